What follows belongs to an exercise in optimizing a design on an open flow for small area and a short achievable clock period; a production flow would make more cautious choices. At most, simulation tests tie the RTL to the original design; equivalence was not proved. The runs stand in the order in which they began. Some may have run side by side, so a run need not build on the results above it, and the first need not be the original design. Not every run is shown, and edits may drop behaviour that the tests do not exercise. No functional check of the RTL was part of runs 3 to 7 and 15. The clock cells of runs 12 to 22 come from the design's own scripts or RTL, not from TritonCTS. No driver is modelled on the clock port, so clock power and skew are understated where the tree is cut down; a real chip needs a root buffer or a tree. Power figures rest on the tool's default switching activity, not on a simulated workload.

[flow/config.mk]
export PLATFORM = sky130hd
export DESIGN_NAME = voting_machine
export DESIGN_NICKNAME = voting_machine
export VERILOG_FILES = /design/flow/design.v
export SDC_FILE = /design/flow/constraint.sdc
export NUM_CORES = 4
export LEC_CHECK = 0
export CAP_MARGIN = 20
export CORE_MARGIN = 2
export CORE_UTILIZATION = 40
export SLEW_MARGIN = 20
[flow/constraint.sdc]
create_clock -name core_clock -period 100.0 [get_ports {clk}]
set_input_delay 20.0000 -clock core_clock [delete_from_list [all_inputs] [get_ports {clk}]]
set_output_delay 20.0000 -clock core_clock [all_outputs]
set_load 0.01 [all_outputs]
[flow/design.v]
module sevseg(in, mode, ones, tens, hundreds, thousands);
	input [2:0] mode;
	input[15:0] in;
	output [6:0] ones;
	output[6:0] tens;
	output[6:0] hundreds;
	output [6:0] thousands;
	wire [2:0] mode;  
	reg [6:0] ones;
	reg [6:0] tens;
	reg[6:0] hundreds;
	reg [6:0] thousands;
always @(*)
begin		
	if (mode == 3'b111) begin
		case({in[3], in[2], in[1], in[0]})
			4'h0: ones = 7'b1000000;
			4'h1: ones = 7'b1111001;
			4'h2: ones = 7'b0100100;
			4'h3: ones = 7'b0110000;
			4'h4: ones = 7'b0011001;
			4'h5: ones = 7'b0010010;
			4'h6: ones = 7'b0000010;
			4'h7: ones = 7'b1111000;
			4'h8: ones = 7'b0000000;
			4'h9: ones = 7'b0010000;
			4'ha: ones = 7'b0001000;
			4'hb: ones = 7'b0000011;
			4'hc: ones = 7'b1000110;
			4'hd: ones = 7'b0100001;
			4'he: ones = 7'b0000110;
			4'hf: ones = 7'b0001110;
			default: ones = 7'b1111111;
		endcase
		case({in[7], in[6], in[5], in[4]})
			4'h0: tens = 7'b1000000;
			4'h1: tens = 7'b1111001;
			4'h2: tens = 7'b0100100;
			4'h3: tens = 7'b0110000;
			4'h4: tens = 7'b0011001;
			4'h5: tens = 7'b0010010;
			4'h6: tens = 7'b0000010;
			4'h7: tens = 7'b1111000;
			4'h8: tens = 7'b0000000;
			4'h9: tens = 7'b0010000;
			4'ha: tens = 7'b0001000;
			4'hb: tens = 7'b0000011;
			4'hc: tens = 7'b1000110;
			4'hd: tens = 7'b0100001;
			4'he: tens = 7'b0000110;
			4'hf: tens = 7'b0001110;
			default: tens = 7'b1111111;
	endcase
		case({in[11], in[10], in[9], in[8]})
			4'h0: hundreds = 7'b1000000;
			4'h1: hundreds = 7'b1111001;
			4'h2: hundreds = 7'b0100100;
			4'h3: hundreds = 7'b0110000;
			4'h4: hundreds = 7'b0011001;
			4'h5: hundreds = 7'b0010010;
			4'h6: hundreds = 7'b0000010;
			4'h7: hundreds = 7'b1111000;
			4'h8: hundreds = 7'b0000000;
			4'h9: hundreds = 7'b0010000;
			4'ha: hundreds = 7'b0001000;
			4'hb: hundreds = 7'b0000011;
			4'hc: hundreds = 7'b1000110;
			4'hd: hundreds = 7'b0100001;
			4'he: hundreds = 7'b0000110;
			4'hf: hundreds = 7'b0001110;
			default: hundreds = 7'b1111111;
		endcase
		case({in[15], in[14], in[13], in[12]})
			4'h0: thousands = 7'b1000000;
			4'h1: thousands = 7'b1111001;
			4'h2: thousands = 7'b0100100;
			4'h3: thousands = 7'b0110000;
			4'h4: thousands = 7'b0011001;
			4'h5: thousands = 7'b0010010;
			4'h6: thousands = 7'b0000010;
			4'h7: thousands = 7'b1111000;
			4'h8: thousands = 7'b0000000;
			4'h9: thousands = 7'b0010000;
			4'ha: thousands = 7'b0001000;
			4'hb: thousands = 7'b0000011;
			4'hc: thousands = 7'b1000110;
			4'hd: thousands = 7'b0100001;
			4'he: thousands = 7'b0000110;
			4'hf: thousands= 7'b0001110;
			default: thousands = 7'b1111111;
		endcase
		end
		else if (mode == 3'b101) begin
			thousands = 7'b1000110;
			hundreds = 7'b1000000;
			tens = 7'b0101011;
			ones = 7'b0001110;
		end	
		else begin
			ones = 7'b1111111;
			tens = 7'b1111111;
			hundreds = 7'b1111111;
			thousands = 7'b1111111;
		end
end
endmodule
module vga_out(clk, rst, run, VGA_R, VGA_G, VGA_B,VGA_HS, VGA_VS,VGA_SYNC, VGA_BLANK,in1,in2);
input clk,rst,run;
input [15:0] in1;
input [15:0] in2;
reg [15:0] height1;
reg [15:0] height2;
output [7:0] VGA_R, VGA_G, VGA_B;
output VGA_BLANK, VGA_SYNC, VGA_HS, VGA_VS;
reg [31:0] pc, lc;
reg [7:0] VGA_R, VGA_G, VGA_B;
reg  VGA_HS, VGA_VS, h_blank, v_blank;
wire VGA_BLANK, VGA_SYNC;
assign VGA_SYNC = 0;
assign VGA_BLANK = h_blank || v_blank;
reg [7:0]r,g,b;
always @(posedge clk or negedge rst)
if (rst==1'b0)begin
	height1<=40;
	height2<=40;
	end
else if (!run) begin
	height1<=40;
	height2<=40;
	end
else begin
	if (in1>in2)begin
		height1<=40;
		height2<=600-560*in2/in1;
		end
	if (in2>in1) begin	
		height2<=40;
		height1<=600-560*in1/in2;
		end
	if(in1==in2) begin 
		height2<=40;
		height1<=40;
		end 
	if (in1==0 &&in2==0)begin
		height1<=600;
		height2<=600;
	end
	end
parameter
		sqpclx=250,sqpcrx=1040,sqlctx=600, sqlcbx=610;
parameter
		sqpcly=250,sqpcry=260,sqlcty=40, sqlcby=610;
parameter
		sqpcl1=400,sqpcr1=500, sqlcb1=600;
parameter
		sqpcl2=800,sqpcr2=900, sqlcb2=600;
parameter
		sqpclg1=250,sqpcrg1=1040,sqlctg1=544, sqlcbg1=545;
parameter
		sqpclg2=250,sqpcrg2=1040,sqlctg2=488, sqlcbg2=489;
parameter
		sqpclg3=250,sqpcrg3=1040,sqlctg3=432, sqlcbg3=433;
parameter
		sqpclg4=250,sqpcrg4=1040,sqlctg4=376, sqlcbg4=377;
parameter
		sqpclg5=250,sqpcrg5=1040,sqlctg5=320, sqlcbg5=321;
parameter
		sqpclg6=250,sqpcrg6=1040,sqlctg6=264, sqlcbg6=265;
parameter
		sqpclg7=250,sqpcrg7=1040,sqlctg7=208, sqlcbg7=209;
parameter
		sqpclg8=250,sqpcrg8=1040,sqlctg8=152, sqlcbg8=153;
parameter
		sqpclg9=250,sqpcrg9=1040,sqlctg9=96, sqlcbg9=97;
always@(posedge clk or negedge rst)
begin
	if (rst==1'b0)
		begin
		r<=8'hff;
		g<=8'hff;
		b<=8'hff;
		end
		else if (!run)
		begin
		r<=8'hff;
		g<=8'hff;
		b<=8'hff;
		end
		else
		begin 
			if((pc>=sqpclx && pc<=sqpcrx)&&(lc>=sqlctx && lc <=sqlcbx)) 
			begin
				r<=8'h0;
				g<=8'hff;
				b<=8'h0;
			end
			else if ((pc>=sqpcly && pc<=sqpcry)&&(lc>=sqlcty && lc <=sqlcby)) 
			begin
				r<=8'h0;
				g<=8'hff;
				b<=8'h0;
			end
			else if ((pc>=sqpcl1 && pc<=sqpcr1)&&(lc>=height1 && lc <=sqlcb1)) 
			begin
				r<=8'hff;
				g<=8'h0;
				b<=8'h0;
			end
			else if ((pc>=sqpcl2 && pc<=sqpcr2)&&(lc>=height2 && lc <=sqlcb2)) 
			begin
				r<=8'h0;
				g<=8'h0;
				b<=8'hff;
			end
			else if ((pc>=sqpclg1 && pc<=sqpcrg1)&&(lc>=sqlctg1 && lc <=sqlcbg1))
			begin
				r<=8'h0;
				g<=8'h0;
				b<=8'h0;
			end
			else if ((pc>=sqpclg2 && pc<=sqpcrg2)&&(lc>=sqlctg2 && lc <=sqlcbg2))
			begin
				r<=8'h0;
				g<=8'h0;
				b<=8'h0;
			end
			else if ((pc>=sqpclg3 && pc<=sqpcrg3)&&(lc>=sqlctg3 && lc <=sqlcbg3))
			begin
				r<=8'h0;
				g<=8'h0;
				b<=8'h0;
			end
			else if ((pc>=sqpclg4 && pc<=sqpcrg4)&&(lc>=sqlctg4 && lc <=sqlcbg4))
			begin
				r<=8'h0;
				g<=8'h0;
				b<=8'h0;
			end
			else if ((pc>=sqpclg5 && pc<=sqpcrg5)&&(lc>=sqlctg5 && lc <=sqlcbg5))
			begin
				r<=8'h0;
				g<=8'h0;
				b<=8'h0;
			end
			else if ((pc>=sqpclg6 && pc<=sqpcrg6)&&(lc>=sqlctg6 && lc <=sqlcbg6))
			begin
				r<=8'h0;
				g<=8'h0;
				b<=8'h0;
			end
			else if ((pc>=sqpclg7 && pc<=sqpcrg7)&&(lc>=sqlctg7 && lc <=sqlcbg7))
			begin
				r<=8'h0;
				g<=8'h0;
				b<=8'h0;
			end
			else if ((pc>=sqpclg8 && pc<=sqpcrg8)&&(lc>=sqlctg8 && lc <=sqlcbg8))
			begin
				r<=8'h0;
				g<=8'h0;
				b<=8'h0;
			end
			else if ((pc>=sqpclg9 && pc<=sqpcrg9)&&(lc>=sqlctg9 && lc <=sqlcbg9))
			begin
				r<=8'h0;
				g<=8'h0;
				b<=8'h0;
			end
			else
			begin 
				r<=8'hff;
				g<=8'hff;
				b<=8'hff;
			end
		end
end
parameter hpixeltotal = 1056;
parameter hpixelwith =     800;
parameter hsynctime = 80;
parameter hfpte = 240;
parameter hbpts = 1040;
parameter vpixeltotal = 625;
parameter vpixelwith =  600;
parameter vsynctime = 3;
parameter vfpte = 24;
parameter vbpts =  624;
always@(posedge clk or negedge rst)
begin
	if (rst==1'b0)
		begin
		pc<=32'd0;
		lc<=32'd0;
		end
		else if (!run)
		begin
		pc<=32'd0;
		lc<=32'd0;
		end
		else
		if (pc>hpixeltotal)
			begin
				pc<=32'd0;
				if (lc>vpixeltotal)
					lc<=32'd0;
				else
					lc<= lc+1;
			end
		else
			pc<= pc+1;
end
always@(posedge clk or negedge rst)
begin
	if (rst == 1'b0)
		begin 
		VGA_HS<=1'b0;
		h_blank<=1'b1;
		VGA_R<=8'h00;
		VGA_G<=8'h00;
		VGA_B<=8'h00;
		end
	else if (!run)
		begin
		VGA_HS<=1'b0;
		h_blank<=1'b1;
		VGA_R<=8'h00;
		VGA_G<=8'h00;
		VGA_B<=8'h00;
		end
	else
	begin
	if (pc<hsynctime)
		VGA_HS<=1'b0;
	else
		VGA_HS<=1'b1;
	if ((pc>=hsynctime && pc<hfpte)|| (pc>=hbpts))
		h_blank<=1'b0;
	else
		h_blank<=1'b1;
	if (pc>=hfpte && pc<hbpts)
		begin
		VGA_R<=r;
		VGA_G<=g;
		VGA_B<=b;
		end
	else
		begin
		VGA_R<=8'h00;
		VGA_G<=8'h00;
		VGA_B<=8'h00;
		end
	end 
end 
always@(posedge clk or negedge rst)
begin 
	if (rst ==1'b0)
		begin
		VGA_VS<=1'b0;
		v_blank <= 1'b0;
		end
	else if (!run)
		begin
		VGA_VS<=1'b0;
		v_blank <= 1'b0;
		end
	else
	begin
	if (lc<vsynctime)
		VGA_VS<=1'b0;
	else
		VGA_VS <= 1'b1;
	if ((lc >=vsynctime && lc<vfpte)|| lc>=vbpts)
		v_blank<=1'b1;
	else
		v_blank <= 1'b0;
	end 
end
endmodule
module voting_machine(clk, reset, vote_r, vote_b, confirmY, confirmN, hex_count0, hex_count1, hex_count2, hex_count3,enable_vga,VGA_R,VGA_G,VGA_B,VGA_HS,VGA_VS,VGA_SYNC,VGA_BLANK);
input clk,  
      reset,  
       vote_r, vote_b,  
       confirmY, confirmN,  
		 enable_vga;  
output [6:0] hex_count0,  hex_count1,  hex_count2, hex_count3;
output [7:0] VGA_R, VGA_G, VGA_B;
output VGA_BLANK, VGA_SYNC, VGA_HS, VGA_VS;
reg [15:0] count_r, count_b, count_t;  
reg [3:0] state;
reg [2:0] mode;  
reg [15:0] r_buffer, b_buffer;
reg [15:0] count;
wire [6:0] hex_count0,  hex_count1,  hex_count2, hex_count3;  
wire vga_run = (state == DISPLAY_MODE) && enable_vga;
vga_out u_vga(clk, reset, vga_run, VGA_R, VGA_G, VGA_B,VGA_HS, VGA_VS,VGA_SYNC, VGA_BLANK, count_r,count_b); 
sevseg u_sevseg(count_t, mode, hex_count0, hex_count1, hex_count2,hex_count3);  
parameter WAITING = 4'b0000, RED_VOTE_BUTTON_PRESSED = 4'b0001, RED_VOTE_RECORDED = 4'b0010, confirm_WAITING = 4'b0011, confirmYES_PRESSED = 4'b0100, confirmYES_RECORDED = 4'b0101, display_count = 4'b0111, BLUE_VOTE_BUTTON_PRESSED = 4'b1000, BLUE_VOTE_RECORDED = 4'b1001, confirmNO_PRESSED = 4'b1010, confirmNO_RECORDED = 4'b1011, DISPLAY_MODE = 4'b1111;
always @ (posedge clk or negedge reset)
begin
	if (!reset)
		begin
		state <= WAITING;
		count_r <= 16'd0;
		count_b <= 16'd0;
		count_t <= 16'd0;
		r_buffer <= 0;
		b_buffer <= 0;
		end
	else begin
		case (state)
			WAITING: begin
				count_r <= count_r;
				count_b <= count_b;
				count_t <= count_t; 
				r_buffer <= 0;
				b_buffer <= 0;			
				if (vote_b == 1'b0) state <=BLUE_VOTE_BUTTON_PRESSED;
				else if (vote_r == 1'b0) state <=RED_VOTE_BUTTON_PRESSED;
				else if (enable_vga == 1'b1) state <= DISPLAY_MODE;
				else state <= WAITING;	
				end
			BLUE_VOTE_BUTTON_PRESSED: begin
				count_r <= count_r;
				count_b <= count_b;
				count_t <= count_t;
				r_buffer <= 0;
				b_buffer <= 0;			
				if (vote_b  == 1'b0)	state <=BLUE_VOTE_BUTTON_PRESSED;
				else state <= BLUE_VOTE_RECORDED;
				end
			BLUE_VOTE_RECORDED: begin
				count_r <= count_r;
				count_b <= count_b;
				count_t <= count_t; 
				r_buffer <= 0;
				b_buffer <= 1;			
				state <= confirm_WAITING;
				end
			RED_VOTE_BUTTON_PRESSED: begin
				count_r <= count_r;
				count_b <= count_b;
				count_t <= count_t; 
				r_buffer <= 0;
				b_buffer <= 0;			
				if (vote_r == 1'b0) state <= RED_VOTE_BUTTON_PRESSED;
				else state <= RED_VOTE_RECORDED;
			   end
			RED_VOTE_RECORDED: begin
				count_r <= count_r;
				count_b <= count_b;
				count_t <= count_t;
				r_buffer <= 1;
				b_buffer <= 0;			
				state <= confirm_WAITING;
				end
			confirm_WAITING: begin
				count_r <= count_r;
				count_b <= count_b;
				count_t <= count_t; 
				r_buffer <= r_buffer;
				b_buffer <= b_buffer;
				if (confirmY == 1'b0) state <=confirmYES_PRESSED;
				else if (confirmN == 1'b0) state <=confirmNO_PRESSED;
				else state <=confirm_WAITING;
				end
			confirmYES_PRESSED: begin
				count_r <= count_r;
				count_b <= count_b;
				count_t <= count_t; 
				r_buffer <= r_buffer;
				b_buffer <= b_buffer;
				if (confirmY == 1'b0) state <= confirmYES_PRESSED;
				else state<= confirmYES_RECORDED;	
				end
			confirmYES_RECORDED: begin
				count_r <= count_r + r_buffer;
				count_b <= count_b + b_buffer;
				count_t <= count_t + 1; 			
				r_buffer <= r_buffer;
				b_buffer <= b_buffer;
				state <= WAITING;
				end
			confirmNO_PRESSED: begin
				count_r <= count_r;
				count_b <= count_b;
				count_t <= count_t; 
				r_buffer <= r_buffer;
				b_buffer <= b_buffer;
				if (confirmN == 1'b0) state <= confirmNO_PRESSED;
				else state<= confirmNO_RECORDED;
				end
			confirmNO_RECORDED: begin
				count_r <= count_r;
				count_b <= count_b;
				count_t <= count_t; 
				r_buffer <= r_buffer;
				b_buffer <= b_buffer;
				state <= WAITING;
				end
			DISPLAY_MODE: begin
				count_r <= count_r;
				count_b <= count_b;
				count_t <= count_t; 
				r_buffer <= 0;
				b_buffer <= 0;			
				if (enable_vga == 0) state <= WAITING;
				else state <= DISPLAY_MODE;
			end
		endcase
	end
end
always @ (*)
begin
	case(state)
		WAITING: mode = 3'b000;
		RED_VOTE_BUTTON_PRESSED: mode = 3'b000;
		RED_VOTE_RECORDED: mode = 3'b000;
		BLUE_VOTE_BUTTON_PRESSED: mode = 3'b000;
		BLUE_VOTE_RECORDED: mode = 3'b000;
		confirm_WAITING: mode = 3'b101;
		confirmYES_PRESSED: mode = 3'b101;
		confirmYES_RECORDED: mode = 3'b101;
		DISPLAY_MODE: mode = 3'b111;
		confirmNO_PRESSED: mode = 3'b101;
		confirmNO_RECORDED: mode = 3'b101;
		default: mode = 3'b000;
	endcase	
end
endmodule
[flow/run.sh]
#!/bin/bash
# synth_recipe.tcl (not shown) runs the flow's synth.tcl, then flattens the netlist and writes it again
# the make line also repeats each setting of config.mk as NAME=value (left out here)
make -C /OpenROAD-flow-scripts/flow DESIGN_CONFIG=/design/flow/config.mk WORK_HOME=/design/flow/orfs CLKGATE_MAP_FILE= SYNTH_SCRIPT=/design/flow/synth_recipe.tcl finish
==> impl_results.md, run 1 <==
- Startpoint of the most critical setup path: count_r[8]
- Clock tree skew after final layout: 0.0123 ns
- Worst skew pair latency: 0.47 ns
- Class of the most critical hold timing path: register to register
- Async set-or-reset flop fraction in the synthesized netlist: 100%
- Total number of nets in the final design: 9,895
- Worst Min Path Start: u_vga.lc[24]
- Outcome: no timing/DRC/antenna violations
- Worst endpoint data arrival time: 93.73 ns
- Via count of the first global-routing pass: 61,181
- Average detailed-routed wire length per instance: 19.8 um
- Startpoint of the worst-slack reg-to-reg timing path: count_r[8]
- Vias per inst: 6.02
- Post-Place Worst Slack: 1.11 ns
- Slowest CP cell: or4b_2
- Number of rows in the core area: 141
- Data required time at the worst endpoint: 100.34 ns
- Terminus of the critical flop-to-flop path: u_vga.height1[14]
- Max Root-Sink Buffers: 2
- # DRC: 0
- I/O pin count: 63
- Slack of the worst reg-to-reg path: 6.61 ns
- Number of routed nets with antenna violations: 0
- Tightest hold margin: 0.489 ns
- Commonest non-fill, non-tap cell in the layout: ha_1
- Final standard cell count with taps included and fillers excluded: 10,818
- Vertical extent of the die: 389 um
- Final Slew Violations: 0
- Final design area excluding fillers: 68,500 um^2
- Final Hold Fails: 0
- Worst slew margin: 24.3%
- Number of max-cap violations: 0
- Ant. Diodes: 0
- First drt pass iteration count: 6
- Clk slew on worst S/H paths: 0.08 ns
- Floorplan core area: 147,000 um^2
- GP Congestion: 0.997
- Average cell area after synthesis: 7.19 um^2
- Cell taking the most area after synthesis: ha_1
- Yosys reg bits: 160
- Critical path endpoint category: register
- Total length of routed met3 wires: 13.4 mm
- Uppermost metal layer occupied by signal nets: met4
- Synth Instances: 8,233
- Filler instances: 14,746
- Metal1 wirelength: 98.4 mm
- Proportion of layout cells with a drive suffix above 1: 14.8%
- Cell with the most instances on the worst path: o21a_1
- Dpl hpwl: 173 mm
- Fmax: 10.7 MHz
- Total number of yosys warnings: 3
- Number of DRC markers in iteration 0: 5,162
- Effective utilization at floorplan: 40.2%
- Library cell used as clock root buffer: clkbuf_16
- GRT Util Overall: 27.3%
- Count of cell types in the netlist: 133
- Path type of the worst setup path: register to register
- Placement Cell Area: 67,100 um^2
- Total gr overflow: 0
- Total via count after detailed routing: 65,130
- Setup violations, final: 0
- Worst setup slack after layout: 6.61 ns
- Most frequent cells in the layout: ha_1 (987), buf_4 (787), nor2_1 (779), nand2_1 (700), a21oi_1 (575)
- Final critical-path required period: 93.39 ns
- CTS tree: built
- Initial antenna violation count: 1
- Mapped cell area: 59,200 um^2
- Worst-margin pin slew: 1.13 ns
- Largest stage delay on the critical path: 0.77 ns
- Sequential-to-total area share from yosys stat: 6.78%
- Top_reg_cell synth: dfrtp_1
- Total CTS buffers: 17
- First-pass GRT wire length: 336 mm
- TritonCTS Sinks: 160
- Number of synthesized flops with an enable pin: 0
- Most area-consuming cells after synthesis: ha_1 (21%), dfrtp_1 (6.4%), nor2_1 (5.0%)
- Reg2Reg Depth: 448
- Synth top area share: 20.9%
- Worst Path Max Fanout: 26
- CP Launch Type: register
- Placed Instances: 10,764
- Largest net degree at the start of global routing: 101
- CTS H-tree depth: 4
- Area overhead of the layout relative to synthesis: 15.6%
- Met2 WL post-DR: 95.8 mm
- Width of the die: 389 um
- Fraction of the cycle the final worst path needs: 93.4%
- Total length of routed wires: 214 mm
- Count of buffers from port buffering: 61
- Die Footprint: 151,000 um^2
- Crit path capture: u_vga.height1[14]
==> area by class of cell <==
cell class                 count  area (um^2)  share of cell area (%)
clock buffer                  17          425                   0.621
clock inverter                15          215                   0.314
inverter                     385         1450                    2.12
multi-input combinational   7455        53300                    77.9
sequential                   160         4020                    5.87
tap                         1930         2410                    3.53
timing repair buffer         856         6630                    9.68
==> through the flow <==
step	setup TNS [ns]	util, %
finish	0	46.5
global route	-0.121	46.5
detailed placement	0	45.5
floorplan	0	-
global placement	0	45.5
CTS	0	46.0
==> synthesized netlist by cell type (19+ instances only) <==
cell type / n
a21boi_0: 34
or3_1: 76
nand2_1: 706
mux2_2: 157
mux2i_1: 62
a21o_1: 222
nor2_1: 792
dfrtp_1: 152
a31o_2: 19
o21ai_1: 38
or4_1: 27
o21ai_0: 424
xor2_1: 162
a31oi_1: 82
inv_1: 381
nand4_1: 112
nand3b_1: 23
buf_2: 27
or2_2: 83
and2_1: 120
a21oi_1: 589
o31a_1: 24
buf_1: 22
a211oi_1: 83
buf_4: 31
nor2b_1: 96
o211ai_1: 72
o31ai_1: 217
o21a_1: 375
fa_1: 26
nor4_1: 70
clkbuf_1: 182
a211o_1: 21
xnor2_1: 315
o22ai_1: 31
nand2b_1: 128
o2111ai_1: 21
and3_1: 82
nor3_1: 445
and4_1: 28
ha_1: 987
o21bai_1: 40
nand3_1: 209
==> logic make-up (layout without fill, tap and decap cells) <==
group	after synthesis	count (layout)	synth area share (%)
AOI/OAI and AO/OA	2612	2613	29.9
xor gates and xnor gates	480	480	7.14
adders and majority gates	1016	1016	21.8
buffers and inverters	650	1273	4.41
DFF	160	160	6.78
muxes	224	224	4.19
other	1	32	0.00633
and+or+nand+nor	3090	3090	25.8
==> worst min-delay path by stage <==
stage	endpoint	slack (ns)	depth (start not counted)
detailed placement	u_vga.lc[28]	0.47	1
floorplan	u_vga.lc[27]	0.45	1
global route	u_vga.lc[26]	0.52	1
finish	u_vga.lc[24]	0.49	1
CTS	u_vga.lc[26]	0.50	1
global placement	u_vga.lc[24]	0.47	1
==> per-layer routing <==
metal	GRT usage (%)	vias to the layer above
li1	-	32054
met1	37.4	30779
met2	45.1	1987
met3	2.97	310
met4	7.53	0
met5	0	-
==> sequential cells by signal, indices dropped and copies added (netlist names) <==
register	count
count_r	16
u_vga.height1	16
u_vga.lc	32
u_vga.v_blank	1
u_vga.height2	16
u_vga.g	1
u_vga.pc	32
u_vga.r	1
u_vga.VGA_R	1
state	4
u_vga.VGA_B	1
u_vga.h_blank	1
count_b	16
b_buffer	1
r_buffer	1
u_vga.VGA_VS	1
u_vga.b	1
u_vga.VGA_G	1
u_vga.VGA_HS	1
count_t	16
==> what timing repair did <==
action / 4_1_cts / 5_1_grt
setup buffers: 0 / 20
hold buffers: 0 / 0
setup endpoints to repair: 0 / 32
gates resized for setup: 0 / 147
endpoints found under the hold margin: 0 / 0
==> critical path, delay by kind of cell, from the launching register on <==
kind	cells	cell delay, ns
xor gates and xnor gates	2	0.47
muxes	11	3.62
buffers and inverters	35	5.82
AOI/OAI and AO/OA	264	53.15
and+or+nand+nor	101	18.91
DFF	1	0.48
adders and majority gates	35	10.68
Power of run 1 is not shown: default switching activity piles up to over one toggle a cycle in this logic, so the estimate is an artifact.
==> run 2, diff against run 1 <==
==> flow/design.v (replaced) <==
module sevseg(in, disp, msg, ones, tens, hundreds, thousands);
	input [15:0] in;
	input disp, msg;
	output [6:0] ones, tens, hundreds, thousands;
	function [6:0] seg;
		input [3:0] d;
		case (d)
			4'h0: seg = 7'b1000000;
			4'h1: seg = 7'b1111001;
			4'h2: seg = 7'b0100100;
			4'h3: seg = 7'b0110000;
			4'h4: seg = 7'b0011001;
			4'h5: seg = 7'b0010010;
			4'h6: seg = 7'b0000010;
			4'h7: seg = 7'b1111000;
			4'h8: seg = 7'b0000000;
			4'h9: seg = 7'b0010000;
			4'ha: seg = 7'b0001000;
			4'hb: seg = 7'b0000011;
			4'hc: seg = 7'b1000110;
			4'hd: seg = 7'b0100001;
			4'he: seg = 7'b0000110;
			default: seg = 7'b0001110;
		endcase
	endfunction
	assign ones      = disp ? seg(in[3:0])   : msg ? 7'b0001110 : 7'b1111111;
	assign tens      = disp ? seg(in[7:4])   : msg ? 7'b0101011 : 7'b1111111;
	assign hundreds  = disp ? seg(in[11:8])  : msg ? 7'b1000000 : 7'b1111111;
	assign thousands = disp ? seg(in[15:12]) : msg ? 7'b1000110 : 7'b1111111;
endmodule
module vga_out(clk, rst, run, VGA_R, VGA_G, VGA_B, VGA_HS, VGA_VS, VGA_SYNC, VGA_BLANK, cnt_t, cnt_b);
input clk, rst, run;
input [15:0] cnt_t, cnt_b;
output [7:0] VGA_R, VGA_G, VGA_B;
output VGA_BLANK, VGA_SYNC, VGA_HS, VGA_VS;
reg vr, vg, vb, hs, vs, blank;
assign VGA_R = {8{vr}};
assign VGA_G = {8{vg}};
assign VGA_B = {8{vb}};
assign VGA_HS = hs;
assign VGA_VS = vs;
assign VGA_BLANK = blank;
assign VGA_SYNC = 1'b0;
reg [10:0] pc;
reg [9:0] lc;
wire pc_wrap = (pc == 11'd1057);
wire lc_wrap = (lc == 10'd626);
always @(posedge clk)
	if (!run) begin
		pc <= 11'd0;
		lc <= 10'd0;
	end else if (pc_wrap) begin
		pc <= 11'd0;
		lc <= lc_wrap ? 10'd0 : lc + 10'd1;
	end else
		pc <= pc + 11'd1;
wire [4:0] cyc = pc[4:0];
wire [3:0] j = pc[8:5];
wire redp = pc[9];
wire c0 = (cyc == 5'd0);
reg [31:0] e;
reg prev, c1, c2, brw, nz, f_red, f_blue;
wire t_c = cnt_t[cyc[3:0]];
wire b_c = cnt_b[cyc[3:0]];
wire brw_in = c0 ? 1'b0 : brw;
wire r_c = t_c ^ b_c ^ brw_in;
wire hi = cyc[4];
wire xv = !hi & (redp ? r_c : b_c);
wire yv = !hi & (redp ? b_c : r_c);
reg aj, cj;
always @(*) begin
	aj = (j == 4'd0) || (j == 4'd4) || (j == 4'd5);
	if (redp)
		cj = (j == 4'd0) || (j == 4'd3) || (j == 4'd5) || (j == 4'd7) || (j == 4'd8) || (j == 4'd9);
	else
		cj = (j == 4'd0) || (j == 4'd3) || (j == 4'd5) || (j == 4'd6);
end
reg lk;
always @(*)
	case (j)
		4'd0: lk = lc[9];
		4'd1: lk = lc[8];
		4'd2: lk = lc[7];
		4'd3: lk = lc[6];
		4'd4: lk = lc[5];
		4'd5: lk = lc[4];
		4'd6: lk = lc[3];
		4'd7: lk = lc[2];
		4'd8: lk = lc[1];
		4'd9: lk = lc[0];
		default: lk = 1'b0;
	endcase
wire ypos = lk & !cj;
wire yneg = !lk & cj;
wire fb = (c0 || j == 4'd0) ? 1'b0 : prev;
wire opa = aj & xv;
wire opb = ypos ? yv : yneg ? !yv : 1'b0;
wire c1_in = c0 ? 1'b0 : c1;
wire c2_in = c0 ? yneg : c2;
wire s1 = fb ^ opa ^ c1_in;
wire e_new = s1 ^ opb ^ c2_in;
always @(posedge clk) begin
	e <= {e_new, e[31:1]};
	prev <= e[0];
	c1 <= (fb & opa) | (fb & c1_in) | (opa & c1_in);
	c2 <= (s1 & opb) | (s1 & c2_in) | (opb & c2_in);
	brw <= (!t_c & b_c) | (!(t_c ^ b_c) & brw_in);
	nz <= (c0 ? 1'b0 : nz) | (!hi & (t_c | b_c));
	if (cyc == 5'd31 && j == 4'd9 && !pc[10]) begin
		if (redp) f_red <= !e_new & nz;
		else f_blue <= !e_new & nz;
	end
end
wire px  = (pc >= 11'd251) && (pc <= 11'd1041);
wire py  = (pc >= 11'd251) && (pc <= 11'd261);
wire pb1 = (pc >= 11'd401) && (pc <= 11'd501);
wire pb2 = (pc >= 11'd801) && (pc <= 11'd901);
wire lx  = (lc >= 10'd600) && (lc <= 10'd610);
wire ly  = (lc >= 10'd40) && (lc <= 10'd610);
wire lg  = (lc == 10'd96) || (lc == 10'd97) || (lc == 10'd152) || (lc == 10'd153) ||
           (lc == 10'd208) || (lc == 10'd209) || (lc == 10'd264) || (lc == 10'd265) ||
           (lc == 10'd320) || (lc == 10'd321) || (lc == 10'd376) || (lc == 10'd377) ||
           (lc == 10'd432) || (lc == 10'd433) || (lc == 10'd488) || (lc == 10'd489) ||
           (lc == 10'd544) || (lc == 10'd545);
wire axis = (px && lx) || (py && ly);
wire bar1 = pb1 && ly && f_red;
wire bar2 = pb2 && ly && f_blue;
wire grid = px && lg;
wire col_r = !axis && (bar1 || !(bar2 || grid));
wire col_g = axis || !(bar1 || bar2 || grid);
wire col_b = !axis && !bar1 && (bar2 || !grid);
wire vis = (pc >= 11'd240) && (pc < 11'd1040);
always @(posedge clk or negedge rst)
	if (!rst) begin
		vr <= 1'b0; vg <= 1'b0; vb <= 1'b0;
		hs <= 1'b0; vs <= 1'b0; blank <= 1'b1;
	end else begin
		vr <= run && vis && col_r;
		vg <= run && vis && col_g;
		vb <= run && vis && col_b;
		hs <= run && (pc >= 11'd80);
		vs <= run && (lc >= 10'd3);
		blank <= !run || !(((pc >= 11'd80) && (pc < 11'd240)) || (pc >= 11'd1040)) ||
		         ((lc >= 10'd3) && (lc < 10'd24)) || (lc >= 10'd624);
	end
endmodule
module voting_machine(clk, reset, vote_r, vote_b, confirmY, confirmN, hex_count0, hex_count1, hex_count2, hex_count3,enable_vga,VGA_R,VGA_G,VGA_B,VGA_HS,VGA_VS,VGA_SYNC,VGA_BLANK);
input clk, reset, vote_r, vote_b, confirmY, confirmN, enable_vga;
output [6:0] hex_count0, hex_count1, hex_count2, hex_count3;
output [7:0] VGA_R, VGA_G, VGA_B;
output VGA_BLANK, VGA_SYNC, VGA_HS, VGA_VS;
localparam [3:0]
	S_WAIT   = 4'b0000,
	S_RP     = 4'b0001,
	S_RR     = 4'b0010,
	S_BP     = 4'b0100,
	S_BR     = 4'b0101,
	S_DISP   = 4'b0111,
	S_CW_R   = 4'b1000,
	S_CW_B   = 4'b1001,
	S_YP_R   = 4'b1010,
	S_YP_B   = 4'b1011,
	S_YR_R   = 4'b1100,
	S_YR_B   = 4'b1101,
	S_NP     = 4'b1110,
	S_NR     = 4'b1111;
reg [3:0] state;
reg [15:0] count_t, count_b;
always @(posedge clk or negedge reset)
	if (!reset) begin
		state <= S_WAIT;
		count_t <= 16'd0;
		count_b <= 16'd0;
	end else begin
		case (state)
			S_WAIT:  state <= !vote_b ? S_BP : !vote_r ? S_RP : enable_vga ? S_DISP : S_WAIT;
			S_BP:    state <= !vote_b ? S_BP : S_BR;
			S_BR:    state <= S_CW_B;
			S_RP:    state <= !vote_r ? S_RP : S_RR;
			S_RR:    state <= S_CW_R;
			S_CW_R:  state <= !confirmY ? S_YP_R : !confirmN ? S_NP : S_CW_R;
			S_CW_B:  state <= !confirmY ? S_YP_B : !confirmN ? S_NP : S_CW_B;
			S_YP_R:  state <= !confirmY ? S_YP_R : S_YR_R;
			S_YP_B:  state <= !confirmY ? S_YP_B : S_YR_B;
			S_YR_R:  state <= S_WAIT;
			S_YR_B:  state <= S_WAIT;
			S_NP:    state <= !confirmN ? S_NP : S_NR;
			S_NR:    state <= S_WAIT;
			S_DISP:  state <= enable_vga ? S_DISP : S_WAIT;
			default: state <= state;
		endcase
		if (state == S_YR_R || state == S_YR_B)
			count_t <= count_t + 16'd1;
		if (state == S_YR_B)
			count_b <= count_b + 16'd1;
	end
wire disp = (state == S_DISP);
wire msg = state[3];
sevseg u_sevseg(count_t, disp, msg, hex_count0, hex_count1, hex_count2, hex_count3);
wire vga_run = disp && enable_vga;
vga_out u_vga(clk, reset, vga_run, VGA_R, VGA_G, VGA_B, VGA_HS, VGA_VS, VGA_SYNC, VGA_BLANK, count_t, count_b);
endmodule
==> run 2 against run 1 <==
First-iteration DRC count fell by 93%; non-clock buffer count shrank 793; via count decreased by 92%; final cell count fell by 92%; maximum frequency rose to 4.1 times the previous value; sequential cell count is 58 lower; highest routed layer unchanged.
==> impl_results.md, run 2 <==
- Outcome: no timing/DRC/antenna violations
- Buffer and inverter count on the worst path: 2 (-94%)
- TritonCTS Sinks: 102 (-36%)
- Final standard cell count with taps included and fillers excluded: 894 (-92%)
- Clock tree skew after final layout: 0.00748 ns (-0.00477 ns)
- GRT Util Overall: 17.1% (-10 points)
- Delay-heaviest family, CP: simple AND/OR/NAND/NOR gates
- Ant. Diodes: 0 (unchanged)
- Reg with most FFs: u_vga.e
- GP Congestion: 0.859 (-14%)
- Worst slew margin: 46.2% (+22 points)
- Slowest CP cell: dfrtp_1
- Worst Path Max Fanout: 28 (+7.7%)
- Initial antenna violation count: 0 (-1)
- CP Cell Sequence: nor2b_1 -> nand2_1 -> nor2_1 -> buf_4 -> nor2_1 -> a21o_1 -> clkdlybuf4s50_1
- Leading cell type by number of instances after synthesis: dfxtp_1
- Proportion of layout cells with a drive suffix above 1: 5.67% (-9.1 points)
- Synth top area share: 18.8% (-2.1 points)
- Worst skew pair latency: 0.34 ns (-0.13 ns)
- Mapped cell area: 6180 um^2 (-90%)
- Critical path endpoint category: output pin
- Power density over the cells: 17.3 nW/um^2
- Number of routed nets with antenna violations: 0 (unchanged)
- Power consumption: 0.121 mW
- Post-Place Worst Slack: 77.64 ns (+76.53 ns)
- Largest stage delay on the critical path: 0.59 ns (-0.18 ns)
- Final critical-path required period: 22.75 ns (-70.64 ns)
- Die Footprint: 16,500 um^2 (-89%)
- Leakage power figure: 2.72 nW
- Fmax: 44.0 MHz (+310%)
- Count of buffers from port buffering: 61 (unchanged)
- Average cell area after synthesis: 8.88 um^2 (+23%)
- First drt pass iteration count: 4 (-2)
- Number of post-CTS setup repair buffers: 0 (unchanged)
- Total number of yosys warnings: 3 (unchanged)
- Dpl hpwl: 9.38 mm (-95%)
- Unrepaired setup endpoints after global routing: false
- Sequential-to-total area share from yosys stat: 36.8% (+30 points)
- Final Slew Violations: 0 (unchanged)
- Largest registers: u_vga.e (32), count_b (16), count_t (16)
- Total gr overflow: 0 (unchanged)
- Total number of nets in the final design: 745 (-92%)
- Clk slew on worst S/H paths: 0.07 ns (about the same)
- First-pass GRT wire length: 23.1 mm (-93%)
- Commonest non-fill, non-tap cell in the layout: clkdlybuf4s50_1
- CTS tree: built
- Class of the most critical hold timing path: register to register
- Cell with the most instances on the worst path: nor2_1
- CTS H-tree depth: 3 (-1)
- Setup violations, final: 0 (unchanged)
- Total length of routed wires: 13.3 mm (-94%)
- Post-cts repair resize count: 0 (unchanged)
- Width of the die: 128 um (-67%)
- Tightest hold margin: 0.329 ns (-0.161 ns)
- Worst-margin pin slew: 0.806 ns (-0.319 ns)
- Largest net degree at the start of global routing: 43 (-57%)
- Average detailed-routed wire length per instance: 14.9 um (-25%)
- Data required time at the worst endpoint: 80.00 ns (-20.34 ns)
- Max Root-Sink Buffers: 2 (unchanged)
- Most frequent cells in the layout: clkdlybuf4s50_1 (60), dfxtp_1 (58), nand2_1 (57)
- Worst endpoint data arrival time: 2.75 ns (-90.98 ns)
- Area overhead of the layout relative to synthesis: 13.2%
- Placed Instances: 878 (-92%)
- Yosys reg bits: 102 (-36%)
- Cell taking the most area after synthesis: dfxtp_1
- Final Hold Fails: 0 (unchanged)
- Floorplan core area: 15,100 um^2 (-90%)
- Number of rows in the core area: 45 (-68%)
- Total via count after detailed routing: 4,888 (-92%)
- Fraction of the cycle the final worst path needs: 22.7% (-71 points)
- Library cell used as clock root buffer: clkbuf_16
- Synth Instances: 696 (-92%)
- CP Launch Type: register
- Number of max-cap violations: 0 (unchanged)
- Count of cell types in the netlist: 70 (-47%)
- Vertical extent of the die: 128 um (-67%)
- Via count of the first global-routing pass: 4,750 (-92%)
- Largest register FFs: 32
- # DRC: 0 (unchanged)
- Number of DRC markers in iteration 0: 352 (-93%)
- Vias per inst: 5.47 (-9.2%)
- Number of hold buffers added after CTS: 0 (unchanged)
- Path type of the worst setup path: register to output pin
- Number of synthesized flops with an enable pin: 2 (+2)
- Most common library cells after synthesis: dfxtp_1 (58), nand2_1 (57), a21oi_1 (44), nor2_1 (44), o21ai_0 (44)
- Top_reg_cell synth: dfxtp_1
- Most area-consuming cells after synthesis: dfxtp_1 (19%), dfrtp_1 (17%), ha_1 (6.9%)
- Sum of negative setup slack: 0 ns (unchanged)
- Worst setup slack after layout: 77.25 ns (+70.64 ns)
- Maximum vdd ir drop: 0.00853 mV
- Total CTS buffers: 9 (-8)
- I/O pin count: 63 (unchanged)
- Effective utilization at floorplan: 40.8% (+0.61 points)
- Async set-or-reset flop fraction in the synthesized netlist: 41.2% (-59 points)
[run 2: kinds of logic after synthesis]
group           count (synthesis)  share of synthesized area (%)
simple gates                  222                           18.7
compound gates                152                           15.5
buf+inv                       111                           8.36
flops                         102                           36.8
xor+xnor                       43                           6.09
fa+ha+maj                      37                           7.86
mux                            28                           6.60
other cells                     1                         0.0607
[run 2: worst paths after layout]
path | start | endpoint | slack [ns] | depth (start not counted)
setup reg to reg | u_vga.pc[2] | u_vga.f_blue | 95.86 | 8
min in group asynchronous | reset | u_vga.vr | 19.65 | 1
hold / removal | u_vga.e[1] | u_vga.e[0] | 0.33 | 0
setup / recovery | state[2] | hex_count2[3] | 77.25 | 7
hold reg to reg | u_vga.e[1] | u_vga.e[0] | 0.33 | 0
max in group asynchronous | reset | count_b[0] | 79.96 | 1
[run 2: layer usage]
metal / global-route usage, % / up-vias / part of all wire (%)
li1: - / 2412 / -
met1: 23.0 / 2355 / 49
met2: 28.2 / 111 / 47
met3: 2.71 / 10 / 2.9
met4: 5.17 / 0 / 0.97
met5: 0 / - / 0
[run 2: worst reg2reg max path: stages (launching register included)]
cell and delay (ns):
dfxtp_1 0.85, mux4_2 0.62, mux4_2 0.52, fa_1 0.55
mux2i_1 0.07, nor2_1 0.16, fa_1 0.47, fa_1 0.59
nor2b_1 0.07
[run 2: report_power, final]
part,internal [mW],total [mW],switching (mW)
Combinational,0.0142,0.0290,0.0148
Sequential,0.0504,0.0562,0.00577
Clock,0.0181,0.0358,0.0177
Total,0.0827,0.121,0.0383
[run 2: through the flow]
| step | utilization (%) | area, um^2 |
|---|---|---|
| 2_1_floorplan | - | 6180 |
| 3_3_place_gp | 44.1 | 6680 |
| 3_5_place_dp | 44.1 | 6680 |
| 4_1_cts | 46.2 | 6990 |
| 5_1_grt | 46.2 | 7000 |
| 6_report | 46.2 | 7000 |
[run 2: layout make-up]
cell class | count | area, um^2
fill | 1441 | 8150
multi-input combinational | 483 | 3390
sequential | 102 | 2270
timing repair buffer | 63 | 623
tap | 188 | 235
clock buffer | 9 | 225
inverter | 42 | 158
clock inverter | 7 | 91.3
==> run 3, diff against run 2 <==
--- a/flow/design.v
+++ b/flow/design.v
@@ -41,24 +41,36 @@
 assign VGA_VS = vs;
 assign VGA_BLANK = blank;
 assign VGA_SYNC = 1'b0;
-reg [10:0] pc;
+reg [4:0] pl;
+reg [5:0] ph;
 reg [9:0] lc;
-wire pc_wrap = (pc == 11'd1057);
+wire pl_wrap = (pl == 5'd26);
+wire pc_wrap = (ph == 6'd39) && (pl == 5'd4);
 wire lc_wrap = (lc == 10'd626);
 always @(posedge clk)
 	if (!run) begin
-		pc <= 11'd0;
+		pl <= 5'd0;
+		ph <= 6'd0;
 		lc <= 10'd0;
 	end else if (pc_wrap) begin
-		pc <= 11'd0;
+		pl <= 5'd0;
+		ph <= 6'd0;
 		lc <= lc_wrap ? 10'd0 : lc + 10'd1;
+	end else if (pl_wrap) begin
+		pl <= 5'd0;
+		ph <= ph + 6'd1;
 	end else
-		pc <= pc + 11'd1;
-wire [4:0] cyc = pc[4:0];
-wire [3:0] j = pc[8:5];
-wire redp = pc[9];
+		pl <= pl + 5'd1;
+function ge;
+	input [5:0] h;
+	input [4:0] l;
+	ge = (ph > h) || (ph == h && pl >= l);
+endfunction
+wire [4:0] cyc = pl;
+wire [3:0] j = ph[3:0];
+wire redp = ph[4];
 wire c0 = (cyc == 5'd0);
-reg [31:0] e;
+reg [26:0] e;
 reg prev, c1, c2, brw, nz, f_red, f_blue;
 wire t_c = cnt_t[cyc[3:0]];
 wire b_c = cnt_b[cyc[3:0]];
@@ -100,21 +112,21 @@
 wire s1 = fb ^ opa ^ c1_in;
 wire e_new = s1 ^ opb ^ c2_in;
 always @(posedge clk) begin
-	e <= {e_new, e[31:1]};
+	e <= {e_new, e[26:1]};
 	prev <= e[0];
 	c1 <= (fb & opa) | (fb & c1_in) | (opa & c1_in);
 	c2 <= (s1 & opb) | (s1 & c2_in) | (opb & c2_in);
 	brw <= (!t_c & b_c) | (!(t_c ^ b_c) & brw_in);
 	nz <= (c0 ? 1'b0 : nz) | (!hi & (t_c | b_c));
-	if (cyc == 5'd31 && j == 4'd9 && !pc[10]) begin
+	if (pl_wrap && j == 4'd9 && !ph[5]) begin
 		if (redp) f_red <= !e_new & nz;
 		else f_blue <= !e_new & nz;
 	end
 end
-wire px  = (pc >= 11'd251) && (pc <= 11'd1041);
-wire py  = (pc >= 11'd251) && (pc <= 11'd261);
-wire pb1 = (pc >= 11'd401) && (pc <= 11'd501);
-wire pb2 = (pc >= 11'd801) && (pc <= 11'd901);
+wire px  = ge(6'd9, 5'd8) && !ge(6'd38, 5'd16);
+wire py  = ge(6'd9, 5'd8) && !ge(6'd9, 5'd19);
+wire pb1 = ge(6'd14, 5'd23) && !ge(6'd18, 5'd16);
+wire pb2 = ge(6'd29, 5'd18) && !ge(6'd33, 5'd11);
 wire lx  = (lc >= 10'd600) && (lc <= 10'd610);
 wire ly  = (lc >= 10'd40) && (lc <= 10'd610);
 wire lg  = (lc == 10'd96) || (lc == 10'd97) || (lc == 10'd152) || (lc == 10'd153) ||
@@ -129,7 +141,7 @@
 wire col_r = !axis && (bar1 || !(bar2 || grid));
 wire col_g = axis || !(bar1 || bar2 || grid);
 wire col_b = !axis && !bar1 && (bar2 || !grid);
-wire vis = (pc >= 11'd240) && (pc < 11'd1040);
+wire vis = ge(6'd8, 5'd24) && !ge(6'd38, 5'd14);
 always @(posedge clk or negedge rst)
 	if (!rst) begin
 		vr <= 1'b0; vg <= 1'b0; vb <= 1'b0;
@@ -138,9 +150,9 @@
 		vr <= run && vis && col_r;
 		vg <= run && vis && col_g;
 		vb <= run && vis && col_b;
-		hs <= run && (pc >= 11'd80);
+		hs <= run && ge(6'd2, 5'd26);
 		vs <= run && (lc >= 10'd3);
-		blank <= !run || !(((pc >= 11'd80) && (pc < 11'd240)) || (pc >= 11'd1040)) ||
+		blank <= !run || !((ge(6'd2, 5'd26) && !ge(6'd8, 5'd24)) || ge(6'd38, 5'd14)) ||
 		         ((lc >= 10'd3) && (lc < 10'd24)) || (lc >= 10'd624);
 	end
 endmodule
==> flow/flow/run.sh (new file) <==
#!/bin/bash
# Standard ORFS layout (standard.sh, standard synthesis unchanged) with
# two changes: ports are buffered with the smallest buffer instead of the
# delay buffer buffer_ports picks by default, and clock tree synthesis uses
# smaller clock buffers and no dummy loads.
set -euo pipefail
KNOBS=(
  "BUFFER_PORTS_ARGS=-buffer_cell sky130_fd_sc_hd__buf_1"
  "CTS_ARGS=-sink_clustering_enable -repair_clock_nets -dont_use_dummy_load -buf_list {sky130_fd_sc_hd__clkbuf_4 sky130_fd_sc_hd__clkbuf_8}"
)
bash standard.sh "${KNOBS[@]}" synth > synth.log 2>&1
bash standard.sh "${KNOBS[@]}" finish > layout.log 2>&1
==> flow/standard.sh (new file) <==
#!/bin/bash
# synth_recipe.tcl (not shown) runs the flow's synth.tcl, then flattens the netlist and writes it again
# the make line also repeats each setting of config.mk as NAME=value (left out here)
make -C /OpenROAD-flow-scripts/flow DESIGN_CONFIG=/design/flow/config.mk WORK_HOME=/design/flow/orfs CLKGATE_MAP_FILE= SYNTH_SCRIPT=/design/flow/synth_recipe.tcl "${@:-finish}"
removed: flow/run.sh
==> run 3 against run 2 <==
Sequential share of layout area up 1.6 points; core utilization down 4.0 points; critical path type unchanged; final area down 9.0%; synthesized area down 0.69%; sequential power about the same.
==> impl_results.md, run 3 <==
- Outcome: no timing/DRC/antenna violations
- Vertical extent of the die: 128 um (-0.34%)
- Fraction of the cycle the final worst path needs: 22.1% (-0.61 points)
- GRT Util Overall: 16.6% (-0.44 points)
- Library cell used as clock root buffer: clkbuf_8
- Class of the most critical hold timing path: register to register
- Max Root-Sink Buffers: 2 (unchanged)
- Largest registers: u_vga.e (27), count_b (16), count_t (16)
- Area used by sequential logic in the layout: 2170 um^2 (-4.4%)
- Clk slew on worst S/H paths: 0.10 ns (+0.03 ns)
- Worst Path Max Fanout: 31 (+11%)
- Via count of the first global-routing pass: 4,638 (-2.4%)
- Data required time at the worst endpoint: 80.00 ns (about the same)
- Sequential-to-total area share from yosys stat: 35.4% (-1.4 points)
- Post-cts repair resize count: 0 (unchanged)
- Reg with most FFs: u_vga.e
- Unrepaired setup endpoints after global routing: false
- Critical path endpoint category: output pin
- Proportion of layout cells with a drive suffix above 1: 6.17% (+0.50 points)
- Total CTS buffers: 9 (unchanged)
- Setup violations, final: 0 (unchanged)
- Top_reg_cell synth: dfxtp_1
- Most common library cells after synthesis: nand2_1 (63), dfxtp_1 (53), nor2_1 (43)
- Largest register FFs: 27 (-16%)
- Final Hold Fails: 0 (unchanged)
- Number of DRC markers in iteration 0: 360 (+2.3%)
- Most area-consuming cells after synthesis: dfxtp_1 (17%), dfrtp_1 (17%), ha_1 (7.7%)
- CTS H-tree depth: 3 (unchanged)
- Total number of nets in the final design: 731 (-1.9%)
- # DRC: 0 (unchanged)
- Clock tree skew after final layout: 0.0268 ns (+0.0194 ns)
- Sum of negative setup slack: 0 ns (unchanged)
- Leading cell type by number of instances after synthesis: nand2_1
- Count of buffers from port buffering: 61 (unchanged)
- Worst setup slack after layout: 77.86 ns (+0.610 ns)
- Reg2Reg Depth: 9 (+1)
- Final critical-path required period: 22.14 ns (-0.610 ns)
- Total via count after detailed routing: 4,858 (-0.61%)
- CTS tree: built
- Count of cell types in the netlist: 80 (+14%)
- Final Slew Violations: 0 (unchanged)
- Initial antenna violation count: 0 (unchanged)
- Total length of routed met3 wires: 665 um (+71%)
- Worst-margin pin slew: 0.846 ns (+0.0406 ns)
- Post-Place Worst Slack: 78.27 ns (+0.631 ns)
- Synth top area share: 17.3% (-1.5 points)
- Synth Instances: 679 (-2.4%)
- Maximum vdd ir drop: 0.0129 mV (+52%)
- Worst endpoint data arrival time: 2.14 ns (-0.61 ns)
- Worst skew pair latency: 0.38 ns (+0.04 ns)
- Met2 WL post-DR: 6.10 mm (-2.9%)
- First drt pass iteration count: 5 (+1)
- Yosys reg bits: 97 (-4.9%)
- Total length of routed wires: 13.1 mm (-2.1%)
- Number of synthesized flops with an enable pin: 2 (unchanged)
- CP Launch Type: register
- Total gr overflow: 0 (unchanged)
- GP Congestion: 0.890 (+3.6%)
- Filler instances: 1,487 (+3.2%)
- Total number of yosys warnings: 3 (unchanged)
- Leakage power figure: 2.47 nW (-9.2%)
- TritonCTS Sinks: 97 (-4.9%)
- Number of cells on the worst hold path: 0 (unchanged)
- Fmax: 45.2 MHz (+2.8%)
- Number of rows in the core area: 45 (unchanged)
- Async set-or-reset flop fraction in the synthesized netlist: 43.3% (+2.1 points)
- Number of post-CTS setup repair buffers: 0 (unchanged)
- Metal1 wirelength: 6.09 mm (-6.8%)
- Floorplan core area: 15,100 um^2 (-0.37%)
- Area used by multi-input combinational logic: 3460 um^2 (+2.0%)
- Dpl hpwl: 9.37 mm (-0.11%)
- Area overhead of the layout relative to synthesis: 3.77%
- First-pass GRT wire length: 22.2 mm (-3.8%)
- Effective utilization at floorplan: 40.7% (-0.13 points)
- Die Footprint: 16,300 um^2 (-0.67%)
- Largest net degree at the start of global routing: 43 (unchanged)
- I/O pin count: 63 (unchanged)
- Average cell area after synthesis: 9.04 um^2 (+1.8%)
- Uppermost metal layer occupied by signal nets: met4
- Vias per inst: 5.59 (+2.2%)
- Most frequent cells in the layout: nand2_1 (63), buf_1 (60), dfxtp_1 (53), nor2_1 (43), dfrtp_1 (41)
- Ant. Diodes: 0 (unchanged)
- Commonest non-fill, non-tap cell in the layout: nand2_1
- Number of max-cap violations: 0 (unchanged)
- Cell taking the most area after synthesis: dfxtp_1
- Power density over the cells: 17.8 nW/um^2 (+3.0%)
- Path type of the worst setup path: register to output pin
- Worst slew margin: 43.1% (-3.1 points)
- Number of hold buffers added after CTS: 0 (unchanged)
- Average detailed-routed wire length per instance: 15.0 um (+0.70%)
- Width of the die: 128 um (-0.34%)
- Mapped cell area: 6140 um^2 (-0.69%)
- Number of routed nets with antenna violations: 0 (unchanged)
==> run 3: cell count changes after synthesis, moves of 9 or more <==
cell      before  now
a21oi_1       44   33
o21ai_0       44   31
inv_1         42   29
xor2_1         8   17
buf_2          5   17
clkbuf_1      35   22
==> run 3: final cells by class <==
| class | count | area share, % |
|---|---|---|
| repair buffers | 65 | 4.09 |
| inverters | 32 | 1.89 |
| flip-flops and latches | 97 | 34.1 |
| clock buffers | 9 | 1.94 |
| well taps | 188 | 3.69 |
| multi-input cells | 478 | 54.3 |
==> run 3: layer usage <==
layer	vias up	global-route usage (%)
met5	-	0
met1	2344	22.2
li1	2351	-
met2	145	26.8
met4	0	5.24
met3	18	3.88
==> run 3: worst max-delay path, cell delays in order, from the launching register on <==
cell,delay [ns]
dfrtp_1,0.62
inv_2,0.14
nor3_2,0.17
buf_4,0.31
nor2_1,0.18
a21o_1,0.20
buf_1,0.13
==> run 3: path summary, 6_finish.rpt <==
kind,start,endpoint,slack [ns]
hold / removal,u_vga.e[24],u_vga.e[23],0.31
hold reg to reg,u_vga.e[24],u_vga.e[23],0.31
setup reg to reg,u_vga.pl[0],u_vga.f_blue,95.60
setup / recovery,state[1],hex_count3[0],77.86
min in group asynchronous,reset,count_t[15],19.69
max in group asynchronous,reset,state[3],79.88
==> run 3: through the flow <==
stage	area, um^2	cells	util (%)	power, mW	hold slack, ns
after floorplan	6140	679	-	0.0834	0.310
after global placement	6240	860	41.4	0.0930	0.313
after detailed placement	6240	860	41.4	0.0945	0.312
after CTS	6370	869	42.2	0.115	0.304
after global routing	6370	869	42.2	0.123	0.305
final	6370	869	42.2	0.113	0.306
==> run 3: cell families (layout without fill, tap and decap cells) <==
kind of cell / Yosys count / in the layout / share of synthesized area [%]
simple gates: 225 / 225 / 19.6
compound gates: 135 / 135 / 14.1
buf+inv: 104 / 106 / 8.36
flops: 97 / 97 / 35.4
xor+xnor: 47 / 47 / 6.83
fa+ha+maj: 42 / 42 / 8.89
mux: 28 / 28 / 6.71
other cells: 1 / 1 / 0.0611
==> run 3: power breakdown <==
part           leakage (nW)  internal [mW]  switching, mW  total, mW
combinational          1.39         0.0157         0.0215     0.0372
clock                0.0647        0.00808         0.0118     0.0199
sequential             1.02         0.0485        0.00786     0.0564
==> run 4, diff against run 3 <==
--- a/flow/design.v
+++ b/flow/design.v
@@ -3,30 +3,22 @@
 	input disp, msg;
 	output [6:0] ones, tens, hundreds, thousands;
 	function [6:0] seg;
-		input [3:0] d;
-		case (d)
-			4'h0: seg = 7'b1000000;
-			4'h1: seg = 7'b1111001;
-			4'h2: seg = 7'b0100100;
-			4'h3: seg = 7'b0110000;
-			4'h4: seg = 7'b0011001;
-			4'h5: seg = 7'b0010010;
-			4'h6: seg = 7'b0000010;
-			4'h7: seg = 7'b1111000;
-			4'h8: seg = 7'b0000000;
-			4'h9: seg = 7'b0010000;
-			4'ha: seg = 7'b0001000;
-			4'hb: seg = 7'b0000011;
-			4'hc: seg = 7'b1000110;
-			4'hd: seg = 7'b0100001;
-			4'he: seg = 7'b0000110;
-			default: seg = 7'b0001110;
-		endcase
+		input [3:0] n;
+		begin
+		seg[0] = !n[3]&!n[2]&!n[1]&n[0] | !n[3]&n[2]&!n[1]&!n[0] | n[3]&!n[2]&n[1]&n[0] | n[3]&n[2]&!n[1]&n[0];
+		seg[1] = n[2]&n[1]&!n[0] | n[3]&n[2]&!n[0] | n[3]&n[1]&n[0] | !n[3]&n[2]&!n[1]&n[0];
+		seg[2] = !n[3]&!n[2]&n[1]&!n[0] | n[3]&n[2]&!n[0] | n[3]&n[2]&n[1];
+		seg[3] = !n[3]&!n[2]&!n[1]&n[0] | !n[3]&n[2]&!n[1]&!n[0] | n[2]&n[1]&n[0] | n[3]&!n[2]&n[1]&!n[0];
+		seg[4] = !n[3]&n[0] | !n[3]&n[2]&!n[1] | !n[2]&!n[1]&n[0];
+		seg[5] = !n[3]&!n[2]&n[0] | !n[3]&!n[2]&n[1] | !n[3]&n[1]&n[0] | n[3]&n[2]&!n[1]&n[0];
+		seg[6] = !n[3]&!n[2]&!n[1] | !n[3]&n[2]&n[1]&n[0] | n[3]&n[2]&!n[1]&!n[0];
+		end
 	endfunction
-	assign ones      = disp ? seg(in[3:0])   : msg ? 7'b0001110 : 7'b1111111;
-	assign tens      = disp ? seg(in[7:4])   : msg ? 7'b0101011 : 7'b1111111;
-	assign hundreds  = disp ? seg(in[11:8])  : msg ? 7'b1000000 : 7'b1111111;
-	assign thousands = disp ? seg(in[15:12]) : msg ? 7'b1000110 : 7'b1111111;
+	wire off = !disp & !msg;
+	assign ones      = {7{disp}} & seg(in[3:0])   | {7{off}} | {7{msg}} & 7'b0001110;
+	assign tens      = {7{disp}} & seg(in[7:4])   | {7{off}} | {7{msg}} & 7'b0101011;
+	assign hundreds  = {7{disp}} & seg(in[11:8])  | {7{off}} | {7{msg}} & 7'b1000000;
+	assign thousands = {7{disp}} & seg(in[15:12]) | {7{off}} | {7{msg}} & 7'b1000110;
 endmodule
 module vga_out(clk, rst, run, VGA_R, VGA_G, VGA_B, VGA_HS, VGA_VS, VGA_SYNC, VGA_BLANK, cnt_t, cnt_b);
 input clk, rst, run;
@@ -47,20 +39,32 @@
 wire pl_wrap = (pl == 5'd26);
 wire pc_wrap = (ph == 6'd39) && (pl == 5'd4);
 wire lc_wrap = (lc == 10'd626);
-always @(posedge clk)
-	if (!run) begin
-		pl <= 5'd0;
-		ph <= 6'd0;
-		lc <= 10'd0;
-	end else if (pc_wrap) begin
-		pl <= 5'd0;
-		ph <= 6'd0;
-		lc <= lc_wrap ? 10'd0 : lc + 10'd1;
-	end else if (pl_wrap) begin
-		pl <= 5'd0;
-		ph <= ph + 6'd1;
-	end else
-		pl <= pl + 5'd1;
+wire [5:0] cpl;
+wire [6:0] cph;
+wire [10:0] clc;
+assign cpl[0] = 1'b1;
+assign cph[0] = pl_wrap;
+assign clc[0] = pc_wrap;
+genvar gi;
+generate
+	for (gi = 0; gi < 5; gi = gi + 1) begin : g_pl
+		assign cpl[gi+1] = cpl[gi] & pl[gi];
+	end
+	for (gi = 0; gi < 6; gi = gi + 1) begin : g_ph
+		assign cph[gi+1] = cph[gi] & ph[gi];
+	end
+	for (gi = 0; gi < 10; gi = gi + 1) begin : g_lc
+		assign clc[gi+1] = clc[gi] & lc[gi];
+	end
+endgenerate
+wire clr_pl = !run || pl_wrap || pc_wrap;
+wire clr_ph = !run || pc_wrap;
+wire clr_lc = !run || (pc_wrap && lc_wrap);
+always @(posedge clk) begin
+	pl <= (pl ^ cpl[4:0]) & {5{!clr_pl}};
+	ph <= (ph ^ cph[5:0]) & {6{!clr_ph}};
+	lc <= (lc ^ clc[9:0]) & {10{!clr_lc}};
+end
 function ge;
 	input [5:0] h;
 	input [4:0] l;
@@ -178,6 +182,16 @@
 	S_NR     = 4'b1111;
 reg [3:0] state;
 reg [15:0] count_t, count_b;
+wire [16:0] ct, cb;
+assign ct[0] = (state == S_YR_R) || (state == S_YR_B);
+assign cb[0] = (state == S_YR_B);
+genvar gi;
+generate for (gi = 0; gi < 16; gi = gi + 1) begin : g_inc
+	assign ct[gi+1] = ct[gi] & count_t[gi];
+	assign cb[gi+1] = cb[gi] & count_b[gi];
+end endgenerate
+wire [15:0] inc_t = ct[15:0];
+wire [15:0] inc_b = cb[15:0];
 always @(posedge clk or negedge reset)
 	if (!reset) begin
 		state <= S_WAIT;
@@ -201,10 +215,8 @@
 			S_DISP:  state <= enable_vga ? S_DISP : S_WAIT;
 			default: state <= state;
 		endcase
-		if (state == S_YR_R || state == S_YR_B)
-			count_t <= count_t + 16'd1;
-		if (state == S_YR_B)
-			count_b <= count_b + 16'd1;
+		count_t <= count_t ^ inc_t;
+		count_b <= count_b ^ inc_b;
 	end
 wire disp = (state == S_DISP);
 wire msg = state[3];
==> run 4 against run 3 <==
Maximum frequency down 2.7%; non-clock buffer count down 4; worst setup slack worse by 0.60 ns; clock power down 3%; sequential cell count unchanged; clock-buffer cell count unchanged; clock skew down 0.0046 ns; combinational power down about 40%; critical endpoint is now hex_count1[0]; highest routed layer unchanged.
==> impl_results.md, run 4 <==
- Outcome: no timing/DRC/antenna violations
- Total length of routed wires: 11.5 mm (-12%)
- Most frequent cells in the layout: buf_1 (60), nor2_1 (53), dfxtp_1 (53), nand2_1 (52), ha_1 (49)
- Library cell used as clock root buffer: clkbuf_8
- Worst slew margin: 37.7% (-5.5 points)
- First drt pass iteration count: 4 (-1)
- Clk slew on worst S/H paths: 0.09 ns (about the same)
- Total CTS buffers: 9 (unchanged)
- Synth top area share: 18.2% (+0.93 points)
- Reg2Reg Depth: 8 (-1)
- Post-cts repair resize count: 0 (unchanged)
- First-pass GRT wire length: 20.1 mm (-9.2%)
- Post-layout utilization of the core: 41.7% (-0.47 points)
- Commonest non-fill, non-tap cell in the layout: buf_1
- TritonCTS Sinks: 97 (unchanged)
- Number of hold buffers added after CTS: 0 (unchanged)
- Placement Cell Area: 5870 um^2 (-6.0%)
- Worst-margin pin slew: 0.931 ns (+0.0850 ns)
- Setup violations, final: 0 (unchanged)
- Proportion of layout cells with a drive suffix above 1: 5.54% (-0.63 points)
- CTS H-tree depth: 3 (unchanged)
- Area overhead of the layout relative to synthesis: 2.96%
- Maximum vdd ir drop: 0.00648 mV (-50%)
- Data required time at the worst endpoint: 80.00 ns (about the same)
- Sequential-to-total area share from yosys stat: 37.3% (+1.9 points)
- Worst skew pair latency: 0.35 ns (-0.03 ns)
- Average cell area after synthesis: 9.23 um^2 (+2.1%)
- GRT Util Overall: 15.3% (-1.3 points)
- Final standard cell count with taps included and fillers excluded: 816 (-6.1%)
- CP Cell Sequence: nor2b_1 -> nand2_1 -> nor2_1 -> o311ai_0 -> buf_1
- GP Congestion: 0.876 (-1.6%)
- CTS tree: built
- Max Root-Sink Buffers: 2 (unchanged)
- Worst endpoint data arrival time: 2.74 ns (+0.60 ns)
- Reg with most FFs: u_vga.e
- Class of the most critical hold timing path: register to register
- Slowest CP cell: nor2_1
- Total number of nets in the final design: 693 (-5.2%)
- Number of cells on the worst hold path: 0 (unchanged)
- Number of post-CTS setup repair buffers: 0 (unchanged)
- Clock tree skew after final layout: 0.0223 ns (-0.00457 ns)
- Via count of the first global-routing pass: 4,300 (-7.3%)
- Largest registers: u_vga.e (27), count_b (16), count_t (16)
- Fmax: 44.0 MHz (-2.7%)
- Fraction of the cycle the final worst path needs: 22.7% (+0.60 points)
- Sum of negative setup slack: 0 ns (unchanged)
- Vias per inst: 5.49 (-1.7%)
- Placed Instances: 807 (-6.2%)
- Power density over the cells: 16.0 nW/um^2 (-10%)
- Delay-heaviest family, CP: simple AND/OR/NAND/NOR gates
- Count of cell types in the netlist: 85 (+6.3%)
- Yosys reg bits: 97 (unchanged)
- CP Launch Type: register
- Critical path endpoint category: output pin
- Tightest hold margin: 0.325 ns (+0.0188 ns)
- Number of synthesized flops with an enable pin: 2 (unchanged)
- Number of max-cap violations: 0 (unchanged)
- Initial antenna violation count: 0 (unchanged)
- Average detailed-routed wire length per instance: 14.1 um (-5.9%)
- I/O pin count: 63 (unchanged)
- CP Depth: 5 (-1)
- Most common library cells after synthesis: dfxtp_1 (53), nor2_1 (53), nand2_1 (52)
- Number of rows in the core area: 44 (-2.2%)
- Dpl hpwl: 8.35 mm (-11%)
- Final critical-path required period: 22.74 ns (+0.603 ns)
- Filler instances: 1,395 (-6.2%)
- Leakage power figure: 2.56 nW (+3.6%)
- Effective utilization at floorplan: 40.5% (-0.14 points)
- Mapped cell area: 5820 um^2 (-5.1%)
- Total number of yosys warnings: 3 (unchanged)
- Most area-consuming cells after synthesis: dfxtp_1 (18%), dfrtp_1 (18%), ha_1 (11%)
- # DRC: 0 (unchanged)
- Worst Path Max Fanout: 32 (+3.2%)
- Final Hold Fails: 0 (unchanged)
- Largest net degree at the start of global routing: 43 (unchanged)
- Largest stage delay on the critical path: 0.73 ns (+0.11 ns)
- Final design area excluding fillers: 6000 um^2 (-5.8%)
- Vertical extent of the die: 125 um (-2.5%)
- Largest register FFs: 27 (unchanged)
- Unrepaired setup endpoints after global routing: false
- Floorplan core area: 14,400 um^2 (-4.8%)
- Final Slew Violations: 0 (unchanged)
- Synth Instances: 631 (-7.1%)
- Top_reg_cell synth: dfxtp_1
- Cell taking the most area after synthesis: dfxtp_1
- Width of the die: 125 um (-2.5%)
- Total via count after detailed routing: 4,482 (-7.7%)
- Buffer and inverter count on the worst path: 1 (-2)
- Async set-or-reset flop fraction in the synthesized netlist: 43.3% (unchanged)
- Number of DRC markers in iteration 0: 316 (-12%)
- Count of buffers from port buffering: 61 (unchanged)
- Path type of the worst setup path: register to output pin
- Ant. Diodes: 0 (unchanged)
- Total gr overflow: 0 (unchanged)
- Die Footprint: 15,500 um^2 (-4.9%)
- Number of routed nets with antenna violations: 0 (unchanged)
==> run 4: path summary, 6_finish.rpt <==
path                                 endpoint  slack (ns)        start
min in group asynchronous         count_t[15]       19.78        reset
worst max-delay path            hex_count1[0]       77.26     state[3]
worst max register to register    u_vga.f_red       95.69  u_vga.pl[0]
max in group asynchronous            u_vga.vs       79.62        reset
worst min register to register     u_vga.e[1]        0.32   u_vga.e[2]
worst min-delay path               u_vga.e[1]        0.32   u_vga.e[2]
==> run 4: cells by family after synthesis <==
family	Yosys count	synth area share, %
xor+xnor	12	1.80
compound gates	139	16.6
flops	97	37.3
buf+inv	84	8.03
simple gates	229	20.6
other cells	1	0.0644
mux	17	4.06
fa+ha+maj	52	11.6
==> run 4: power breakdown <==
| group | leakage, nW | total (mW) | internal (mW) | switching [mW] |
|---|---|---|---|---|
| Clock | 0.0647 | 0.0194 | 0.00809 | 0.0114 |
| Sequential | 1.02 | 0.0542 | 0.0466 | 0.00755 |
| Combinational | 1.48 | 0.0223 | 0.0103 | 0.0120 |
==> run 4: per-stage QoR <==
step           total power [mW]  setup slack, ns
6_report                 0.0960            77.26
5_1_grt                   0.103            77.02
4_1_cts                  0.0975            77.25
3_5_place_dp             0.0776            77.66
3_3_place_gp             0.0765            77.83
2_1_floorplan            0.0710            78.57
==> run 4: layout make-up <==
type	instances	area (um^2)	share of cell area [%]
timing repair buffer	61	230	3.84
clock buffer	9	124	2.07
tap	184	230	3.84
sequential	97	2170	36.2
inverter	15	56.3	0.939
multi-input combinational	450	3180	53.1
==> run 4: per-layer routing <==
layer	GRT usage, %	wire length, um	part of all wire [%]
met4	6.15	242	2.1
met5	0	0	0
met2	24.3	5320	46
met1	20.3	5510	48
met3	3.26	468	4.1
==> run 5, diff against run 4 <==
--- a/flow/config.mk
+++ b/flow/config.mk
@@ -8,4 +8,4 @@
 export CAP_MARGIN = 20
 export CORE_MARGIN = 2
 export CORE_UTILIZATION = 40
-export SLEW_MARGIN = 20
+export SLEW_MARGIN = 75
==> run 5 against run 4 <==
Still clean on timing, DRC and antenna; die area unchanged; combinational power rose by 3%; final area increased by 2.9%; largest power group unchanged.
==> impl_results.md, run 5 <==
- Outcome: no timing/DRC/antenna violations
- Sum of negative setup slack: 0 ns (unchanged)
- Fraction of the cycle the final worst path needs: 22.0% (-0.70 points)
- Path type of the worst setup path: register to output pin
- Max Root-Sink Buffers: 2 (unchanged)
- Number of rows in the core area: 44 (unchanged)
- Die Footprint: 15,500 um^2 (unchanged)
- Sequential-to-total area share from yosys stat: 37.3% (unchanged)
- Leakage power figure: 2.59 nW (+0.91%)
- XOR/XNOR Fraction of Synth Area: 1.80% (unchanged)
- Largest net degree at the start of global routing: 43 (unchanged)
- Total length of routed wires: 11.6 mm (+0.95%)
- Total number of yosys warnings: 3 (unchanged)
- Vertical extent of the die: 125 um (unchanged)
- Library cell used as clock root buffer: clkbuf_8
- Most frequent cells in the layout: buf_1 (60), nand2_1 (52), nor2_1 (51), ha_1 (49), dfxtp_1 (36)
- Number of DRC markers in iteration 0: 385 (+22%)
- Number of max-cap violations: 0 (unchanged)
- Most area-consuming cells after synthesis: dfxtp_1 (18%), dfrtp_1 (18%), ha_1 (11%)
- Largest family of logic cells by synthesized area: simple AND/OR/NAND/NOR gates
- Count of cell types in the netlist: 85 (unchanged)
- Number of hold buffers added after CTS: 0 (unchanged)
- Vias per inst: 5.49 (-0.12%)
- Commonest non-fill, non-tap cell in the layout: buf_1
- Reg with most FFs: u_vga.e
- Effective utilization at floorplan: 40.5% (unchanged)
- # DRC: 0 (unchanged)
- GRT Util Overall: 15.0% (-0.29 points)
- Maximum vdd ir drop: 0.00689 mV (+6.3%)
- TritonCTS Sinks: 97 (unchanged)
- Number of post-CTS setup repair buffers: 0 (unchanged)
- Width of the die: 125 um (unchanged)
- Worst endpoint data arrival time: 2.04 ns (-0.70 ns)
- Share of cell area taken by muxes after synthesis: 4.06% (unchanged)
- Async set-or-reset flop fraction in the synthesized netlist: 43.3% (unchanged)
- Total CTS buffers: 9 (unchanged)
- Final Hold Fails: 0 (unchanged)
- Synth Instances: 631 (unchanged)
- Critical path endpoint category: output pin
- Clk slew on worst S/H paths: 0.10 ns (about the same)
- Final critical-path required period: 22.04 ns (-0.698 ns)
- Synthesized-area fraction occupied by ao, oa, aoi and oai cells: 16.6% (unchanged)
- Most common library cells after synthesis: dfxtp_1 (53), nor2_1 (53), nand2_1 (52)
- Post-cts repair resize count: 0 (unchanged)
- Cell taking the most area after synthesis: dfxtp_1
- CTS tree: built
- Total number of nets in the final design: 698 (+0.72%)
- Worst Path Max Fanout: 32 (unchanged)
- Average detailed-routed wire length per instance: 14.2 um (+0.34%)
- Initial antenna violation count: 0 (unchanged)
- Post-Place Worst Slack: 78.31 ns (+0.652 ns)
- Power density over the cells: 15.7 nW/um^2 (-1.8%)
- Number of routed nets with antenna violations: 0 (unchanged)
- Fmax: 45.4 MHz (+3.2%)
- Via count of the first global-routing pass: 4,111 (-4.4%)
- Largest registers: u_vga.e (27), count_b (16), count_t (16)
- Number of synthesized flops with an enable pin: 2 (unchanged)
- Adder-cell share of the synthesized area: 11.6% (unchanged)
- Unrepaired setup endpoints after global routing: false
- Count of buffers from port buffering: 61 (unchanged)
- Total via count after detailed routing: 4,504 (+0.49%)
- First drt pass iteration count: 4 (unchanged)
- Synth top area share: 18.2% (unchanged)
- Mapped cell area: 5820 um^2 (unchanged)
- Worst setup slack after layout: 77.96 ns (+0.698 ns)
- Largest register FFs: 27 (unchanged)
- CP Cell Sequence: nor2b_1 -> nand2_1 -> nor2_4 -> o221ai_1 -> buf_1
- Floorplan core area: 14,400 um^2 (unchanged)
- CP Launch Type: register
- Clock tree skew after final layout: 0.0262 ns (+0.00389 ns)
- Total gr overflow: 0 (unchanged)
- Setup violations, final: 0 (unchanged)
- Worst skew pair latency: 0.36 ns (about the same)
- Area fraction in and, or, nand and nor cells after synthesis: 20.6% (unchanged)
- Largest stage delay on the critical path: 0.62 ns (-0.11 ns)
- Filler instances: 1,389 (-0.43%)
- I/O pin count: 63 (unchanged)
- Data required time at the worst endpoint: 80.00 ns (about the same)
- First-pass GRT wire length: 19.8 mm (-1.9%)
- Dpl hpwl: 8.35 mm (about the same)
- CTS H-tree depth: 3 (unchanged)
- Ant. Diodes: 0 (unchanged)
- Proportion of layout cells with a drive suffix above 1: 13.2% (+7.6 points)
- Post-layout utilization of the core: 42.9% (+1.2 points)
- Average cell area after synthesis: 9.23 um^2 (unchanged)
- Class of the most critical hold timing path: register to register
- GP Congestion: 0.876 (unchanged)
- Area overhead of the layout relative to synthesis: 5.91%
- Yosys reg bits: 97 (unchanged)
- Final Slew Violations: 0 (unchanged)
- Top_reg_cell synth: dfxtp_1
- Slowest CP cell: dfrtp_4
==> run 5: metrics by stage <==
step	instances	area [um^2]	total power [mW]	hold slack [ns]
floorplan	631	5820	0.0710	0.310
global placement	807	5870	0.0765	0.313
detailed placement	811	6000	0.0781	0.312
CTS	820	6120	0.0980	0.319
global route	821	6170	0.104	0.320
finish	821	6170	0.0969	0.315
==> run 5: worst paths after layout <==
kind	startpoint	endpoint	slack (ns)	depth (start not counted)
setup reg to reg	state[3]	count_b[15]	96.17	18
max in group asynchronous	reset	u_vga.blank	80.12	2
hold / removal	u_vga.e[4]	u_vga.e[3]	0.31	0
min in group asynchronous	reset	count_t[15]	19.43	1
setup / recovery	state[3]	hex_count1[5]	77.96	5
hold reg to reg	u_vga.e[4]	u_vga.e[3]	0.31	0
==> run 5: layout make-up <==
cell class | count | area, um^2 | share of cell area (%)
Multi-Input combinational cell | 450 | 3250 | 52.6
Sequential cell | 97 | 2230 | 36.1
Timing Repair Buffer | 66 | 285 | 4.62
Tap cell | 184 | 230 | 3.73
Clock buffer | 9 | 124 | 2.01
Inverter | 15 | 56.3 | 0.913
==> run 5: worst max-delay path: cells and delay by family (launching register included) <==
| kind | cells | cell delay (ns) |
|---|---|---|
| simple gates | 3 | 0.71 |
| flops | 1 | 0.62 |
| compound gates | 1 | 0.19 |
| buf+inv | 1 | 0.16 |
==> run 5: where the power goes <==
group	internal, mW	total [mW]	leakage [nW]	switching (mW)
sequential	0.0470	0.0546	1.01	0.00766
clock	0.00808	0.0194	0.0647	0.0113
combinational	0.0106	0.0229	1.51	0.0123
total	0.0656	0.0969	2.59	0.0313
==> run 5: metal layers <==
| metal | GRT usage [%] | share of wire [%] |
|---|---|---|
| met5 | 0 | 0 |
| met1 | 21.1 | 48 |
| met4 | 4.23 | 1.0 |
| met3 | 2.96 | 4.3 |
| met2 | 23.5 | 46 |
==> run 5: cell families (layout without fill, tap and decap cells) <==
kind of cell,count (synthesis),in the layout
simple gates,229,229
xor+xnor,12,12
buf+inv,84,90
fa+ha+maj,52,52
other cells,1,1
compound gates,139,139
mux,17,17
flops,97,97
==> run 6, diff against run 5 <==
--- a/flow/config.mk
+++ b/flow/config.mk
@@ -5,7 +5,7 @@
 export SDC_FILE = /design/flow/constraint.sdc
 export NUM_CORES = 4
 export LEC_CHECK = 0
-export CAP_MARGIN = 20
+export CAP_MARGIN = 60
 export CORE_MARGIN = 2
 export CORE_UTILIZATION = 40
-export SLEW_MARGIN = 75
+export SLEW_MARGIN = 60
==> run 6 against run 5 <==
Maximum frequency shrank 1.0%; non-clock buffer count shrank 4; global-route usage grew 0.20 points; critical path type unchanged; critical endpoint is now hex_count2[1]; largest cell class unchanged.
==> impl_results.md, run 6 <==
- Vias per inst: 5.51 (+0.38%)
- Async set-or-reset flop fraction in the synthesized netlist: 43.3% (unchanged)
- Filler instances: 1,421 (+2.3%)
- Number of cells on the worst hold path: 0 (unchanged)
- Worst Min Path Start: u_vga.e[4]
- Reg with most FFs: u_vga.e
- Most common library cells after synthesis: dfxtp_1 (53), nor2_1 (53), nand2_1 (52)
- Unrepaired setup endpoints after global routing: false
- Vertical extent of the die: 125 um (unchanged)
- Leakage power figure: 2.57 nW (-0.65%)
- Top_reg_cell synth: dfxtp_1
- Worst endpoint data arrival time: 2.27 ns (+0.23 ns)
- Data required time at the worst endpoint: 80.00 ns (about the same)
- Mapped cell area: 5820 um^2 (unchanged)
- Max Root-Sink Buffers: 2 (unchanged)
- Worst-margin pin slew: 0.559 ns
- Placement Cell Area: 5900 um^2 (-1.7%)
- CP Cell Sequence: nor2b_1 -> nand3_1 -> a221oi_1 -> nor2_1 -> buf_1
- Fraction of the cycle the final worst path needs: 22.3% (+0.23 points)
- Total number of nets in the final design: 694 (-0.57%)
- Floorplan core area: 14,400 um^2 (unchanged)
- Number of synthesized flops with an enable pin: 2 (unchanged)
- Largest register FFs: 27 (unchanged)
- Hold worst-path end: u_vga.e[3]
- # DRC: 0 (unchanged)
- Commonest non-fill, non-tap cell in the layout: buf_1
- Sequential-to-total area share from yosys stat: 37.3% (unchanged)
- Number of DRC markers in iteration 0: 290 (-25%)
- First drt pass iteration count: 6 (+2)
- Largest registers: u_vga.e (27), count_b (16), count_t (16)
- Startpoint of the most critical setup path: state[2]
- Die Footprint: 15,500 um^2 (unchanged)
- Adder-cell share of the synthesized area: 11.6% (unchanged)
- Critical path endpoint category: output pin
- First-pass GRT wire length: 20.0 mm (+1.4%)
- GP Congestion: 0.876 (unchanged)
- Slowest CP cell: dfrtp_1
- CP Launch Type: register
- Class of the most critical hold timing path: register to register
- Final Slew Violations: 0 (unchanged)
- Number of routed nets with antenna violations: 0 (unchanged)
- Power consumption: 0.0964 mW (-0.56%)
- Maximum vdd ir drop: 0.00648 mV (-5.9%)
- Total length of routed wires: 11.6 mm (-0.13%)
- Largest stage delay on the critical path: 0.63 ns (about the same)
- Synthesized-area fraction occupied by ao, oa, aoi and oai cells: 16.6% (unchanged)
- Most frequent cells in the layout: buf_1 (60), nand2_1 (52), nor2_1 (52), ha_1 (49), dfxtp_1 (46)
- Proportion of layout cells with a drive suffix above 1: 7.58% (-5.6 points)
- Ant. Diodes: 0 (unchanged)
- Path type of the worst setup path: register to output pin
- Outcome: no timing/DRC/antenna violations
- Worst Path Max Fanout: 16 (-50%)
- Count of cell types in the netlist: 85 (unchanged)
- Startpoint of the worst-slack reg-to-reg timing path: u_vga.pl[0]
- Setup violations, final: 0 (unchanged)
- Synth top area share: 18.2% (unchanged)
- Total number of yosys warnings: 3 (unchanged)
- GRT Util Overall: 15.2% (+0.20 points)
- Slack of the worst reg-to-reg path: 95.89 ns (-0.28 ns)
- Initial antenna violation count: 0 (unchanged)
- Total gr overflow: 0 (unchanged)
- XOR/XNOR Fraction of Synth Area: 1.80% (unchanged)
- Dpl hpwl: 8.33 mm (-0.16%)
- Total via count after detailed routing: 4,499 (-0.11%)
- Fmax: 44.9 MHz (-1.0%)
- Number of hold buffers added after CTS: 0 (unchanged)
- Width of the die: 125 um (unchanged)
- Area fraction in and, or, nand and nor cells after synthesis: 20.6% (unchanged)
- CTS H-tree depth: 3 (unchanged)
- Effective utilization at floorplan: 40.5% (unchanged)
- Library cell used as clock root buffer: clkbuf_8
- Reg2Reg Depth: 8 (-10)
- Via count of the first global-routing pass: 4,212 (+2.5%)
- Power density over the cells: 15.9 nW/um^2 (+1.5%)
- Final critical-path required period: 22.27 ns (+0.227 ns)
- Sum of negative setup slack: 0 ns (unchanged)
- Area used by multi-input combinational logic: 3210 um^2 (-1.3%)
- Largest net degree at the start of global routing: 43 (unchanged)
- Number of post-CTS setup repair buffers: 0 (unchanged)
- Count of buffers from port buffering: 61 (unchanged)
- Average cell area after synthesis: 9.23 um^2 (unchanged)
- I/O pin count: 63 (unchanged)
- Number of max-cap violations: 0 (unchanged)
- Post-cts repair resize count: 0 (unchanged)
- Worst skew pair latency: 0.36 ns (about the same)
- Largest family of logic cells by synthesized area: simple AND/OR/NAND/NOR gates
- Area used by sequential logic in the layout: 2180 um^2 (-1.9%)
- Share of cell area taken by muxes after synthesis: 4.06% (unchanged)
- Number of rows in the core area: 44 (unchanged)
- Synth Instances: 631 (unchanged)
- Terminus of the critical flop-to-flop path: u_vga.f_red
- Average detailed-routed wire length per instance: 14.2 um (+0.36%)
- Most area-consuming cells after synthesis: dfxtp_1 (18%), dfrtp_1 (18%), ha_1 (11%)
- Cell taking the most area after synthesis: dfxtp_1
- Clock tree skew after final layout: 0.0282 ns (+0.00204 ns)
- Area overhead of the layout relative to synthesis: 3.78%
- Worst slew margin: 62.7%
- Final design area excluding fillers: 6040 um^2 (-2.0%)
- CTS tree: built
- Total CTS buffers: 9 (unchanged)
- Clk slew on worst S/H paths: 0.10 ns (about the same)
- TritonCTS Sinks: 97 (unchanged)
- Final Hold Fails: 0 (unchanged)
- Yosys reg bits: 97 (unchanged)
## run 6: cell types whose count changed in the layout (fill, tap and decap cells not counted), moves of 2 or more
| cell | change |
|---|---|
| o311ai_1 | -2 |
| dfxtp_1 | +10 |
| dfxtp_2 | -7 |
| o311ai_0 | +2 |
| dfrtp_2 | -14 |
| buf_2 | -2 |
| a2111oi_0 | +2 |
| dfxtp_4 | -3 |
| a2111oi_2 | -2 |
| dfrtp_1 | +15 |
## run 6: metrics by stage
step | std cells | hold WS [ns] | util (%) | setup slack, ns
global route | 817 | 0.324 | 42.1 | 77.48
CTS | 816 | 0.322 | 41.9 | 77.68
detailed placement | 807 | 0.312 | 41.0 | 78.09
floorplan | 631 | 0.310 | - | 78.57
finish | 817 | 0.314 | 42.1 | 77.73
global placement | 807 | 0.313 | 40.9 | 77.83
## run 6: power breakdown
| group | internal, mW | switching (mW) | total (mW) | leakage, nW |
|---|---|---|---|---|
| registers | 0.0467 | 0.00761 | 0.0543 | 1.02 |
| clock network | 0.00809 | 0.0114 | 0.0195 | 0.0647 |
| logic | 0.0103 | 0.0123 | 0.0226 | 1.48 |
| total | 0.0651 | 0.0313 | 0.0964 | 2.57 |
## run 6: critical path: cells and delay by family (launching register included)
kind                   cells  cell delay, ns
AND/OR/NAND/NOR            3            0.73
flip-flops                 1            0.63
buffers and inverters      1            0.14
AO/OA/AOI/OAI              1            0.41
## run 6: how the worst max path moves through the flow
stage | cells after the start | slack [ns] | to
after detailed placement | 5 | 78.09 | hex_count1[0]
final | 5 | 77.73 | hex_count2[1]
after floorplan | 5 | 78.57 | hex_count1[5]
after global routing | 5 | 77.48 | hex_count0[5]
after CTS | 5 | 77.68 | hex_count1[0]
after global placement | 5 | 77.83 | hex_count1[3]
## run 6: cell type report
cell class / count / area share [%]
multi-input combinational: 450 / 53.0
sequential: 97 / 36.1
timing repair buffer: 62 / 4.04
tap: 184 / 3.81
clock buffer: 9 / 2.05
inverter: 15 / 0.931
## run 6: per-layer routing
metal | part of all wire, % | routed length [um] | GRT usage [%]
met1 | 47 | 5480 | 20.4
met2 | 47 | 5510 | 25.0
met3 | 4.3 | 504 | 2.41
met4 | 1.1 | 130 | 5.35
met5 | 0 | 0 | 0
## run 6: cell families after synthesis
family / count (synthesis)
buffers and inverters: 84
flip-flops: 97
XOR/XNOR: 12
AND/OR/NAND/NOR: 229
multiplexers: 17
AO/OA/AOI/OAI: 139
other: 1
adder cells (fa/ha/maj): 52
==> run 7, diff against run 6 <==
==> flow/flow/run.sh (replaced) <==
#!/bin/bash
# The standard layout (standard.sh) with three changes:
#  - after the standard synthesis, the combinational logic between the
#    registers is mapped again with an area-oriented ABC script; every
#    register keeps its instance name and cell type (flow/resynth.sh);
#  - ports are buffered with the smallest buffer instead of the delay buffer
#    buffer_ports picks by default;
#  - clock tree synthesis uses smaller clock buffers and no dummy loads.
# Each tool's output goes to a log file of its own in this folder.
set -euo pipefail
KNOBS=(
  "BUFFER_PORTS_ARGS=-buffer_cell sky130_fd_sc_hd__buf_1"
  "CTS_ARGS=-sink_clustering_enable -repair_clock_nets -dont_use_dummy_load -buf_list {sky130_fd_sc_hd__clkbuf_4 sky130_fd_sc_hd__clkbuf_8}"
)
RES=orfs/results/${FLOW_PLATFORM}/voting_machine/base
bash standard.sh "${KNOBS[@]}" "$PWD/$RES/1_2_yosys.v" > synth.log 2>&1
bash flow/resynth.sh "$RES/1_2_yosys.v" > resynth.log 2>&1
bash standard.sh "${KNOBS[@]}" finish > layout.log 2>&1
==> flow/flow/resynth.sh (new file) <==
#!/bin/bash
# Re-map the combinational cells of a synthesized netlist (in place).
# Sequential cells are kept as they are (same instances, names and types);
# everything else is flattened to gates and mapped again by ABC.
set -euo pipefail
NET=$1
YOSYS=${YOSYS_EXE:-$FLOW_HOME/../tools/install/yosys/bin/yosys}
LIB=$FLOW_HOME/platforms/$FLOW_PLATFORM/lib/sky130_fd_sc_hd__tt_025C_1v80.lib
# cells ABC may not use: clock, delay, low-power, probe, tie and large cells
DU=$(grep -o 'cell ("sky130_fd_sc_hd__[a-z0-9_]*")' "$LIB" | sed 's/cell ("//;s/")//' \
  | grep -E 'lpflow|probe|clk|dly|_12$|_16$|_8$|_6$|einv|ebuf|conb|tap|fill|decap|diode' \
  | sed 's/^/-dont_use /' | tr '\n' ' ')
cp "$NET" resynth_in.v
cat > resynth.abc <<'EOS'
strash; &get -n; &fraig -x; &put; scorr; dc2; strash; &get -n; &dch -f; &nf -R 1000; &put; topo; dnsize
EOS
"$YOSYS" -p "
read_liberty -ignore_miss_func $LIB
blackbox sky130_fd_sc_hd__df* sky130_fd_sc_hd__edf* sky130_fd_sc_hd__sdf* sky130_fd_sc_hd__sedf* sky130_fd_sc_hd__dl*
read_verilog resynth_in.v
hierarchy -top $FLOW_TOP
flatten
opt_clean -purge
abc -liberty $LIB $DU -script resynth.abc
opt_clean -purge
hilomap -singleton -hicell sky130_fd_sc_hd__conb_1 HI -locell sky130_fd_sc_hd__conb_1 LO
insbuf -buf sky130_fd_sc_hd__buf_1 A X
tee -o resynth_stat.txt stat -liberty $LIB
write_verilog -noattr -nohex -nodec resynth_out.v
"
cp resynth_out.v "$NET"
--- a/flow/config.mk
+++ b/flow/config.mk
@@ -5,7 +5,7 @@
 export SDC_FILE = /design/flow/constraint.sdc
 export NUM_CORES = 4
 export LEC_CHECK = 0
-export CAP_MARGIN = 60
+export CAP_MARGIN = 20
 export CORE_MARGIN = 2
 export CORE_UTILIZATION = 40
-export SLEW_MARGIN = 60
+export SLEW_MARGIN = 20
==> run 7 against run 6 <==
First-iteration DRC count grew 20%; maximum frequency fell by 0.51%; sequential power is 3% higher; highest routed layer unchanged; synthesized cell count fell by 2.9%; clock-buffer cell count unchanged; wire length rose by 1.5%; total power increased by 8.3%.
==> impl_results.md, run 7 <==
- Outcome: no timing/DRC/antenna violations
- Final critical-path required period: 22.38 ns (+0.113 ns)
- Worst skew pair latency: 0.36 ns (about the same)
- Max Root-Sink Buffers: 2 (unchanged)
- Ant. Diodes: 0 (unchanged)
- Critical path endpoint category: output pin
- First-pass GRT wire length: 19.8 mm (-1.1%)
- Worst Path Max Fanout: 27 (+11)
- Count of buffers from port buffering: 61 (unchanged)
- TritonCTS Sinks: 97 (unchanged)
- Power density over the cells: 19.1 nW/um^2 (+20%)
- Effective utilization at floorplan: 41.3% (+0.77 points)
- Width of the die: 116 um (-7.3%)
- Clk slew on worst S/H paths: 0.09 ns (about the same)
- Final Slew Violations: 0 (unchanged)
- Worst endpoint data arrival time: 2.38 ns (+0.11 ns)
- Total number of yosys warnings: 3 (unchanged)
- Final Hold Fails: 0 (unchanged)
- Mapped cell area: 4980 um^2 (-14%)
- Sum of negative setup slack: 0 ns (unchanged)
- Maximum vdd ir drop: 0.0123 mV (+90%)
- Clock tree skew after final layout: 0.0238 ns (-0.00444 ns)
- Total via count after detailed routing: 4,658 (+3.5%)
- Number of max-cap violations: 0 (unchanged)
- Area overhead of the layout relative to synthesis: 9.54%
- Fmax: 44.7 MHz (-0.51%)
- First drt pass iteration count: 5 (-1)
- Number of routed nets with antenna violations: 0 (unchanged)
- Proportion of layout cells with a drive suffix above 1: 1.82% (-5.8 points)
- CTS tree: built
- Number of hold buffers added after CTS: 0 (unchanged)
- Average cell area after synthesis: 8.13 um^2 (-12%)
- Commonest non-fill, non-tap cell in the layout: nor2_1
- Filler instances: 1,226 (-14%)
- Largest net degree at the start of global routing: 43 (unchanged)
- Setup violations, final: 0 (unchanged)
- Path type of the worst setup path: register to output pin
- Total length of routed wires: 11.8 mm (+1.5%)
- Dpl hpwl: 8.26 mm (-0.83%)
- Reg with most FFs: u_vga.e
- GRT Util Overall: 18.3% (+3.1 points)
- Die Footprint: 13,400 um^2 (-14%)
- GP Congestion: 0.886 (+1.2%)
- # DRC: 0 (unchanged)
- CP Launch Type: register
- Class of the most critical hold timing path: register to register
- Worst slew margin: 38.8% (-24 points)
- Total number of nets in the final design: 667 (-3.9%)
- Via count of the first global-routing pass: 4,136 (-1.8%)
- Average detailed-routed wire length per instance: 14.3 um (+0.40%)
- Synth Instances: 613 (-2.9%)
- CTS H-tree depth: 3 (unchanged)
- Vertical extent of the die: 116 um (-7.3%)
- Number of post-CTS setup repair buffers: 0 (unchanged)
- Fraction of the cycle the final worst path needs: 22.4% (+0.11 points)
- Floorplan core area: 12,100 um^2 (-16%)
- Total CTS buffers: 9 (unchanged)
- Number of DRC markers in iteration 0: 348 (+20%)
- Initial antenna violation count: 0 (unchanged)
- I/O pin count: 63 (unchanged)
- Worst-margin pin slew: 0.917 ns (+0.358 ns)
- Most frequent cells in the layout: nor2_1 (79), nand2_1 (67), a21oi_1 (60), buf_1 (60), dfxtp_1 (53)
- Post-cts repair resize count: 0 (unchanged)
- Leakage power figure: 2.03 nW (-21%)
- Vias per inst: 5.64 (+2.4%)
- Final design area excluding fillers: 5460 um^2 (-9.7%)
- Library cell used as clock root buffer: clkbuf_8
- Placement Cell Area: 5330 um^2 (-9.7%)
- Total gr overflow: 0 (unchanged)
- Data required time at the worst endpoint: 80.00 ns (about the same)
- Largest register FFs: 27 (unchanged)
- Largest registers: u_vga.e (27), count_b (16), count_t (16)
- Unrepaired setup endpoints after global routing: false
- Number of rows in the core area: 40 (-9.1%)
run 7: stage by stage:
| stage | instances | utilization, % | setup slack, ns | total power [mW] | hold WS, ns |
|---|---|---|---|---|---|
| 2_1_floorplan | 613 | - | 78.32 | 0.0754 | 0.310 |
| 3_3_place_gp | 817 | 44.2 | 77.78 | 0.0839 | 0.313 |
| 3_5_place_dp | 817 | 44.2 | 77.61 | 0.0851 | 0.312 |
| 4_1_cts | 826 | 45.2 | 77.19 | 0.105 | 0.311 |
| 5_1_grt | 826 | 45.2 | 77.33 | 0.112 | 0.320 |
| 6_report | 826 | 45.2 | 77.62 | 0.104 | 0.306 |
run 7: critical path, cell delays in order (launching register included):
cell and delay [ns]:
dfrtp_1 0.69, nor3_2 0.76, o21ai_0 0.18, a31oi_1 0.18
nor2_1 0.05, buf_1 0.16
run 7: power breakdown:
part | switching (mW) | internal [mW]
sequential | 0.00778 | 0.0481
combinational | 0.0170 | 0.0116
clock | 0.0118 | 0.00809
run 7: worst paths after layout:
check,start,to,slack [ns],cells past startpoint
max,state[3],hex_count3[5],77.62,5
max in group asynchronous,reset,count_b[14],79.66,1
min reg2reg,u_vga.e[1],u_vga.e[0],0.31,0
max reg2reg,u_vga.pl[0],u_vga.f_blue,96.30,12
min,u_vga.e[1],u_vga.e[0],0.31,0
min in group asynchronous,reset,count_t[13],19.77,1
run 7: cell type report:
| cell class | count | area (um^2) | share of cell area (%) |
|---|---|---|---|
| Multi-Input combinational cell | 471 | 2650 | 48.5 |
| Sequential cell | 97 | 2170 | 39.8 |
| Timing Repair Buffer | 61 | 230 | 4.22 |
| Tap cell | 168 | 210 | 3.85 |
| Clock buffer | 9 | 124 | 2.27 |
| Inverter | 20 | 75.1 | 1.38 |
run 7: routing by layer:
layer / global-route usage, % / part of all wire [%] / vias to the layer above
met2: 28.6 / 46 / 120
met5: 0 / 0 / -
met4: 5.06 / 1.1 / 0
met3: 3.50 / 4.3 / 16
li1: - / - / 2284
met1: 25.9 / 49 / 2238
==> run 8, diff against run 7 <==
--- a/flow/design.v
+++ b/flow/design.v
@@ -1,6 +1,6 @@
-module sevseg(in, disp, msg, ones, tens, hundreds, thousands);
+module sevseg(in, disp, off, ones, tens, hundreds, thousands);
 	input [15:0] in;
-	input disp, msg;
+	input disp, off;   
 	output [6:0] ones, tens, hundreds, thousands;
 	function [6:0] seg;
 		input [3:0] n;
@@ -14,11 +14,10 @@
 		seg[6] = !n[3]&!n[2]&!n[1] | !n[3]&n[2]&n[1]&n[0] | n[3]&n[2]&!n[1]&!n[0];
 		end
 	endfunction
-	wire off = !disp & !msg;
-	assign ones      = {7{disp}} & seg(in[3:0])   | {7{off}} | {7{msg}} & 7'b0001110;
-	assign tens      = {7{disp}} & seg(in[7:4])   | {7{off}} | {7{msg}} & 7'b0101011;
-	assign hundreds  = {7{disp}} & seg(in[11:8])  | {7{off}} | {7{msg}} & 7'b1000000;
-	assign thousands = {7{disp}} & seg(in[15:12]) | {7{off}} | {7{msg}} & 7'b1000110;
+	assign ones      = disp ? seg(in[3:0]) : off ? 7'b1111111 : 7'b0001110;
+	assign tens      = disp ? seg(in[7:4]) : off ? 7'b1111111 : 7'b0101011;
+	assign hundreds  = disp ? seg(in[11:8]) : off ? 7'b1111111 : 7'b1000000;
+	assign thousands = disp ? seg(in[15:12]) : off ? 7'b1111111 : 7'b1000110;
 endmodule
 module vga_out(clk, rst, run, VGA_R, VGA_G, VGA_B, VGA_HS, VGA_VS, VGA_SYNC, VGA_BLANK, cnt_t, cnt_b);
 input clk, rst, run;
@@ -192,35 +191,41 @@
 end endgenerate
 wire [15:0] inc_t = ct[15:0];
 wire [15:0] inc_b = cb[15:0];
+reg [3:0] nstate;
+always @(*)
+	case (state)
+		S_WAIT:  nstate = !vote_b ? S_BP : !vote_r ? S_RP : enable_vga ? S_DISP : S_WAIT;
+		S_BP:    nstate = !vote_b ? S_BP : S_BR;
+		S_BR:    nstate = S_CW_B;
+		S_RP:    nstate = !vote_r ? S_RP : S_RR;
+		S_RR:    nstate = S_CW_R;
+		S_CW_R:  nstate = !confirmY ? S_YP_R : !confirmN ? S_NP : S_CW_R;
+		S_CW_B:  nstate = !confirmY ? S_YP_B : !confirmN ? S_NP : S_CW_B;
+		S_YP_R:  nstate = !confirmY ? S_YP_R : S_YR_R;
+		S_YP_B:  nstate = !confirmY ? S_YP_B : S_YR_B;
+		S_YR_R:  nstate = S_WAIT;
+		S_YR_B:  nstate = S_WAIT;
+		S_NP:    nstate = !confirmN ? S_NP : S_NR;
+		S_NR:    nstate = S_WAIT;
+		S_DISP:  nstate = enable_vga ? S_DISP : S_WAIT;
+		default: nstate = state;
+	endcase
+reg disp, off;
 always @(posedge clk or negedge reset)
 	if (!reset) begin
 		state <= S_WAIT;
+		disp <= 1'b0;
+		off <= 1'b1;
 		count_t <= 16'd0;
 		count_b <= 16'd0;
 	end else begin
-		case (state)
-			S_WAIT:  state <= !vote_b ? S_BP : !vote_r ? S_RP : enable_vga ? S_DISP : S_WAIT;
-			S_BP:    state <= !vote_b ? S_BP : S_BR;
-			S_BR:    state <= S_CW_B;
-			S_RP:    state <= !vote_r ? S_RP : S_RR;
-			S_RR:    state <= S_CW_R;
-			S_CW_R:  state <= !confirmY ? S_YP_R : !confirmN ? S_NP : S_CW_R;
-			S_CW_B:  state <= !confirmY ? S_YP_B : !confirmN ? S_NP : S_CW_B;
-			S_YP_R:  state <= !confirmY ? S_YP_R : S_YR_R;
-			S_YP_B:  state <= !confirmY ? S_YP_B : S_YR_B;
-			S_YR_R:  state <= S_WAIT;
-			S_YR_B:  state <= S_WAIT;
-			S_NP:    state <= !confirmN ? S_NP : S_NR;
-			S_NR:    state <= S_WAIT;
-			S_DISP:  state <= enable_vga ? S_DISP : S_WAIT;
-			default: state <= state;
-		endcase
+		state <= nstate;
+		disp <= (nstate == S_DISP);
+		off <= !nstate[3] && (nstate != S_DISP);
 		count_t <= count_t ^ inc_t;
 		count_b <= count_b ^ inc_b;
 	end
-wire disp = (state == S_DISP);
-wire msg = state[3];
-sevseg u_sevseg(count_t, disp, msg, hex_count0, hex_count1, hex_count2, hex_count3);
+sevseg u_sevseg(count_t, disp, off, hex_count0, hex_count1, hex_count2, hex_count3);
 wire vga_run = disp && enable_vga;
 vga_out u_vga(clk, reset, vga_run, VGA_R, VGA_G, VGA_B, VGA_HS, VGA_VS, VGA_SYNC, VGA_BLANK, count_t, count_b);
 endmodule
==> run 8 against run 7 <==
Sequential power grew 3%; hold slack lost 0.0047 ns; clock-buffer cell count unchanged; critical path depth decreased by 1; total power grew 5.8%; sequential cell count increased by 2; highest routed layer unchanged; final area up 1.6%; sequential share of layout area up 0.31 points; die area is 1.6% higher; first-iteration DRC count up 15%; synthesized area is 1.7% higher; combinational power increased by 16%.
==> impl_results.md, run 8 <==
- Outcome: no timing/DRC/antenna violations
- Area overhead of the layout relative to synthesis: 9.44% (about the same)
- Number of hold buffers added after CTS: 0 (unchanged)
- Worst skew pair latency: 0.38 ns (+0.02 ns)
- Effective utilization at floorplan: 40.6% (-0.68 points)
- CTS tree: built
- Reg2Reg Depth: 14 (+2)
- Reg with most FFs: u_vga.e
- Maximum vdd ir drop: 0.00962 mV (-22%)
- Class of the most critical hold timing path: register to register
- Commonest non-fill, non-tap cell in the layout: nand2_1
- Final Slew Violations: 0 (unchanged)
- Sum of negative setup slack: 0 ns (unchanged)
- Startpoint of the worst-slack reg-to-reg timing path: u_vga.pl[0]
- Critical path endpoint category: output pin
- Post-Place Worst Slack: 78.30 ns (+0.692 ns)
- Total gr overflow: 0 (unchanged)
- First-pass GRT wire length: 19.1 mm (-3.9%)
- Largest register FFs: 27 (unchanged)
- Startpoint of the most critical setup path: disp
- Ant. Diodes: 0 (unchanged)
- Number of DRC markers in iteration 0: 401 (+15%)
- Filler instances: 1,272 (+3.8%)
- Initial antenna violation count: 0 (unchanged)
- Max Root-Sink Buffers: 2 (unchanged)
- CTS H-tree depth: 3 (unchanged)
- Number of max-cap violations: 0 (unchanged)
- Vias per inst: 5.50 (-2.4%)
- CP Launch Type: register
- Vertical extent of the die: 117 um (+0.80%)
- Final critical-path required period: 22.11 ns (-0.275 ns)
- Average detailed-routed wire length per instance: 13.8 um (-3.8%)
- Post-cts repair resize count: 0 (unchanged)
- Die Footprint: 13,600 um^2 (+1.6%)
- Number of cells on the worst hold path: 0 (unchanged)
- First drt pass iteration count: 7 (+2)
- Number of routed nets with antenna violations: 0 (unchanged)
- Clk slew on worst S/H paths: 0.11 ns (+0.02 ns)
- Library cell used as clock root buffer: clkbuf_8
- Clock tree skew after final layout: 0.0335 ns (+0.00972 ns)
- Total via count after detailed routing: 4,616 (-0.90%)
- Total length of routed wires: 11.5 mm (-2.2%)
- Worst setup slack after layout: 77.89 ns (+0.275 ns)
- Fraction of the cycle the final worst path needs: 22.1% (-0.27 points)
- Most frequent cells in the layout: nand2_1 (85), nor2_1 (77), buf_1 (60), dfxtp_1 (53), dfrtp_1 (42)
- Worst Path Max Fanout: 23 (-15%)
- Synth Instances: 622 (+1.5%)
- Largest registers: u_vga.e (27), count_b (16), count_t (16)
- TritonCTS Sinks: 99 (+2.1%)
- Total number of nets in the final design: 676 (+1.3%)
- Leakage power figure: 2.11 nW (+4.1%)
- Average cell area after synthesis: 8.14 um^2 (+0.19%)
- Fmax: 45.2 MHz (+1.2%)
- GRT Util Overall: 17.4% (-0.85 points)
- Floorplan core area: 12,500 um^2 (+3.4%)
- Setup violations, final: 0 (unchanged)
- Worst endpoint data arrival time: 2.11 ns (-0.27 ns)
- Total CTS buffers: 9 (unchanged)
- Power consumption: 0.110 mW (+5.8%)
- Worst Min Path Start: u_vga.e[25]
- Number of post-CTS setup repair buffers: 0 (unchanged)
- Final Hold Fails: 0 (unchanged)
- Count of buffers from port buffering: 61 (unchanged)
- Unrepaired setup endpoints after global routing: false
- Worst-margin pin slew: 0.762 ns (-0.156 ns)
- Number of rows in the core area: 41 (+2.5%)
- Width of the die: 117 um (+0.80%)
- # DRC: 0 (unchanged)
- Mapped cell area: 5060 um^2 (+1.7%)
- Data required time at the worst endpoint: 80.00 ns (about the same)
- Dpl hpwl: 8.16 mm (-1.3%)
- Proportion of layout cells with a drive suffix above 1: 1.80% (-0.025 points)
- Largest net degree at the start of global routing: 45 (+4.7%)
- Via count of the first global-routing pass: 4,053 (-2.0%)
- Total number of yosys warnings: 3 (unchanged)
- Power density over the cells: 19.9 nW/um^2 (+4.2%)
- Path type of the worst setup path: register to output pin
- I/O pin count: 63 (unchanged)
- Post-layout utilization of the core: 44.5% (-0.78 points)
- Worst slew margin: 49.0% (+10 points)
- GP Congestion: 0.827 (-6.6%)
run 8: routing by layer:
metal	track usage, %	routed length (um)
met5	0	0
met4	4.76	103
met3	3.74	589
met2	27.9	5330
met1	23.9	5510
run 8: critical path: stages (launching register included):
cell and delay, ns:
dfrtp_1 0.64, nor2_1 0.71, a221o_1 0.21, nand2_1 0.05
buf_1 0.14
run 8: per-stage QoR:
stage	hold WS [ns]	cells	instance area (um^2)
6_report	0.301	839	5540
5_1_grt	0.310	839	5540
4_1_cts	0.304	839	5540
3_5_place_dp	0.312	830	5420
3_3_place_gp	0.313	830	5420
2_1_floorplan	0.310	622	5060
run 8: where the power goes:
part           switching (mW)  internal (mW)  total, mW
Combinational          0.0197         0.0135     0.0332
Sequential            0.00769         0.0496     0.0573
Clock                  0.0119        0.00809     0.0200
run 8: worst paths after layout:
kind,slack [ns],end
max,77.89,hex_count0[6]
min,0.30,u_vga.e[24]
max reg2reg,96.40,u_vga.f_blue
min reg2reg,0.30,u_vga.e[24]
max in group asynchronous,79.98,u_vga.blank
min in group asynchronous,19.60,count_b[12]
run 8: area by class of cell:
type                       instances  area, um^2  area share [%]
clock buffer                       9         124            2.23
timing repair buffer              61         233            4.20
sequential                        99        2220            40.1
tap                              172         215            3.88
inverter                          15        56.3            1.02
multi-input combinational        483        2690            48.5
==> run 9, diff against run 8 <==
--- a/flow/config.mk
+++ b/flow/config.mk
@@ -5,7 +5,7 @@
 export SDC_FILE = /design/flow/constraint.sdc
 export NUM_CORES = 4
 export LEC_CHECK = 0
-export CAP_MARGIN = 20
+export CAP_MARGIN = 60
 export CORE_MARGIN = 2
 export CORE_UTILIZATION = 40
-export SLEW_MARGIN = 20
+export SLEW_MARGIN = 60
==> run 9 against run 8 <==
Still clean; first-iteration DRC count increased by 6.0%; clock-buffer cell count unchanged; sequential power about the same; wire length fell by 0.73%; critical endpoint is now hex_count2[2]; largest power group unchanged.
==> impl_results.md, run 9 <==
- Largest net degree at the start of global routing: 45 (unchanged)
- Ant. Diodes: 0 (unchanged)
- Via count of the first global-routing pass: 4,098 (+1.1%)
- Power density over the cells: 19.9 nW/um^2 (-0.39%)
- Fmax: 45.6 MHz (+0.88%)
- Average detailed-routed wire length per instance: 13.7 um (-0.73%)
- Tightest hold margin: 0.327 ns (+0.0254 ns)
- Total gr overflow: 0 (unchanged)
- First-pass GRT wire length: 19.4 mm (+1.8%)
- Largest registers: u_vga.e (27), count_b (16), count_t (16)
- Worst setup slack after layout: 78.08 ns (+0.194 ns)
- Final Hold Fails: 0 (unchanged)
- Average cell area after synthesis: 8.14 um^2 (unchanged)
- Number of post-CTS setup repair buffers: 0 (unchanged)
- # DRC: 0 (unchanged)
- Fraction of the cycle the final worst path needs: 21.9% (-0.19 points)
- CP Launch Type: register
- Worst endpoint data arrival time: 1.92 ns (-0.19 ns)
- Outcome: no timing/DRC/antenna violations
- Max Root-Sink Buffers: 2 (unchanged)
- Switching Power: 0.0392 mW (-0.49%)
- Largest register FFs: 27 (unchanged)
- Area overhead of the layout relative to synthesis: 9.76%
- Placed Instances: 830 (unchanged)
- Mapped cell area: 5060 um^2 (unchanged)
- Clock power frac: 18.1% (about the same)
- Clk slew on worst S/H paths: 0.10 ns (about the same)
- Vertical extent of the die: 117 um (unchanged)
- CTS tree: built
- Effective utilization at floorplan: 40.6% (unchanged)
- Path type of the worst setup path: register to output pin
- Worst-margin pin slew: 0.554 ns (-0.208 ns)
- Total via count after detailed routing: 4,581 (-0.76%)
- Most frequent cells in the layout: nand2_1 (85), nor2_1 (75), buf_1 (60), dfxtp_1 (52), dfrtp_1 (41)
- Vias per inst: 5.46 (-0.76%)
- Critical path endpoint category: output pin
- Dpl hpwl: 8.14 mm (-0.18%)
- GP Congestion: 0.827 (unchanged)
- Sequential group share of total power: 51.9% (about the same)
- Count of buffers from port buffering: 61 (unchanged)
- Switching Fraction: 35.5% (-0.14 points)
- Number of hold buffers added after CTS: 0 (unchanged)
- Cell-internal power: 0.0712 mW (+0.12%)
- Number of rows in the core area: 41 (unchanged)
- Worst slew margin: 63.0% (+14 points)
- Width of the die: 117 um (unchanged)
- Final critical-path required period: 21.92 ns (-0.194 ns)
- Clock tree skew after final layout: 0.0308 ns (-0.00265 ns)
- Post-cts repair resize count: 0 (unchanged)
- Die Footprint: 13,600 um^2 (unchanged)
- Leakage power figure: 2.11 nW (+0.16%)
- Final Slew Violations: 0 (unchanged)
- Initial antenna violation count: 0 (unchanged)
- Library cell used as clock root buffer: clkbuf_8
- Post-layout utilization of the core: 44.6% (+0.13 points)
- Combinational share of power: 30.1% (about the same)
- Synth Instances: 622 (unchanged)
- Total length of routed wires: 11.5 mm (-0.73%)
- CP Cell Sequence: xor2_1 -> or3_1 -> a31oi_1 -> buf_1
- Final standard cell count with taps included and fillers excluded: 839 (unchanged)
- Post-Place Worst Slack: 78.49 ns (+0.192 ns)
- Commonest non-fill, non-tap cell in the layout: nand2_1
- Number of DRC markers in iteration 0: 425 (+6.0%)
- GRT Util Overall: 17.7% (+0.31 points)
- Unrepaired setup endpoints after global routing: false
- Number of routed nets with antenna violations: 0 (unchanged)
- Total number of yosys warnings: 3 (unchanged)
- CTS H-tree depth: 3 (unchanged)
- Largest stage delay on the critical path: 0.63 ns (-0.08 ns)
- Setup violations, final: 0 (unchanged)
- Worst skew pair latency: 0.38 ns (about the same)
- Reg with most FFs: u_vga.e
- TritonCTS Sinks: 99 (unchanged)
- Floorplan core area: 12,500 um^2 (unchanged)
- Total CTS buffers: 9 (unchanged)
- I/O pin count: 63 (unchanged)
- Data required time at the worst endpoint: 80.00 ns (about the same)
- First drt pass iteration count: 4 (-3)
- Maximum vdd ir drop: 0.0102 mV (+6.4%)
- Sum of negative setup slack: 0 ns (unchanged)
- Slowest CP cell: dfrtp_1
- Total number of nets in the final design: 676 (unchanged)
- Worst Path Max Fanout: 15 (-35%)
- Class of the most critical hold timing path: register to register
- Number of max-cap violations: 0 (unchanged)
- Filler instances: 1,250 (-1.7%)
- Proportion of layout cells with a drive suffix above 1: 2.55% (+0.75 points)
run 9: metal layers:
metal,part of all wire [%],vias up,GRT usage (%)
met3,4.7,11,4.20
met4,1.2,0,4.52
li1,-,2296,-
met5,0,-,0
met1,48,2149,24.0
met2,47,125,28.7
run 9: path summary, 6_finish.rpt:
check,endpoint,cells after the start,slack (ns),start
worst max register to register,u_vga.f_blue,14,96.50,u_vga.pl[0]
worst min-delay path,u_vga.e[24],0,0.33,u_vga.e[25]
worst min register to register,u_vga.e[24],0,0.33,u_vga.e[25]
max in group asynchronous,u_vga.blank,1,80.12,reset
min in group asynchronous,count_b[10],1,19.54,reset
worst max-delay path,hex_count2[2],4,78.08,count_t[10]
run 9: worst max-delay path, delay by kind of cell, from the launching register on:
kind	cells	cell delay [ns]
AOI/OAI and AO/OA	1	0.19
xor gates and xnor gates	1	0.19
and+or+nand+nor	1	0.38
DFF	1	0.63
buffers and inverters	1	0.17
run 9: layout make-up:
| class | instances | area [um^2] | share of cell area (%) |
|---|---|---|---|
| multi-input combinational | 483 | 2700 | 48.5 |
| sequential | 99 | 2230 | 40.1 |
| timing repair buffer | 61 | 239 | 4.30 |
| tap | 172 | 215 | 3.87 |
| clock buffer | 9 | 124 | 2.23 |
| inverter | 15 | 56.3 | 1.01 |
run 9: per-stage QoR:
step                area (um^2)  total power [mW]
floorplan                  5060            0.0804
global placement           5420            0.0902
detailed placement         5430            0.0912
CTS                        5550             0.112
global route               5560             0.119
finish                     5560             0.110
run 9: power by group through the flow:
stage / Sequential [mW] / Clock [mW] / Combinational, mW
floorplan: 0.0556 / 0 / 0.0248
global placement: 0.0576 / 0 / 0.0326
detailed placement: 0.0579 / 0 / 0.0333
CTS: 0.0572 / 0.0208 / 0.0334
global route: 0.0588 / 0.0224 / 0.0375
finish: 0.0572 / 0.0200 / 0.0332
==> run 10, diff against run 9 <==
--- a/flow/flow/resynth.sh
+++ b/flow/flow/resynth.sh
@@ -12,7 +12,7 @@
   | sed 's/^/-dont_use /' | tr '\n' ' ')
 cp "$NET" resynth_in.v
 cat > resynth.abc <<'EOS'
-strash; &get -n; &fraig -x; &put; scorr; dc2; strash; &get -n; &dch -f; &nf -R 1000; &put; topo; dnsize
+strash; &get -n; &deepsyn -T 60 -S 1; &put; strash; &get -n; &dch -f; &nf -R 1000; &put; topo; dnsize
 EOS
 "$YOSYS" -p "
 read_liberty -ignore_miss_func $LIB
==> run 10 against run 9 <==
Highest routed layer unchanged; combinational power down 11%; via count down 5.4%; largest power group unchanged; clock power up 2%; register-to-register slack worse by 0.02 ns; final cell count down 9.7%; synthesized area down 5.7%; final area down 5.4%.
==> impl_results.md, run 10 <==
- Area overhead of the layout relative to synthesis: 10.2%
- GP Congestion: 0.886 (+7.1%)
- Largest net degree at the start of global routing: 45 (unchanged)
- Clock power frac: 19.1% (+1.0 points)
- Final Slew Violations: 0 (unchanged)
- Mapped cell area: 4770 um^2 (-5.7%)
- Switching Fraction: 35.3% (-0.15 points)
- Sequential group share of total power: 53.1% (+1.2 points)
- Final critical-path required period: 22.63 ns (+0.716 ns)
- Total via count after detailed routing: 4,332 (-5.4%)
- I/O pin count: 63 (unchanged)
- Worst skew pair latency: 0.38 ns (about the same)
- Setup violations, final: 0 (unchanged)
- Total CTS buffers: 9 (unchanged)
- Synth Instances: 569 (-8.5%)
- Number of max-cap violations: 0 (unchanged)
- Worst slew margin: 63.6% (+0.61 points)
- Library cell used as clock root buffer: clkbuf_8
- Floorplan core area: 11,500 um^2 (-7.6%)
- # DRC: 0 (unchanged)
- Data required time at the worst endpoint: 80.00 ns (about the same)
- Final Hold Fails: 0 (unchanged)
- Power density over the cells: 20.3 nW/um^2 (+2.4%)
- Path type of the worst setup path: register to output pin
- Leakage power figure: 2.01 nW (-4.7%)
- Ant. Diodes: 0 (unchanged)
- Largest register FFs: 27 (unchanged)
- Clk slew on worst S/H paths: 0.09 ns (about the same)
- Average detailed-routed wire length per instance: 14.7 um (+7.5%)
- Total length of routed wires: 11.1 mm (-2.9%)
- Average cell area after synthesis: 8.39 um^2 (+3.0%)
- First-pass GRT wire length: 18.7 mm (-3.3%)
- Worst Path Max Fanout: 15 (unchanged)
- TritonCTS Sinks: 99 (unchanged)
- Unrepaired setup endpoints after global routing: false
- Dpl hpwl: 7.74 mm (-5.0%)
- Max Root-Sink Buffers: 2 (unchanged)
- Total number of nets in the final design: 624 (-7.7%)
- Vertical extent of the die: 113 um (-2.8%)
- Most frequent cells in the layout: nor2_1 (77), nand2_1 (61), buf_1 (60), dfxtp_1 (52), dfrtp_1 (42)
- Count of buffers from port buffering: 61 (unchanged)
- Critical path endpoint category: output pin
- Fmax: 44.2 MHz (-3.2%)
- Number of routed nets with antenna violations: 0 (unchanged)
- Number of rows in the core area: 39 (-4.9%)
- Power consumption: 0.107 mW (-3.1%)
- Sum of negative setup slack: 0 ns (unchanged)
- CTS tree: built
- Post-cts repair resize count: 0 (unchanged)
- Worst endpoint data arrival time: 2.63 ns (+0.71 ns)
- Worst-margin pin slew: 0.546 ns (-0.00795 ns)
- Cell-internal power: 0.0692 mW (-2.9%)
- Total number of yosys warnings: 3 (unchanged)
- Outcome: no timing/DRC/antenna violations
- Switching Power: 0.0378 mW (-3.5%)
- Width of the die: 113 um (-2.8%)
- CP Launch Type: register
- GRT Util Overall: 18.1% (+0.32 points)
- First drt pass iteration count: 17 (+13)
- Maximum vdd ir drop: 0.0143 mV (+39%)
- Number of post-CTS setup repair buffers: 0 (unchanged)
- Combinational share of power: 27.8% (-2.3 points)
- Initial antenna violation count: 0 (unchanged)
- Number of hold buffers added after CTS: 0 (unchanged)
- CTS H-tree depth: 3 (unchanged)
- Total gr overflow: 0 (unchanged)
- Fraction of the cycle the final worst path needs: 22.6% (+0.72 points)
- Proportion of layout cells with a drive suffix above 1: 3.58% (+1.0 points)
- Clock tree skew after final layout: 0.0207 ns (-0.0102 ns)
- Largest registers: u_vga.e (27), count_b (16), count_t (16)
- Reg with most FFs: u_vga.e
- Number of DRC markers in iteration 0: 380 (-11%)
- Class of the most critical hold timing path: register to register
- Commonest non-fill, non-tap cell in the layout: nor2_1
- Vias per inst: 5.72 (+4.7%)
- Via count of the first global-routing pass: 3,806 (-7.1%)
- Effective utilization at floorplan: 41.5% (+0.83 points)
- Die Footprint: 12,800 um^2 (-5.5%)
[run 10: power by group through the flow]
| stage | registers, mW | clock network (mW) | logic (mW) |
|---|---|---|---|
| 2_1_floorplan | 0.0553 | 0 | 0.0215 |
| 3_3_place_gp | 0.0574 | 0 | 0.0290 |
| 3_5_place_dp | 0.0575 | 0 | 0.0296 |
| 4_1_cts | 0.0569 | 0.0213 | 0.0298 |
| 5_1_grt | 0.0582 | 0.0227 | 0.0336 |
| 6_report | 0.0568 | 0.0205 | 0.0297 |
[run 10: final cells by class]
class                           count  area [um^2]
Fill cell                        1125         6260
Multi-Input combinational cell    429         2430
Sequential cell                    99         2230
Timing Repair Buffer               62          241
Tap cell                          143          179
Clock buffer                        9          124
Inverter                           16         60.1
[run 10: path summary, 6_finish.rpt]
kind                                 end  slack [ns]   startpoint  cells after the start
setup / recovery           hex_count2[2]       77.37         disp                      9
hold / removal               u_vga.e[22]        0.32  u_vga.e[23]                      0
setup reg to reg            u_vga.f_blue       96.48  u_vga.pl[1]                     13
hold reg to reg              u_vga.e[22]        0.32  u_vga.e[23]                      0
max in group asynchronous            off       80.01        reset                      2
min in group asynchronous       u_vga.vg       19.62        reset                      2
[run 10: layer usage]
layer / wire length (um) / track usage (%) / share of wire [%] / vias to the layer above
met5: 0 / 0 / 0 / -
met4: 101 / 5.37 / 0.91 / 0
met3: 630 / 4.50 / 5.7 / 9
met2: 5090 / 27.7 / 46 / 153
met1: 5300 / 25.3 / 48 / 2041
li1: - / - / - / 2129
[run 10: metrics by stage]
stage,hold slack [ns],util (%),area [um^2],std cells,setup WS (ns)
2_1_floorplan,0.310,-,4770,569,78.06
3_3_place_gp,0.313,44.3,5100,749,77.83
3_5_place_dp,0.312,44.6,5130,749,77.73
4_1_cts,0.326,45.6,5260,758,77.31
5_1_grt,0.333,45.7,5260,758,77.07
6_report,0.321,45.7,5260,758,77.37
[run 10: critical path: stages (launching register included)]
cell	delay (ns)
dfrtp_1	0.66
inv_1	0.28
nor2_1	0.22
a21oi_1	0.12
o31a_1	0.28
o21ai_0	0.14
xnor2_1	0.18
nand3_1	0.10
o211ai_1	0.11
buf_1	0.17
==> run 11, diff against run 10 <==
--- a/flow/flow/run.sh
+++ b/flow/flow/run.sh
@@ -9,6 +9,7 @@
 # Each tool's output goes to a log file of its own in this folder.
 set -euo pipefail
 KNOBS=(
+  "SETUP_SLACK_MARGIN=78.8"
   "BUFFER_PORTS_ARGS=-buffer_cell sky130_fd_sc_hd__buf_1"
   "CTS_ARGS=-sink_clustering_enable -repair_clock_nets -dont_use_dummy_load -buf_list {sky130_fd_sc_hd__clkbuf_4 sky130_fd_sc_hd__clkbuf_8}"
 )
==> run 11 against run 10 <==
Still clean; clock skew decreased by 0.0062 ns; non-clock buffer count grew 49; global-route usage grew 1.4 points; register-to-register slack better by 0.08 ns; worst setup slack gained 0.52 ns; synthesized area did not move; sequential share of layout area decreased by 5.7 points; clock power decreased by 2%; highest routed layer unchanged.
==> impl_results.md, run 11 <==
- Outcome: no timing/DRC/antenna violations
- CP Cell Sequence: nand3_4 -> o21ai_4 -> nor2_2 -> a21o_1 -> o21ai_2 -> or4_4 -> a31oi_4 -> buf_6
- Startpoint of the worst-slack reg-to-reg timing path: u_vga.pl[0]
- Sum of negative setup slack: 0 ns (unchanged)
- Average detailed-routed wire length per instance: 15.6 um (+6.5%)
- Critical path endpoint category: output pin
- CTS tree: built
- Largest registers: u_vga.e (27), count_b (16), count_t (16)
- Final standard cell count with taps included and fillers excluded: 807 (+6.5%)
- Total number of nets in the final design: 673 (+7.9%)
- Most frequent cells in the layout: nor2_1 (73), nand2_1 (53), dfxtp_1 (52), a21oi_1 (37), buf_4 (35)
- Synth Instances: 569 (unchanged)
- Sequential group share of total power: 43.4% (-9.7 points)
- Largest stage delay on the critical path: 0.48 ns (-0.18 ns)
- Effective utilization at floorplan: 41.5% (unchanged)
- Worst Min Path Start: u_vga.e[11]
- Total length of routed wires: 12.6 mm (+13%)
- Final Hold Fails: 0 (unchanged)
- Power density over the cells: 21.0 nW/um^2 (+3.1%)
- Number of cells on the worst hold path: 0 (unchanged)
- Slack of the worst reg-to-reg path: 96.56 ns (+0.08 ns)
- Switching Fraction: 35.1% (-0.22 points)
- First drt pass iteration count: 17 (unchanged)
- Worst Path Max Fanout: 4 (-11)
- Proportion of layout cells with a drive suffix above 1: 23.5% (+20 points)
- Fmax: 45.2 MHz (+2.3%)
- Cell-internal power: 0.0834 mW (+21%)
- TritonCTS Sinks: 99 (unchanged)
- I/O pin count: 63 (unchanged)
- Class of the most critical hold timing path: register to register
- Total number of yosys warnings: 3 (unchanged)
- Combinational share of power: 41.0% (+13 points)
- GP Congestion: 0.913 (+3.0%)
- Via count of the first global-routing pass: 4,181 (+9.9%)
- Setup violations, final: 0 (unchanged)
- Number of DRC markers in iteration 0: 405 (+6.6%)
- Commonest non-fill, non-tap cell in the layout: nor2_1
- Total gr overflow: 0 (unchanged)
- Initial antenna violation count: 0 (unchanged)
- Largest net degree at the start of global routing: 45 (unchanged)
- Vias per inst: 5.69 (-0.37%)
- Number of routed nets with antenna violations: 0 (unchanged)
- Reg with most FFs: u_vga.e
- Unrepaired setup endpoints after global routing: true
- # DRC: 0 (unchanged)
- Total CTS buffers: 9 (unchanged)
- CP Launch Type: register
- GRT Util Overall: 19.5% (+1.4 points)
- Clock power frac: 15.6% (-3.5 points)
- Worst-margin pin slew: 0.543 ns (-0.00288 ns)
- Switching Power: 0.0451 mW (+19%)
- Final critical-path required period: 22.12 ns (-0.516 ns)
- Largest register FFs: 27 (unchanged)
- Data required time at the worst endpoint: 80.00 ns (about the same)
- Ant. Diodes: 0 (unchanged)
- Dpl hpwl: 7.95 mm (+2.7%)
- Path type of the worst setup path: register to output pin
- Fraction of the cycle the final worst path needs: 22.1% (-0.52 points)
- Terminus of the critical flop-to-flop path: u_vga.f_red
- Slowest CP cell: or4_4
- Die Footprint: 12,800 um^2 (unchanged)
- Count of buffers from port buffering: 61 (unchanged)
- Clock tree skew after final layout: 0.0145 ns (-0.00619 ns)
- Final Slew Violations: 0 (unchanged)
- Delay-heaviest family, CP: simple AND/OR/NAND/NOR gates
- Post-Place Worst Slack: 78.17 ns (+0.434 ns)
- Number of rows in the core area: 39 (unchanged)
- Area overhead of the layout relative to synthesis: 28.4%
- Hold worst-path end: u_vga.e[10]
- Placed Instances: 750 (+0.13%)
- Buffer and inverter count on the worst path: 1 (-1)
- Worst setup slack after layout: 77.88 ns (+0.516 ns)
- First-pass GRT wire length: 20.2 mm (+7.9%)
- Maximum vdd ir drop: 0.0173 mV (+21%)
- Total via count after detailed routing: 4,595 (+6.1%)
- Worst endpoint data arrival time: 2.12 ns (-0.51 ns)
- CTS H-tree depth: 3 (unchanged)
- Library cell used as clock root buffer: clkbuf_8
- Width of the die: 113 um (unchanged)
- Number of max-cap violations: 0 (unchanged)
- Leakage power figure: 2.38 nW (+18%)
- Floorplan core area: 11,500 um^2 (unchanged)
- Vertical extent of the die: 113 um (unchanged)
- Placement Cell Area: 5250 um^2 (+2.4%)
- Worst skew pair latency: 0.37 ns (about the same)
- Final design area excluding fillers: 6130 um^2 (+17%)
- Max Root-Sink Buffers: 2 (unchanged)
- Number of hold buffers added after CTS: 0 (unchanged)
- CP Depth: 8 (-1)
- Average cell area after synthesis: 8.39 um^2 (unchanged)
- Worst slew margin: 63.5% (-0.14 points)
- Mapped cell area: 4770 um^2 (unchanged)
- Reg2Reg Depth: 13 (unchanged)
- Clk slew on worst S/H paths: 0.09 ns (about the same)
-- run 11: cell types whose count changed in the layout (fill, tap and decap cells not counted), moves of 4 or more --
cell / before / now
nor2_1: 77 / 73
nand2_2: 0 / 5
o21ai_2: 0 / 5
buf_1: 60 / 34
dfrtp_1: 42 / 28
buf_4: 0 / 35
nand3_1: 31 / 24
o21ai_0: 30 / 20
nand3_2: 0 / 4
dfrtp_2: 0 / 14
buf_2: 0 / 17
nand2_1: 61 / 53
buf_6: 1 / 19
-- run 11: repair_timing --
item | in CTS | in global routing
resized for setup | 61 | 43
pin swaps | 15 | 16
endpoints found under the setup margin | 28 | 28
setup buffers | 30 | 18
-- run 11: worst max-delay path by stage --
stage	startpoint	end	slack [ns]
global route	count_t[0]	hex_count0[4]	77.80
floorplan	disp	hex_count2[2]	78.39
CTS	disp	hex_count2[2]	77.91
finish	count_t[0]	hex_count0[4]	77.88
global placement	disp	hex_count0[4]	78.19
detailed placement	disp	hex_count2[2]	78.17
-- run 11: power groups by stage --
stage,clock network (mW),logic [mW],registers (mW)
2_1_floorplan,0,0.0237,0.0558
3_3_place_gp,0,0.0313,0.0575
3_5_place_dp,0,0.0325,0.0579
4_1_cts,0.0212,0.0438,0.0560
5_1_grt,0.0225,0.0568,0.0569
6_report,0.0201,0.0527,0.0557
-- run 11: per-stage QoR --
stage	hold slack, ns	total power, mW	utilization, %
after floorplan	0.310	0.0795	-
after global placement	0.312	0.0889	45.4
after detailed placement	0.313	0.0905	45.6
after CTS	0.334	0.121	50.3
after global routing	0.339	0.136	53.2
final	0.329	0.129	53.2
-- run 11: final cells by class --
class                   instances  area [um^2]
inverters                      16         67.6
flip-flops and latches         99         2240
well taps                     143          179
multi-input cells             429         2740
repair buffers                111          774
fillers                      1019         5380
clock buffers                   9          124
-- run 11: layer usage --
| layer | global-route usage, % | up-vias | wire, um |
|---|---|---|---|
| met3 | 5.03 | 16 | 617 |
| met1 | 25.7 | 2204 | 5780 |
| met5 | 0 | - | 0 |
| li1 | - | 2216 | - |
| met2 | 31.0 | 159 | 6030 |
| met4 | 6.99 | 0 | 188 |
==> run 12, diff against run 11 <==
--- a/flow/flow/run.sh
+++ b/flow/flow/run.sh
@@ -9,7 +9,7 @@
 # Each tool's output goes to a log file of its own in this folder.
 set -euo pipefail
 KNOBS=(
-  "SETUP_SLACK_MARGIN=78.8"
+  "PRE_CTS_TCL=$PWD/flow/clock_tree.tcl"
   "BUFFER_PORTS_ARGS=-buffer_cell sky130_fd_sc_hd__buf_1"
   "CTS_ARGS=-sink_clustering_enable -repair_clock_nets -dont_use_dummy_load -buf_list {sky130_fd_sc_hd__clkbuf_4 sky130_fd_sc_hd__clkbuf_8}"
 )
==> flow/flow/clock_tree.tcl (new file) <==
# Clock tree of one level: the clock port drives NBUF clock buffers, each
# driving the clock pins of one group of registers (groups by k-means on
# register location). Replaces clock_tree_synthesis for this small design.
set nbuf 4
set block [ord::get_db_block]
set db [ord::get_db]
set clknet [$block findNet clk]
set sinks {}
foreach it [$clknet getITerms] {
  set inst [$it getInst]
  lassign [$inst getLocation] x y
  set m [$inst getMaster]
  set cx [expr {$x + [$m getWidth] / 2}]
  set cy [expr {$y + [$m getHeight] / 2}]
  lappend sinks [list $it $cx $cy]
}
set n [llength $sinks]
puts "manual clock tree: $n sinks, $nbuf buffers"
# k-means, seeded by spreading over the sinks sorted by x then y
set sorted [lsort -integer -index 1 $sinks]
set cent {}
for {set k 0} {$k < $nbuf} {incr k} {
  set s [lindex $sorted [expr {int(($k + 0.5) * $n / $nbuf)}]]
  lappend cent [list [lindex $s 1] [lindex $s 2]]
}
for {set iter 0} {$iter < 30} {incr iter} {
  set groups {}
  for {set k 0} {$k < $nbuf} {incr k} { lappend groups {} }
  foreach s $sinks {
    set best 0; set bd 1e30
    for {set k 0} {$k < $nbuf} {incr k} {
      lassign [lindex $cent $k] gx gy
      set d [expr {abs([lindex $s 1] - $gx) + abs([lindex $s 2] - $gy)}]
      if {$d < $bd} { set bd $d; set best $k }
    }
    lset groups $best [concat [lindex $groups $best] [list $s]]
  }
  set newc {}
  for {set k 0} {$k < $nbuf} {incr k} {
    set g [lindex $groups $k]
    if {[llength $g] == 0} { lappend newc [lindex $cent $k]; continue }
    set sx 0; set sy 0
    foreach s $g { set sx [expr {$sx + [lindex $s 1]}]; set sy [expr {$sy + [lindex $s 2]}] }
    lappend newc [list [expr {$sx / [llength $g]}] [expr {$sy / [llength $g]}]]
  }
  set cent $newc
}
set master [$db findMaster sky130_fd_sc_hd__clkbuf_16]
for {set k 0} {$k < $nbuf} {incr k} {
  set g [lindex $groups $k]
  if {[llength $g] == 0} continue
  set buf [odb::dbInst_create $block $master "clkbuf_m_$k"]
  set net [odb::dbNet_create $block "clknet_m_$k"]
  $net setSigType CLOCK
  [$buf findITerm A] connect $clknet
  [$buf findITerm X] connect $net
  foreach s $g {
    set it [lindex $s 0]
    $it disconnect
    $it connect $net
  }
  lassign [lindex $cent $k] gx gy
  $buf setLocation [expr {int($gx)}] [expr {int($gy)}]
  $buf setPlacementStatus PLACED
  puts "  buffer $k: [llength $g] sinks at $gx $gy"
}
$clknet setSigType CLOCK
global_connect
rename clock_tree_synthesis my_unused_clock_tree_synthesis
proc clock_tree_synthesis {args} {
  puts "clock_tree_synthesis skipped: clock tree built by PRE_CTS_TCL"
  set_propagated_clock [all_clocks]
}
==> run 12 against run 11 <==
Final cell count shrank 6.7%; register-to-register slack worse by 0.09 ns; first-iteration DRC count fell by 24%; worst setup slack lost 0.34 ns; sequential power rose by 2%; clock skew rose by 0.0060 ns; combinational power down 44%; highest routed layer unchanged; sequential share of layout area increased by 5.9 points; wire length shrank 14%; still clean; global-route usage down 2.8 points; core utilization shrank 7.8 points.
==> impl_results.md, run 12 <==
- Outcome: no timing/DRC/antenna violations
- Number of DRC markers in iteration 0: 309 (-24%)
- Largest stage delay on the critical path: 0.68 ns (+0.20 ns)
- First-pass GRT wire length: 18.5 mm (-8.7%)
- Count of buffers from port buffering: 61 (unchanged)
- Worst Path Max Fanout: 15 (+11)
- Ant. Diodes: 0 (unchanged)
- Worst endpoint data arrival time: 2.45 ns (+0.33 ns)
- CP Depth: 9 (+1)
- Number of cells on the worst hold path: 0 (unchanged)
- Startpoint of the most critical setup path: disp
- Largest registers: u_vga.e (27), count_b (16), count_t (16)
- Clk slew on worst S/H paths: 0.10 ns (about the same)
- Reg with most FFs: u_vga.e
- Clock tree skew after final layout: 0.0205 ns (+0.00598 ns)
- GP Congestion: 0.886 (-2.9%)
- Final Slew Violations: 0 (unchanged)
- Average cell area after synthesis: 8.39 um^2 (unchanged)
- Delay-heaviest family, CP: flip-flops
- Path type of the worst setup path: register to output pin
- Mapped cell area: 4770 um^2 (unchanged)
- Unrepaired setup endpoints after global routing: false
- Largest register FFs: 27 (unchanged)
- Number of rows in the core area: 39 (unchanged)
- Final Hold Fails: 0 (unchanged)
- Post-layout utilization of the core: 45.5% (-7.8 points)
- Post-cts repair resize count: 0 (-100%)
- Worst Min Path Start: u_vga.e[3]
- Proportion of layout cells with a drive suffix above 1: 2.79% (-21 points)
- Vias per inst: 5.65 (-0.78%)
- Filler instances: 1,126 (+11%)
- Startpoint of the worst-slack reg-to-reg timing path: u_vga.pl[1]
- I/O pin count: 63 (unchanged)
- Number of max-cap violations: 0 (unchanged)
- Total number of nets in the final design: 619 (-8.0%)
- Number of hold buffers added after CTS: 0 (unchanged)
- Area overhead of the layout relative to synthesis: 9.67%
- Terminus of the critical flop-to-flop path: u_vga.f_blue
- Most frequent cells in the layout: nor2_1 (77), nand2_1 (61), buf_1 (60), dfxtp_1 (52), dfrtp_1 (42)
- Floorplan core area: 11,500 um^2 (unchanged)
- First drt pass iteration count: 16 (-1)
- Hold worst-path end: u_vga.e[2]
- Setup violations, final: 0 (unchanged)
- # DRC: 0 (unchanged)
- Vertical extent of the die: 113 um (unchanged)
- Worst skew pair latency: 0.16 ns (-0.21 ns)
- CP Launch Type: register
- Die Footprint: 12,800 um^2 (unchanged)
- Total number of yosys warnings: 3 (unchanged)
- Reg2Reg Depth: 13 (unchanged)
- Final critical-path required period: 22.45 ns (+0.337 ns)
- Dpl hpwl: 7.74 mm (-2.7%)
- Post-Place Worst Slack: 77.73 ns (-0.434 ns)
- Buffer and inverter count on the worst path: 2 (+1)
- Placement Cell Area: 5130 um^2 (-2.3%)
- Total length of routed wires: 10.9 mm (-14%)
- Total gr overflow: 0 (unchanged)
- Total via count after detailed routing: 4,254 (-7.4%)
- Critical path endpoint category: output pin
- Data required time at the worst endpoint: 80.00 ns (about the same)
- Power density over the cells: 19.8 nW/um^2 (-5.6%)
- Commonest non-fill, non-tap cell in the layout: nor2_1
- Number of routed nets with antenna violations: 0 (unchanged)
- Fmax: 44.5 MHz (-1.5%)
- Leakage power figure: 2.00 nW (-16%)
- Synth Instances: 569 (unchanged)
- Fraction of the cycle the final worst path needs: 22.5% (+0.34 points)
- CP Cell Sequence: inv_1 -> nor2_1 -> a21oi_1 -> o31a_1 -> o21ai_0 -> xnor2_1 -> nand3_1 -> o211ai_1 -> buf_1
- Slack of the worst reg-to-reg path: 96.47 ns (-0.09 ns)
- Sum of negative setup slack: 0 ns (unchanged)
- GRT Util Overall: 16.7% (-2.8 points)
- Worst setup slack after layout: 77.55 ns (-0.337 ns)
- Worst-margin pin slew: 0.520 ns (-0.0229 ns)
- Width of the die: 113 um (unchanged)
- Slowest CP cell: dfrtp_1
- Class of the most critical hold timing path: register to register
- Largest net degree at the start of global routing: 45 (unchanged)
- Maximum vdd ir drop: 0.0132 mV (-24%)
- Average detailed-routed wire length per instance: 14.5 um (-7.5%)
- Final design area excluding fillers: 5240 um^2 (-15%)
- Number of post-CTS setup repair buffers: 0 (-100%)
- Effective utilization at floorplan: 41.5% (unchanged)
- Via count of the first global-routing pass: 3,745 (-10%)
- Initial antenna violation count: 0 (unchanged)
- Worst slew margin: 65.0% (+1.5 points)
-- run 12: per-stage QoR --
step                      power (mW)  cells  hold WS, ns
after floorplan               0.0768    569        0.310
after global placement        0.0863    749        0.313
after detailed placement      0.0871    749        0.312
after CTS                      0.104    753        0.331
after global routing           0.111    753        0.340
final                          0.104    753        0.331
-- run 12: how the worst max path moves through the flow --
| stage | endpoint |
|---|---|
| 4_1_cts | hex_count2[2] |
| 2_1_floorplan | hex_count2[2] |
| 3_3_place_gp | hex_count2[2] |
| 3_5_place_dp | hex_count2[2] |
| 6_report | hex_count2[2] |
| 5_1_grt | hex_count2[2] |
-- run 12: cell type report --
| cell class | count | area, um^2 | share of cell area (%) |
|---|---|---|---|
| Multi-Input combinational cell | 429 | 2430 | 46.4 |
| Sequential cell | 99 | 2230 | 42.5 |
| Timing Repair Buffer | 62 | 241 | 4.61 |
| Tap cell | 143 | 179 | 3.42 |
| Buffer | 4 | 100 | 1.91 |
| Inverter | 16 | 60.1 | 1.15 |
-- run 12: worst reg2reg max path: stages, from the launching register on --
cell and delay, ns:
dfxtp_1 0.52, and2_1 0.53, a222oi_1 0.23, nand3_1 0.13
nand4_1 0.22, xnor2_1 0.27, nand2b_1 0.09, xor2_1 0.18
nor4_1 0.41, nor3_1 0.10, a21oi_1 0.18, nand2_1 0.11
xnor2_1 0.19, nor2b_1 0.11
-- run 12: routing by layer --
| metal | vias to the layer above | GRT usage (%) | part of all wire (%) |
|---|---|---|---|
| met5 | - | 0 | 0 |
| met4 | 0 | 1.46 | 0.56 |
| met3 | 4 | 0.911 | 5.1 |
| met2 | 137 | 27.1 | 46 |
| met1 | 1994 | 25.7 | 49 |
| li1 | 2119 | - | - |
-- run 12: where the power goes --
part	internal (mW)	switching, mW	total [mW]	leakage, nW
registers	0.0497	0.00719	0.0569	1.05
clock network	0.00735	0.00973	0.0171	0.0493
logic	0.0114	0.0183	0.0297	0.902
==> run 13, diff against run 12 <==
--- a/flow/flow/clock_tree.tcl
+++ b/flow/flow/clock_tree.tcl
@@ -1,3 +1,22 @@
+# Drive strength: registers that start paths to the output ports get the
+# strongest variant of their cell type, then cells on the slowest paths to the
+# outputs are sized up (sizing only: no buffers, no restructuring).
+set db [ord::get_db]
+set block [ord::get_db_block]
+foreach inst [$block getInsts] {
+  set n [$inst getName]
+  if {[string match "count_t*" $n] || [string match "disp*" $n] || [string match "off*" $n]} {
+    set m [[$inst getMaster] getName]
+    regsub {_[12]$} $m {_4} nm
+    if {$nm ne $m} {
+      set nmaster [$db findMaster $nm]
+      if {$nmaster ne "NULL" && $nmaster ne ""} { $inst swapMaster $nmaster; puts "upsized $n to $nm" }
+    }
+  }
+}
+estimate_parasitics -placement
+repair_timing -setup -setup_margin 79.0 -sequence "sizeup,swap" -skip_last_gasp -verbose
+
 # Clock tree of one level: the clock port drives NBUF clock buffers, each
 # driving the clock pins of one group of registers (groups by k-means on
 # register location). Replaces clock_tree_synthesis for this small design.
==> run 13 against run 12 <==
Combinational power increased by 12%; register-to-register slack improved by 0.03 ns; critical path depth unchanged; die area unchanged; synthesized cell count unchanged; hold slack improved by 0.0012 ns; core utilization increased by 1.8 points; wire length increased by 1.8%; final area increased by 3.9%; maximum frequency increased by 1.6%; sequential cell count unchanged; largest cell class unchanged.
==> impl_results.md, run 13 <==
- Path type of the worst setup path: register to output pin
- Number of routed nets with antenna violations: 0 (unchanged)
- Maximum vdd ir drop: 0.0139 mV (+5.0%)
- Data required time at the worst endpoint: 80.00 ns (about the same)
- GP Congestion: 0.886 (unchanged)
- Number of hold buffers added after CTS: 0 (unchanged)
- Critical path endpoint category: output pin
- Combinational share of power: 30.5% (+1.8 points)
- Unrepaired setup endpoints after global routing: false
- Number of DRC markers in iteration 0: 314 (+1.6%)
- Startpoint of the worst-slack reg-to-reg timing path: u_vga.pl[1]
- Reg2Reg Depth: 13 (unchanged)
- Switching Fraction: 34.3% (+0.28 points)
- M1 GR Usage: 26.1% (+0.39 points)
- Sum of negative setup slack: 0 ns (unchanged)
- Delay-heaviest family, CP: flip-flops
- Dpl hpwl: 7.74 mm (unchanged)
- Met3 track utilization from global routing: 0.964% (+0.054 points)
- Clock power frac: 15.7% (-0.8 points)
- Floorplan core area: 11,500 um^2 (unchanged)
- GRT Max-Usage Layer: met2
- Average detailed-routed wire length per instance: 14.7 um (+1.8%)
- Number of rows in the core area: 39 (unchanged)
- Average cell area after synthesis: 8.39 um^2 (unchanged)
- Final Slew Violations: 0 (unchanged)
- Synth Instances: 569 (unchanged)
- Post-layout utilization of the core: 47.2% (+1.8 points)
- Die Footprint: 12,800 um^2 (unchanged)
- CP Depth: 9 (unchanged)
- # DRC: 0 (unchanged)
- Worst Path Max Fanout: 15 (unchanged)
- Final Hold Fails: 0 (unchanged)
- Worst slew margin: 65.3% (+0.32 points)
- Terminus of the critical flop-to-flop path: u_vga.f_red
- I/O pin count: 63 (unchanged)
- Largest registers: u_vga.e (27), count_b (16), count_t (16)
- Reg with most FFs: u_vga.e
- Worst setup slack after layout: 77.91 ns (+0.362 ns)
- Largest stage delay on the critical path: 0.55 ns (-0.13 ns)
- Sequential group share of total power: 53.8% (-1.1 points)
- Slowest CP cell: dfrtp_4
- Fmax: 45.3 MHz (+1.6%)
- Buffer and inverter count on the worst path: 2 (unchanged)
- Power density over the cells: 20.0 nW/um^2 (+0.91%)
- Area overhead of the layout relative to synthesis: 13.9%
- Total gr overflow: 0 (unchanged)
- Fraction of the cycle the final worst path needs: 22.1% (-0.36 points)
- Total via count after detailed routing: 4,286 (+0.75%)
- Number of cells on the worst hold path: 0 (unchanged)
- Class of the most critical hold timing path: register to register
- Vertical extent of the die: 113 um (unchanged)
- Clk slew on worst S/H paths: 0.10 ns (about the same)
- Ant. Diodes: 0 (unchanged)
- CP Launch Type: register
- Total length of routed wires: 11.1 mm (+1.8%)
- Clock tree skew after final layout: 0.0127 ns (-0.00772 ns)
- CP Cell Sequence: clkinvlp_4 -> nor2_4 -> a21oi_2 -> o31a_1 -> o21ai_2 -> xnor2_1 -> nand3_1 -> o211ai_1 -> buf_2
- Largest net degree at the start of global routing: 45 (unchanged)
- Worst-margin pin slew: 0.515 ns (-0.00483 ns)
- Global-route met2 utilization: 27.5% (+0.36 points)
- Tightest hold margin: 0.332 ns (+0.00123 ns)
- Total number of yosys warnings: 3 (unchanged)
- Most frequent cells in the layout: nor2_1 (75), nand2_1 (59), dfxtp_1 (52), buf_1 (42), a21oi_1 (39)
- Width of the die: 113 um (unchanged)
- Worst skew pair latency: 0.16 ns (about the same)
- Mapped cell area: 4770 um^2 (unchanged)
- Post-Place Worst Slack: 77.73 ns (unchanged)
- Final critical-path required period: 22.09 ns (-0.362 ns)
- Commonest non-fill, non-tap cell in the layout: nor2_1
- Filler instances: 1,121 (-0.44%)
- Outcome: no timing/DRC/antenna violations
- Worst Min Path Start: u_vga.e[3]
- Vias per inst: 5.69 (+0.75%)
- Power consumption: 0.109 mW (+4.8%)
- Cell-internal power: 0.0714 mW (+4.4%)
- First drt pass iteration count: 17 (+1)
- Effective utilization at floorplan: 41.5% (unchanged)
- Leakage power figure: 2.04 nW (+2.0%)
- Slack of the worst reg-to-reg path: 96.50 ns (+0.03 ns)
- Number of max-cap violations: 0 (unchanged)
- Worst endpoint data arrival time: 2.09 ns (-0.36 ns)
- Hold worst-path end: u_vga.e[2]
- Setup violations, final: 0 (unchanged)
- Count of buffers from port buffering: 61 (unchanged)
- Total number of nets in the final design: 619 (unchanged)
- First-pass GRT wire length: 18.8 mm (+1.8%)
- Switching Power: 0.0372 mW (+5.7%)
- Initial antenna violation count: 0 (unchanged)
- Largest register FFs: 27 (unchanged)
- Via count of the first global-routing pass: 3,775 (+0.80%)
- Proportion of layout cells with a drive suffix above 1: 11.1% (+8.4 points)
- GRT Util Overall: 17.0% (+0.27 points)
==> run 13: cell type report <==
type,count,area (um^2),share of cell area [%]
flip-flops and latches,99,2290,42.2
inverters,16,63.8,1.17
plain buffers,4,100,1.84
multi-input cells,429,2540,46.7
well taps,143,179,3.29
repair buffers,62,264,4.85
==> run 13: per-layer routing <==
layer | share of wire [%] | up-vias
li1 | - | 2120
met4 | 0.88 | 0
met2 | 46 | 115
met3 | 4.2 | 8
met5 | 0 | -
met1 | 49 | 2043
==> run 13: worst max-delay path by stage <==
stage                     from       endpoint  slack [ns]
after CTS                 disp  hex_count2[2]       77.90
final                     disp  hex_count2[2]       77.91
after global placement    disp  hex_count2[2]       77.83
after floorplan           disp  hex_count2[2]       78.06
after detailed placement  disp  hex_count2[2]       77.73
after global routing      disp  hex_count2[2]       77.71
==> run 13: stage by stage <==
step	area, um^2	instances
finish	5440	753
global route	5440	753
CTS	5430	753
detailed placement	5130	749
global placement	5100	749
floorplan	4770	569
==> run 13: timing repair <==
action,CTS,global route
endpoints found under the setup margin,51,0
setup buffers,0,0
gates resized for setup,59,0
==> run 13: power by group through the flow <==
stage / Sequential, mW / Clock [mW] / Combinational, mW
after floorplan: 0.0553 / 0 / 0.0215
final: 0.0584 / 0.0171 / 0.0332
after global placement: 0.0574 / 0 / 0.0290
after CTS: 0.0585 / 0.0176 / 0.0332
after global routing: 0.0600 / 0.0191 / 0.0368
after detailed placement: 0.0575 / 0 / 0.0296
==> run 14, diff against run 13 <==
--- a/flow/design.v
+++ b/flow/design.v
@@ -35,8 +35,8 @@
 reg [4:0] pl;
 reg [5:0] ph;
 reg [9:0] lc;
-wire pl_wrap = (pl == 5'd26);
-wire pc_wrap = (ph == 6'd39) && (pl == 5'd4);
+wire pl_wrap = (pl == 5'd19);
+wire pc_wrap = (ph == 6'd52) && (pl == 5'd17);
 wire lc_wrap = (lc == 10'd626);
 wire [5:0] cpl;
 wire [6:0] cph;
@@ -71,10 +71,11 @@
 endfunction
 wire [4:0] cyc = pl;
 wire [3:0] j = ph[3:0];
-wire redp = ph[4];
+wire redp = ph[5];
+wire active = !ph[4] && (j <= 4'd9);
 wire c0 = (cyc == 5'd0);
-reg [26:0] e;
-reg prev, c1, c2, brw, nz, f_red, f_blue;
+reg [19:0] e;
+reg prev, c1, c2, brw, nz, dec, f_red, f_blue;
 wire t_c = cnt_t[cyc[3:0]];
 wire b_c = cnt_b[cyc[3:0]];
 wire brw_in = c0 ? 1'b0 : brw;
@@ -114,22 +115,30 @@
 wire c2_in = c0 ? yneg : c2;
 wire s1 = fb ^ opa ^ c1_in;
 wire e_new = s1 ^ opb ^ c2_in;
+wire big = (e_new != e[19]) || (e[19] != e[18]);
+wire pass_end = pl_wrap && active;
+wire decide = pass_end && !dec && (big || j == 4'd9);
+wire flag = !e_new & nz;
 always @(posedge clk) begin
-	e <= {e_new, e[26:1]};
+	e <= {e_new, e[19:1]};
 	prev <= e[0];
 	c1 <= (fb & opa) | (fb & c1_in) | (opa & c1_in);
 	c2 <= (s1 & opb) | (s1 & c2_in) | (opb & c2_in);
 	brw <= (!t_c & b_c) | (!(t_c ^ b_c) & brw_in);
 	nz <= (c0 ? 1'b0 : nz) | (!hi & (t_c | b_c));
-	if (pl_wrap && j == 4'd9 && !ph[5]) begin
-		if (redp) f_red <= !e_new & nz;
-		else f_blue <= !e_new & nz;
+	if (pass_end && j == 4'd0)
+		dec <= 1'b0;   
+	else if (decide)
+		dec <= 1'b1;
+	if (decide) begin
+		if (redp) f_red <= flag;
+		else f_blue <= flag;
 	end
 end
-wire px  = ge(6'd9, 5'd8) && !ge(6'd38, 5'd16);
-wire py  = ge(6'd9, 5'd8) && !ge(6'd9, 5'd19);
-wire pb1 = ge(6'd14, 5'd23) && !ge(6'd18, 5'd16);
-wire pb2 = ge(6'd29, 5'd18) && !ge(6'd33, 5'd11);
+wire px  = ge(6'd12, 5'd11) && !ge(6'd52, 5'd2);
+wire py  = ge(6'd12, 5'd11) && !ge(6'd13, 5'd2);
+wire pb1 = ge(6'd20, 5'd1) && !ge(6'd25, 5'd2);
+wire pb2 = ge(6'd40, 5'd1) && !ge(6'd45, 5'd2);
 wire lx  = (lc >= 10'd600) && (lc <= 10'd610);
 wire ly  = (lc >= 10'd40) && (lc <= 10'd610);
 wire lg  = (lc == 10'd96) || (lc == 10'd97) || (lc == 10'd152) || (lc == 10'd153) ||
@@ -144,7 +153,7 @@
 wire col_r = !axis && (bar1 || !(bar2 || grid));
 wire col_g = axis || !(bar1 || bar2 || grid);
 wire col_b = !axis && !bar1 && (bar2 || !grid);
-wire vis = ge(6'd8, 5'd24) && !ge(6'd38, 5'd14);
+wire vis = ge(6'd12, 5'd0) && !ge(6'd52, 5'd0);
 always @(posedge clk or negedge rst)
 	if (!rst) begin
 		vr <= 1'b0; vg <= 1'b0; vb <= 1'b0;
@@ -153,9 +162,9 @@
 		vr <= run && vis && col_r;
 		vg <= run && vis && col_g;
 		vb <= run && vis && col_b;
-		hs <= run && ge(6'd2, 5'd26);
+		hs <= run && ge(6'd4, 5'd0);
 		vs <= run && (lc >= 10'd3);
-		blank <= !run || !((ge(6'd2, 5'd26) && !ge(6'd8, 5'd24)) || ge(6'd38, 5'd14)) ||
+		blank <= !run || !((ge(6'd4, 5'd0) && !ge(6'd12, 5'd0)) || ge(6'd52, 5'd0)) ||
 		         ((lc >= 10'd3) && (lc < 10'd24)) || (lc >= 10'd624);
 	end
 endmodule
--- a/flow/flow/clock_tree.tcl
+++ b/flow/flow/clock_tree.tcl
@@ -1,22 +1,3 @@
-# Drive strength: registers that start paths to the output ports get the
-# strongest variant of their cell type, then cells on the slowest paths to the
-# outputs are sized up (sizing only: no buffers, no restructuring).
-set db [ord::get_db]
-set block [ord::get_db_block]
-foreach inst [$block getInsts] {
-  set n [$inst getName]
-  if {[string match "count_t*" $n] || [string match "disp*" $n] || [string match "off*" $n]} {
-    set m [[$inst getMaster] getName]
-    regsub {_[12]$} $m {_4} nm
-    if {$nm ne $m} {
-      set nmaster [$db findMaster $nm]
-      if {$nmaster ne "NULL" && $nmaster ne ""} { $inst swapMaster $nmaster; puts "upsized $n to $nm" }
-    }
-  }
-}
-estimate_parasitics -placement
-repair_timing -setup -setup_margin 79.0 -sequence "sizeup,swap" -skip_last_gasp -verbose
-
 # Clock tree of one level: the clock port drives NBUF clock buffers, each
 # driving the clock pins of one group of registers (groups by k-means on
 # register location). Replaces clock_tree_synthesis for this small design.
==> run 14 against run 13 <==
Combinational power increased by 8.7%; total power decreased by 2.2%; wire length decreased by 4.5%; synthesized area decreased by 0.81%; final area decreased by 4.7%; first-iteration DRC count increased by 13%; register-to-register slack got worse by 0.45 ns; sequential share of layout area decreased by 1.5 points; sequential power decreased by 8.2%.
==> impl_results.md, run 14 <==
- Effective utilization at floorplan: 41.3% (-0.16 points)
- # DRC: 0 (unchanged)
- Number of post-CTS setup repair buffers: 0 (unchanged)
- Placement Cell Area: 5080 um^2 (-1.1%)
- Critical path endpoint category: output pin
- Clock power frac: 15.5% (-0.2 points)
- Largest net degree at the start of global routing: 45 (unchanged)
- Delay-heaviest family, CP: simple AND/OR/NAND/NOR gates
- Final design area excluding fillers: 5180 um^2 (-4.7%)
- Outcome: no timing/DRC/antenna violations
- Largest registers: u_vga.e (20), count_b (16), count_t (16)
- Setup violations, final: 0 (unchanged)
- Total number of yosys warnings: 3 (unchanged)
- Total number of nets in the final design: 618 (-0.16%)
- Count of buffers from port buffering: 61 (unchanged)
- Switching Power: 0.0393 mW (+5.6%)
- GP Congestion: 0.835 (-5.7%)
- Fraction of the cycle the final worst path needs: 22.0% (-0.095 points)
- Combinational share of power: 34.0% (+3.5 points)
- Power density over the cells: 20.5 nW/um^2 (+2.6%)
- Clk slew on worst S/H paths: 0.09 ns (about the same)
- Largest register FFs: 20 (-26%)
- Average detailed-routed wire length per instance: 14.1 um (-4.4%)
- Vias per inst: 5.64 (-0.92%)
- Fmax: 45.5 MHz (+0.43%)
- Worst endpoint data arrival time: 2.00 ns (-0.09 ns)
- Final critical-path required period: 22.00 ns (-0.0947 ns)
- Most frequent cells in the layout: nor2_1 (65), nand2_1 (62), buf_1 (60), dfxtp_1 (47), dfrtp_1 (41)
- Post-cts repair resize count: 0 (-100%)
- Worst slew margin: 65.2% (-0.13 points)
- Unrepaired setup endpoints after global routing: false
- Clock tree skew after final layout: 0.0174 ns (+0.00464 ns)
- Total length of routed wires: 10.6 mm (-4.5%)
- Slowest CP cell: dfrtp_2
- Sequential group share of total power: 50.5% (-3.3 points)
- Reg with most FFs: u_vga.e
- Switching Fraction: 37.0% (+2.7 points)
- Number of routed nets with antenna violations: 0 (unchanged)
- Width of the die: 113 um (-0.39%)
- Path type of the worst setup path: register to output pin
- First-pass GRT wire length: 18.4 mm (-2.0%)
- Post-layout utilization of the core: 45.2% (-2.0 points)
- Number of hold buffers added after CTS: 0 (unchanged)
- Area overhead of the layout relative to synthesis: 9.48%
- Via count of the first global-routing pass: 3,849 (+2.0%)
- Sum of negative setup slack: 0 ns (unchanged)
- Number of rows in the core area: 39 (unchanged)
- Synth Instances: 569 (unchanged)
- I/O pin count: 63 (unchanged)
- Total gr overflow: 0 (unchanged)
- Commonest non-fill, non-tap cell in the layout: nor2_1
- Leakage power figure: 1.93 nW (-5.3%)
- Die Footprint: 12,700 um^2 (-0.78%)
- First drt pass iteration count: 5 (-12)
- Data required time at the worst endpoint: 80.00 ns (about the same)
- Floorplan core area: 11,500 um^2 (-0.42%)
- Vertical extent of the die: 113 um (-0.39%)
- Largest stage delay on the critical path: 0.60 ns (+0.05 ns)
- Initial antenna violation count: 0 (unchanged)
- Number of max-cap violations: 0 (unchanged)
- Dpl hpwl: 7.65 mm (-1.1%)
- Ant. Diodes: 0 (unchanged)
- Maximum vdd ir drop: 0.0151 mV (+8.5%)
- Buffer and inverter count on the worst path: 2 (unchanged)
- Worst skew pair latency: 0.16 ns (about the same)
- Total via count after detailed routing: 4,241 (-1.0%)
- Class of the most critical hold timing path: register to register
- Filler instances: 1,112 (-0.80%)
- CP Launch Type: register
- Final Slew Violations: 0 (unchanged)
- Mapped cell area: 4740 um^2 (-0.81%)
- Average cell area after synthesis: 8.32 um^2 (-0.81%)
- GRT Util Overall: 16.5% (-0.51 points)
- Worst Path Max Fanout: 23 (+8)
- Number of DRC markers in iteration 0: 354 (+13%)
- Proportion of layout cells with a drive suffix above 1: 2.13% (-9.0 points)
- Worst-margin pin slew: 0.520 ns (+0.00440 ns)
- Final Hold Fails: 0 (unchanged)
- CP Cell Sequence: inv_1 -> or4_1 -> nand4_1 -> nand2_1 -> o311ai_0 -> buf_1
- Cell-internal power: 0.0669 mW (-6.3%)
==> run 14: per-layer routing <==
metal	GRT usage [%]	routed length, um
met5	0	0
met4	1.87	129
met3	1.18	488
met2	27.8	5000
met1	24.0	4960
==> run 14: path summary, 6_finish.rpt <==
| path | startpoint | to | slack, ns | cells after the start |
|---|---|---|---|---|
| max | disp | hex_count2[0] | 78.00 | 6 |
| min | u_vga.e[1] | u_vga.e[0] | 0.33 | 0 |
| max reg2reg | u_vga.pl[1] | u_vga.f_red | 96.05 | 16 |
| min reg2reg | u_vga.e[1] | u_vga.e[0] | 0.33 | 0 |
| max in group asynchronous | reset | u_vga.blank | 79.91 | 1 |
| min in group asynchronous | reset | state[2] | 19.75 | 1 |
==> run 14: worst reg2reg max path: stages, from the launching register on <==
cell	delay (ns)
dfxtp_1	0.37
and2_2	0.33
a222oi_1	0.37
nand4_1	0.17
and4_1	0.31
xnor2_1	0.25
nor2b_1	0.20
a21oi_1	0.08
o21ai_0	0.12
nor3_1	0.07
a21oi_1	0.22
xor2_1	0.20
xor2_1	0.24
inv_1	0.08
a21oi_1	0.19
o211ai_1	0.17
nor3b_1	0.25
==> run 14: through the flow <==
| stage | total power [mW] | hold slack (ns) | cells | setup slack [ns] |
|---|---|---|---|---|
| floorplan | 0.0780 | 0.310 | 569 | 78.38 |
| CTS | 0.107 | 0.336 | 752 | 78.02 |
| finish | 0.106 | 0.332 | 752 | 78.00 |
| global route | 0.115 | 0.344 | 752 | 77.85 |
| global placement | 0.0895 | 0.313 | 748 | 78.06 |
| detailed placement | 0.0906 | 0.312 | 748 | 78.19 |
==> run 14: cell type report <==
cell class / count / area, um^2 / area share, %
repair buffers: 61 / 239 / 4.61
well taps: 143 / 179 / 3.45
flip-flops and latches: 93 / 2110 / 40.6
multi-input cells: 436 / 2500 / 48.3
plain buffers: 4 / 100 / 1.93
inverters: 15 / 56.3 / 1.09
==> run 14: power groups by stage <==
stage	registers (mW)	logic [mW]	clock network (mW)
after floorplan	0.0519	0.0261	0
after global placement	0.0539	0.0356	0
after detailed placement	0.0542	0.0364	0
after CTS	0.0536	0.0365	0.0169
after global routing	0.0551	0.0411	0.0184
final	0.0536	0.0361	0.0165
==> run 15, diff against run 14 <==
--- a/flow/design.v
+++ b/flow/design.v
@@ -24,55 +24,53 @@
 input [15:0] cnt_t, cnt_b;
 output [7:0] VGA_R, VGA_G, VGA_B;
 output VGA_BLANK, VGA_SYNC, VGA_HS, VGA_VS;
-reg vr, vg, vb, hs, vs, blank;
-assign VGA_R = {8{vr}};
-assign VGA_G = {8{vg}};
-assign VGA_B = {8{vb}};
-assign VGA_HS = hs;
-assign VGA_VS = vs;
-assign VGA_BLANK = blank;
 assign VGA_SYNC = 1'b0;
-reg [4:0] pl;
-reg [5:0] ph;
-reg [9:0] lc;
-wire pl_wrap = (pl == 5'd19);
-wire pc_wrap = (ph == 6'd52) && (pl == 5'd17);
-wire lc_wrap = (lc == 10'd626);
-wire [5:0] cpl;
-wire [6:0] cph;
-wire [10:0] clc;
-assign cpl[0] = 1'b1;
-assign cph[0] = pl_wrap;
-assign clc[0] = pc_wrap;
+reg [4:0] ql;
+reg [5:0] qh;
+reg [9:0] l;
+wire ql_wrap = (ql == 5'd19);
+wire q_wrap = (qh == 6'd52) && (ql == 5'd18);
+wire l_wrap = (l == 10'd626);
+wire [5:0] cql;
+wire [6:0] cqh;
+wire [10:0] cl;
+assign cql[0] = 1'b1;
+assign cqh[0] = ql_wrap;
+assign cl[0] = q_wrap;
 genvar gi;
 generate
-	for (gi = 0; gi < 5; gi = gi + 1) begin : g_pl
-		assign cpl[gi+1] = cpl[gi] & pl[gi];
-	end
-	for (gi = 0; gi < 6; gi = gi + 1) begin : g_ph
-		assign cph[gi+1] = cph[gi] & ph[gi];
-	end
-	for (gi = 0; gi < 10; gi = gi + 1) begin : g_lc
-		assign clc[gi+1] = clc[gi] & lc[gi];
+	for (gi = 0; gi < 5; gi = gi + 1) begin : g_ql
+		assign cql[gi+1] = cql[gi] & ql[gi];
+	end
+	for (gi = 0; gi < 6; gi = gi + 1) begin : g_qh
+		assign cqh[gi+1] = cqh[gi] & qh[gi];
+	end
+	for (gi = 0; gi < 10; gi = gi + 1) begin : g_l
+		assign cl[gi+1] = cl[gi] & l[gi];
 	end
 endgenerate
-wire clr_pl = !run || pl_wrap || pc_wrap;
-wire clr_ph = !run || pc_wrap;
-wire clr_lc = !run || (pc_wrap && lc_wrap);
-always @(posedge clk) begin
-	pl <= (pl ^ cpl[4:0]) & {5{!clr_pl}};
-	ph <= (ph ^ cph[5:0]) & {6{!clr_ph}};
-	lc <= (lc ^ clc[9:0]) & {10{!clr_lc}};
-end
+wire clr_ql = !run || ql_wrap || q_wrap;
+wire clr_qh = !run || q_wrap;
+wire clr_l = !run || (q_wrap && l_wrap);
+always @(posedge clk or negedge rst)
+	if (!rst) begin
+		ql <= 5'd0;
+		qh <= 6'd0;
+	end else begin
+		ql <= ((ql ^ cql[4:0]) & {5{!clr_ql}}) | {4'd0, run && q_wrap};
+		qh <= (qh ^ cqh[5:0]) & {6{!clr_qh}};
+	end
+always @(posedge clk)
+	l <= (l ^ cl[9:0]) & {10{!clr_l}};
 function ge;
 	input [5:0] h;
-	input [4:0] l;
-	ge = (ph > h) || (ph == h && pl >= l);
+	input [4:0] n;
+	ge = (qh > h) || (qh == h && ql >= n);
 endfunction
-wire [4:0] cyc = pl;
-wire [3:0] j = ph[3:0];
-wire redp = ph[5];
-wire active = !ph[4] && (j <= 4'd9);
+wire [4:0] cyc = ql;
+wire [3:0] jp = qh[3:0];           
+wire redp = qh[5];
+wire active = !qh[4] && (jp >= 4'd1) && (jp <= 4'd10);
 wire c0 = (cyc == 5'd0);
 reg [19:0] e;
 reg prev, c1, c2, brw, nz, dec, f_red, f_blue;
@@ -85,30 +83,30 @@
 wire yv = !hi & (redp ? b_c : r_c);
 reg aj, cj;
 always @(*) begin
-	aj = (j == 4'd0) || (j == 4'd4) || (j == 4'd5);
+	aj = (jp == 4'd1) || (jp == 4'd5) || (jp == 4'd6);
 	if (redp)
-		cj = (j == 4'd0) || (j == 4'd3) || (j == 4'd5) || (j == 4'd7) || (j == 4'd8) || (j == 4'd9);
+		cj = (jp == 4'd1) || (jp == 4'd4) || (jp == 4'd6) || (jp == 4'd8) || (jp == 4'd9) || (jp == 4'd10);
 	else
-		cj = (j == 4'd0) || (j == 4'd3) || (j == 4'd5) || (j == 4'd6);
+		cj = (jp == 4'd1) || (jp == 4'd4) || (jp == 4'd6) || (jp == 4'd7);
 end
 reg lk;
 always @(*)
-	case (j)
-		4'd0: lk = lc[9];
-		4'd1: lk = lc[8];
-		4'd2: lk = lc[7];
-		4'd3: lk = lc[6];
-		4'd4: lk = lc[5];
-		4'd5: lk = lc[4];
-		4'd6: lk = lc[3];
-		4'd7: lk = lc[2];
-		4'd8: lk = lc[1];
-		4'd9: lk = lc[0];
+	case (jp)
+		4'd1: lk = l[9];
+		4'd2: lk = l[8];
+		4'd3: lk = l[7];
+		4'd4: lk = l[6];
+		4'd5: lk = l[5];
+		4'd6: lk = l[4];
+		4'd7: lk = l[3];
+		4'd8: lk = l[2];
+		4'd9: lk = l[1];
+		4'd10: lk = l[0];
 		default: lk = 1'b0;
 	endcase
 wire ypos = lk & !cj;
 wire yneg = !lk & cj;
-wire fb = (c0 || j == 4'd0) ? 1'b0 : prev;
+wire fb = (c0 || jp == 4'd1) ? 1'b0 : prev;
 wire opa = aj & xv;
 wire opb = ypos ? yv : yneg ? !yv : 1'b0;
 wire c1_in = c0 ? 1'b0 : c1;
@@ -116,8 +114,8 @@
 wire s1 = fb ^ opa ^ c1_in;
 wire e_new = s1 ^ opb ^ c2_in;
 wire big = (e_new != e[19]) || (e[19] != e[18]);
-wire pass_end = pl_wrap && active;
-wire decide = pass_end && !dec && (big || j == 4'd9);
+wire pass_end = ql_wrap && active;
+wire decide = pass_end && !dec && (big || jp == 4'd10);
 wire flag = !e_new & nz;
 always @(posedge clk) begin
 	e <= {e_new, e[19:1]};
@@ -126,7 +124,7 @@
 	c2 <= (s1 & opb) | (s1 & c2_in) | (opb & c2_in);
 	brw <= (!t_c & b_c) | (!(t_c ^ b_c) & brw_in);
 	nz <= (c0 ? 1'b0 : nz) | (!hi & (t_c | b_c));
-	if (pass_end && j == 4'd0)
+	if (pass_end && jp == 4'd1)
 		dec <= 1'b0;   
 	else if (decide)
 		dec <= 1'b1;
@@ -135,17 +133,18 @@
 		else f_blue <= flag;
 	end
 end
-wire px  = ge(6'd12, 5'd11) && !ge(6'd52, 5'd2);
-wire py  = ge(6'd12, 5'd11) && !ge(6'd13, 5'd2);
-wire pb1 = ge(6'd20, 5'd1) && !ge(6'd25, 5'd2);
-wire pb2 = ge(6'd40, 5'd1) && !ge(6'd45, 5'd2);
-wire lx  = (lc >= 10'd600) && (lc <= 10'd610);
-wire ly  = (lc >= 10'd40) && (lc <= 10'd610);
-wire lg  = (lc == 10'd96) || (lc == 10'd97) || (lc == 10'd152) || (lc == 10'd153) ||
-           (lc == 10'd208) || (lc == 10'd209) || (lc == 10'd264) || (lc == 10'd265) ||
-           (lc == 10'd320) || (lc == 10'd321) || (lc == 10'd376) || (lc == 10'd377) ||
-           (lc == 10'd432) || (lc == 10'd433) || (lc == 10'd488) || (lc == 10'd489) ||
-           (lc == 10'd544) || (lc == 10'd545);
+wire ran = (qh != 6'd0) || (ql != 5'd0);    
+wire px  = ge(6'd12, 5'd12) && !ge(6'd52, 5'd3);
+wire py  = ge(6'd12, 5'd12) && !ge(6'd13, 5'd3);
+wire pb1 = ge(6'd20, 5'd2) && !ge(6'd25, 5'd3);
+wire pb2 = ge(6'd40, 5'd2) && !ge(6'd45, 5'd3);
+wire lx  = (l >= 10'd600) && (l <= 10'd610);
+wire ly  = (l >= 10'd40) && (l <= 10'd610);
+wire lg  = (l == 10'd96) || (l == 10'd97) || (l == 10'd152) || (l == 10'd153) ||
+           (l == 10'd208) || (l == 10'd209) || (l == 10'd264) || (l == 10'd265) ||
+           (l == 10'd320) || (l == 10'd321) || (l == 10'd376) || (l == 10'd377) ||
+           (l == 10'd432) || (l == 10'd433) || (l == 10'd488) || (l == 10'd489) ||
+           (l == 10'd544) || (l == 10'd545);
 wire axis = (px && lx) || (py && ly);
 wire bar1 = pb1 && ly && f_red;
 wire bar2 = pb2 && ly && f_blue;
@@ -153,20 +152,14 @@
 wire col_r = !axis && (bar1 || !(bar2 || grid));
 wire col_g = axis || !(bar1 || bar2 || grid);
 wire col_b = !axis && !bar1 && (bar2 || !grid);
-wire vis = ge(6'd12, 5'd0) && !ge(6'd52, 5'd0);
-always @(posedge clk or negedge rst)
-	if (!rst) begin
-		vr <= 1'b0; vg <= 1'b0; vb <= 1'b0;
-		hs <= 1'b0; vs <= 1'b0; blank <= 1'b1;
-	end else begin
-		vr <= run && vis && col_r;
-		vg <= run && vis && col_g;
-		vb <= run && vis && col_b;
-		hs <= run && ge(6'd4, 5'd0);
-		vs <= run && (lc >= 10'd3);
-		blank <= !run || !((ge(6'd4, 5'd0) && !ge(6'd12, 5'd0)) || ge(6'd52, 5'd0)) ||
-		         ((lc >= 10'd3) && (lc < 10'd24)) || (lc >= 10'd624);
-	end
+wire vis = ge(6'd12, 5'd1) && !ge(6'd52, 5'd1);
+assign VGA_R = {8{vis && col_r}};
+assign VGA_G = {8{vis && col_g}};
+assign VGA_B = {8{vis && col_b}};
+assign VGA_HS = ge(6'd4, 5'd1);
+assign VGA_VS = ran && (l >= 10'd3);
+assign VGA_BLANK = !ran || !((ge(6'd4, 5'd1) && !ge(6'd12, 5'd1)) || ge(6'd52, 5'd1)) ||
+                   ((l >= 10'd3) && (l < 10'd24)) || (l >= 10'd624);
 endmodule
 module voting_machine(clk, reset, vote_r, vote_b, confirmY, confirmN, hex_count0, hex_count1, hex_count2, hex_count3,enable_vga,VGA_R,VGA_G,VGA_B,VGA_HS,VGA_VS,VGA_SYNC,VGA_BLANK);
 input clk, reset, vote_r, vote_b, confirmY, confirmN, enable_vga;
==> run 15 against run 14 <==
Sequential share of layout area is 1.4 points lower; core utilization shrank 0.29 points; register-to-register slack improved by 0.25 ns; still clean on timing, DRC and antenna; clock skew up 0.026 ns; highest routed layer unchanged; first-iteration DRC count shrank 11%; hold slack better by 0.010 ns; sequential cell count decreased by 6.
==> impl_results.md, run 15 <==
- First drt pass iteration count: 6 (+1)
- Final design area excluding fillers: 5130 um^2 (-1.1%)
- Critical path endpoint category: output pin
- Placement Cell Area: 5020 um^2 (-1.2%)
- Vias per inst: 5.63 (-0.13%)
- Number of rows in the core area: 39 (unchanged)
- CP Launch Type: register
- Total number of yosys warnings: 3 (unchanged)
- Worst skew pair latency: 0.18 ns (+0.02 ns)
- Delay-heaviest family, CP: simple AND/OR/NAND/NOR gates
- Largest net degree at the start of global routing: 50 (+11%)
- Unrepaired setup endpoints after global routing: false
- Clock power frac: 16.9% (+1.4 points)
- Total via count after detailed routing: 4,292 (+1.2%)
- Worst slew margin: 63.5% (-1.7 points)
- Initial antenna violation count: 0 (unchanged)
- Largest registers: u_vga.e (20), count_b (16), count_t (16)
- Final critical-path required period: 22.73 ns (+0.733 ns)
- Clock tree skew after final layout: 0.0431 ns (+0.0257 ns)
- Largest stage delay on the critical path: 0.49 ns (-0.11 ns)
- Floorplan core area: 11,400 um^2 (-0.42%)
- Ant. Diodes: 0 (unchanged)
- GRT Util Overall: 16.7% (+0.26 points)
- Leakage power figure: 1.98 nW (+2.4%)
- Total number of nets in the final design: 628 (+1.6%)
- Commonest non-fill, non-tap cell in the layout: nor2_1
- Most frequent cells in the layout: nor2_1 (77), buf_1 (60), nand2_1 (55), a21oi_1 (48), dfrtp_1 (47)
- Total gr overflow: 0 (unchanged)
- Worst-margin pin slew: 0.543 ns (+0.0231 ns)
- Path type of the worst setup path: register to output pin
- I/O pin count: 63 (unchanged)
- CP Cell Sequence: or3_1 -> or3_1 -> a21oi_1 -> o21ai_0 -> or2_0 -> a21oi_1 -> buf_1
- Largest register FFs: 20 (unchanged)
- Effective utilization at floorplan: 40.8% (-0.46 points)
- Buffer and inverter count on the worst path: 1 (-1)
- Final Slew Violations: 0 (unchanged)
- Slowest CP cell: or3_1
- Class of the most critical hold timing path: register to register
- Sum of negative setup slack: 0 ns (unchanged)
- Proportion of layout cells with a drive suffix above 1: 2.10% (-0.034 points)
- # DRC: 0 (unchanged)
- Reg with most FFs: u_vga.e
- Average detailed-routed wire length per instance: 14.2 um (+0.67%)
- Filler instances: 1,179 (+6.0%)
- Outcome: no timing/DRC/antenna violations
- Mapped cell area: 4660 um^2 (-1.5%)
- Number of routed nets with antenna violations: 0 (unchanged)
- Switching Fraction: 35.5% (-1.5 points)
- Fmax: 44.0 MHz (-3.2%)
- Die Footprint: 12,500 um^2 (-1.5%)
- Cell-internal power: 0.0616 mW (-7.9%)
- Maximum vdd ir drop: 0.0140 mV (-7.3%)
- Sequential group share of total power: 51.4% (+0.9 points)
- Count of buffers from port buffering: 61 (unchanged)
- Setup violations, final: 0 (unchanged)
- Worst Path Max Fanout: 8 (-65%)
- Final standard cell count with taps included and fillers excluded: 762 (+1.3%)
- Tightest hold margin: 0.342 ns (+0.0103 ns)
- Number of post-CTS setup repair buffers: 0 (unchanged)
- Average cell area after synthesis: 8.12 um^2 (-2.4%)
- GP Congestion: 0.876 (+4.9%)
- Worst endpoint data arrival time: 2.73 ns (+0.73 ns)
- Switching Power: 0.0340 mW (-14%)
- Total length of routed wires: 10.8 mm (+2.0%)
- Combinational share of power: 31.7% (-2.3 points)
- Dpl hpwl: 7.83 mm (+2.3%)
- Final Hold Fails: 0 (unchanged)
- Post-cts repair resize count: 0 (unchanged)
- Width of the die: 112 um (-0.74%)
- Data required time at the worst endpoint: 80.00 ns (about the same)
- Via count of the first global-routing pass: 3,717 (-3.4%)
- Clk slew on worst S/H paths: 0.12 ns (+0.03 ns)
- Vertical extent of the die: 112 um (-0.74%)
- Area overhead of the layout relative to synthesis: 10.0%
- Power density over the cells: 18.6 nW/um^2 (-9.0%)
- Number of DRC markers in iteration 0: 316 (-11%)
- Number of max-cap violations: 0 (unchanged)
- Power consumption: 0.0956 mW (-10%)
- Synth Instances: 574 (+0.88%)
- Placed Instances: 758 (+1.3%)
- First-pass GRT wire length: 18.3 mm (-0.44%)
- Fraction of the cycle the final worst path needs: 22.7% (+0.73 points)
- Number of hold buffers added after CTS: 0 (unchanged)
==> run 15: path summary, 6_finish.rpt <==
path,start,endpoint,slack (ns),cells after the start
worst max register to register,u_vga.ql[1],u_vga.f_red,96.30,13
max in group asynchronous,reset,off,79.76,2
worst min-delay path,u_vga.e[5],u_vga.e[4],0.34,0
worst min register to register,u_vga.e[5],u_vga.e[4],0.34,0
min in group asynchronous,reset,count_b[3],19.84,2
worst max-delay path,u_vga.ql[4],VGA_R[2],77.27,7
==> run 15: final cells by class <==
class | instances | area (um^2) | share of cell area, %
inverter | 19 | 71.3 | 1.39
timing repair buffer | 63 | 249 | 4.85
tap | 143 | 179 | 3.49
buffer | 4 | 100 | 1.95
sequential | 87 | 2010 | 39.2
multi-input combinational | 446 | 2520 | 49.1
==> run 15: worst reg2reg max path: stages, from the launching register on <==
cell,delay [ns]
dfrtp_1,0.47
and2_1,0.32
a222oi_1,0.38
nand4b_1,0.14
and4_1,0.27
xor2_1,0.17
nand2b_1,0.16
o21ai_0,0.32
xor2_1,0.26
xnor2_1,0.17
a21oi_1,0.21
a221o_1,0.14
o2111ai_1,0.17
nor3b_1,0.26
==> run 15: metal layers <==
layer	track usage (%)	share of wire, %	vias up
li1	-	-	2156
met1	26.8	51	2007
met2	25.3	44	119
met3	1.25	4.3	10
met4	2.20	0.95	0
met5	0	0	-
==> run 15: power groups by stage <==
stage	sequential [mW]	clock (mW)	combinational (mW)
after floorplan	0.0475	0	0.0223
after global placement	0.0494	0	0.0296
after detailed placement	0.0497	0	0.0301
after CTS	0.0491	0.0164	0.0303
after global routing	0.0504	0.0180	0.0343
final	0.0491	0.0161	0.0304
==> run 15: through the flow <==
step,utilization [%],worst slack [ns]
4_1_cts,44.8,77.24
2_1_floorplan,-,77.59
6_report,44.9,77.27
3_3_place_gp,43.8,77.46
3_5_place_dp,43.9,77.42
5_1_grt,44.9,77.02
==> run 16, diff against run 15 <==
==> flow/design.v: back to that of run 14 <==
--- a/flow/config.mk
+++ b/flow/config.mk
@@ -5,7 +5,7 @@
 export SDC_FILE = /design/flow/constraint.sdc
 export NUM_CORES = 4
 export LEC_CHECK = 0
-export CAP_MARGIN = 60
+export CAP_MARGIN = 20
 export CORE_MARGIN = 2
 export CORE_UTILIZATION = 40
-export SLEW_MARGIN = 60
+export SLEW_MARGIN = 20
==> run 16 against run 15 <==
Critical path type unchanged; critical path depth shrank 1; synthesized area grew 1.6%; final area grew 0.95%; die area grew 1.5%; register-to-register slack lost 0.51 ns.
==> impl_results.md, run 16 <==
- Outcome: no timing/DRC/antenna violations
- # DRC: 0 (unchanged)
- Largest net degree at the start of global routing: 29 (-42%)
- Number of rows in the core area: 39 (unchanged)
- Data required time at the worst endpoint: 80.00 ns (about the same)
- Fmax: 45.0 MHz (+2.3%)
- Setup violations, final: 0 (unchanged)
- Unrepaired setup endpoints after global routing: false
- Worst-margin pin slew: 0.928 ns (+0.385 ns)
- Sum of negative setup slack: 0 ns (unchanged)
- Dpl hpwl: 7.78 mm (-0.60%)
- Vias per inst: 5.64 (about the same)
- Effective utilization at floorplan: 41.3% (+0.46 points)
- Terminus of the critical flop-to-flop path: u_vga.f_red
- Worst slew margin: 37.6% (-26 points)
- Class of the most critical hold timing path: register to register
- Path type of the worst setup path: register to output pin
- Delay-heaviest family, CP: simple AND/OR/NAND/NOR gates
- Total gr overflow: 0 (unchanged)
- I/O pin count: 63 (unchanged)
- Commonest non-fill, non-tap cell in the layout: nor2_1
- Hold worst-path end: u_vga.prev
- Via count of the first global-routing pass: 3,847 (+3.5%)
- Number of max-cap violations: 0 (unchanged)
- Final critical-path required period: 22.22 ns (-0.505 ns)
- Proportion of layout cells with a drive suffix above 1: 1.31% (-0.79 points)
- Floorplan core area: 11,500 um^2 (+0.43%)
- Worst setup slack after layout: 77.78 ns (+0.505 ns)
- Number of DRC markers in iteration 0: 339 (+7.3%)
- GRT Util Overall: 16.3% (-0.42 points)
- Number of post-CTS setup repair buffers: 0 (unchanged)
- Largest stage delay on the critical path: 0.76 ns (+0.27 ns)
- Post-cts repair resize count: 0 (unchanged)
- Number of hold buffers added after CTS: 0 (unchanged)
- Total via count after detailed routing: 4,244 (-1.1%)
- Number of cells on the worst hold path: 0 (unchanged)
- First drt pass iteration count: 5 (-1)
- Startpoint of the worst-slack reg-to-reg timing path: u_vga.pl[0]
- Synth Instances: 569 (-0.87%)
- Worst endpoint data arrival time: 2.22 ns (-0.51 ns)
- Leakage power figure: 1.92 nW (-2.8%)
- Power density over the cells: 20.5 nW/um^2 (+10%)
- GP Congestion: 0.835 (-4.7%)
- Total number of yosys warnings: 3 (unchanged)
- Worst Path Max Fanout: 23 (+15)
- Filler instances: 1,114 (-5.5%)
- Clock tree skew after final layout: 0.0223 ns (-0.0208 ns)
- Largest register FFs: 20 (unchanged)
- Mapped cell area: 4740 um^2 (+1.6%)
- Vertical extent of the die: 113 um (+0.75%)
- Final Hold Fails: 0 (unchanged)
- CP Launch Type: register
- Count of buffers from port buffering: 61 (unchanged)
- Critical path endpoint category: output pin
- First-pass GRT wire length: 18.2 mm (-0.79%)
- Total length of routed wires: 10.5 mm (-2.8%)
- Initial antenna violation count: 0 (unchanged)
- Clk slew on worst S/H paths: 0.08 ns (-0.04 ns)
- Width of the die: 113 um (+0.75%)
- Slowest CP cell: dfrtp_1
- Worst skew pair latency: 0.16 ns (-0.02 ns)
- Slack of the worst reg-to-reg path: 95.79 ns (-0.51 ns)
- Post-Place Worst Slack: 77.98 ns (+0.559 ns)
- Total number of nets in the final design: 619 (-1.4%)
- Most frequent cells in the layout: nor2_1 (66), nand2_1 (62), buf_1 (60), dfxtp_1 (47), dfrtp_1 (42)
- Average detailed-routed wire length per instance: 13.9 um (-1.7%)
- Reg with most FFs: u_vga.e
- Ant. Diodes: 0 (unchanged)
- Number of routed nets with antenna violations: 0 (unchanged)
- Area overhead of the layout relative to synthesis: 9.35%
- Largest registers: u_vga.e (20), count_b (16), count_t (16)
- Buffer and inverter count on the worst path: 2 (+1)
- Reg2Reg Depth: 16 (+3)
- Die Footprint: 12,700 um^2 (+1.5%)
- Worst Min Path Start: u_vga.e[0]
- CP Cell Sequence: inv_1 -> or4_1 -> nand4_1 -> nand2_1 -> o311ai_0 -> buf_1
- Fraction of the cycle the final worst path needs: 22.2% (-0.50 points)
- Final Slew Violations: 0 (unchanged)
- Maximum vdd ir drop: 0.0147 mV (+5.1%)
- Average cell area after synthesis: 8.32 um^2 (+2.4%)
-- run 16: stage by stage --
| stage | total power, mW | utilization, % | std cells | area [um^2] | hold slack, ns |
|---|---|---|---|---|---|
| 6_report | 0.106 | 45.2 | 753 | 5180 | 0.329 |
| 5_1_grt | 0.115 | 45.2 | 753 | 5180 | 0.338 |
| 4_1_cts | 0.107 | 45.2 | 753 | 5180 | 0.332 |
| 3_5_place_dp | 0.0907 | 44.3 | 749 | 5080 | 0.312 |
| 3_3_place_gp | 0.0895 | 44.0 | 748 | 5050 | 0.313 |
| 2_1_floorplan | 0.0780 | - | 569 | 4740 | 0.310 |
-- run 16: cell type report --
cell class	instances	area (um^2)	area share, %
multi-input combinational	436	2480	47.9
sequential	93	2100	40.6
timing repair buffer	62	258	4.98
tap	143	179	3.45
buffer	4	100	1.93
inverter	15	56.3	1.09
-- run 16: worst max path at each step --
stage,from,to,slack [ns],cells past startpoint
floorplan,disp,hex_count2[0],78.38,5
global placement,disp,hex_count2[0],78.06,6
detailed placement,disp,hex_count2[0],77.98,6
CTS,disp,hex_count2[0],77.81,6
global route,disp,hex_count2[0],77.59,6
finish,disp,hex_count2[0],77.78,6
-- run 16: metal layers --
metal / vias to the layer above / track usage [%] / wire length [um]
met5: - / 0 / 0
met4: 0 / 2.76 / 154
met3: 9 / 0.589 / 380
met2: 100 / 28.2 / 4940
met1: 2037 / 23.2 / 5010
li1: 2098 / - / -
-- run 16: report_power, final --
| part | leakage [nW] | switching (mW) | internal [mW] |
|---|---|---|---|
| Clock | 0.0493 | 0.00914 | 0.00732 |
| Sequential | 0.993 | 0.00748 | 0.0460 |
| Combinational | 0.878 | 0.0227 | 0.0136 |
| Total | 1.92 | 0.0393 | 0.0669 |
==> run 17, diff against run 16 <==
--- a/flow/design.v
+++ b/flow/design.v
@@ -173,22 +173,22 @@
 output [6:0] hex_count0, hex_count1, hex_count2, hex_count3;
 output [7:0] VGA_R, VGA_G, VGA_B;
 output VGA_BLANK, VGA_SYNC, VGA_HS, VGA_VS;
-localparam [3:0]
-	S_WAIT   = 4'b0000,
-	S_RP     = 4'b0001,
-	S_RR     = 4'b0010,
-	S_BP     = 4'b0100,
-	S_BR     = 4'b0101,
-	S_DISP   = 4'b0111,
-	S_CW_R   = 4'b1000,
-	S_CW_B   = 4'b1001,
-	S_YP_R   = 4'b1010,
-	S_YP_B   = 4'b1011,
-	S_YR_R   = 4'b1100,
-	S_YR_B   = 4'b1101,
-	S_NP     = 4'b1110,
-	S_NR     = 4'b1111;
-reg [3:0] state;
+localparam [4:0]
+	S_DISP   = 5'b10_000,
+	S_WAIT   = 5'b01_000,
+	S_RP     = 5'b01_001,
+	S_RR     = 5'b01_010,
+	S_BP     = 5'b01_101,
+	S_BR     = 5'b01_110,
+	S_CW_R   = 5'b00_000,
+	S_CW_B   = 5'b00_001,
+	S_YP_R   = 5'b00_010,
+	S_YP_B   = 5'b00_011,
+	S_YR_R   = 5'b00_100,
+	S_YR_B   = 5'b00_101,
+	S_NP     = 5'b00_110,
+	S_NR     = 5'b00_111;
+reg [4:0] state;
 reg [15:0] count_t, count_b;
 wire [16:0] ct, cb;
 assign ct[0] = (state == S_YR_R) || (state == S_YR_B);
@@ -200,7 +200,7 @@
 end endgenerate
 wire [15:0] inc_t = ct[15:0];
 wire [15:0] inc_b = cb[15:0];
-reg [3:0] nstate;
+reg [4:0] nstate;
 always @(*)
 	case (state)
 		S_WAIT:  nstate = !vote_b ? S_BP : !vote_r ? S_RP : enable_vga ? S_DISP : S_WAIT;
@@ -217,23 +217,20 @@
 		S_NP:    nstate = !confirmN ? S_NP : S_NR;
 		S_NR:    nstate = S_WAIT;
 		S_DISP:  nstate = enable_vga ? S_DISP : S_WAIT;
-		default: nstate = state;
+		default: nstate = S_WAIT;
 	endcase
-reg disp, off;
 always @(posedge clk or negedge reset)
 	if (!reset) begin
 		state <= S_WAIT;
-		disp <= 1'b0;
-		off <= 1'b1;
 		count_t <= 16'd0;
 		count_b <= 16'd0;
 	end else begin
 		state <= nstate;
-		disp <= (nstate == S_DISP);
-		off <= !nstate[3] && (nstate != S_DISP);
 		count_t <= count_t ^ inc_t;
 		count_b <= count_b ^ inc_b;
 	end
+wire disp = state[4];
+wire off = state[3];
 sevseg u_sevseg(count_t, disp, off, hex_count0, hex_count1, hex_count2, hex_count3);
 wire vga_run = disp && enable_vga;
 vga_out u_vga(clk, reset, vga_run, VGA_R, VGA_G, VGA_B, VGA_HS, VGA_VS, VGA_SYNC, VGA_BLANK, count_t, count_b);
--- a/flow/config.mk
+++ b/flow/config.mk
@@ -5,7 +5,7 @@
 export SDC_FILE = /design/flow/constraint.sdc
 export NUM_CORES = 4
 export LEC_CHECK = 0
-export CAP_MARGIN = 20
+export CAP_MARGIN = 60
 export CORE_MARGIN = 2
 export CORE_UTILIZATION = 40
-export SLEW_MARGIN = 20
+export SLEW_MARGIN = 60
==> run 17 against run 16 <==
Via count fell by 0.38%; die area fell by 2.2%; still clean; sequential power fell by 3%; synthesized cell count fell by 1.2%; global-route usage fell by 0.57 points; critical path depth rose by 3; critical path type unchanged; core utilization fell by 0.50 points; combinational power fell by 19%; critical endpoint is now hex_count2[2].
==> impl_results.md, run 17 <==
- Largest net degree at the start of global routing: 44 (+52%)
- Final standard cell count with taps included and fillers excluded: 748 (-0.66%)
- Post-cts repair resize count: 0 (unchanged)
- Number of post-CTS setup repair buffers: 0 (unchanged)
- Via count of the first global-routing pass: 3,639 (-5.4%)
- Final Hold Fails: 0 (unchanged)
- Uppermost metal layer occupied by signal nets: met4
- Path type of the worst setup path: register to output pin
- Leakage power figure: 1.92 nW (about the same)
- Largest registers: u_vga.e (20), count_b (16), count_t (16)
- Average detailed-routed wire length per instance: 14.1 um (+1.5%)
- Sum of negative setup slack: 0 ns (unchanged)
- Class of the most critical hold timing path: register to register
- Delay-heaviest family, CP: simple AND/OR/NAND/NOR gates
- Final critical-path required period: 22.24 ns (+0.0108 ns)
- Mapped cell area: 4630 um^2 (-2.3%)
- First-pass GRT wire length: 17.4 mm (-4.5%)
- Most frequent cells in the layout: nor2_1 (72), nand2_1 (61), buf_1 (60), dfxtp_1 (47), o21ai_0 (41)
- Effective utilization at floorplan: 40.7% (-0.61 points)
- Fmax: 45.0 MHz (about the same)
- Filler instances: 1,118 (+0.36%)
- Largest register FFs: 20 (unchanged)
- Sequential group share of total power: 53.0% (+2.7 points)
- Number of DRC markers in iteration 0: 302 (-11%)
- CP Cell Sequence: nand2_1 -> or2_0 -> a21oi_1 -> nand3_1 -> nand4b_1 -> nand3_1 -> o21ai_0 -> o41ai_1 -> buf_1
- Outcome: no timing/DRC/antenna violations
- Clk slew on worst S/H paths: 0.10 ns (+0.02 ns)
- Proportion of layout cells with a drive suffix above 1: 2.15% (+0.84 points)
- Combinational share of power: 30.1% (-4.1 points)
- Tightest hold margin: 0.334 ns (+0.00504 ns)
- CP Depth: 9 (+3)
- Width of the die: 112 um (-1.1%)
- Total length of routed met3 wires: 442 um (+16%)
- Slack of the worst reg-to-reg path: 96.23 ns (+0.44 ns)
- Number of routed nets with antenna violations: 0 (unchanged)
- Final Slew Violations: 0 (unchanged)
- Fraction of the cycle the final worst path needs: 22.2% (about the same)
- Synth Instances: 562 (-1.2%)
- Vias per inst: 5.65 (+0.29%)
- Total via count after detailed routing: 4,228 (-0.38%)
- Buffer and inverter count on the worst path: 1 (-1)
- Worst Path Max Fanout: 30 (+30%)
- Critical path endpoint category: output pin
- Total number of nets in the final design: 614 (-0.81%)
- Unrepaired setup endpoints after global routing: false
- Switching Fraction: 35.1% (-1.9 points)
- First drt pass iteration count: 5 (unchanged)
- Data required time at the worst endpoint: 80.00 ns (about the same)
- Initial antenna violation count: 0 (unchanged)
- Number of rows in the core area: 39 (unchanged)
- Power density over the cells: 19.3 nW/um^2 (-6.1%)
- Worst endpoint data arrival time: 2.24 ns (+0.02 ns)
- CP Launch Type: register
- GP Congestion: 0.880 (+5.4%)
- Startpoint of the worst-slack reg-to-reg timing path: u_vga.pl[0]
- Ant. Diodes: 0 (unchanged)
- Cell with the most instances on the worst path: nand3_1
- Reg2Reg Depth: 16 (unchanged)
- Cell-internal power: 0.0635 mW (-5.1%)
- Power consumption: 0.0978 mW (-7.9%)
- Placed Instances: 744 (-0.67%)
- Commonest non-fill, non-tap cell in the layout: nor2_1
- Largest stage delay on the critical path: 0.68 ns (-0.08 ns)
- Vertical extent of the die: 112 um (-1.1%)
- Number of hold buffers added after CTS: 0 (unchanged)
- Post-layout utilization of the core: 44.7% (-0.50 points)
- Total length of routed wires: 10.6 mm (+0.83%)
- Reg with most FFs: u_vga.e
- Floorplan core area: 11,400 um^2 (-0.85%)
- Switching Power: 0.0343 mW (-13%)
- Average cell area after synthesis: 8.23 um^2 (-1.1%)
- Number of max-cap violations: 0 (unchanged)
- Total number of yosys warnings: 3 (unchanged)
- Area overhead of the layout relative to synthesis: 9.76%
- Maximum vdd ir drop: 0.0182 mV (+24%)
- Terminus of the critical flop-to-flop path: u_vga.f_red
- Setup violations, final: 0 (unchanged)
- Metal1 wirelength: 5.21 mm (+4.0%)
- Total gr overflow: 0 (unchanged)
- Die Footprint: 12,400 um^2 (-2.2%)
- Dpl hpwl: 7.66 mm (-1.5%)
- I/O pin count: 63 (unchanged)
- # DRC: 0 (unchanged)
- Clock tree skew after final layout: 0.0294 ns (+0.00710 ns)
- Count of buffers from port buffering: 61 (unchanged)
- GRT Util Overall: 15.7% (-0.57 points)
- Worst skew pair latency: 0.16 ns (about the same)
- Startpoint of the most critical setup path: state[4]
- Clock power frac: 16.8% (+1.3 points)
- Met2 WL post-DR: 4.80 mm (-2.9%)
- Crit path capture: hex_count2[2]
- Slowest CP cell: dfrtp_2
==> run 17: worst min-delay path by stage <==
stage	from	endpoint	slack (ns)	cells after the start
6_report	u_vga.e[2]	u_vga.e[1]	0.33	0
5_1_grt	u_vga.e[17]	u_vga.e[16]	0.34	0
4_1_cts	u_vga.e[6]	u_vga.e[5]	0.34	0
3_5_place_dp	u_vga.e[6]	u_vga.e[5]	0.31	0
3_3_place_gp	u_vga.e[4]	u_vga.e[3]	0.31	0
2_1_floorplan	u_vga.e[1]	u_vga.e[0]	0.31	0
==> run 17: routing by layer <==
metal / vias to the layer above / track usage (%)
li1: 2096 / -
met1: 1994 / 23.8
met2: 131 / 25.9
met3: 7 / 0.762
met4: 0 / 1.98
met5: - / 0
==> run 17: worst register-to-register path, delay by kind of cell (launching register included) <==
family	cells	cell delay, ns
compound gates	9	1.71
xor+xnor	1	0.16
flops	1	0.50
simple gates	6	1.10
==> run 17: layout make-up <==
cell class / count / area [um^2] / share of cell area [%]
well taps: 143 / 179 / 3.52
flip-flops and latches: 92 / 2080 / 41.0
repair buffers: 64 / 256 / 5.05
plain buffers: 4 / 100 / 1.97
inverters: 15 / 56.3 / 1.11
multi-input cells: 430 / 2400 / 47.4
==> run 17: stage by stage <==
step / worst slack, ns / instance area, um^2
final: 77.76 / 5080
after detailed placement: 78.02 / 4970
after floorplan: 77.88 / 4630
after global routing: 77.58 / 5080
after global placement: 77.78 / 4960
after CTS: 77.81 / 5070
==> run 17: power by group through the flow <==
stage	logic (mW)	clock network (mW)	registers [mW]
CTS	0.0295	0.0170	0.0518
finish	0.0294	0.0165	0.0519
floorplan	0.0212	0	0.0502
global placement	0.0288	0	0.0523
global route	0.0328	0.0181	0.0531
detailed placement	0.0294	0	0.0526
==> run 18, diff against run 17 <==
==> flow/flow/resynth.sh (replaced) <==
#!/bin/bash
# Re-map the combinational cells of a synthesized netlist (in place).
# Sequential cells are kept as they are (same instances, names and types);
# everything else is flattened to gates and mapped again by ABC: first the
# logic between the registers and the seven-segment outputs (the paths that
# set the clock period) on its own, then the rest, both for area.
set -euo pipefail
NET=$1
YOSYS=${YOSYS_EXE:-$FLOW_HOME/../tools/install/yosys/bin/yosys}
cp "$NET" resynth_in.v
LIB=$FLOW_HOME/platforms/$FLOW_PLATFORM/lib/sky130_fd_sc_hd__tt_025C_1v80.lib
# cells ABC may not use: clock, delay, low-power, probe, tie and large cells
DU=$(grep -o 'cell ("sky130_fd_sc_hd__[a-z0-9_]*")' "$LIB" | sed 's/cell ("//;s/")//' \
  | grep -E 'lpflow|probe|clk|dly|_12$|_16$|_8$|_6$|einv|ebuf|conb|tap|fill|decap|diode' \
  | sed 's/^/-dont_use /' | tr '\n' ' ')
cat > resynth_cone.abc <<'EOS'
strash; &get -n; &deepsyn -T 20 -S 1; &put; strash; &get -n; &dch -f; &nf -R 0; &put; topo; dnsize
EOS
cat > resynth.abc <<'EOS'
strash; &get -n; &deepsyn -T 60 -S 1; &put; strash; &get -n; &dch -f; &nf -R 1000; &put; topo; dnsize
EOS
# do not cross the registers when collecting the output logic
STOP=$(grep -o 'sky130_fd_sc_hd__[a-z]*df[a-z]*_[0-9]' resynth_in.v | sort -u | sed 's/^/-/' | tr '\n' ':' | sed 's/:$//')
"$YOSYS" -p "
read_liberty -ignore_miss_func $LIB
blackbox sky130_fd_sc_hd__df* sky130_fd_sc_hd__edf* sky130_fd_sc_hd__sdf* sky130_fd_sc_hd__sedf* sky130_fd_sc_hd__dl*
read_verilog resynth_in.v
hierarchy -top $FLOW_TOP
flatten
opt_clean -purge
select -set cone o:hex_count* %ci*:$STOP
select @cone
abc -liberty $LIB $DU -script resynth_cone.abc
select -clear
abc -liberty $LIB $DU -script resynth.abc
opt_clean -purge
hilomap -singleton -hicell sky130_fd_sc_hd__conb_1 HI -locell sky130_fd_sc_hd__conb_1 LO
insbuf -buf sky130_fd_sc_hd__buf_1 A X
tee -o resynth_stat.txt stat -liberty $LIB
write_verilog -noattr -nohex -nodec resynth_out.v
"
cp resynth_out.v "$NET"
==> run 18 against run 17 <==
Maximum frequency up 0.27%; synthesized area grew 1.1%; die area increased by 1.0%; final cell count down 1.6%; critical endpoint is now hex_count1[2].
==> impl_results.md, run 18 <==
- Total number of yosys warnings: 3 (unchanged)
- Slowest CP cell: dfrtp_1
- Worst skew pair latency: 0.17 ns (about the same)
- Critical path endpoint category: output pin
- Effective utilization at floorplan: 40.9% (+0.26 points)
- Worst-margin pin slew: 0.492 ns
- Largest net degree at the start of global routing: 44 (unchanged)
- Leakage power figure: 1.92 nW (+0.16%)
- Number of routed nets with antenna violations: 0 (unchanged)
- GP Congestion: 0.904 (+2.7%)
- Fraction of the cycle the final worst path needs: 22.2% (-0.060 points)
- Total gr overflow: 0 (unchanged)
- Die Footprint: 12,600 um^2 (+1.0%)
- Total via count after detailed routing: 4,157 (-1.7%)
- Proportion of layout cells with a drive suffix above 1: 1.52% (-0.63 points)
- CP Cell Sequence: xnor2_1 -> o2111ai_1 -> a41oi_1 -> o21ai_0 -> a32o_1 -> buf_1
- I/O pin count: 63 (unchanged)
- Width of the die: 112 um (+0.52%)
- Average detailed-routed wire length per instance: 14.2 um (+0.53%)
- Average cell area after synthesis: 8.46 um^2 (+2.7%)
- Mapped cell area: 4680 um^2 (+1.1%)
- CP Launch Type: register
- Synth Instances: 553 (-1.6%)
- Number of max-cap violations: 0 (unchanged)
- Tightest hold margin: 0.332 ns (-0.00244 ns)
- Worst Path Max Fanout: 13 (-57%)
- Worst slew margin: 66.8%
- Number of cells on the worst hold path: 0 (unchanged)
- Area overhead of the layout relative to synthesis: 9.23%
- Vias per inst: 5.65 (about the same)
- Class of the most critical hold timing path: register to register
- Post-Place Worst Slack: 78.04 ns (+0.0161 ns)
- Worst Min Path Start: u_vga.e[2]
- Hold worst-path end: u_vga.e[1]
- Count of buffers from port buffering: 61 (unchanged)
- Data required time at the worst endpoint: 80.00 ns (about the same)
- Power density over the cells: 19.4 nW/um^2 (+0.66%)
- Clk slew on worst S/H paths: 0.09 ns (about the same)
- Terminus of the critical flop-to-flop path: u_vga.f_blue
- Maximum vdd ir drop: 0.0101 mV (-45%)
- Buffer and inverter count on the worst path: 1 (unchanged)
- Final Hold Fails: 0 (unchanged)
- Delay-heaviest family, CP: compound AO/OA/AOI/OAI gates
- Power consumption: 0.0990 mW (+1.3%)
- Sum of negative setup slack: 0 ns (unchanged)
- Total number of nets in the final design: 602 (-2.0%)
- Startpoint of the most critical setup path: count_t[6]
- Most frequent cells in the layout: buf_1 (60), nor2_1 (58), nand2_1 (57), dfxtp_1 (47), dfrtp_1 (40)
- Dpl hpwl: 7.71 mm (+0.72%)
- First drt pass iteration count: 6 (+1)
- Largest register FFs: 20 (unchanged)
- Startpoint of the worst-slack reg-to-reg timing path: u_vga.pl[0]
- Total length of routed wires: 10.5 mm (-1.1%)
- GRT Util Overall: 16.3% (+0.54 points)
- Largest registers: u_vga.e (20), count_b (16), count_t (16)
- Clock tree skew after final layout: 0.0354 ns (+0.00594 ns)
- Via count of the first global-routing pass: 3,675 (+0.99%)
- Largest stage delay on the critical path: 0.53 ns (-0.15 ns)
- Setup violations, final: 0 (unchanged)
- Number of hold buffers added after CTS: 0 (unchanged)
- # DRC: 0 (unchanged)
- Number of DRC markers in iteration 0: 329 (+8.9%)
- Initial antenna violation count: 0 (unchanged)
- Outcome: no timing/DRC/antenna violations
- Slack of the worst reg-to-reg path: 96.20 ns (-0.03 ns)
- Number of rows in the core area: 39 (unchanged)
- Reg2Reg Depth: 15 (-1)
- Vertical extent of the die: 112 um (+0.52%)
- Fmax: 45.1 MHz (+0.27%)
- Worst endpoint data arrival time: 2.18 ns (-0.06 ns)
- Unrepaired setup endpoints after global routing: false
- Path type of the worst setup path: register to output pin
- Floorplan core area: 11,400 um^2 (+0.43%)
- Ant. Diodes: 0 (unchanged)
- Commonest non-fill, non-tap cell in the layout: buf_1
- First-pass GRT wire length: 18.0 mm (+3.4%)
- Reg with most FFs: u_vga.e
- Number of post-CTS setup repair buffers: 0 (unchanged)
- Post-cts repair resize count: 0 (unchanged)
- Final Slew Violations: 0 (unchanged)
- Worst setup slack after layout: 77.82 ns (+0.0598 ns)
- Final critical-path required period: 22.18 ns (-0.0598 ns)
run 18: area by class of cell:
type                            count  area (um^2)
Multi-Input combinational cell    418         2440
Tap cell                          143          179
Inverter                           18         67.6
Sequential cell                    92         2080
Timing Repair Buffer               61          239
Buffer                              4          100
Fill cell                        1115         6310
run 18: worst max path at each step:
stage	to	slack, ns	cells after the start
2_1_floorplan	hex_count1[2]	78.21	5
3_3_place_gp	hex_count2[1]	78.08	5
3_5_place_dp	hex_count1[2]	78.04	6
4_1_cts	hex_count1[2]	77.85	6
5_1_grt	hex_count1[2]	77.62	6
6_report	hex_count1[2]	77.82	6
run 18: through the flow:
stage          instance area, um^2  instances  utilization [%]
6_report                      5110        736             44.7
5_1_grt                       5110        736             44.7
4_1_cts                       5110        736             44.7
3_5_place_dp                  5010        732             43.9
3_3_place_gp                  4990        732             43.7
2_1_floorplan                 4680        553                -
run 18: worst reg2reg max path, stage by stage, from the launching register on:
cell and delay (ns):
dfxtp_1 0.47, or2_0 0.38, nor2_1 0.07, or3_1 0.38, nand3_1 0.13, nand3_1 0.15, xnor2_1 0.26, nand2_1 0.10
xnor2_1 0.15, nand3_1 0.13, xor2_1 0.24, xnor2_1 0.14, xnor2_1 0.37, a21oi_1 0.15, a21oi_1 0.24, and2_0 0.17
run 18: report_power, final:
part / leakage (nW) / total [mW] / switching, mW / internal, mW
Clock: 0.0493 / 0.0164 / 0.00909 / 0.00732
Combinational: 0.890 / 0.0312 / 0.0188 / 0.0124
Sequential: 0.983 / 0.0514 / 0.00651 / 0.0449
Total: 1.92 / 0.0990 / 0.0344 / 0.0646
run 18: routing by layer:
metal	up-vias	global-route usage (%)	part of all wire (%)	routed length, um
li1	2051	-	-	-
met1	1969	24.8	48	5050
met2	128	26.5	45	4750
met3	9	0.756	5.0	519
met4	0	2.36	1.3	132
met5	-	0	0	0
==> run 19, diff against run 18 <==
==> flow/flow/resynth.sh (replaced) <==
#!/bin/bash
# Re-map the combinational cells of a synthesized netlist (in place).
# Sequential cells are kept as they are (same instances, names and types);
# everything else is flattened to gates and mapped again by ABC.
set -euo pipefail
NET=$1
YOSYS=${YOSYS_EXE:-$FLOW_HOME/../tools/install/yosys/bin/yosys}
LIB=$FLOW_HOME/platforms/$FLOW_PLATFORM/lib/sky130_fd_sc_hd__tt_025C_1v80.lib
# cells ABC may not use: clock, delay, low-power, probe, tie and large cells
DU=$(grep -o 'cell ("sky130_fd_sc_hd__[a-z0-9_]*")' "$LIB" | sed 's/cell ("//;s/")//' \
  | grep -E 'lpflow|probe|clk|dly|_12$|_16$|_8$|_6$|einv|ebuf|conb|tap|fill|decap|diode' \
  | sed 's/^/-dont_use /' | tr '\n' ' ')
cp "$NET" resynth_in.v
cat > resynth.abc <<'EOS'
strash; &get -n; &deepsyn -T 60 -S 1; &put; strash; &get -n; &dch -f; &nf -R 1000; &put; topo; dnsize
EOS
"$YOSYS" -p "
read_liberty -ignore_miss_func $LIB
blackbox sky130_fd_sc_hd__df* sky130_fd_sc_hd__edf* sky130_fd_sc_hd__sdf* sky130_fd_sc_hd__sedf* sky130_fd_sc_hd__dl*
read_verilog resynth_in.v
hierarchy -top $FLOW_TOP
flatten
opt_clean -purge
abc -liberty $LIB $DU -script resynth.abc
opt_clean -purge
hilomap -singleton -hicell sky130_fd_sc_hd__conb_1 HI -locell sky130_fd_sc_hd__conb_1 LO
insbuf -buf sky130_fd_sc_hd__buf_1 A X
tee -o resynth_stat.txt stat -liberty $LIB
write_verilog -noattr -nohex -nodec resynth_out.v
"
cp resynth_out.v "$NET"
--- a/flow/config.mk
+++ b/flow/config.mk
@@ -5,7 +5,7 @@
 export SDC_FILE = /design/flow/constraint.sdc
 export NUM_CORES = 4
 export LEC_CHECK = 0
-export CAP_MARGIN = 60
+export CAP_MARGIN = 80
 export CORE_MARGIN = 2
 export CORE_UTILIZATION = 40
-export SLEW_MARGIN = 60
+export SLEW_MARGIN = 80
==> run 19 against run 18 <==
Still clean on timing, DRC and antenna; clock power about the same; via count up 3.8%; clock skew down 0.0061 ns; critical path type unchanged; largest cell class unchanged.
==> impl_results.md, run 19 <==
- First-pass GRT wire length: 18.2 mm (+1.5%)
- CP Cell Sequence: buf_6 -> nand2_1 -> or2_0 -> a21oi_1 -> nand3_1 -> nand4b_1 -> nand3_1 -> o21ai_0 -> o41ai_2 -> buf_1
- Path type of the worst setup path: register to output pin
- Clock tree skew after final layout: 0.0292 ns (-0.00613 ns)
- Initial antenna violation count: 0 (unchanged)
- Most frequent cells in the layout: nor2_1 (64), buf_1 (62), nand2_1 (59), o21ai_0 (37), a21oi_1 (34)
- Largest register FFs: 20 (unchanged)
- Clk slew on worst S/H paths: 0.10 ns (about the same)
- Total number of nets in the final design: 622 (+3.3%)
- Total length of routed wires: 10.7 mm (+2.3%)
- Post-cts repair resize count: 0 (unchanged)
- Final critical-path required period: 22.20 ns (+0.0203 ns)
- Number of post-CTS setup repair buffers: 0 (unchanged)
- Vertical extent of the die: 112 um (-0.52%)
- Via count of the first global-routing pass: 3,852 (+4.8%)
- Final Hold Fails: 0 (unchanged)
- Die Footprint: 12,400 um^2 (-1.0%)
- Total via count after detailed routing: 4,313 (+3.8%)
- Area overhead of the layout relative to synthesis: 15.4%
- Proportion of layout cells with a drive suffix above 1: 12.2% (+11 points)
- Setup violations, final: 0 (unchanged)
- Tightest hold margin: 0.335 ns (+0.00363 ns)
- Sum of negative setup slack: 0 ns (unchanged)
- Class of the most critical hold timing path: register to register
- First drt pass iteration count: 5 (-1)
- Worst skew pair latency: 0.16 ns (about the same)
- # DRC: 0 (unchanged)
- Largest registers: u_vga.e (20), count_b (16), count_t (16)
- Number of hold buffers added after CTS: 0 (unchanged)
- Final standard cell count with taps included and fillers excluded: 756 (+2.7%)
- Worst endpoint data arrival time: 2.20 ns (+0.02 ns)
- Slowest CP cell: dfrtp_4
- Critical path endpoint category: output pin
- Power density over the cells: 18.8 nW/um^2 (-3.2%)
- Largest stage delay on the critical path: 0.51 ns (-0.02 ns)
- Average cell area after synthesis: 8.23 um^2 (-2.7%)
- GP Congestion: 0.880 (-2.6%)
- Final Slew Violations: 0 (unchanged)
- Effective utilization at floorplan: 40.7% (-0.26 points)
- Floorplan core area: 11,400 um^2 (-0.43%)
- Fmax: 45.1 MHz (about the same)
- CP Launch Type: register
- GRT Util Overall: 16.5% (+0.20 points)
- Maximum vdd ir drop: 0.0146 mV (+45%)
- Total number of yosys warnings: 3 (unchanged)
- Synth Instances: 562 (+1.6%)
- Unrepaired setup endpoints after global routing: false
- Number of routed nets with antenna violations: 0 (unchanged)
- I/O pin count: 63 (unchanged)
- Outcome: no timing/DRC/antenna violations
- Leakage power figure: 1.98 nW (+3.1%)
- Dpl hpwl: 7.82 mm (+1.3%)
- Placed Instances: 751 (+2.6%)
- Largest net degree at the start of global routing: 31 (-30%)
- Reg with most FFs: u_vga.e
- Mapped cell area: 4630 um^2 (-1.1%)
- Cell with the most instances on the worst path: nand3_1
- Average detailed-routed wire length per instance: 14.2 um (-0.40%)
- Number of DRC markers in iteration 0: 269 (-18%)
- Vias per inst: 5.71 (+1.0%)
- Worst Path Max Fanout: 19 (+6)
- Number of max-cap violations: 0 (unchanged)
- Width of the die: 112 um (-0.52%)
- Count of buffers from port buffering: 61 (unchanged)
- Total gr overflow: 0 (unchanged)
- Ant. Diodes: 0 (unchanged)
- Fraction of the cycle the final worst path needs: 22.2% (about the same)
- Commonest non-fill, non-tap cell in the layout: nor2_1
- Number of rows in the core area: 39 (unchanged)
- Data required time at the worst endpoint: 80.00 ns (about the same)
==> run 19: power by group <==
group	switching, mW	internal, mW
Sequential	0.00678	0.0450
Clock	0.00912	0.00732
Combinational	0.0191	0.0129
==> run 19: per-layer routing <==
metal | part of all wire [%] | GRT usage (%) | wire length (um) | up-vias
li1 | - | - | - | 2118
met1 | 48 | 24.1 | 5160 | 2069
met2 | 47 | 27.9 | 5040 | 115
met3 | 3.5 | 0.817 | 374 | 11
met4 | 1.2 | 2.30 | 128 | 0
met5 | 0 | 0 | 0 | -
==> run 19: metrics by stage <==
step                      area [um^2]  worst slack, ns  power (mW)  util [%]
final                            5340            77.80       0.100      47.0
after CTS                        5250            77.87       0.100      46.1
after global placement           4960            77.78      0.0811      43.7
after global routing             5340            77.58       0.107      47.0
after detailed placement         5140            78.08      0.0837      45.3
after floorplan                  4630            77.88      0.0714         -
==> run 19: final timing paths <==
path,start,slack [ns],to,cells after the start
worst max-delay path,state[4],77.80,hex_count2[2],10
worst min-delay path,u_vga.e[2],0.34,u_vga.e[1],0
worst max register to register,u_vga.pl[2],96.17,u_vga.f_red,16
worst min register to register,u_vga.e[2],0.34,u_vga.e[1],0
max in group asynchronous,reset,79.77,u_vga.blank,3
min in group asynchronous,reset,19.76,count_b[14],2
==> run 19: worst max-delay path, delay by kind of cell, from the launching register on <==
family,cells,cell delay [ns]
buffers and inverters,2,0.33
AND/OR/NAND/NOR,5,0.77
AO/OA/AOI/OAI,3,0.42
flip-flops,1,0.51
==> run 19: final cells by class <==
class	count	area (um^2)
buffer	4	100
inverter	15	56.3
tap	143	179
multi-input combinational	430	2530
fill	1089	6030
sequential	92	2120
timing repair buffer	72	347
==> run 20, diff against run 19 <==
--- a/flow/config.mk
+++ b/flow/config.mk
@@ -5,7 +5,7 @@
 export SDC_FILE = /design/flow/constraint.sdc
 export NUM_CORES = 4
 export LEC_CHECK = 0
-export CAP_MARGIN = 80
+export CAP_MARGIN = 40
 export CORE_MARGIN = 2
 export CORE_UTILIZATION = 40
-export SLEW_MARGIN = 80
+export SLEW_MARGIN = 40
==> run 20 against run 19 <==
Global-route usage down 0.70 points; sequential share of layout area up 1.3 points; clock skew up 0.0031 ns; critical path depth down 1; maximum frequency about the same; combinational power down 7.8%; synthesized cell count unchanged; final cell count down 1.1%; critical endpoint is now hex_count3[5]; total power down 2.4%; still clean; register-to-register slack worse by 0.06 ns.
==> impl_results.md, run 20 <==
- Sequential group share of total power: 53.1% (+1.4 points)
- Vias per inst: 5.64 (-1.2%)
- GP Congestion: 0.880 (unchanged)
- Setup violations, final: 0 (unchanged)
- Dpl hpwl: 7.59 mm (-2.9%)
- Effective utilization at floorplan: 40.7% (unchanged)
- Critical path endpoint category: output pin
- Largest net degree at the start of global routing: 44 (+42%)
- Worst skew pair latency: 0.16 ns (about the same)
- Cell-internal power: 0.0635 mW (-2.7%)
- Floorplan core area: 11,400 um^2 (unchanged)
- Largest stage delay on the critical path: 0.67 ns (+0.16 ns)
- Total length of routed wires: 10.5 mm (-2.1%)
- Mapped cell area: 4630 um^2 (unchanged)
- Total via count after detailed routing: 4,215 (-2.3%)
- GRT Util Overall: 15.8% (-0.70 points)
- Most frequent cells in the layout: nor2_1 (73), nand2_1 (61), buf_1 (60), dfxtp_1 (47), o21ai_0 (41)
- Outcome: no timing/DRC/antenna violations
- Total number of yosys warnings: 3 (unchanged)
- Final Slew Violations: 0 (unchanged)
- Total number of nets in the final design: 614 (-1.3%)
- Vertical extent of the die: 112 um (unchanged)
- # DRC: 0 (unchanged)
- Leakage power figure: 1.91 nW (-3.4%)
- Combinational share of power: 30.2% (-1.7 points)
- Buffer and inverter count on the worst path: 1 (-1)
- Count of buffers from port buffering: 61 (unchanged)
- Post-cts repair resize count: 0 (unchanged)
- Number of DRC markers in iteration 0: 241 (-10%)
- Largest registers: u_vga.e (20), count_b (16), count_t (16)
- Class of the most critical hold timing path: register to register
- Number of rows in the core area: 39 (unchanged)
- Number of hold buffers added after CTS: 0 (unchanged)
- Number of max-cap violations: 0 (unchanged)
- Width of the die: 112 um (unchanged)
- Data required time at the worst endpoint: 80.00 ns (about the same)
- Maximum vdd ir drop: 0.0167 mV (+14%)
- Sum of negative setup slack: 0 ns (unchanged)
- Power density over the cells: 19.3 nW/um^2 (+2.9%)
- Switching Fraction: 35.1% (+0.19 points)
- Delay-heaviest family, CP: compound AO/OA/AOI/OAI gates
- CP Cell Sequence: o21ai_0 -> a31oi_1 -> o21ai_0 -> a31oi_1 -> nor2_1 -> o21ai_0 -> a32oi_1 -> o21ai_0 -> buf_1
- Path type of the worst setup path: register to output pin
- Die Footprint: 12,400 um^2 (unchanged)
- First-pass GRT wire length: 17.5 mm (-4.1%)
- Clk slew on worst S/H paths: 0.10 ns (about the same)
- Ant. Diodes: 0 (unchanged)
- Area overhead of the layout relative to synthesis: 9.49%
- Proportion of layout cells with a drive suffix above 1: 1.82% (-10 points)
- Reg with most FFs: u_vga.e
- Average cell area after synthesis: 8.23 um^2 (unchanged)
- Number of routed nets with antenna violations: 0 (unchanged)
- Final design area excluding fillers: 5060 um^2 (-5.2%)
- Fmax: 45.0 MHz (about the same)
- Total gr overflow: 0 (unchanged)
- Clock tree skew after final layout: 0.0324 ns (+0.00314 ns)
- Slowest CP cell: dfrtp_2
- Final Hold Fails: 0 (unchanged)
- Filler instances: 1,155 (+6.1%)
- Initial antenna violation count: 0 (unchanged)
- Worst Path Max Fanout: 30 (+11)
- Largest register FFs: 20 (unchanged)
- First drt pass iteration count: 4 (-1)
- Worst endpoint data arrival time: 2.21 ns (about the same)
- Power consumption: 0.0978 mW (-2.4%)
- I/O pin count: 63 (unchanged)
- Worst-margin pin slew: 0.743 ns
- Worst slew margin: 49.2%
- Average detailed-routed wire length per instance: 14.0 um (-1.1%)
- Synth Instances: 562 (unchanged)
- Unrepaired setup endpoints after global routing: false
- Fraction of the cycle the final worst path needs: 22.2% (about the same)
- Number of post-CTS setup repair buffers: 0 (unchanged)
- Final critical-path required period: 22.21 ns (+0.00940 ns)
- Cell with the most instances on the worst path: o21ai_0
- CP Launch Type: register
- Via count of the first global-routing pass: 3,686 (-4.3%)
- Clock power frac: 16.7% (+0.3 points)
- Switching Power: 0.0344 mW (-1.9%)
- Commonest non-fill, non-tap cell in the layout: nor2_1
- Placement Cell Area: 4960 um^2 (-3.5%)
[run 20: per-layer routing]
metal	GRT usage [%]	vias to the layer above	share of wire [%]
met3	0.653	8	3.0
li1	-	2100	-
met1	23.3	2008	50
met4	1.81	0	1.1
met5	0	-	0
met2	26.7	99	46
[run 20: cell type report]
class	count	area (um^2)	share of cell area, %
flip-flops and latches	92	2080	41.1
inverters	15	56.3	1.11
multi-input cells	430	2400	47.3
well taps	143	179	3.53
repair buffers	64	253	4.99
plain buffers	4	100	1.98
[run 20: worst paths after layout]
path	end	depth (start not counted)	start	slack, ns
max	hex_count3[5]	9	state[4]	77.79
min	u_vga.e[13]	0	u_vga.e[14]	0.34
max reg2reg	u_vga.f_red	17	u_vga.pl[0]	96.11
min reg2reg	u_vga.e[13]	0	u_vga.e[14]	0.34
max in group asynchronous	u_vga.blank	2	reset	79.67
min in group asynchronous	count_t[13]	2	reset	19.91
[run 20: worst register-to-register path, cell delays in order (launching register included)]
cell and delay (ns):
dfxtp_1 0.50, and2_0 0.54, a222oi_1 0.15, nand3_1 0.12, o21ai_0 0.08, a22o_1 0.24
a31oi_1 0.37, a21oi_1 0.12, o21ai_0 0.12, nor2_1 0.08, a21oi_1 0.18, xnor2_1 0.11
or2_0 0.22, nand2_1 0.14, o21ai_0 0.14, nand2_1 0.09, o2111ai_1 0.16, nor3b_1 0.24
[run 20: power by group through the flow]
| stage | clock network, mW | logic (mW) | registers, mW |
|---|---|---|---|
| after detailed placement | 0 | 0.0294 | 0.0525 |
| final | 0.0164 | 0.0295 | 0.0520 |
| after floorplan | 0 | 0.0212 | 0.0502 |
| after CTS | 0.0170 | 0.0296 | 0.0519 |
| after global placement | 0 | 0.0288 | 0.0523 |
| after global routing | 0.0179 | 0.0331 | 0.0531 |
[run 20: per-stage QoR]
step / cells / worst slack, ns / hold WS, ns / utilization (%)
6_report: 748 / 77.79 / 0.336 / 44.5
5_1_grt: 748 / 77.55 / 0.342 / 44.5
4_1_cts: 748 / 77.52 / 0.340 / 44.5
3_5_place_dp: 744 / 77.72 / 0.314 / 43.7
3_3_place_gp: 744 / 77.78 / 0.313 / 43.7
2_1_floorplan: 562 / 77.88 / 0.310 / -
==> run 21, diff against run 20 <==
--- a/flow/design.v
+++ b/flow/design.v
@@ -130,11 +130,15 @@
 		dec <= 1'b0;   
 	else if (decide)
 		dec <= 1'b1;
-	if (decide) begin
+end
+always @(posedge clk or negedge rst)
+	if (!rst) begin
+		f_red <= 1'b0;
+		f_blue <= 1'b0;
+	end else if (decide) begin
 		if (redp) f_red <= flag;
 		else f_blue <= flag;
 	end
-end
 wire px  = ge(6'd12, 5'd11) && !ge(6'd52, 5'd2);
 wire py  = ge(6'd12, 5'd11) && !ge(6'd13, 5'd2);
 wire pb1 = ge(6'd20, 5'd1) && !ge(6'd25, 5'd2);
==> run 21 against run 20 <==
Largest power group unchanged; synthesized cell count grew 2.0%; still clean on timing, DRC and antenna; maximum frequency is essentially flat; combinational power is essentially flat; critical path type unchanged.
==> impl_results.md, run 21 <==
- Outcome: no timing/DRC/antenna violations
- Total number of nets in the final design: 623 (+1.5%)
- # DRC: 0 (unchanged)
- Total via count after detailed routing: 4,319 (+2.5%)
- Final critical-path required period: 22.22 ns (+0.0140 ns)
- Die Footprint: 12,700 um^2 (+2.4%)
- Slack of the worst reg-to-reg path: 95.30 ns (-0.81 ns)
- Power density over the cells: 18.9 nW/um^2 (-2.0%)
- Worst slew margin: 49.6% (+0.38 points)
- Startpoint of the worst-slack reg-to-reg timing path: u_vga.pl[0]
- Filler instances: 1,150 (-0.43%)
- Total number of yosys warnings: 3 (unchanged)
- Number of max-cap violations: 0 (unchanged)
- Post-layout utilization of the core: 45.0% (+0.47 points)
- Path type of the worst setup path: register to output pin
- Vias per inst: 5.71 (+1.2%)
- Area overhead of the layout relative to synthesis: 8.95%
- Largest net degree at the start of global routing: 46 (+4.5%)
- Largest registers: u_vga.e (20), count_b (16), count_t (16)
- I/O pin count: 63 (unchanged)
- First drt pass iteration count: 5 (+1)
- Number of cells on the worst hold path: 0 (unchanged)
- Worst Path Max Fanout: 8 (-73%)
- Worst skew pair latency: 0.17 ns (about the same)
- Synth Instances: 573 (+2.0%)
- Ant. Diodes: 0 (unchanged)
- Sum of negative setup slack: 0 ns (unchanged)
- Total gr overflow: 0 (unchanged)
- Width of the die: 113 um (+1.2%)
- Vertical extent of the die: 113 um (+1.2%)
- Dpl hpwl: 7.82 mm (+3.1%)
- Post-Place Worst Slack: 77.67 ns (-0.0530 ns)
- Leakage power figure: 1.95 nW (+1.7%)
- Count of buffers from port buffering: 61 (unchanged)
- Clock tree skew after final layout: 0.0281 ns (-0.00425 ns)
- Number of routed nets with antenna violations: 0 (unchanged)
- Floorplan core area: 11,500 um^2 (+0.86%)
- Terminus of the critical flop-to-flop path: u_vga.f_blue
- Number of DRC markers in iteration 0: 341 (+41%)
- Worst Min Path Start: u_vga.e[4]
- Data required time at the worst endpoint: 80.00 ns (about the same)
- Class of the most critical hold timing path: register to register
- Average cell area after synthesis: 8.27 um^2 (+0.47%)
- Most frequent cells in the layout: nand2_1 (66), nor2_1 (62), buf_1 (60), dfxtp_1 (47), dfrtp_1 (42)
- Unrepaired setup endpoints after global routing: false
- Fraction of the cycle the final worst path needs: 22.2% (about the same)
- Clk slew on worst S/H paths: 0.11 ns (about the same)
- CP Launch Type: register
- Hold worst-path end: u_vga.e[3]
- Commonest non-fill, non-tap cell in the layout: nand2_1
- Initial antenna violation count: 0 (unchanged)
- Post-cts repair resize count: 0 (unchanged)
- Critical path endpoint category: output pin
- Number of post-CTS setup repair buffers: 0 (unchanged)
- Proportion of layout cells with a drive suffix above 1: 1.47% (-0.35 points)
- Worst endpoint data arrival time: 2.22 ns (about the same)
- GRT Util Overall: 17.2% (+1.4 points)
- Worst setup slack after layout: 77.78 ns (-0.0140 ns)
- Setup violations, final: 0 (unchanged)
- Worst-margin pin slew: 0.749 ns (+0.00657 ns)
- Number of rows in the core area: 39 (unchanged)
- Reg2Reg Depth: 17 (unchanged)
- Fmax: 45.0 MHz (about the same)
- Final Slew Violations: 0 (unchanged)
- Maximum vdd ir drop: 0.0132 mV (-21%)
- Effective utilization at floorplan: 41.3% (+0.64 points)
- GP Congestion: 0.855 (-2.8%)
- Via count of the first global-routing pass: 3,826 (+3.8%)
- Reg with most FFs: u_vga.e
- Average detailed-routed wire length per instance: 14.6 um (+4.6%)
- First-pass GRT wire length: 19.0 mm (+8.4%)
- Largest register FFs: 20 (unchanged)
- Mapped cell area: 4740 um^2 (+2.4%)
- Total length of routed wires: 11.1 mm (+5.8%)
- Final Hold Fails: 0 (unchanged)
- Number of hold buffers added after CTS: 0 (unchanged)
[run 21: cell count changes in the layout (fill, tap and decap cells not counted), sizes merged, moves of 6 or more]
cell,previous run,this run
a22oi,0,7
nand2b,15,6
nor2,73,62
nor2b,8,15
nor3,24,30
o21ai,41,29
o31ai,0,8
[run 21: metal layers]
| layer | GRT usage [%] | vias up | wire, um |
|---|---|---|---|
| li1 | - | 2140 | - |
| met1 | 26.3 | 2036 | 5530 |
| met2 | 27.1 | 132 | 4830 |
| met3 | 1.98 | 11 | 616 |
| met4 | 1.95 | 0 | 111 |
| met5 | 0 | - | 0 |
[run 21: area by class of cell]
class / instances / area (um^2) / share of cell area (%)
buffer: 4 / 100 / 1.94
multi-input combinational: 437 / 2500 / 48.5
timing repair buffer: 62 / 238 / 4.60
tap: 143 / 179 / 3.47
inverter: 19 / 71.3 / 1.38
sequential: 92 / 2070 / 40.1
[run 21: worst max path at each step]
stage | start | endpoint | slack, ns
2_1_floorplan | state[4] | hex_count2[1] | 78.27
3_3_place_gp | state[4] | hex_count2[1] | 77.75
3_5_place_dp | state[4] | hex_count2[0] | 77.67
4_1_cts | state[4] | hex_count2[0] | 77.49
5_1_grt | count_t[12] | hex_count3[0] | 77.64
6_report | count_t[15] | hex_count3[0] | 77.78
[run 21: stage by stage]
stage / area [um^2] / std cells / hold slack (ns) / total power, mW
2_1_floorplan: 4740 / 573 / 0.310 / 0.0717
3_3_place_gp: 5060 / 753 / 0.314 / 0.0811
3_5_place_dp: 5060 / 753 / 0.312 / 0.0818
4_1_cts: 5160 / 757 / 0.338 / 0.0982
5_1_grt: 5160 / 757 / 0.347 / 0.105
6_report: 5160 / 757 / 0.337 / 0.0978
[run 21: critical path, stage by stage (launching register included)]
cell and delay (ns):
dfrtp_1 0.42, inv_1 0.23, nand2_1 0.12, nand2_1 0.09
nor2_1 0.05, nor3_1 0.28, inv_1 0.10, a211o_1 0.32
nor3_1 0.14, nor2_1 0.07, o31ai_1 0.07, buf_1 0.18
[run 21: power breakdown]
group | internal [mW] | leakage (nW) | total, mW | switching [mW]
clock network | 0.00732 | 0.0493 | 0.0165 | 0.00916
logic | 0.0117 | 0.907 | 0.0293 | 0.0176
registers | 0.0447 | 0.991 | 0.0520 | 0.00734
total | 0.0636 | 1.95 | 0.0978 | 0.0341
==> run 22, diff against run 21 <==
--- a/flow/flow/resynth.sh
+++ b/flow/flow/resynth.sh
@@ -12,7 +12,7 @@
   | sed 's/^/-dont_use /' | tr '\n' ' ')
 cp "$NET" resynth_in.v
 cat > resynth.abc <<'EOS'
-strash; &get -n; &deepsyn -T 60 -S 1; &put; strash; &get -n; &dch -f; &nf -R 1000; &put; topo; dnsize
+strash; &get -n; &deepsyn -T 150 -S 1; &put; strash; &get -n; &dch -f; &nf -R 1000; &put; topo; dnsize
 EOS
 "$YOSYS" -p "
 read_liberty -ignore_miss_func $LIB
==> run 22 against run 21 <==
Via count is 0.12% lower; hold slack worse by 0.028 ns; die area is 0.46% lower; total power is 2.7% higher; global-route usage is 1.0 points lower; maximum frequency is 1.6% higher; core utilization is 0.14 points lower; sequential power is 3% lower; sequential cell count stayed put; critical path type unchanged; critical endpoint is now hex_count2[3]; largest cell class unchanged; largest power group unchanged.
==> impl_results.md, run 22 <==
- Startpoint of the worst-slack reg-to-reg timing path: u_vga.pl[0]
- Initial antenna violation count: 0 (unchanged)
- Placement Cell Area: 5050 um^2 (-0.30%)
- Reg with most FFs: u_vga.e
- Ant. Diodes: 0 (unchanged)
- Largest register FFs: 20 (unchanged)
- Final design area excluding fillers: 5150 um^2 (-0.31%)
- Final Hold Fails: 0 (unchanged)
- Die Footprint: 12,700 um^2 (-0.46%)
- Area overhead of the layout relative to synthesis: 9.13%
- Largest net degree at the start of global routing: 46 (unchanged)
- Via count of the first global-routing pass: 3,822 (-0.10%)
- Startpoint of the most critical setup path: state[3]
- Total gr overflow: 0 (unchanged)
- Power consumption: 0.100 mW (+2.7%)
- Effective utilization at floorplan: 41.1% (-0.20 points)
- Final Slew Violations: 0 (unchanged)
- Average detailed-routed wire length per instance: 14.0 um (-4.6%)
- Commonest non-fill, non-tap cell in the layout: nor2_1
- Total length of routed wires: 10.7 mm (-3.9%)
- Worst-margin pin slew: 0.739 ns (-0.0107 ns)
- Class of the most critical hold timing path: register to register
- Average cell area after synthesis: 8.16 um^2 (-1.3%)
- Worst slew margin: 49.5% (-0.097 points)
- Most frequent cells in the layout: nor2_1 (73), nand2_1 (62), buf_1 (60), dfxtp_1 (47), o21ai_0 (46)
- I/O pin count: 63 (unchanged)
- Worst skew pair latency: 0.17 ns (about the same)
- Leakage power figure: 1.96 nW (+0.71%)
- Outcome: no timing/DRC/antenna violations
- Width of the die: 113 um (-0.23%)
- Worst Path Max Fanout: 11 (+3)
- Maximum vdd ir drop: 0.0162 mV (+22%)
- Data required time at the worst endpoint: 80.00 ns (about the same)
- Largest stage delay on the critical path: 0.63 ns (+0.21 ns)
- Total number of nets in the final design: 629 (+0.96%)
- Vertical extent of the die: 113 um (-0.23%)
- Dpl hpwl: 7.68 mm (-1.9%)
- Post-cts repair resize count: 0 (unchanged)
- Placed Instances: 759 (+0.80%)
- Number of post-CTS setup repair buffers: 0 (unchanged)
- CP Launch Type: register
- Final critical-path required period: 21.86 ns (-0.358 ns)
- Clock tree skew after final layout: 0.0255 ns (-0.00260 ns)
- Final standard cell count with taps included and fillers excluded: 763 (+0.79%)
- First-pass GRT wire length: 18.1 mm (-4.6%)
- GP Congestion: 0.871 (+1.8%)
- Buffer and inverter count on the worst path: 1 (-2)
- Fmax: 45.7 MHz (+1.6%)
- Number of hold buffers added after CTS: 0 (unchanged)
- Slowest CP cell: dfstp_2
- Proportion of layout cells with a drive suffix above 1: 1.45% (-0.014 points)
- Tightest hold margin: 0.309 ns (-0.0279 ns)
- Synth Instances: 578 (+0.87%)
- # DRC: 0 (unchanged)
- Largest registers: u_vga.e (20), count_b (16), count_t (16)
- Delay-heaviest family, CP: simple AND/OR/NAND/NOR gates
- Floorplan core area: 11,500 um^2 (unchanged)
- CP Cell Sequence: nor2b_1 -> nor2_1 -> o311ai_0 -> buf_1
- Number of max-cap violations: 0 (unchanged)
- Worst Min Path Start: u_vga.e[11]
- Path type of the worst setup path: register to output pin
- Critical path endpoint category: output pin
- Mapped cell area: 4720 um^2 (-0.48%)
- First drt pass iteration count: 5 (unchanged)
- Number of DRC markers in iteration 0: 421 (+23%)
- Unrepaired setup endpoints after global routing: false
- Vias per inst: 5.65 (-0.90%)
- Count of buffers from port buffering: 61 (unchanged)
- GRT Util Overall: 16.2% (-1.0 points)
- Power density over the cells: 19.5 nW/um^2 (+3.0%)
- Sum of negative setup slack: 0 ns (unchanged)
- Worst endpoint data arrival time: 1.86 ns (-0.36 ns)
- Fraction of the cycle the final worst path needs: 21.9% (-0.36 points)
- Total via count after detailed routing: 4,314 (-0.12%)
- Number of routed nets with antenna violations: 0 (unchanged)
- Setup violations, final: 0 (unchanged)
- Total number of yosys warnings: 3 (unchanged)
- Filler instances: 1,142 (-0.70%)
- Number of rows in the core area: 39 (unchanged)
- Clk slew on worst S/H paths: 0.11 ns (about the same)
-- run 22: metrics by stage --
stage                     setup slack [ns]  util [%]
after floorplan                      78.29         -
after global placement               78.35      44.0
after detailed placement             78.32      44.0
after CTS                            78.10      44.9
after global routing                 77.96      44.9
final                                78.14      44.9
-- run 22: final timing paths --
path | end | slack, ns | cells after the start
min | u_vga.e[10] | 0.31 | 0
min in group asynchronous | state[1] | 19.90 | 2
max | hex_count2[3] | 78.14 | 4
max in group asynchronous | u_vga.f_blue | 79.64 | 2
max reg2reg | u_vga.f_red | 96.14 | 18
min reg2reg | u_vga.e[10] | 0.31 | 0
-- run 22: per-layer routing --
metal | vias to the layer above | GRT usage [%] | share of wire, %
met1 | 2043 | 24.7 | 49
li1 | 2134 | - | -
met5 | - | 0 | 0
met3 | 8 | 0.972 | 4.9
met2 | 129 | 26.5 | 46
met4 | 0 | 1.14 | 0.67
-- run 22: where the power goes --
| part | switching (mW) | internal (mW) |
|---|---|---|
| combinational | 0.0209 | 0.0128 |
| clock | 0.00882 | 0.00731 |
| sequential | 0.00610 | 0.0445 |
| total | 0.0359 | 0.0645 |
-- run 22: layout make-up --
type | count | area, um^2 | area share (%)
Buffer | 4 | 100 | 1.95
Inverter | 16 | 60.1 | 1.17
Multi-Input combinational cell | 445 | 2490 | 48.4
Sequential cell | 92 | 2070 | 40.2
Tap cell | 143 | 179 | 3.48
Timing Repair Buffer | 63 | 245 | 4.77

==> port drivers added, routing unchanged <==
Ports are ideal in the flow. The routed layouts listed here were re-timed in OpenROAD.
Step 1 (the two cells are an assumption about what drives the block):
set clk [get_ports {clk}]
set_driving_cell -lib_cell sky130_fd_sc_hd__clkbuf_16 $clk
set_driving_cell -lib_cell sky130_fd_sc_hd__buf_2 [delete_from_list [all_inputs] $clk]
Step 2 adds t to the input delays and takes it off the output delays; t is the mean of the earliest and latest rising clock arrival at the registers after step 1. Input paths then give back, and output paths get back, about the clock's delay inside the block.
a / b / c = no drivers / after step 1 / after step 2; a / b = the first two.
run | shift t [ns] | setup slack, ns | worst setup path at the end
run 1 | 0.524 | 6.611 / 6.611 / 6.611 | register to register
run 2 | 0.381 | 77.252 / 77.213 / 77.593 | register to output
run 3 | 0.404 | 77.862 / 77.823 / 78.228 | register to output
run 4 | 0.378 | 77.259 / 77.223 / 77.601 | register to output
run 5 | 0.385 | 77.957 / 77.919 / 78.303 | register to output
run 6 | 0.380 | 77.730 / 77.694 / 78.074 | register to output
run 7 | 0.385 | 77.616 / 77.585 / 77.970 | register to output
run 8 | 0.394 | 77.891 / 77.858 / 78.252 | register to output
run 9 | 0.395 | 78.085 / 78.052 / 78.447 | register to output
run 10 | 0.405 | 77.369 / 77.333 / 77.738 | register to output
run 11 | 0.397 | 77.884 / 77.847 / 78.244 | register to output
run 12 | 0.235 | 77.547 / 77.464 / 77.699 | register to output
run 13 | 0.236 | 77.908 / 77.825 / 78.062 | register to output
run 14 | 0.236 | 78.003 / 77.917 / 78.154 | register to output
run 15 | 0.236 | 77.270 / 77.193 / 77.429 | register to output
run 16 | 0.242 | 77.775 / 77.682 / 77.925 | register to output
run 17 | 0.229 | 77.765 / 77.684 / 77.913 | register to output
run 18 | 0.232 | 77.824 / 77.741 / 77.973 | register to output
run 19 | 0.227 | 77.804 / 77.723 / 77.951 | register to output
run 20 | 0.225 | 77.795 / 77.714 / 77.939 | register to output
run 21 | 0.238 | 77.781 / 77.696 / 77.935 | register to output
run 22 | 0.226 | 78.138 / 78.065 / 78.291 | register to output
After both steps every run listed still meets setup and hold.
